From an optimization exercise on the open Yosys and OpenROAD flow, aimed at small area; shortcuts taken in it are not production practice. At most, simulation tests tie the RTL to the original design; equivalence was not proved. The runs stand in the order in which they began. Some may have run side by side, so a run need not build on the results above it, and the first need not be the original design. Some runs may be left out. An edit can pass the tests and still lose a function that they never use. Function not checked in runs 2 and 7 to 13: the RTL went through the layout flow alone. The flow treats the clock pin as an ideal source, which a real chip does not have. Power and IR drop assume default switching activity.

[design/flow/config.mk]
export PLATFORM = sky130hd
export DESIGN_NAME = crt
export DESIGN_NICKNAME = crt
export VERILOG_FILES = /design/flow/design.v
export SDC_FILE = /design/flow/constraint.sdc
export NUM_CORES = 4
export LEC_CHECK = 0
export CAP_MARGIN = 20
export CORE_MARGIN = 2
export CORE_UTILIZATION = 40
export SLEW_MARGIN = 20
[design/flow/constraint.sdc]
create_clock -name core_clock -period 7.5 [get_ports {clk}]
set_input_delay 1.5000 -clock core_clock [delete_from_list [all_inputs] [get_ports {clk}]]
set_output_delay 1.5000 -clock core_clock [all_outputs]
set_load 0.01 [all_outputs]
[design/flow/design.v]
module crt_address_decoder(addr, cs, q);
localparam WIDTH = 4;
localparam OUTPUT_WIDTH = {1'b1, {WIDTH{1'b0}}};
input [WIDTH-1:0] addr;
input cs;
output [OUTPUT_WIDTH-1:0] q;
reg [OUTPUT_WIDTH-1:0] m;
assign q = m & {OUTPUT_WIDTH{cs}};
always @(addr)
begin
	case(addr)
	default: m = 16'b0;
	4'h0: m = 16'b0000000000000001;
	4'h1: m = 16'b0000000000000010;
	4'h2: m = 16'b0000000000000100;
	4'h3: m = 16'b0000000000001000;
	4'h4: m = 16'b0000000000010000;
	4'h5: m = 16'b0000000000100000;
	4'h6: m = 16'b0000000001000000;
	4'h7: m = 16'b0000000010000000;
	4'h8: m = 16'b0000000100000000;
	4'h9: m = 16'b0000001000000000;
	4'hA: m = 16'b0000010000000000;
	4'hB: m = 16'b0000100000000000;
	4'hC: m = 16'b0001000000000000;
	4'hD: m = 16'b0010000000000000;
	4'hE: m = 16'b0100000000000000;
	4'hF: m = 16'b1000000000000000;
	endcase
end
endmodule
module crt_register(clk, reset, resetvalue, cs, we, value, data);
parameter WIDTH = 16;
input wire clk;
input wire reset;
input wire [WIDTH-1:0] resetvalue;
input wire cs;
input wire we;
output reg [WIDTH-1:0] value;
input wire [WIDTH-1:0] data;
wire cs_wr = cs & we;
wire [WIDTH-1:0] write_mux = cs_wr ? data : value;
wire [WIDTH-1:0] value_mux = reset ? resetvalue : write_mux;
always @(posedge clk)
begin	
	value <= value_mux;
end
endmodule
module crt(
	input clk,
	input reset,
	input cs,
	input we,
	input [3:0] addr,
	input [15:0] data_in,
	output [15:0] data_out,
	output irq,
	output vs,
	output hs,
	output ven,
	output [2:0] clksel,
	output [31:0] pixaddr
);
wire addr_cr, addr_ia, addr_ir, addr_ic;
wire addr_sh, addr_sl, addr_fh, addr_fl; 
wire addr_ve, addr_vf, addr_vv, addr_vb;
wire addr_he, addr_hf, addr_hv, addr_hb;
localparam [15:0] T_HS = 16'd44;		 
localparam [15:0] T_HB = 16'd148;		 
localparam [15:0] T_HV = 16'd1920;	 
localparam [15:0] T_HF = 16'd88;		 
localparam [15:0] T_VS = 16'd5;		 
localparam [15:0] T_VB = 16'd36;		 
localparam [15:0] T_VV = 16'd540;	 
localparam [15:0] T_VF = 16'd4;		 
localparam [15:0] INIT_HB = (T_HS);
localparam [15:0] INIT_HV = (T_HS + T_HB);
localparam [15:0] INIT_HF = (T_HS + T_HB + T_HV);
localparam [15:0] INIT_HE = (T_HS + T_HB + T_HV + T_HF - 16'd1);
localparam [15:0] INIT_VB = (T_VS);
localparam [15:0] INIT_VV = (T_VS + T_VB);
localparam [15:0] INIT_VF = (T_VS + T_VB + T_VV);
localparam [15:0] INIT_VE = (T_VS + T_VB + T_VV + T_VF - 16'd1);
localparam [15:0] INIT_IC = 16'd0;
localparam [15:0] INIT_IR = 16'd0;
localparam [15:0] INIT_CR = 16'h0002;
localparam [15:0] INIT_SL = 16'h0080;
localparam [15:0] INIT_SH = 16'h0000;
localparam [15:0] INIT_FL = 16'h0000;
localparam [15:0] INIT_FH = 16'h0001;
localparam [15:0] INIT_IRQ = 16'h0000;
wire [15:0] address_decode;
crt_address_decoder addr_decode(
	.addr(addr),
	.cs(cs),
	.q(address_decode)
);
assign {
	addr_cr, addr_ia, addr_ir, addr_ic,
	addr_sh, addr_sl, addr_fh, addr_fl,
	addr_ve, addr_vf, addr_vv, addr_vb,
	addr_he, addr_hf, addr_hv, addr_hb
} = address_decode;
wire irq_set;
wire [15:0] irqout;
wire [15:0] irq_set_data;
wire video_interlaced;
reg [15:0] currentrow;
reg [15:0] currentcol;
reg [31:0] currentaddr;
reg currentfield;
wire [15:0] hbporch, hvideo, hfporch, hend;
wire [15:0] vbporch, vvideo, vfporch, vend;
wire [15:0] irqc, irqr;
wire [15:0] control;
wire [31:0] startaddr;
wire [31:0] stride;
wire [31:0] row2row = (hend - hvideo) + stride;
wire [31:0] startaddr2 = startaddr + row2row;
wire [31:0] nextstartaddr = currentfield ? startaddr2 : startaddr;
wire [15:0] hend2 = {1'b0, hend[15:1]};
wire [15:0] hendv = video_interlaced ? hend2 : hend;
crt_register #(.WIDTH(16)) reg_hb(
	.clk(clk),
	.reset(reset),
	.resetvalue(INIT_HB),
	.cs(addr_hb),
	.we(we),
	.value(hbporch),
	.data(data_in)
);
crt_register #(.WIDTH(16)) reg_hv(
	.clk(clk),
	.reset(reset),
	.resetvalue(INIT_HV),
	.cs(addr_hv),
	.we(we),
	.value(hvideo),
	.data(data_in)
);
crt_register #(.WIDTH(16)) reg_hf(
	.clk(clk),
	.reset(reset),
	.resetvalue(INIT_HF),
	.cs(addr_hf),
	.we(we),
	.value(hfporch),
	.data(data_in)
);
crt_register #(.WIDTH(16)) reg_he(
	.clk(clk),
	.reset(reset),
	.resetvalue(INIT_HE),
	.cs(addr_he),
	.we(we),
	.value(hend),
	.data(data_in)
);
crt_register #(.WIDTH(16)) reg_vb(
	.clk(clk),
	.reset(reset),
	.resetvalue(INIT_VB),
	.cs(addr_vb),
	.we(we),
	.value(vbporch),
	.data(data_in)
);
crt_register #(.WIDTH(16)) reg_vv(
	.clk(clk),
	.reset(reset),
	.resetvalue(INIT_VV),
	.cs(addr_vv),
	.we(we),
	.value(vvideo),
	.data(data_in)
);
crt_register #(.WIDTH(16)) reg_vf(
	.clk(clk),
	.reset(reset),
	.resetvalue(INIT_VF),
	.cs(addr_vf),
	.we(we),
	.value(vfporch),
	.data(data_in)
);
crt_register #(.WIDTH(16)) reg_ve(
	.clk(clk),
	.reset(reset),
	.resetvalue(INIT_VE),
	.cs(addr_ve),
	.we(we),
	.value(vend),
	.data(data_in)
);
crt_register #(.WIDTH(16)) reg_ic(
	.clk(clk),
	.reset(reset),
	.resetvalue(INIT_IC),
	.cs(addr_ic),
	.we(we),
	.value(irqc),
	.data(data_in)
);
crt_register #(.WIDTH(16)) reg_ir(
	.clk(clk),
	.reset(reset),
	.resetvalue(INIT_IR),
	.cs(addr_ir),
	.we(we),
	.value(irqr),
	.data(data_in)
);
crt_register #(.WIDTH(16)) reg_cr(
	.clk(clk),
	.reset(reset),
	.resetvalue(INIT_CR),
	.cs(addr_cr),
	.we(we),
	.value(control),
	.data(data_in)
);
crt_register #(.WIDTH(16)) reg_sl(
	.clk(clk),
	.reset(reset),
	.resetvalue(INIT_SL),
	.cs(addr_sl),
	.we(we),
	.value(stride[15:0]),
	.data(data_in)
);
crt_register #(.WIDTH(16)) reg_sh(
	.clk(clk),
	.reset(reset),
	.resetvalue(INIT_SH),
	.cs(addr_sh),
	.we(we),
	.value(stride[31:16]),
	.data(data_in)
);
crt_register #(.WIDTH(16)) reg_fl(
	.clk(clk),
	.reset(reset),
	.resetvalue(INIT_FL),
	.cs(addr_fl),
	.we(we),
	.value(startaddr[15:0]),
	.data(data_in)
);
crt_register #(.WIDTH(16)) reg_fh(
	.clk(clk),
	.reset(reset),
	.resetvalue(INIT_FH),
	.cs(addr_fh),
	.we(we),
	.value(startaddr[31:16]),
	.data(data_in)
);
crt_register #(.WIDTH(16)) reg_ia(
	.clk(clk),
	.reset(reset | (we & addr_ia)),
	.resetvalue(INIT_IRQ),
	.cs(irq_set),
	.we(irq_set),
	.value(irqout),
	.data(irq_set_data)
);
wire irq_enabled = control[15];
wire hsync_invert = control[14];
wire vsync_invert = control[13];
assign video_interlaced = control[1];
wire video_enabled = ~control[0];
wire [2:0] clk_select = control[7:5];
wire is_currentcol_0 = (currentcol == 1'b0);
wire is_currentcol_ge_hvideo = (currentcol >= hvideo);
wire is_currentcol_lt_hbporch = (currentcol < hbporch);
wire is_currentcol_lt_hfporch = (currentcol < hfporch);
wire is_currentcol_hfporch = (currentcol == hfporch);
wire is_currentcol_hendv = (currentcol == hendv);
wire is_currentcol_hend = (currentcol == hend);
wire is_currentrow_0 = (currentrow == 1'b0);
wire is_currentrow_ge_vvideo = (currentrow >= vvideo);
wire is_currentrow_lt_vbporch = (currentrow < vbporch);
wire is_currentrow_lt_vfporch = (currentrow < vfporch);
wire is_currentrow_vfporch = (currentrow == vfporch);
wire is_currentrow_vend = (currentrow == vend);
wire in_start = is_currentrow_0 & is_currentcol_0;
wire in_end = is_currentrow_vfporch & is_currentcol_hfporch;
wire in_restart_addr = (in_start | in_end);
wire in_hsync = is_currentcol_lt_hbporch;
wire in_hvideo = is_currentcol_ge_hvideo & is_currentcol_lt_hfporch;
wire in_hend = (video_interlaced & is_currentrow_vend &
	is_currentcol_hendv) | is_currentcol_hend;
wire in_vsync = is_currentrow_lt_vbporch;
wire in_vvideo = is_currentrow_ge_vvideo && is_currentrow_lt_vfporch;
wire in_vend = is_currentcol_hendv & is_currentrow_vend;
wire irq_rowmatch = (currentrow == irqr);
wire irq_colmatch = (currentcol == irqc);
wire irq_match = irq_rowmatch & irq_colmatch;
assign irq_set = irq_match & irq_enabled;
assign irq_set_data = 16'b1;
wire in_video = in_hvideo & in_vvideo;
wire [15:0] nextcol = currentcol + 1'b1;
wire [15:0] nextrow = currentrow + 1'b1;
wire [31:0] nextpixeladdr = currentaddr + 1'b1;
wire [31:0] nextrowaddr = currentaddr + stride;
assign hs = in_hsync ^ hsync_invert;
assign vs = in_vsync ^ vsync_invert;
assign ven = in_video & video_enabled;
assign clksel = clk_select;
assign pixaddr = currentaddr;
assign irq = irqout[0];
wire rd = ~we;
assign data_out =
	({16{addr_cr & rd}} & control) |
	({16{addr_ir & rd}} & irqr) |
	({16{addr_ic & rd}} & irqc) |
	({16{addr_sh & rd}} & stride[31:16]) |
	({16{addr_sl & rd}} & stride[15:0]) |
	({16{addr_fh & rd}} & startaddr[31:16]) |
	({16{addr_fl & rd}} & startaddr[15:0]) |
	({16{addr_ve & rd}} & vend) |
	({16{addr_vf & rd}} & vfporch) |
	({16{addr_vv & rd}} & vvideo) |
	({16{addr_vb & rd}} & vbporch) |
	({16{addr_he & rd}} & hend) |
	({16{addr_hf & rd}} & hfporch) |
	({16{addr_hv & rd}} & hvideo) |
	({16{addr_hb & rd}} & hbporch);
always @(posedge clk)
begin
	currentfield <= (reset | ~in_vend) ? (currentfield & ~reset)
		: ((currentfield & video_interlaced) ^ video_interlaced);
	currentaddr <= (reset | in_restart_addr) ? nextstartaddr :
		(in_hend & in_vvideo) ? nextrowaddr :
		in_video ? nextpixeladdr :
		currentaddr;
	currentrow <= (reset | in_vend) ? 1'b0 : 
		in_hend ? nextrow :
		currentrow;
	currentcol <= (reset | in_hend) ? 1'b0 :
		nextcol;
end
endmodule
[design/flow/run.sh]
#!/bin/bash
# synth_recipe.tcl (not shown) runs the flow's synth.tcl, then flattens the netlist and writes it again
# the make line also repeats each setting of config.mk as NAME=value (left out here)
make -C /OpenROAD-flow-scripts/flow DESIGN_CONFIG=/design/flow/config.mk WORK_HOME=/design/flow/orfs CLKGATE_MAP_FILE= SYNTH_SCRIPT=/design/flow/synth_recipe.tcl finish
==> results of run 1 <==
## power groups by stage
stage | combinational (W) | clock, W | sequential [W]
global route | 0.000535 | 0.00210 | 0.00175
floorplan | 0.000284 | 0 | 0.00177
detailed placement | 0.000484 | 0 | 0.00178
global placement | 0.000477 | 0 | 0.00178
finish | 0.000492 | 0.00201 | 0.00175
CTS | 0.000486 | 0.00203 | 0.00175
## layer usage
layer | global-route usage | share of wire | up-vias
met4 | 0.210 | 0.070 | 2
met5 | 0 | 0.00014 | -
met3 | 0.0669 | 0.098 | 291
met1 | 0.455 | 0.41 | 10000
li1 | - | - | 9433
met2 | 0.527 | 0.42 | 1193
## final cells by class
type | instances | share of cell area
repair buffers | 124 | 0.0462
flip-flops and latches | 306 | 0.269
diodes | 2 | 0.000209
well taps | 688 | 0.0359
multi-input cells | 2064 | 0.563
clock inverters | 10 | 0.00527
clock buffers | 60 | 0.0509
inverters | 191 | 0.0299
## through the flow
step / instances / power [W] / instance area [um^2] / hold WS, ns
6_report: 3445 / 0.00425 / 24000 / 0.460
5_1_grt: 3443 / 0.00438 / 24000 / 0.490
4_1_cts: 3443 / 0.00426 / 24000 / 0.458
3_5_place_dp: 3373 / 0.00227 / 22600 / 0.449
3_3_place_gp: 3373 / 0.00226 / 22600 / 0.443
2_1_floorplan: 2709 / 0.00206 / 21200 / 0.436
## final timing paths
kind                     endpoint  cells after the start
setup / recovery  currentaddr[30]                     19
hold / removal    reg_cr.value[3]                      2
setup reg to reg  currentaddr[30]                     19
hold reg to reg   reg_cr.value[3]                      2
## kinds of logic (layout without fill, tap and decap cells)
family / count (synthesis) / after routing / share of synthesized area
AO/OA/AOI/OAI: 677 / 677 / 0.204
adder cells (fa/ha/maj): 210 / 210 / 0.136
AND/OR/NAND/NOR: 973 / 973 / 0.207
XOR/XNOR: 169 / 169 / 0.0701
buffers and inverters: 339 / 385 / 0.0616
other: 0 / 2 / 0
flip-flops: 306 / 306 / 0.304
multiplexers: 35 / 35 / 0.0166
## layout by cell type (no fill, tap or decap), types with 36 or more instances in the layout
cell type / count
sky130_fd_sc_hd__nand2_1: 549
sky130_fd_sc_hd__a21oi_1: 309
sky130_fd_sc_hd__dfxtp_1: 272
sky130_fd_sc_hd__inv_1: 190
sky130_fd_sc_hd__ha_1: 176
sky130_fd_sc_hd__nor2_1: 136
sky130_fd_sc_hd__xnor2_1: 121
sky130_fd_sc_hd__clkdlybuf4s50_1: 73
sky130_fd_sc_hd__o21ai_0: 65
sky130_fd_sc_hd__a22oi_1: 65
sky130_fd_sc_hd__a21o_1: 55
sky130_fd_sc_hd__xor2_1: 47
sky130_fd_sc_hd__buf_4: 46
sky130_fd_sc_hd__nand4_1: 43
sky130_fd_sc_hd__clkbuf_16: 43
sky130_fd_sc_hd__and2_1: 36
## critical path: stages (launching register included)
cell,delay [ns]
sky130_fd_sc_hd__dfxtp_2,0.75
sky130_fd_sc_hd__mux2i_1,0.30
sky130_fd_sc_hd__xnor2_1,0.22
sky130_fd_sc_hd__nor4_2,0.81
sky130_fd_sc_hd__nand4_1,0.21
sky130_fd_sc_hd__o21ai_2,0.19
sky130_fd_sc_hd__buf_4,0.29
sky130_fd_sc_hd__nor4b_4,0.26
sky130_fd_sc_hd__buf_4,0.38
sky130_fd_sc_hd__nand2_1,0.17
sky130_fd_sc_hd__fa_1,0.47
sky130_fd_sc_hd__nand2b_1,0.19
sky130_fd_sc_hd__a21oi_1,0.29
sky130_fd_sc_hd__o211ai_2,0.17
sky130_fd_sc_hd__o21ai_2,0.25
sky130_fd_sc_hd__a311oi_2,0.19
sky130_fd_sc_hd__o41a_2,0.54
sky130_fd_sc_hd__o21ai_1,0.26
sky130_fd_sc_hd__mux2i_1,0.24
sky130_fd_sc_hd__o311a_1,0.17
==> key figures, run 1 <==
Run status
  • Result of the run: complete, no violations

Yosys
  • Most numerous cell in the Yosys netlist: sky130_fd_sc_hd__nand2_1
  • Sequential element share of the synthesized area: 0.304
  • Area share of the largest cell type after synthesis: 0.259
  • Count of yosys warnings during synthesis: 3
  • Summed instance area of the synthesized netlist: 21200 um^2
  • Most instantiated cells after synthesis: sky130_fd_sc_hd__nand2_1, sky130_fd_sc_hd__a21oi_1, sky130_fd_sc_hd__dfxtp_1
  • Dominant register cell in the synthesized netlist: sky130_fd_sc_hd__dfxtp_1
  • Synth cell types: 84
  • Synthesized flop and latch total: 306
  • Number of instances in the synthesized netlist: 2709
  • EDFF count, synth: 32
  • Post-synth net total: 2943
  • Mean area per synthesized cell: 7.83 um^2
  • Post-synth top area cell: sky130_fd_sc_hd__dfxtp_1
  • Biggest area contributors in the synthesized netlist: sky130_fd_sc_hd__dfxtp_1, sky130_fd_sc_hd__ha_1, sky130_fd_sc_hd__nand2_1
  • Share of flip-flops with an asynchronous set or reset after synthesis: 0

Critical path
  • Kind of end point of the critical path: flip-flop
  • Data required time of the worst path: 7.94 ns
  • R2R Path Start: reg_cr.value[1]
  • Max FO, Critical Path: 33
  • Worst setup path start: reg_cr.value[1]
  • Critical path start-end classification: reg2reg
  • Critical Path Source Type: flip-flop
  • R2r setup slk: 0.96 ns
  • Crit path DAT: 6.98 ns

Timing
  • Final critical path time including I/O delays and setup: 6.54 ns
  • Unrepaired setup endpoints after global routing: false
  • Number of pins exceeding their max-slew limit in the final report: 0
  • Period Utilization, post-route: 0.872
  • Final setup TNS: 0 ns
  • Final worst setup slack: 0.960 ns
  • Maximum clock frequency: 0.153 GHz
  • Setup skew after layout: 0.0173 ns
  • Slew of the pin with the lowest slew margin: 1.17 ns
  • Number of hold-slack violations in the final timing report: 0
  • Relative max-transition margin: 0.216
  • Final-report setup violation count: 0

Final layout
  • Sequential cell area: 6450 um^2
  • Max reg flops: 32
  • Footprint of the multi-input gates: 13500 um^2
  • Nets@finish: 2960
  • Top reg by flops: currentaddr
  • Synth-to-Final Area Change: 13.1%
  • Share of the core filled with cells in the final layout: 0.457
  • Total of fill cells in the finished design: 5161
  • Fraction of layout instances using a drive strength above 1: 0.0534

Placement
  • Number of buffers added on ports: 78
  • Estimated wirelength of the detail-placed design: 70.3 mm
  • Worst setup slack before clock tree synthesis: 1.12 ns
  • GPL Wtd Cong: 1.07

Clock network
  • Total clock buffers created by CTS: 39
  • Post-CTS setup repair buffer count: 0
  • Worst skew pair latency: 0.57 ns
  • Clock sink total: 306
  • Clock-pin slew on the worst setup and hold paths: 0.06 ns
  • Clock tree from TritonCTS: built
  • CTS H-Tree Depth: 2
  • CTS Root Buffer Type: sky130_fd_sc_hd__clkbuf_16
  • Post-CTS Hold Fix Bufs: 0
  • Maximum clock insertion buffer count: 3
  • Resized Gates After CTS: 0

Power and ir drop
  • Sequential share of power: 0.411
  • Clock network fraction of design power: 0.474
  • Maximum resistive drop on vdd: 0.157 mV
  • Pint: 0.00311 W
  • Total net switching power: 0.00114 W
  • Part of the power in combinational logic: 0.116
  • Switching part of the total: 0.269
  • Leakage Power: 9.38 nW
  • Power density normalized to cell area: 177 nW/um^2

Worst hold path
  • Worst Hold Class: reg2reg
  • HP Start: reg_cr.value[3]

Floorplan
  • Die boundary height: 234 um
  • Number of primary I/O pins: 79
  • Number of rows created at floorplan: 84
  • Width of the chip: 234 um
  • Area of the die: 54900 um^2
  • Std-Cell Core Area: 52400 um^2
  • Initial core utilization: 0.404

Routing
  • Post-route DRC violation count: 0
  • Antenna-violating nets left: 0
  • 1st-iter DRT viols: 2593
  • Detail-routed net length per standard cell: 27.6 um
  • Total wire length: 95.2 mm
  • First-pass iteration count of the detailed router: 6
  • Vias post-DR: 20900
  • Routed vias/inst: 6.08

GRT
  • Combined global-route utilization of all metal layers: 0.347
  • Vias in the first global route: 19500
  • First-pass GRT wire length: 137 mm
  • Antenna violations before repair: 2
  • Largest net degree at the start of global routing: 110
  • Total congestion overflow after global routing: 0

Job
  • Number of max-cap violations: 0
==> inputs of run 2 (changes only) <==
==> design/flow/design.v (replaced) <==
module crt(
	input clk,
	input reset,
	input cs,
	input we,
	input [3:0] addr,
	input [15:0] data_in,
	output [15:0] data_out,
	output irq,
	output vs,
	output hs,
	output ven,
	output [2:0] clksel,
	output [31:0] pixaddr
);
reg [15:0] hb, hv, hf, he, vb, vv, vf, ve;
reg [15:0] fl, fh, sl, sh, ic, ir, cr;
reg [15:0] col, row;
reg [31:0] pa;
reg field;
reg irq_r;
wire wr = cs & we;
wire [15:0] d0 = data_in & {16{~reset}};	 
wire [15:0] d1 = data_in | {16{reset}};		 
function [15:0] pick;
	input [15:0] rv;
	begin
		pick = (d1 & rv) | (d0 & ~rv);
	end
endfunction
wire [15:0] wsel;
genvar k;
generate for (k = 0; k < 16; k = k + 1) begin : dec
	assign wsel[k] = reset | (wr & (addr == k));
end endgenerate
always @(posedge clk) begin
	if (wsel[4'h0]) hb <= pick(16'd44);
	if (wsel[4'h1]) hv <= pick(16'd192);
	if (wsel[4'h2]) hf <= pick(16'd2112);
	if (wsel[4'h3]) he <= pick(16'd2199);
	if (wsel[4'h4]) vb <= pick(16'd5);
	if (wsel[4'h5]) vv <= pick(16'd41);
	if (wsel[4'h6]) vf <= pick(16'd581);
	if (wsel[4'h7]) ve <= pick(16'd584);
	if (wsel[4'h8]) fl <= pick(16'h0000);
	if (wsel[4'h9]) fh <= pick(16'h0001);
	if (wsel[4'hA]) sl <= pick(16'h0080);
	if (wsel[4'hB]) sh <= pick(16'h0000);
	if (wsel[4'hC]) ic <= pick(16'd0);
	if (wsel[4'hD]) ir <= pick(16'd0);
	if (wsel[4'hF]) cr <= pick(16'h0002);
end
reg [15:0] rd;
always @(*) begin
	case (addr)
	4'h0: rd = hb;
	4'h1: rd = hv;
	4'h2: rd = hf;
	4'h3: rd = he;
	4'h4: rd = vb;
	4'h5: rd = vv;
	4'h6: rd = vf;
	4'h7: rd = ve;
	4'h8: rd = fl;
	4'h9: rd = fh;
	4'hA: rd = sl;
	4'hB: rd = sh;
	4'hC: rd = ic;
	4'hD: rd = ir;
	4'hE: rd = 16'h0000;
	default: rd = cr;
	endcase
end
assign data_out = rd;
wire interlaced = cr[1];
function lt16;	 
	input [15:0] a, b;
	integer i;
	reg c;
	begin
		c = 1'b0;
		for (i = 0; i < 16; i = i + 1)
			c = (~a[i] & b[i]) | (~(a[i] ^ b[i]) & c);
		lt16 = c;
	end
endfunction
wire col_lt_hb = lt16(col, hb);
wire col_lt_hv = lt16(col, hv);
wire col_lt_hf = lt16(col, hf);
wire row_lt_vb = lt16(row, vb);
wire row_lt_vv = lt16(row, vv);
wire row_lt_vf = lt16(row, vf);
wire col_0 = ~|col;
wire row_0 = ~|row;
wire col_hf = (col == hf);
wire col_he = (col == he);
wire col_he2 = (col == {1'b0, he[15:1]});
wire col_ic = (col == ic);
wire row_vf = (row == vf);
wire row_ve = (row == ve);
wire row_ir = (row == ir);
wire in_hvideo = ~col_lt_hv & col_lt_hf;
wire in_vvideo = ~row_lt_vv & row_lt_vf;
wire in_video = in_hvideo & in_vvideo;
wire in_hend = col_he | (interlaced & row_ve & col_he2);
wire in_vend = row_ve & (interlaced ? col_he2 : col_he);
wire restart = (row_0 & col_0) | (row_vf & col_hf);
wire ld = reset | restart;
wire sf = ld & field;
wire rowinc = in_hend & in_vvideo;
wire [31:0] xa = ld ? {fh, fl} : pa;
wire [31:0] ya = (ld ? field : rowinc) ? {sh, sl} : 32'd0;
wire [31:0] za = sf ? ({16'd0, he} + {16'hffff, ~hv}) : 32'd0;
wire ci = sf | (~ld & ~rowinc & in_video);
wire [31:0] pa_next = xa + ya + za + {31'd0, ci};
always @(posedge clk) begin
	pa <= pa_next;
	field <= reset ? 1'b0 : in_vend ? (interlaced & ~field) : field;
	row <= (reset | in_vend) ? 16'd0 : row + {15'd0, in_hend};
	col <= (reset | in_hend) ? 16'd0 : col + 16'd1;
	irq_r <= ~reset & ~(wr & (addr == 4'hE)) & (irq_r | (cr[15] & row_ir & col_ic));
end
assign hs = col_lt_hb ^ cr[14];
assign vs = row_lt_vb ^ cr[13];
assign ven = in_video & ~cr[0];
assign clksel = cr[7:5];
assign pixaddr = pa;
assign irq = irq_r;
endmodule
==> run 2 against run 1 <==
Net effect: still clean on timing, DRC and antenna; first-iteration DRC count shrank 43%; register-to-register slack gained 0.34 ns; clock power shrank 8%; synthesized area shrank 17%; fmax rose by 5.4%; largest power group is now sequential cells.
==> key figures, run 2 <==
GRT
  • Largest net degree at the start of global routing: 46 (was 110)
  • Antenna violations before repair: 1 (was 2)
  • Total congestion overflow after global routing: 0 (unchanged)
  • Combined global-route utilization of all metal layers: 0.265 (was 0.347)
  • First-pass GRT wire length: 89.7 mm (was 137 mm)
  • Vias in the first global route: 13200 (was 19500)

Clock network
  • CTS Root Buffer Type: sky130_fd_sc_hd__clkbuf_16 (unchanged)
  • Resized Gates After CTS: 0 (unchanged)
  • CTS H-Tree Depth: 2 (unchanged)
  • Clock tree from TritonCTS: built (unchanged)
  • Maximum clock insertion buffer count: 3 (unchanged)
  • Clock-pin slew on the worst setup and hold paths: 0.07 ns (was 0.06 ns)
  • Post-CTS setup repair buffer count: 0 (unchanged)
  • Worst skew pair latency: 0.55 ns (was 0.57 ns)
  • Total clock buffers created by CTS: 36 (was 39)
  • Post-CTS Hold Fix Bufs: 0 (unchanged)
  • Clock sink total: 306 (unchanged)

Yosys
  • Synth cell types: 65 (was 84)
  • Area share of the largest cell type after synthesis: 0.407 (was 0.259)
  • Most instantiated cells after synthesis: sky130_fd_sc_hd__edfxtp_1, sky130_fd_sc_hd__ha_1, sky130_fd_sc_hd__xnor2_1 (was sky130_fd_sc_hd__nand2_1, sky130_fd_sc_hd__a21oi_1, sky130_fd_sc_hd__dfxtp_1)
  • Most numerous cell in the Yosys netlist: sky130_fd_sc_hd__edfxtp_1 (was sky130_fd_sc_hd__nand2_1)
  • Count of yosys warnings during synthesis: 1 (was 3)
  • Dominant register cell in the synthesized netlist: sky130_fd_sc_hd__edfxtp_1 (was sky130_fd_sc_hd__dfxtp_1)
  • Mean area per synthesized cell: 11.3 um^2 (was 7.83 um^2)
  • Share of flip-flops with an asynchronous set or reset after synthesis: 0 (unchanged)
  • Summed instance area of the synthesized netlist: 17700 um^2 (was 21200 um^2)
  • Number of instances in the synthesized netlist: 1566 (was 2709)
  • EDFF count, synth: 240 (was 32)
  • Sequential element share of the synthesized area: 0.482 (was 0.304)
  • Post-synth net total: 1766 (was 2943)
  • Synthesized flop and latch total: 306 (unchanged)
  • Biggest area contributors in the synthesized netlist: sky130_fd_sc_hd__edfxtp_1, sky130_fd_sc_hd__ha_1, sky130_fd_sc_hd__dfxtp_1 (was sky130_fd_sc_hd__dfxtp_1, sky130_fd_sc_hd__ha_1, sky130_fd_sc_hd__nand2_1)
  • Post-synth top area cell: sky130_fd_sc_hd__edfxtp_1 (was sky130_fd_sc_hd__dfxtp_1)

Routing
  • Vias post-DR: 13500 (was 20900)
  • Routed vias/inst: 5.95 (was 6.08)
  • Post-route DRC violation count: 0 (unchanged)
  • Antenna-violating nets left: 0 (unchanged)
  • Total wire length: 62.1 mm (was 95.2 mm)
  • Detail-routed net length per standard cell: 27.4 um (was 27.6 um)
  • 1st-iter DRT viols: 1485 (was 2593)
  • First-pass iteration count of the detailed router: 6 (unchanged)

Critical path
  • Buf+Inv Stages, Crit Path: 3 (was 2)
  • Delay of the slowest critical-path stage: 0.63 ns (was 0.81 ns)
  • Worst r2r path cells: 21 (was 19)
  • Kind of end point of the critical path: flip-flop (unchanged)
  • Critical-path cell list: inv_1 -> ha_1 -> nand4_1 -> nor4_1 -> and3_1 -> or2_2 -> buf_4 -> and2_1 -> nand2_1 -> fa_1 -> inv_1 -> ha_1 -> o21ai_1 -> o211ai_1 -> a41oi_1 -> o21ai_1 -> nand4_2 -> a21boi_2 -> a2111oi_2 -> o41ai_2 -> xnor2_1 (was mux2i_1 -> xnor2_1 -> nor4_2 -> nand4_1 -> o21ai_2 -> buf_4 -> nor4b_4 -> buf_4 -> nand2_1 -> fa_1 -> nand2b_1 -> a21oi_1 -> o211ai_2 -> o21ai_2 -> a311oi_2 -> o41a_2 -> o21ai_1 -> mux2i_1 -> o311a_1)
  • Top cell family by delay on the critical path: compound AO/OA/AOI/OAI gates (unchanged)
  • Max FO, Critical Path: 36 (was 33)
  • Critical path start-end classification: reg2reg (unchanged)
  • Cell with the largest stage delay on the worst path: sky130_fd_sc_hd__dfxtp_1 (was sky130_fd_sc_hd__nor4_2)
  • Critical path depth: 21 (was 19)
  • Critical Path Source Type: flip-flop (unchanged)
  • Crit path DAT: 6.62 ns (was 6.98 ns)
  • Data required time of the worst path: 7.92 ns (was 7.94 ns)

Power and ir drop
  • Part of the power in combinational logic: 0.156 (was 0.116)
  • Total net switching power: 0.00133 W (was 0.00114 W)
  • Switching part of the total: 0.280 (was 0.269)
  • Clock network fraction of design power: 0.391 (was 0.474)
  • Overall power of the completed layout: 0.00474 W (was 0.00425 W)
  • Power density normalized to cell area: 231 nW/um^2 (was 177 nW/um^2)
  • Sequential share of power: 0.453 (was 0.411)
  • Pint: 0.00341 W (was 0.00311 W)
  • Leakage Power: 7.73 nW (was 9.38 nW)
  • Maximum resistive drop on vdd: 0.115 mV (was 0.157 mV)

Final layout
  • Commonest cells after routing, fill and taps aside: sky130_fd_sc_hd__edfxtp_1, sky130_fd_sc_hd__ha_1, sky130_fd_sc_hd__xnor2_1 (was sky130_fd_sc_hd__nand2_1, sky130_fd_sc_hd__a21oi_1, sky130_fd_sc_hd__dfxtp_1)
  • Top reg by flops: pa (was currentaddr)
  • Nets@finish: 1844 (was 2960)
  • Final instance count without filler cells: 2265 (was 3445)
  • Share of the core filled with cells in the final layout: 0.466 (was 0.457)
  • Leading cell type in the layout, fill and taps excluded: sky130_fd_sc_hd__edfxtp_1 (was sky130_fd_sc_hd__nand2_1)
  • Fraction of layout instances using a drive strength above 1: 0.0849 (was 0.0534)
  • Max reg flops: 32 (unchanged)
  • Synth-to-Final Area Change: 15.5% (was 13.1%)

Timing
  • Setup skew after layout: 0.0218 ns (was 0.0173 ns)
  • Final critical path time including I/O delays and setup: 6.20 ns (was 6.54 ns)
  • Period Utilization, post-route: 0.827 (was 0.872)
  • Relative max-transition margin: 0.274 (was 0.216)
  • Final worst setup slack: 1.30 ns (was 0.960 ns)
  • Slew of the pin with the lowest slew margin: 1.09 ns (was 1.17 ns)
  • Number of hold-slack violations in the final timing report: 0 (unchanged)
  • Final-report setup violation count: 0 (unchanged)
  • Maximum clock frequency: 0.161 GHz (was 0.153 GHz)
  • Unrepaired setup endpoints after global routing: false (unchanged)
  • Number of pins exceeding their max-slew limit in the final report: 0 (unchanged)
  • Final setup TNS: 0 ns (unchanged)

Placement
  • Worst setup slack before clock tree synthesis: 1.37 ns (was 1.12 ns)
  • Number of placed instances, taps included: 2198 (was 3373)
  • GPL Wtd Cong: 0.956 (was 1.07)
  • Number of buffers added on ports: 78 (unchanged)
  • Estimated wirelength of the detail-placed design: 47.8 mm (was 70.3 mm)

Floorplan
  • Area of the die: 46000 um^2 (was 54900 um^2)
  • Number of rows created at floorplan: 77 (was 84)
  • Width of the chip: 214 um (was 234 um)
  • Initial core utilization: 0.403 (was 0.404)
  • Die boundary height: 214 um (was 234 um)
  • Number of primary I/O pins: 79 (unchanged)
  • Std-Cell Core Area: 43900 um^2 (was 52400 um^2)

Job
  • Number of max-cap violations: 0 (unchanged)

Worst hold path
  • Worst Hold Class: reg2reg (unchanged)
  • Number of cells traversed by the worst hold path: 2 (unchanged)

Run status
  • Result of the run: complete, no violations (unchanged)
run 2: cell types whose count changed after synthesis, moves of 73 or more:
cell | before | now
sky130_fd_sc_hd__nand2_1 | 549 | 76
sky130_fd_sc_hd__clkbuf_1 | 131 | 42
sky130_fd_sc_hd__a21oi_1 | 309 | 66
sky130_fd_sc_hd__inv_1 | 190 | 117
sky130_fd_sc_hd__edfxtp_1 | 32 | 240
sky130_fd_sc_hd__dfxtp_1 | 274 | 66
run 2: logic make-up (layout without fill, tap and decap cells):
family,count (synthesis),in the layout,share of synthesized area
buf+inv,184,290,0.0413
simple gates,382,382,0.109
compound gates,335,335,0.137
fa+ha+maj,176,176,0.138
flops,306,306,0.482
xor+xnor,148,148,0.0732
mux,35,35,0.0201
other cells,0,1,0
run 2: through the flow:
stage	hold slack (ns)	cell area, um^2
after CTS	0.560	20500
after floorplan	0.503	17700
after detailed placement	0.539	19200
after global routing	0.592	20500
final	0.557	20500
after global placement	0.533	19200
run 2: cell type report:
type,instances,area (um^2)
fillers,4037,23500
clock buffers,43,990
multi-input cells,1076,8500
repair buffers,107,997
flip-flops and latches,306,8530
inverters,117,439
diodes,1,2.50
well taps,592,741
clock inverters,23,263
run 2: worst min-delay path: cells and delay by family (launching register included):
family | cells | cell delay [ns]
flops | 1 | 0.34
simple gates | 2 | 0.17
run 2: worst paths after layout:
kind	endpoint	startpoint	slack (ns)
setup / recovery	pa[31]	col[11]	1.30
hold / removal	irq_r	irq_r	0.56
setup reg to reg	pa[31]	col[11]	1.30
hold reg to reg	irq_r	irq_r	0.56
run 2: metal layers:
| metal | share of wire | GRT usage | vias to the layer above |
|---|---|---|---|
| met5 | 0.00019 | 0 | - |
| met2 | 0.45 | 0.415 | 703 |
| met1 | 0.41 | 0.363 | 6657 |
| met3 | 0.081 | 0.0382 | 155 |
| met4 | 0.052 | 0.129 | 2 |
| li1 | - | - | 5966 |
run 2: power groups by stage:
stage | logic (W) | clock network [W] | registers (W)
finish | 0.000739 | 0.00185 | 0.00215
global route | 0.000802 | 0.00194 | 0.00215
detailed placement | 0.000726 | 0 | 0.00218
floorplan | 0.000444 | 0 | 0.00210
CTS | 0.000732 | 0.00187 | 0.00214
global placement | 0.000720 | 0 | 0.00218
==> inputs of run 3 (changes only) <==
--- a/design/flow/design.v
+++ b/design/flow/design.v
@@ -109,10 +109,40 @@
 wire sf = ld & field;
 wire rowinc = in_hend & in_vvideo;
 wire [31:0] xa = ld ? {fh, fl} : pa;
-wire [31:0] ya = (ld ? field : rowinc) ? {sh, sl} : 32'd0;
-wire [31:0] za = sf ? ({16'd0, he} + {16'hffff, ~hv}) : 32'd0;
+wire ysel = ld ? field : rowinc;
+wire [31:0] ya = {32{ysel}} & {sh, sl};
+wire [31:0] wa = {{16{sf}}, {16{sf}} & he};
+wire [15:0] na = {16{sf}} & ~hv;
 wire ci = sf | (~ld & ~rowinc & in_video);
-wire [31:0] pa_next = xa + ya + za + {31'd0, ci};
+wire [31:0] s1 = xa ^ ya ^ wa;
+wire [32:0] c1 = {(xa & ya) | (xa & wa) | (ya & wa), ci};
+wire [31:0] n2 = {16'd0, na};
+wire [31:0] s2 = s1 ^ c1[31:0] ^ n2;
+wire [32:0] c2 = {(s1 & c1[31:0]) | (s1 & n2) | (c1[31:0] & n2), 1'b0};
+function [31:0] bk_add;
+	input [31:0] a, b;
+	reg [31:0] g, p, G, P;
+	reg [31:0] gn, pn;
+	integer i, d;
+	begin
+		g = a & b;
+		p = a ^ b;
+		G = g;
+		P = p;
+		for (d = 1; d < 32; d = d * 2)
+			for (i = 2 * d - 1; i < 32; i = i + 2 * d) begin
+				G[i] = G[i] | (P[i] & G[i - d]);
+				P[i] = P[i] & P[i - d];
+			end
+		for (d = 8; d >= 1; d = d / 2)
+			for (i = 3 * d - 1; i < 32; i = i + 2 * d) begin
+				G[i] = G[i] | (P[i] & G[i - d]);
+				P[i] = P[i] & P[i - d];
+			end
+		bk_add = p ^ {G[30:0], 1'b0};
+	end
+endfunction
+wire [31:0] pa_next = bk_add(s2, c2[31:0]);
 always @(posedge clk) begin
 	pa <= pa_next;
 	field <= reset ? 1'b0 : in_vend ? (interlaced & ~field) : field;
--- a/design/flow/config.mk
+++ b/design/flow/config.mk
@@ -8,4 +8,6 @@
 export CAP_MARGIN = 20
 export CORE_MARGIN = 2
 export CORE_UTILIZATION = 40
+export CTS_BUF_LIST = sky130_fd_sc_hd__clkbuf_4
+export CTS_CLUSTER_SIZE = 20
 export SLEW_MARGIN = 20
==> run 3 against run 2 <==
Net effect: clock skew rose by 0.032 ns; wire length rose by 4.4%; fmax decreased by 11%; cell area fell by 0.87%; synthesized area down 1.2%; power shrank 7.0%; clock power fell by 15%; sequential share of layout area up 0.36 points; highest routed layer is now met4.
==> key figures, run 3 <==
Clock network
  • CTS Root Buffer Type: sky130_fd_sc_hd__clkbuf_4 (was sky130_fd_sc_hd__clkbuf_16)
  • Clock tree from TritonCTS: built (unchanged)
  • Resized Gates After CTS: 0 (unchanged)
  • Clock-pin slew on the worst setup and hold paths: 0.06 ns (was 0.07 ns)
  • Post-CTS Hold Fix Bufs: 0 (unchanged)
  • CTS H-Tree Depth: 3 (was 2)
  • Post-CTS setup repair buffer count: 0 (unchanged)
  • Worst skew pair latency: 0.79 ns (was 0.55 ns)
  • Clock sink total: 306 (unchanged)
  • Total clock buffers created by CTS: 87 (was 36)
  • Maximum clock insertion buffer count: 3 (unchanged)

Yosys
  • Post-synth net total: 1706 (was 1766)
  • Synthesized flop and latch total: 306 (unchanged)
  • Most instantiated cells after synthesis: sky130_fd_sc_hd__edfxtp_1, sky130_fd_sc_hd__ha_1, sky130_fd_sc_hd__inv_1 (was sky130_fd_sc_hd__edfxtp_1, sky130_fd_sc_hd__ha_1, sky130_fd_sc_hd__xnor2_1)
  • Area share of the largest cell type after synthesis: 0.412 (was 0.407)
  • Most numerous cell in the Yosys netlist: sky130_fd_sc_hd__edfxtp_1 (unchanged)
  • Synth cell types: 57 (was 65)
  • Dominant register cell in the synthesized netlist: sky130_fd_sc_hd__edfxtp_1 (unchanged)
  • Share of flip-flops with an asynchronous set or reset after synthesis: 0 (unchanged)
  • Mean area per synthesized cell: 11.8 um^2 (was 11.3 um^2)
  • EDFF count, synth: 240 (unchanged)
  • Count of yosys warnings during synthesis: 1 (unchanged)
  • Number of instances in the synthesized netlist: 1480 (was 1566)
  • Biggest area contributors in the synthesized netlist: sky130_fd_sc_hd__edfxtp_1, sky130_fd_sc_hd__ha_1, sky130_fd_sc_hd__dfxtp_1 (unchanged)
  • Summed instance area of the synthesized netlist: 17500 um^2 (was 17700 um^2)
  • Post-synth top area cell: sky130_fd_sc_hd__edfxtp_1 (unchanged)
  • Sequential element share of the synthesized area: 0.488 (was 0.482)

Placement
  • Estimated wirelength of the detail-placed design: 49.7 mm (was 47.8 mm)
  • Worst setup slack before clock tree synthesis: 0.247 ns (was 1.37 ns)
  • GPL Wtd Cong: 1.00 (was 0.956)
  • Number of buffers added on ports: 78 (unchanged)

GRT
  • Total congestion overflow after global routing: 0 (unchanged)
  • Vias in the first global route: 13600 (was 13200)
  • First-pass GRT wire length: 92.7 mm (was 89.7 mm)
  • Largest net degree at the start of global routing: 46 (unchanged)
  • Antenna violations before repair: 1 (unchanged)
  • Combined global-route utilization of all metal layers: 0.291 (was 0.265)

Critical path
  • Worst flop-to-flop path endpoint: pa[31] (unchanged)
  • Kind of end point of the critical path: flip-flop (unchanged)
  • Delay of the slowest critical-path stage: 0.49 ns (was 0.63 ns)
  • Max FO, Critical Path: 7 (was 36)
  • R2R Path Start: row[5] (was col[11])
  • Data required time of the worst path: 8.12 ns (was 7.92 ns)
  • R2r setup slk: 0.52 ns (was 1.30 ns)
  • Worst r2r path cells: 25 (was 21)
  • Cell occurring most often along the worst timing path: sky130_fd_sc_hd__xnor2_1
  • Buf+Inv Stages, Crit Path: 2 (was 3)
  • Crit path DAT: 7.60 ns (was 6.62 ns)
  • Critical path start-end classification: reg2reg (unchanged)
  • Cell with the largest stage delay on the worst path: sky130_fd_sc_hd__fa_1 (was sky130_fd_sc_hd__dfxtp_1)
  • Top cell family by delay on the critical path: compound AO/OA/AOI/OAI gates (unchanged)
  • Critical Path Source Type: flip-flop (unchanged)

Timing
  • Number of pins exceeding their max-slew limit in the final report: 0 (unchanged)
  • Final critical path time including I/O delays and setup: 6.98 ns (was 6.20 ns)
  • Final-report setup violation count: 0 (unchanged)
  • Maximum clock frequency: 0.143 GHz (was 0.161 GHz)
  • Relative max-transition margin: 0.231 (was 0.274)
  • Final setup TNS: 0 ns (unchanged)
  • Unrepaired setup endpoints after global routing: false (unchanged)
  • Final worst setup slack: 0.523 ns (was 1.30 ns)
  • Period Utilization, post-route: 0.930 (was 0.827)
  • Slew of the pin with the lowest slew margin: 1.15 ns (was 1.09 ns)
  • Setup skew after layout: 0.0535 ns (was 0.0218 ns)
  • Number of hold-slack violations in the final timing report: 0 (unchanged)

Routing
  • Vias post-DR: 13400 (was 13500)
  • 1st-iter DRT viols: 1576 (was 1485)
  • Detail-routed net length per standard cell: 28.3 um (was 27.4 um)
  • Post-route DRC violation count: 0 (unchanged)
  • First-pass iteration count of the detailed router: 6 (unchanged)
  • Routed vias/inst: 5.84 (was 5.95)
  • Total wire length: 64.9 mm (was 62.1 mm)
  • Antenna-violating nets left: 0 (unchanged)

Floorplan
  • Initial core utilization: 0.406 (was 0.403)
  • Area of the die: 45400 um^2 (was 46000 um^2)
  • Width of the chip: 213 um (was 214 um)
  • Number of rows created at floorplan: 76 (was 77)
  • Number of primary I/O pins: 79 (unchanged)
  • Die boundary height: 213 um (was 214 um)
  • Std-Cell Core Area: 43100 um^2 (was 43900 um^2)

Worst hold path
  • Endpoint, Worst Hold: irq_r (unchanged)
  • Number of cells traversed by the worst hold path: 2 (unchanged)
  • Worst Hold Class: reg2reg (unchanged)
  • HP Start: irq_r (unchanged)

Power and ir drop
  • Leakage Power: 7.92 nW (was 7.73 nW)
  • Maximum resistive drop on vdd: 0.121 mV (was 0.115 mV)
  • Power density normalized to cell area: 217 nW/um^2 (was 231 nW/um^2)

Final layout
  • Top reg by flops: pa (unchanged)
  • Max reg flops: 32 (unchanged)
  • Synth-to-Final Area Change: 16.0% (was 15.5%)
  • Commonest cells after routing, fill and taps aside: sky130_fd_sc_hd__edfxtp_1, sky130_fd_sc_hd__ha_1, sky130_fd_sc_hd__clkbuf_4 (was sky130_fd_sc_hd__edfxtp_1, sky130_fd_sc_hd__ha_1, sky130_fd_sc_hd__xnor2_1)
  • Fraction of layout instances using a drive strength above 1: 0.147 (was 0.0849)
  • Nets@finish: 1856 (was 1844)
  • Leading cell type in the layout, fill and taps excluded: sky130_fd_sc_hd__edfxtp_1 (unchanged)

Job
  • Number of max-cap violations: 0 (unchanged)

Run status
  • Result of the run: complete, no violations (unchanged)
==> run 3: cell count changes in the layout (fill, tap and decap cells not counted), sizes merged, moves of 12 or more <==
cell    delta
xnor2     -60
xor2      +38
clkbuf    +93
nor2      -12
nand2     -22
inv       +18
fa        +28
and3      +12
nand3     -12
buf       +20
a21oi     -17
==> run 3: final cells by class <==
| class | instances | area (um^2) |
|---|---|---|
| Fill cell | 3935 | 22800 |
| Sequential cell | 306 | 8530 |
| Multi-Input combinational cell | 976 | 8260 |
| Timing Repair Buffer | 127 | 1140 |
| Clock buffer | 136 | 1020 |
| Tap cell | 585 | 732 |
| Inverter | 132 | 495 |
| Clock inverter | 25 | 97.6 |
| Antenna cell | 1 | 2.50 |
==> run 3: report_power, final <==
group | total, W | switching (W) | internal, W
clock network | 0.00158 | 0.000760 | 0.000823
registers | 0.00216 | 0.000166 | 0.00199
logic | 0.000661 | 0.000374 | 0.000286
==> run 3: kinds of logic after synthesis <==
family / share of synthesized area
simple gates: 0.100
flops: 0.488
compound gates: 0.114
fa+ha+maj: 0.171
buf+inv: 0.0449
xor+xnor: 0.0631
mux: 0.0191
==> run 3: worst max path at each step <==
| stage | start | end | cells past startpoint |
|---|---|---|---|
| 2_1_floorplan | reset | pa[31] | 25 |
| 3_3_place_gp | reset | pa[31] | 23 |
| 3_5_place_dp | reset | pa[31] | 23 |
| 4_1_cts | row[5] | pa[31] | 25 |
| 5_1_grt | row[7] | pa[31] | 25 |
| 6_report | row[5] | pa[31] | 25 |
==> run 3: metrics by stage <==
step | instances | instance area (um^2) | power, W | utilization | hold slack, ns
3_5_place_dp | 2126 | 19200 | 0.00283 | 0.445 | 0.494
6_report | 2288 | 20300 | 0.00440 | 0.471 | 0.504
2_1_floorplan | 1480 | 17500 | 0.00246 | - | 0.510
3_3_place_gp | 2126 | 19200 | 0.00283 | 0.445 | 0.491
5_1_grt | 2288 | 20300 | 0.00459 | 0.471 | 0.596
4_1_cts | 2287 | 20300 | 0.00442 | 0.471 | 0.503
==> run 3: per-layer routing <==
layer / share of wire / track usage
met1: 0.40 / 0.372
met2: 0.45 / 0.453
met3: 0.091 / 0.0691
met4: 0.058 / 0.163
met5: 0 / 0
==> run 3: worst min-delay path, delay by kind of cell (launching register included) <==
kind | cells | cell delay (ns)
flops | 1 | 0.32
simple gates | 2 | 0.15
==> inputs of run 4 (changes only) <==
--- a/design/flow/config.mk
+++ b/design/flow/config.mk
@@ -7,7 +7,8 @@
 export LEC_CHECK = 0
 export CAP_MARGIN = 20
 export CORE_MARGIN = 2
-export CORE_UTILIZATION = 40
-export CTS_BUF_LIST = sky130_fd_sc_hd__clkbuf_4
+export CORE_UTILIZATION = 50
+export CTS_BUF_LIST = sky130_fd_sc_hd__clkbuf_8
+export CTS_CLUSTER_DIAMETER = 50
 export CTS_CLUSTER_SIZE = 20
 export SLEW_MARGIN = 20
==> run 4 against run 3 <==
Net effect: worst setup slack worse by 0.064 ns; core utilization is 11 points higher; clock skew is 0.017 ns lower; combinational power is 0.9% lower; sequential cell count stayed put; clock-buffer cell count is 94 lower; critical path depth is 1 higher; power is 3.3% lower; clock power is 8% lower; critical endpoint unchanged; highest routed layer is now met5.
==> key figures, run 4 <==
Run status
  • Result of the run: complete, no violations (unchanged)

Yosys
  • Mean area per synthesized cell: 11.8 um^2 (unchanged)
  • Synthesized flop and latch total: 306 (unchanged)
  • Post-synth net total: 1706 (unchanged)
  • EDFF count, synth: 240 (unchanged)
  • Dominant register cell in the synthesized netlist: sky130_fd_sc_hd__edfxtp_1 (unchanged)
  • Count of yosys warnings during synthesis: 1 (unchanged)
  • Synth cell types: 57 (unchanged)
  • Most instantiated cells after synthesis: sky130_fd_sc_hd__edfxtp_1, sky130_fd_sc_hd__ha_1, sky130_fd_sc_hd__inv_1 (unchanged)
  • Number of instances in the synthesized netlist: 1480 (unchanged)
  • Share of flip-flops with an asynchronous set or reset after synthesis: 0 (unchanged)
  • Sequential element share of the synthesized area: 0.488 (unchanged)
  • Biggest area contributors in the synthesized netlist: sky130_fd_sc_hd__edfxtp_1, sky130_fd_sc_hd__ha_1, sky130_fd_sc_hd__dfxtp_1 (unchanged)
  • Post-synth top area cell: sky130_fd_sc_hd__edfxtp_1 (unchanged)
  • Area share of the largest cell type after synthesis: 0.412 (unchanged)
  • Summed instance area of the synthesized netlist: 17500 um^2 (unchanged)
  • Most numerous cell in the Yosys netlist: sky130_fd_sc_hd__edfxtp_1 (unchanged)

Critical path
  • Crit path DAT: 7.50 ns (was 7.60 ns)
  • Data required time of the worst path: 7.96 ns (was 8.12 ns)
  • Critical Path Source Type: flip-flop (unchanged)
  • Cell with the largest stage delay on the worst path: sky130_fd_sc_hd__dfxtp_1 (was sky130_fd_sc_hd__fa_1)
  • Critical path start-end classification: reg2reg (unchanged)
  • Max FO, Critical Path: 6 (was 7)
  • Delay of the slowest critical-path stage: 0.59 ns (was 0.49 ns)
  • Kind of end point of the critical path: flip-flop (unchanged)

Final layout
  • Top reg by flops: pa (unchanged)
  • Max reg flops: 32 (unchanged)
  • Total of fill cells in the finished design: 2929 (was 3935)
  • Synth-to-Final Area Change: 13.9% (was 16.0%)
  • Fraction of layout instances using a drive strength above 1: 0.113 (was 0.147)
  • Diode count: 0 (was 1)
  • Leading cell type in the layout, fill and taps excluded: sky130_fd_sc_hd__edfxtp_1 (unchanged)
  • Commonest cells after routing, fill and taps aside: sky130_fd_sc_hd__edfxtp_1, sky130_fd_sc_hd__ha_1, sky130_fd_sc_hd__inv_1 (was sky130_fd_sc_hd__edfxtp_1, sky130_fd_sc_hd__ha_1, sky130_fd_sc_hd__clkbuf_4)
  • Nets@finish: 1809 (was 1856)

Routing
  • Detail-routed net length per standard cell: 31.2 um (was 28.3 um)
  • Routed vias/inst: 6.31 (was 5.84)
  • Post-route DRC violation count: 0 (unchanged)
  • Antenna-violating nets left: 0 (unchanged)
  • 1st-iter DRT viols: 1584 (was 1576)
  • Vias post-DR: 13100 (was 13400)
  • Total wire length: 64.5 mm (was 64.9 mm)
  • First-pass iteration count of the detailed router: 5 (was 6)

Worst hold path
  • Worst Hold Class: reg2reg (unchanged)

Timing
  • Final-report setup violation count: 0 (unchanged)
  • Final critical path time including I/O delays and setup: 7.04 ns (was 6.98 ns)
  • Maximum clock frequency: 0.142 GHz (was 0.143 GHz)
  • Relative max-transition margin: 0.227 (was 0.231)
  • Number of hold-slack violations in the final timing report: 0 (unchanged)
  • Setup skew after layout: 0.0362 ns (was 0.0535 ns)
  • Number of pins exceeding their max-slew limit in the final report: 0 (unchanged)
  • Final setup TNS: 0 ns (unchanged)
  • Unrepaired setup endpoints after global routing: false (unchanged)
  • Slew of the pin with the lowest slew margin: 1.16 ns (was 1.15 ns)
  • Period Utilization, post-route: 0.939 (was 0.930)

GRT
  • Antenna violations before repair: 2 (was 1)
  • First-pass GRT wire length: 92.7 mm (about the same)
  • Vias in the first global route: 13000 (was 13600)
  • Largest net degree at the start of global routing: 46 (unchanged)
  • Combined global-route utilization of all metal layers: 0.363 (was 0.291)
  • Total congestion overflow after global routing: 0 (unchanged)

Placement
  • Number of buffers added on ports: 78 (unchanged)
  • GPL Wtd Cong: 0.985 (was 1.00)
  • Estimated wirelength of the detail-placed design: 49.4 mm (was 49.7 mm)

Clock network
  • Maximum clock insertion buffer count: 3 (unchanged)
  • Resized Gates After CTS: 0 (unchanged)
  • Worst skew pair latency: 0.62 ns (was 0.79 ns)
  • Total clock buffers created by CTS: 39 (was 87)
  • Post-CTS Hold Fix Bufs: 0 (unchanged)
  • Post-CTS setup repair buffer count: 0 (unchanged)
  • CTS Root Buffer Type: sky130_fd_sc_hd__clkbuf_8 (was sky130_fd_sc_hd__clkbuf_4)
  • Clock tree from TritonCTS: built (unchanged)
  • Clock sink total: 306 (unchanged)
  • Clock-pin slew on the worst setup and hold paths: 0.09 ns (was 0.06 ns)
  • CTS H-Tree Depth: 2 (was 3)

Power and ir drop
  • Sequential share of power: 0.506 (was 0.490)
  • Switching part of the total: 0.312 (was 0.295)
  • Power density normalized to cell area: 214 nW/um^2 (was 217 nW/um^2)
  • Part of the power in combinational logic: 0.154 (was 0.150)
  • Maximum resistive drop on vdd: 0.114 mV (was 0.121 mV)
  • Overall power of the completed layout: 0.00426 W (was 0.00440 W)
  • Leakage Power: 7.70 nW (was 7.92 nW)
  • Clock network fraction of design power: 0.340 (was 0.360)
  • Total net switching power: 0.00133 W (was 0.00130 W)
  • Pint: 0.00293 W (was 0.00310 W)

Floorplan
  • Width of the chip: 191 um (was 213 um)
  • Std-Cell Core Area: 34500 um^2 (was 43100 um^2)
  • Number of rows created at floorplan: 68 (was 76)
  • Area of the die: 36500 um^2 (was 45400 um^2)
  • Number of primary I/O pins: 79 (unchanged)
  • Die boundary height: 191 um (was 213 um)
  • Initial core utilization: 0.508 (was 0.406)

Job
  • Number of max-cap violations: 0 (unchanged)
-- run 4: cell counts after synthesis --
No cell type changed its count.
-- run 4: area by class of cell --
type | instances | area [um^2] | area share
Multi-Input combinational cell | 976 | 8270 | 0.415
Sequential cell | 306 | 8530 | 0.428
Tap cell | 455 | 569 | 0.0286
Clock inverter | 30 | 330 | 0.0166
Timing Repair Buffer | 128 | 1150 | 0.0578
Clock buffer | 42 | 578 | 0.0290
Inverter | 132 | 495 | 0.0249
-- run 4: final timing paths --
check	start	to	slack [ns]	cells after the start
setup reg to reg	row[8]	pa[31]	0.46	26
hold reg to reg	irq_r	irq_r	0.59	2
hold / removal	irq_r	irq_r	0.59	2
setup / recovery	row[8]	pa[31]	0.46	26
-- run 4: critical path, delay by kind of cell (launching register included) --
family / cells / cell delay [ns]
compound gates: 12 / 3.13
fa+ha+maj: 5 / 1.72
flops: 1 / 0.59
buf+inv: 3 / 0.54
xor+xnor: 4 / 0.54
simple gates: 2 / 0.35
-- run 4: metrics by stage --
step | utilization | hold slack, ns | cell area (um^2) | std cells | setup slack (ns)
after floorplan | - | 0.510 | 17500 | 1480 | 0.740
after global placement | 0.552 | 0.555 | 19000 | 1997 | 0.454
after detailed placement | 0.552 | 0.570 | 19000 | 1997 | 0.385
after CTS | 0.578 | 0.596 | 19900 | 2069 | 0.495
after global routing | 0.578 | 0.624 | 19900 | 2069 | 0.0579
final | 0.578 | 0.595 | 19900 | 2069 | 0.459
-- run 4: logic make-up after synthesis --
kind of cell | Yosys count | share of synthesized area
XOR/XNOR | 126 | 0.0631
adder cells (fa/ha/maj) | 202 | 0.171
AO/OA/AOI/OAI | 276 | 0.114
AND/OR/NAND/NOR | 340 | 0.100
multiplexers | 32 | 0.0191
flip-flops | 306 | 0.488
buffers and inverters | 198 | 0.0449
-- run 4: power groups by stage --
stage,clock network (W),registers [W],logic (W)
floorplan,0,0.00210,0.000363
global placement,0,0.00219,0.000638
detailed placement,0,0.00218,0.000642
CTS,0.00146,0.00215,0.000648
global route,0.00152,0.00216,0.000712
finish,0.00145,0.00215,0.000655
-- run 4: metal layers --
layer	share of wire	GRT usage	vias up	wire, um
met5	0.00017	0	-	11
met4	0.052	0.165	2	3360
met3	0.097	0.0753	163	6230
met2	0.46	0.576	756	29500
met1	0.39	0.482	6485	25300
li1	-	-	5644	-
==> inputs of run 5 (changes only) <==
--- a/design/flow/config.mk
+++ b/design/flow/config.mk
@@ -8,7 +8,7 @@
 export CAP_MARGIN = 20
 export CORE_MARGIN = 2
 export CORE_UTILIZATION = 50
-export CTS_BUF_LIST = sky130_fd_sc_hd__clkbuf_8
-export CTS_CLUSTER_DIAMETER = 50
-export CTS_CLUSTER_SIZE = 20
+export CTS_BUF_LIST = sky130_fd_sc_hd__clkbuf_16
+export CTS_CLUSTER_DIAMETER = 80
+export CTS_CLUSTER_SIZE = 40
 export SLEW_MARGIN = 20
==> run 5 against run 4 <==
Net effect: sequential share of layout area rose by 0.42 points; cell count fell by 1.9%; global-route usage fell by 0.46 points; clock power fell by 13%; cell area fell by 0.97%; first-iteration DRC count rose by 3.7%.
==> key figures, run 5 <==
Final layout
  • Commonest cells after routing, fill and taps aside: sky130_fd_sc_hd__edfxtp_1, sky130_fd_sc_hd__ha_1, sky130_fd_sc_hd__inv_1 (unchanged)
  • Leading cell type in the layout, fill and taps excluded: sky130_fd_sc_hd__edfxtp_1 (unchanged)
  • Max reg flops: 32 (unchanged)
  • Top reg by flops: pa (unchanged)
  • Diode count: 0 (unchanged)
  • Nets@finish: 1789 (was 1809)
  • Share of the core filled with cells in the final layout: 0.572 (was 0.578)
  • Total of fill cells in the finished design: 2912 (was 2929)
  • Fraction of layout instances using a drive strength above 1: 0.0914 (was 0.113)
  • Synth-to-Final Area Change: 12.8% (was 13.9%)

Routing
  • Total wire length: 64.0 mm (was 64.5 mm)
  • First-pass iteration count of the detailed router: 8 (was 5)
  • Detail-routed net length per standard cell: 31.5 um (was 31.2 um)
  • Routed vias/inst: 6.38 (was 6.31)
  • 1st-iter DRT viols: 1643 (was 1584)
  • Post-route DRC violation count: 0 (unchanged)
  • Vias post-DR: 12900 (was 13100)
  • Antenna-violating nets left: 0 (unchanged)

Yosys
  • Post-synth net total: 1706 (unchanged)
  • Dominant register cell in the synthesized netlist: sky130_fd_sc_hd__edfxtp_1 (unchanged)
  • Summed instance area of the synthesized netlist: 17500 um^2 (unchanged)
  • Biggest area contributors in the synthesized netlist: sky130_fd_sc_hd__edfxtp_1, sky130_fd_sc_hd__ha_1, sky130_fd_sc_hd__dfxtp_1 (unchanged)
  • Most instantiated cells after synthesis: sky130_fd_sc_hd__edfxtp_1, sky130_fd_sc_hd__ha_1, sky130_fd_sc_hd__inv_1 (unchanged)
  • Synthesized flop and latch total: 306 (unchanged)
  • Sequential element share of the synthesized area: 0.488 (unchanged)
  • Share of flip-flops with an asynchronous set or reset after synthesis: 0 (unchanged)
  • Most numerous cell in the Yosys netlist: sky130_fd_sc_hd__edfxtp_1 (unchanged)
  • Post-synth top area cell: sky130_fd_sc_hd__edfxtp_1 (unchanged)
  • Number of instances in the synthesized netlist: 1480 (unchanged)
  • Area share of the largest cell type after synthesis: 0.412 (unchanged)
  • EDFF count, synth: 240 (unchanged)
  • Count of yosys warnings during synthesis: 1 (unchanged)
  • Mean area per synthesized cell: 11.8 um^2 (unchanged)
  • Synth cell types: 57 (unchanged)

Timing
  • Number of hold-slack violations in the final timing report: 0 (unchanged)
  • Period Utilization, post-route: 0.936 (was 0.939)
  • Post-Route Hold Slack: 0.602 ns (was 0.595 ns)
  • Final-report setup violation count: 0 (unchanged)
  • Final critical path time including I/O delays and setup: 7.02 ns (was 7.04 ns)
  • Slew of the pin with the lowest slew margin: 1.16 ns (about the same)
  • Relative max-transition margin: 0.227 (about the same)
  • Number of pins exceeding their max-slew limit in the final report: 0 (unchanged)
  • Setup skew after layout: 0.0343 ns (was 0.0362 ns)
  • Final setup TNS: 0 ns (unchanged)
  • Maximum clock frequency: 0.142 GHz (about the same)
  • Unrepaired setup endpoints after global routing: false (unchanged)

Floorplan
  • Width of the chip: 191 um (unchanged)
  • Std-Cell Core Area: 34500 um^2 (unchanged)
  • Die boundary height: 191 um (unchanged)
  • Number of rows created at floorplan: 68 (unchanged)
  • Area of the die: 36500 um^2 (unchanged)
  • Number of primary I/O pins: 79 (unchanged)
  • Initial core utilization: 0.508 (unchanged)

Power and ir drop
  • Overall power of the completed layout: 0.00407 W (was 0.00426 W)
  • Total net switching power: 0.00123 W (was 0.00133 W)
  • Power density normalized to cell area: 206 nW/um^2 (was 214 nW/um^2)
  • Pint: 0.00284 W (was 0.00293 W)
  • Sequential share of power: 0.530 (was 0.506)
  • Switching part of the total: 0.303 (was 0.312)
  • Clock network fraction of design power: 0.309 (was 0.340)
  • Maximum resistive drop on vdd: 0.196 mV (was 0.114 mV)
  • Leakage Power: 7.59 nW (was 7.70 nW)
  • Part of the power in combinational logic: 0.161 (was 0.154)

Critical path
  • Top cell family by delay on the critical path: compound AO/OA/AOI/OAI gates (unchanged)
  • Kind of end point of the critical path: flip-flop (unchanged)
  • Max FO, Critical Path: 6 (unchanged)
  • Buf+Inv Stages, Crit Path: 3 (unchanged)
  • Cell with the largest stage delay on the worst path: sky130_fd_sc_hd__fa_1 (was sky130_fd_sc_hd__dfxtp_1)
  • Delay of the slowest critical-path stage: 0.50 ns (was 0.59 ns)
  • Crit path DAT: 7.43 ns (was 7.50 ns)
  • Critical Path Source Type: flip-flop (unchanged)
  • Critical path start-end classification: reg2reg (unchanged)
  • Data required time of the worst path: 7.91 ns (was 7.96 ns)

Clock network
  • Total clock buffers created by CTS: 19 (was 39)
  • Resized Gates After CTS: 0 (unchanged)
  • Clock-pin slew on the worst setup and hold paths: 0.11 ns (was 0.09 ns)
  • CTS H-Tree Depth: 1 (was 2)
  • CTS Root Buffer Type: sky130_fd_sc_hd__clkbuf_16 (was sky130_fd_sc_hd__clkbuf_8)
  • Clock sink total: 306 (unchanged)
  • Post-CTS setup repair buffer count: 0 (unchanged)
  • Clock tree from TritonCTS: built (unchanged)
  • Post-CTS Hold Fix Bufs: 0 (unchanged)
  • Worst skew pair latency: 0.55 ns (was 0.62 ns)
  • Maximum clock insertion buffer count: 3 (unchanged)

Job
  • Number of max-cap violations: 0 (unchanged)

Placement
  • Number of buffers added on ports: 78 (unchanged)
  • Estimated wirelength of the detail-placed design: 49.4 mm (unchanged)
  • GPL Wtd Cong: 0.985 (unchanged)

Run status
  • Result of the run: complete, no violations (unchanged)

GRT
  • Antenna violations before repair: 3 (was 2)
  • Combined global-route utilization of all metal layers: 0.359 (was 0.363)
  • Largest net degree at the start of global routing: 46 (unchanged)
  • Vias in the first global route: 12800 (was 13000)
  • First-pass GRT wire length: 91.8 mm (was 92.7 mm)
  • Total congestion overflow after global routing: 0 (unchanged)

Worst hold path
  • Worst Hold Class: reg2reg (unchanged)
## run 5: per-stage QoR
step | cells | setup slack [ns] | cell area, um^2
2_1_floorplan | 1480 | 0.740 | 17500
3_3_place_gp | 1997 | 0.454 | 19000
3_5_place_dp | 1997 | 0.385 | 19000
4_1_cts | 2030 | 0.507 | 19700
5_1_grt | 2030 | 0.0518 | 19700
6_report | 2030 | 0.479 | 19700
## run 5: final timing paths
kind           start      to  slack, ns  cells past startpoint
max reg2reg  row[14]  pa[31]       0.48                     26
max          row[14]  pa[31]       0.48                     26
min            irq_r   irq_r       0.60                      2
min reg2reg    irq_r   irq_r       0.60                      2
## run 5: kinds of logic after synthesis
| group | after synthesis | synth area share |
|---|---|---|
| AND/OR/NAND/NOR | 340 | 0.100 |
| flip-flops | 306 | 0.488 |
| AO/OA/AOI/OAI | 276 | 0.114 |
| adder cells (fa/ha/maj) | 202 | 0.171 |
| buffers and inverters | 198 | 0.0449 |
| XOR/XNOR | 126 | 0.0631 |
| multiplexers | 32 | 0.0191 |
## run 5: area by class of cell
| type | instances | area (um^2) | share of cell area |
|---|---|---|---|
| Clock buffer | 19 | 475 | 0.0241 |
| Tap cell | 455 | 569 | 0.0289 |
| Sequential cell | 306 | 8530 | 0.432 |
| Multi-Input combinational cell | 976 | 8270 | 0.419 |
| Timing Repair Buffer | 128 | 1150 | 0.0584 |
| Inverter | 132 | 495 | 0.0251 |
| Clock inverter | 14 | 239 | 0.0121 |
## run 5: worst min-delay path, stage by stage (launching register included)
cell,delay (ns)
sky130_fd_sc_hd__dfxtp_1,0.36
sky130_fd_sc_hd__nor2_1,0.14
sky130_fd_sc_hd__nor3_1,0.06
## run 5: power groups by stage
stage,clock network [W],registers (W),logic [W]
6_report,0.00126,0.00215,0.000655
5_1_grt,0.00132,0.00216,0.000713
4_1_cts,0.00128,0.00215,0.000648
3_5_place_dp,0,0.00218,0.000642
3_3_place_gp,0,0.00219,0.000638
2_1_floorplan,0,0.00210,0.000363
## run 5: layer usage
| metal | vias up | global-route usage | routed length (um) |
|---|---|---|---|
| met3 | 160 | 0.0683 | 6120 |
| met1 | 6430 | 0.477 | 25200 |
| met5 | - | 0 | 24 |
| met4 | 4 | 0.164 | 3580 |
| met2 | 763 | 0.570 | 29100 |
| li1 | 5591 | - | - |
==> inputs of run 6 (changes only) <==
==> design/flow/flow/run.sh (new file) <==
#!/bin/bash
# Standard ORFS layout (standard.sh, unchanged synthesis) with three changes:
#  - ports are buffered with the smallest buffer (buf_1) instead of the default choice
#  - clock tree built without dummy loads
#  - clock tree buffers and clustering set below
set -euo pipefail
CTS="-sink_clustering_enable -repair_clock_nets -dont_use_dummy_load -sink_clustering_size 20 -sink_clustering_max_diameter 50 -buf_list sky130_fd_sc_hd__clkbuf_8"
bash standard.sh \
  "BUFFER_PORTS_ARGS=-buffer_cell sky130_fd_sc_hd__buf_1" \
  "CTS_ARGS=$CTS" \
  finish > flow_standard.log 2>&1
==> design/flow/standard.sh (new file) <==
#!/bin/bash
# synth_recipe.tcl (not shown) runs the flow's synth.tcl, then flattens the netlist and writes it again
# the make line also repeats each setting of config.mk as NAME=value (left out here)
make -C /OpenROAD-flow-scripts/flow DESIGN_CONFIG=/design/flow/config.mk WORK_HOME=/design/flow/orfs CLKGATE_MAP_FILE= SYNTH_SCRIPT=/design/flow/synth_recipe.tcl "${@:-finish}"
--- a/design/flow/config.mk
+++ b/design/flow/config.mk
@@ -8,7 +8,4 @@
 export CAP_MARGIN = 20
 export CORE_MARGIN = 2
 export CORE_UTILIZATION = 50
-export CTS_BUF_LIST = sky130_fd_sc_hd__clkbuf_16
-export CTS_CLUSTER_DIAMETER = 80
-export CTS_CLUSTER_SIZE = 40
 export SLEW_MARGIN = 20
removed: design/flow/run.sh
==> run 6 against run 5 <==
Net effect: critical path depth is the same; clock skew grew 0.027 ns; worst hold slack lost 0.057 ns; via count grew 0.73%; still clean on timing, DRC and antenna; core utilization shrank 1.9 points; first-iteration DRC count grew 9.1%; register-to-register slack gained 0.08 ns; wire length shrank 1.2%; fmax grew 1.2%; largest power group unchanged; synthesized cell count is the same; power shrank 6.8%; clock-buffer cell count grew 19.
==> key figures, run 6 <==
Final layout
  • Diode count: 0 (unchanged)
  • Leading cell type in the layout, fill and taps excluded: sky130_fd_sc_hd__edfxtp_1 (unchanged)
  • Commonest cells after routing, fill and taps aside: sky130_fd_sc_hd__edfxtp_1, sky130_fd_sc_hd__ha_1, sky130_fd_sc_hd__inv_1 (unchanged)
  • Top reg by flops: pa (unchanged)
  • Synth-to-Final Area Change: 9.03% (was 12.8%)
  • Total of fill cells in the finished design: 3030 (was 2912)
  • Nets@finish: 1808 (was 1789)
  • Layout Cell Area excl Fill: 19100 um^2 (was 19700 um^2)
  • Fraction of layout instances using a drive strength above 1: 0.0962 (was 0.0914)
  • Max reg flops: 32 (unchanged)

Critical path
  • Critical Path Source Type: flip-flop (unchanged)
  • Critical path start-end classification: reg2reg (unchanged)
  • Cell with the largest stage delay on the worst path: sky130_fd_sc_hd__fa_1 (unchanged)
  • Max FO, Critical Path: 6 (unchanged)
  • Top cell family by delay on the critical path: compound AO/OA/AOI/OAI gates (unchanged)
  • R2r setup slk: 0.56 ns (was 0.48 ns)
  • Cell occurring most often along the worst timing path: sky130_fd_sc_hd__xnor2_1
  • Kind of end point of the critical path: flip-flop (unchanged)
  • Crit path DAT: 7.39 ns (was 7.43 ns)
  • Data required time of the worst path: 7.96 ns (was 7.91 ns)
  • Buf+Inv Stages, Crit Path: 3 (unchanged)
  • Delay of the slowest critical-path stage: 0.49 ns (was 0.50 ns)

Floorplan
  • Area of the die: 36500 um^2 (unchanged)
  • Std-Cell Core Area: 34500 um^2 (unchanged)
  • Die boundary height: 191 um (unchanged)
  • Width of the chip: 191 um (unchanged)
  • Number of primary I/O pins: 79 (unchanged)
  • Number of rows created at floorplan: 68 (unchanged)
  • Initial core utilization: 0.508 (unchanged)

Routing
  • Highest routed metal layer: met5 (unchanged)
  • 1st-iter DRT viols: 1792 (was 1643)
  • Total wire length: 63.3 mm (was 64.0 mm)
  • Met3 WL: 6.16 mm (was 6.12 mm)
  • Detail-routed net length per standard cell: 31.1 um (was 31.5 um)
  • First-pass iteration count of the detailed router: 6 (was 8)
  • Vias post-DR: 13000 (was 12900)
  • Routed metal-1 wirelength: 25.2 mm (about the same)
  • Post-route DRC violation count: 0 (unchanged)
  • Antenna-violating nets left: 0 (unchanged)
  • Routed met2 length: 28.6 mm (was 29.1 mm)
  • Routed vias/inst: 6.41 (was 6.38)

Yosys
  • Count of yosys warnings during synthesis: 1 (unchanged)
  • Share of flip-flops with an asynchronous set or reset after synthesis: 0 (unchanged)
  • Post-synth top area cell: sky130_fd_sc_hd__edfxtp_1 (unchanged)
  • Dominant register cell in the synthesized netlist: sky130_fd_sc_hd__edfxtp_1 (unchanged)
  • Biggest area contributors in the synthesized netlist: sky130_fd_sc_hd__edfxtp_1, sky130_fd_sc_hd__ha_1, sky130_fd_sc_hd__dfxtp_1 (unchanged)
  • Synth cell types: 57 (unchanged)
  • Synthesized flop and latch total: 306 (unchanged)
  • Sequential element share of the synthesized area: 0.488 (unchanged)
  • Mean area per synthesized cell: 11.8 um^2 (unchanged)
  • Most instantiated cells after synthesis: sky130_fd_sc_hd__edfxtp_1, sky130_fd_sc_hd__ha_1, sky130_fd_sc_hd__inv_1 (unchanged)
  • Number of instances in the synthesized netlist: 1480 (unchanged)
  • EDFF count, synth: 240 (unchanged)
  • Summed instance area of the synthesized netlist: 17500 um^2 (unchanged)
  • Post-synth net total: 1706 (unchanged)
  • Most numerous cell in the Yosys netlist: sky130_fd_sc_hd__edfxtp_1 (unchanged)
  • Area share of the largest cell type after synthesis: 0.412 (unchanged)

GRT
  • Vias in the first global route: 13200 (was 12800)
  • First-pass GRT wire length: 90.8 mm (was 91.8 mm)
  • Combined global-route utilization of all metal layers: 0.354 (was 0.359)
  • Largest net degree at the start of global routing: 46 (unchanged)
  • Antenna violations before repair: 1 (was 3)
  • Total congestion overflow after global routing: 0 (unchanged)

Power and ir drop
  • Power density normalized to cell area: 199 nW/um^2 (was 206 nW/um^2)
  • Leakage Power: 7.32 nW (was 7.59 nW)
  • Maximum resistive drop on vdd: 0.148 mV (was 0.196 mV)
  • Overall power of the completed layout: 0.00379 W (was 0.00407 W)

Timing
  • Post-Route Hold Slack: 0.545 ns (was 0.602 ns)
  • Period Utilization, post-route: 0.925 (was 0.936)
  • Relative max-transition margin: 0.161 (was 0.227)
  • Final setup TNS: 0 ns (unchanged)
  • Number of pins exceeding their max-slew limit in the final report: 0 (unchanged)
  • Final critical path time including I/O delays and setup: 6.94 ns (was 7.02 ns)
  • Final-report setup violation count: 0 (unchanged)
  • Unrepaired setup endpoints after global routing: false (unchanged)
  • Maximum clock frequency: 0.144 GHz (was 0.142 GHz)
  • Slew of the pin with the lowest slew margin: 1.26 ns (was 1.16 ns)
  • Setup skew after layout: 0.0617 ns (was 0.0343 ns)
  • Number of hold-slack violations in the final timing report: 0 (unchanged)

Placement
  • Number of buffers added on ports: 78 (unchanged)
  • Area of placed instances: 18500 um^2 (was 19000 um^2)
  • Estimated wirelength of the detail-placed design: 48.2 mm (was 49.4 mm)
  • GPL Wtd Cong: 0.996 (was 0.985)

Clock network
  • Maximum clock insertion buffer count: 3 (unchanged)
  • Worst skew pair latency: 0.60 ns (was 0.55 ns)
  • Resized Gates After CTS: 0 (unchanged)
  • Clock-pin slew on the worst setup and hold paths: 0.09 ns (was 0.11 ns)
  • Total clock buffers created by CTS: 38 (was 19)
  • Post-CTS Hold Fix Bufs: 0 (unchanged)
  • Clock tree from TritonCTS: built (unchanged)
  • Post-CTS setup repair buffer count: 0 (unchanged)
  • Clock sink total: 306 (unchanged)
  • CTS Root Buffer Type: sky130_fd_sc_hd__clkbuf_8 (was sky130_fd_sc_hd__clkbuf_16)
  • CTS H-Tree Depth: 2 (was 1)

Run status
  • Result of the run: complete, no violations (unchanged)

Worst hold path
  • Worst Hold Class: reg2reg (unchanged)

Job
  • Number of max-cap violations: 0 (unchanged)
==> run 6: per-layer routing <==
layer | track usage | up-vias
li1 | - | 5600
met1 | 0.477 | 6432
met2 | 0.554 | 830
met3 | 0.0615 | 178
met4 | 0.173 | 2
met5 | 0 | -
==> run 6: per-stage QoR <==
stage	std cells	util	setup slack, ns
floorplan	1480	-	0.740
finish	2035	0.553	0.563
global placement	1996	0.538	0.449
detailed placement	1996	0.538	0.412
global route	2035	0.553	0.231
CTS	2034	0.553	0.579
==> run 6: final timing paths <==
| path | startpoint | to | depth (start not counted) |
|---|---|---|---|
| max | row[6] | pa[31] | 26 |
| min | col[9] | col[9] | 2 |
| max reg2reg | row[6] | pa[31] | 26 |
| min reg2reg | col[9] | col[9] | 2 |
==> run 6: logic make-up (layout without fill, tap and decap cells) <==
family | after synthesis | in the layout | share of synthesized area
buffers and inverters | 198 | 298 | 0.0449
multiplexers | 32 | 32 | 0.0191
AND/OR/NAND/NOR | 340 | 340 | 0.100
AO/OA/AOI/OAI | 276 | 276 | 0.114
XOR/XNOR | 126 | 126 | 0.0631
adder cells (fa/ha/maj) | 202 | 202 | 0.171
flip-flops | 306 | 306 | 0.488
==> run 6: worst min-delay path, stage by stage (launching register included) <==
cell and delay (ns):
sky130_fd_sc_hd__dfxtp_1 0.36, sky130_fd_sc_hd__xnor2_1 0.09, sky130_fd_sc_hd__nor2_1 0.07
==> run 6: power by group <==
group | switching (W) | total (W) | internal (W)
logic | 0.000371 | 0.000594 | 0.000223
clock network | 0.000597 | 0.00105 | 0.000450
registers | 0.000160 | 0.00215 | 0.00199
==> run 6: cell type report <==
type	count	area (um^2)	share of cell area
clock buffer	38	523	0.0274
inverter	132	495	0.0260
multi-input combinational	976	8280	0.434
sequential	306	8530	0.447
tap	455	569	0.0298
timing repair buffer	128	677	0.0355
==> inputs of run 7 (changes only) <==
--- a/design/flow/design.v
+++ b/design/flow/design.v
@@ -80,7 +80,7 @@
 	begin
 		c = 1'b0;
 		for (i = 0; i < 16; i = i + 1)
-			c = (~a[i] & b[i]) | (~(a[i] ^ b[i]) & c);
+			c = (~a[i] & b[i]) | (~a[i] & c) | (b[i] & c);
 		lt16 = c;
 	end
 endfunction
@@ -142,7 +142,41 @@
 		bk_add = p ^ {G[30:0], 1'b0};
 	end
 endfunction
-wire [31:0] pa_next = bk_add(s2, c2[31:0]);
+function [31:0] blk_add;
+	input [31:0] a, b;
+	reg [31:0] g, p;
+	reg [7:0] BG, BP, CG, CP;
+	reg c;
+	integer i, j, d;
+	begin
+		g = a & b;
+		p = a ^ b;
+		for (j = 0; j < 8; j = j + 1) begin
+			BG[j] = g[4*j+3] | (p[4*j+3] & (g[4*j+2] | (p[4*j+2] & (g[4*j+1] | (p[4*j+1] & g[4*j])))));
+			BP[j] = &p[4*j+:4];
+		end
+		CG = BG;
+		CP = BP;
+		for (d = 1; d < 8; d = d * 2)
+			for (i = 2 * d - 1; i < 8; i = i + 2 * d) begin
+				CG[i] = CG[i] | (CP[i] & CG[i - d]);
+				CP[i] = CP[i] & CP[i - d];
+			end
+		for (d = 2; d >= 1; d = d / 2)
+			for (i = 3 * d - 1; i < 8; i = i + 2 * d) begin
+				CG[i] = CG[i] | (CP[i] & CG[i - d]);
+				CP[i] = CP[i] & CP[i - d];
+			end
+		for (j = 0; j < 8; j = j + 1) begin
+			c = (j == 0) ? 1'b0 : CG[j - 1];
+			for (i = 0; i < 4; i = i + 1) begin
+				blk_add[4*j+i] = p[4*j+i] ^ c;
+				c = g[4*j+i] | (p[4*j+i] & c);
+			end
+		end
+	end
+endfunction
+wire [31:0] pa_next = blk_add(s2, c2[31:0]);
 always @(posedge clk) begin
 	pa <= pa_next;
 	field <= reset ? 1'b0 : in_vend ? (interlaced & ~field) : field;
==> design/flow/config.mk (replaced) <==
export PLATFORM = sky130hd
export DESIGN_NAME = crt
export DESIGN_NICKNAME = crt
export VERILOG_FILES = /design/flow/design.v
export SDC_FILE = /design/flow/constraint.sdc
export NUM_CORES = 4
export LEC_CHECK = 0
export CAP_MARGIN = 5
export CORE_MARGIN = 2
export CORE_UTILIZATION = 55
export SLEW_MARGIN = 5
==> run 7 against run 6 <==
Net effect: clock skew decreased by 0.0070 ns; wire length decreased by 6.4%; via count increased by 0.48%; critical path depth increased by 7; highest routed layer is now met4; largest power group unchanged.
==> key figures, run 7 <==
Floorplan
  • Die boundary height: 181 um (was 191 um)
  • Number of rows created at floorplan: 64 (was 68)
  • Std-Cell Core Area: 30700 um^2 (was 34500 um^2)
  • Initial core utilization: 0.560 (was 0.508)
  • Width of the chip: 181 um (was 191 um)
  • Area of the die: 32800 um^2 (was 36500 um^2)
  • Number of primary I/O pins: 79 (unchanged)

Routing
  • 1st-iter DRT viols: 1883 (was 1792)
  • Vias post-DR: 13100 (was 13000)
  • Detail-routed net length per standard cell: 29.4 um (was 31.1 um)
  • Routed vias/inst: 6.51 (was 6.41)
  • Antenna-violating nets left: 0 (unchanged)
  • Post-route DRC violation count: 0 (unchanged)
  • Total wire length: 59.2 mm (was 63.3 mm)
  • First-pass iteration count of the detailed router: 8 (was 6)

Worst hold path
  • Number of cells traversed by the worst hold path: 2 (unchanged)
  • Worst Hold Class: reg2reg (unchanged)

Final layout
  • Total of fill cells in the finished design: 2548 (was 3030)
  • Diode count: 0 (unchanged)
  • Commonest cells after routing, fill and taps aside: sky130_fd_sc_hd__edfxtp_1, sky130_fd_sc_hd__inv_1, sky130_fd_sc_hd__buf_4 (was sky130_fd_sc_hd__edfxtp_1, sky130_fd_sc_hd__ha_1, sky130_fd_sc_hd__inv_1)
  • Nets@finish: 1790 (was 1808)
  • Leading cell type in the layout, fill and taps excluded: sky130_fd_sc_hd__edfxtp_1 (unchanged)
  • Fraction of layout instances using a drive strength above 1: 0.143 (was 0.0962)
  • Synth-to-Final Area Change: 11.2% (was 9.03%)
  • Top reg by flops: pa (unchanged)
  • Max reg flops: 32 (unchanged)

Yosys
  • Fraction of the mapped netlist area in compound gates: 0.114 (about the same)
  • Synth cell types: 67 (was 57)
  • Combinational family with the most area after synthesis: adder cells (unchanged)
  • Dominant register cell in the synthesized netlist: sky130_fd_sc_hd__edfxtp_1 (unchanged)
  • Post-synth net total: 1644 (was 1706)
  • Count of yosys warnings during synthesis: 1 (unchanged)
  • Share of flip-flops with an asynchronous set or reset after synthesis: 0 (unchanged)
  • Mean area per synthesized cell: 11.7 um^2 (was 11.8 um^2)
  • Summed instance area of the synthesized netlist: 17200 um^2 (was 17500 um^2)
  • Post-synth top area cell: sky130_fd_sc_hd__edfxtp_1 (unchanged)
  • Synthesized flop and latch total: 306 (unchanged)
  • Most numerous cell in the Yosys netlist: sky130_fd_sc_hd__edfxtp_1 (unchanged)
  • Area share of fa/ha/maj cells after synthesis: 0.150 (was 0.171)
  • Fraction of synthesized area in multiplexers: 0.0182 (was 0.0191)
  • Simple-Gate Fraction of Synth Area: 0.108 (was 0.100)
  • Post-synthesis share of cell area spent on xor and xnor gates: 0.0610 (was 0.0631)
  • Sequential element share of the synthesized area: 0.495 (was 0.488)
  • Number of instances in the synthesized netlist: 1474 (was 1480)
  • Biggest area contributors in the synthesized netlist: sky130_fd_sc_hd__edfxtp_1, sky130_fd_sc_hd__fa_1, sky130_fd_sc_hd__dfxtp_1 (was sky130_fd_sc_hd__edfxtp_1, sky130_fd_sc_hd__ha_1, sky130_fd_sc_hd__dfxtp_1)
  • EDFF count, synth: 240 (unchanged)
  • Area share of the largest cell type after synthesis: 0.418 (was 0.412)
  • Most instantiated cells after synthesis: sky130_fd_sc_hd__edfxtp_1, sky130_fd_sc_hd__inv_1, sky130_fd_sc_hd__a22oi_1 (was sky130_fd_sc_hd__edfxtp_1, sky130_fd_sc_hd__ha_1, sky130_fd_sc_hd__inv_1)

Clock network
  • Worst skew pair latency: 0.57 ns (was 0.60 ns)
  • Post-CTS Hold Fix Bufs: 0 (unchanged)
  • Maximum clock insertion buffer count: 3 (unchanged)
  • Clock-pin slew on the worst setup and hold paths: 0.09 ns (about the same)
  • Clock tree from TritonCTS: built (unchanged)
  • CTS Root Buffer Type: sky130_fd_sc_hd__clkbuf_8 (unchanged)
  • Clock sink total: 306 (unchanged)
  • Total clock buffers created by CTS: 38 (unchanged)
  • CTS H-Tree Depth: 2 (unchanged)

GRT
  • First-pass GRT wire length: 86.6 mm (was 90.8 mm)
  • Grt met1 use: 0.507 (was 0.477)
  • Largest net degree at the start of global routing: 46 (unchanged)
  • Vias in the first global route: 13000 (was 13200)
  • Combined global-route utilization of all metal layers: 0.364 (was 0.354)
  • Met2 usage in global routing: 0.570 (was 0.554)
  • Antenna violations before repair: 0 (was 1)
  • Met3 track utilization from global routing: 0.0651 (was 0.0615)
  • Peak-usage layer in the global routing report: met2 (unchanged)
  • Total congestion overflow after global routing: 0 (unchanged)

Critical path
  • Data required time of the worst path: 8.01 ns (was 7.96 ns)
  • Cell with the largest stage delay on the worst path: sky130_fd_sc_hd__fa_1 (unchanged)
  • Worst r2r path cells: 33 (was 26)
  • Critical Path Source Type: flip-flop (unchanged)
  • Delay of the slowest critical-path stage: 0.51 ns (was 0.49 ns)
  • Cell occurring most often along the worst timing path: sky130_fd_sc_hd__fa_2 (was sky130_fd_sc_hd__xnor2_1)
  • Critical path start-end classification: reg2reg (unchanged)
  • Crit path DAT: 7.86 ns (was 7.39 ns)
  • Max FO, Critical Path: 3 (was 6)
  • Kind of end point of the critical path: flip-flop (unchanged)

Timing
  • Number of pins exceeding their max-slew limit in the final report: 0 (unchanged)
  • Unrepaired setup endpoints after global routing: true (was false)
  • Final-report setup violation count: 0 (unchanged)
  • Slew of the pin with the lowest slew margin: 1.30 ns (was 1.26 ns)
  • Period Utilization, post-route: 0.980 (was 0.925)
  • Maximum clock frequency: 0.136 GHz (was 0.144 GHz)
  • Final worst setup slack: 0.152 ns (was 0.563 ns)
  • Relative max-transition margin: 0.135 (was 0.161)
  • Final critical path time including I/O delays and setup: 7.35 ns (was 6.94 ns)
  • Post-Route Hold Slack: 0.550 ns (was 0.545 ns)
  • Setup skew after layout: 0.0547 ns (was 0.0617 ns)
  • Number of hold-slack violations in the final timing report: 0 (unchanged)
  • Final setup TNS: 0 ns (unchanged)

Power and ir drop
  • Overall power of the completed layout: 0.00370 W (was 0.00379 W)
  • Sequential share of power: 0.576 (was 0.567)
  • Switching part of the total: 0.288 (was 0.297)
  • Clock network fraction of design power: 0.281 (was 0.276)
  • Power density normalized to cell area: 193 nW/um^2 (was 199 nW/um^2)
  • Pint: 0.00264 W (was 0.00266 W)
  • Maximum resistive drop on vdd: 0.152 mV (was 0.148 mV)
  • Total net switching power: 0.00106 W (was 0.00113 W)
  • Leakage Power: 7.28 nW (was 7.32 nW)
  • Part of the power in combinational logic: 0.143 (was 0.157)

Placement
  • Worst setup slack before clock tree synthesis: -0.205 ns (was 0.412 ns)
  • GPL Wtd Cong: 0.972 (was 0.996)
  • Estimated wirelength of the detail-placed design: 45.0 mm (was 48.2 mm)
  • Number of buffers added on ports: 78 (unchanged)

Run status
  • Result of the run: complete, no violations (unchanged)

Job
  • Number of max-cap violations: 0 (unchanged)
==> run 7: cell type report <==
type	count	area (um^2)	area share
flip-flops and latches	306	8530	0.445
multi-input cells	939	7950	0.415
inverters	153	578	0.0302
well taps	396	495	0.0258
repair buffers	182	1090	0.0569
clock buffers	38	523	0.0273
==> run 7: per-layer routing <==
metal | routed length [um] | part of all wire
met5 | 0 | 0
met4 | 2820 | 0.048
met3 | 5940 | 0.10
met2 | 26800 | 0.45
met1 | 23600 | 0.40
==> run 7: timing repair <==
action,4_1_cts,5_1_grt
buffers inserted,3,2
resized for setup,3,8
setup endpoints to repair,1,11
pin swaps,3,6
==> run 7: worst max-delay path, delay by kind of cell, from the launching register on <==
kind                     cells  cell delay [ns]
AO/OA/AOI/OAI               13             2.49
XOR/XNOR                     4             0.54
adder cells (fa/ha/maj)     10             3.13
buffers and inverters        4             0.47
flip-flops                   1             0.40
AND/OR/NAND/NOR              2             0.24
==> run 7: worst paths after layout <==
check	startpoint	end	slack [ns]
max	vv[10]	pa[31]	0.15
min	irq_r	irq_r	0.55
max reg2reg	vv[10]	pa[31]	0.15
min reg2reg	irq_r	irq_r	0.55
==> run 7: power groups by stage <==
| stage | clock network (W) | registers, W | logic, W |
|---|---|---|---|
| final | 0.00104 | 0.00213 | 0.000528 |
| after global routing | 0.00112 | 0.00214 | 0.000573 |
| after CTS | 0.00105 | 0.00213 | 0.000519 |
| after detailed placement | 0 | 0.00216 | 0.000511 |
| after global placement | 0 | 0.00216 | 0.000506 |
| after floorplan | 0 | 0.00210 | 0.000313 |
==> run 7: stage by stage <==
step	std cells	instance area [um^2]	utilization
finish	2014	19200	0.623
global route	2014	19200	0.623
CTS	2012	19100	0.622
detailed placement	1971	18600	0.603
global placement	1971	18600	0.603
floorplan	1474	17300	-
==> run 7: kinds of logic after synthesis <==
logic type      after synthesis
compound gates              263
xor+xnor                    120
fa+ha+maj                   168
buf+inv                     229
flops                       306
mux                          31
simple gates                357
==> inputs of run 8 (changes only) <==
--- a/design/flow/design.v
+++ b/design/flow/design.v
@@ -84,19 +84,34 @@
 		lt16 = c;
 	end
 endfunction
+function [1:0] lteq16;
+	input [15:0] a, b;
+	reg [15:0] l, e;
+	integer i, w;
+	begin
+		l = ~a & b;
+		e = ~(a ^ b);
+		for (w = 1; w < 16; w = w * 2)
+			for (i = 0; i < 16; i = i + 2 * w) begin
+				l[i] = l[i + w] | (e[i + w] & l[i]);
+				e[i] = e[i + w] & e[i];
+			end
+		lteq16 = {l[0], e[0]};
+	end
+endfunction
 wire col_lt_hb = lt16(col, hb);
 wire col_lt_hv = lt16(col, hv);
-wire col_lt_hf = lt16(col, hf);
 wire row_lt_vb = lt16(row, vb);
 wire row_lt_vv = lt16(row, vv);
-wire row_lt_vf = lt16(row, vf);
 wire col_0 = ~|col;
 wire row_0 = ~|row;
-wire col_hf = (col == hf);
+wire col_lt_hf, col_hf;
+assign {col_lt_hf, col_hf} = lteq16(col, hf);
 wire col_he = (col == he);
 wire col_he2 = (col == {1'b0, he[15:1]});
 wire col_ic = (col == ic);
-wire row_vf = (row == vf);
+wire row_lt_vf, row_vf;
+assign {row_lt_vf, row_vf} = lteq16(row, vf);
 wire row_ve = (row == ve);
 wire row_ir = (row == ir);
 wire in_hvideo = ~col_lt_hv & col_lt_hf;
==> design/flow/config.mk (replaced) <==
export PLATFORM = sky130hd
export DESIGN_NAME = crt
export DESIGN_NICKNAME = crt
export VERILOG_FILES = /design/flow/design.v
export SDC_FILE = /design/flow/constraint.sdc
export NUM_CORES = 4
export LEC_CHECK = 0
export CAP_MARGIN = 20
export CORE_MARGIN = 2
export CORE_UTILIZATION = 50
export SLEW_MARGIN = 20
==> run 8 against run 7 <==
Net effect: still clean on timing, DRC and antenna; critical path depth is 2 lower; global-route usage decreased by 2.2 points; worst setup slack better by 0.068 ns; cell area is 2.8% higher; via count decreased by 0.79%; die area up 7.9%.
==> key figures, run 8 <==
Placement
  • Estimated wirelength of the detail-placed design: 45.7 mm (was 45.0 mm)
  • Area of placed instances: 18800 um^2 (was 18600 um^2)
  • Number of buffers added on ports: 78 (unchanged)
  • GPL Wtd Cong: 0.980 (was 0.972)

Timing
  • Period Utilization, post-route: 0.971 (was 0.980)
  • Relative max-transition margin: 0.229 (was 0.135)
  • Number of hold-slack violations in the final timing report: 0 (unchanged)
  • Final-report setup violation count: 0 (unchanged)
  • Setup skew after layout: 0.0852 ns (was 0.0547 ns)
  • Slew of the pin with the lowest slew margin: 1.15 ns (was 1.30 ns)
  • Final setup TNS: 0 ns (unchanged)
  • Post-Route Hold Slack: 0.494 ns (was 0.550 ns)
  • Maximum clock frequency: 0.137 GHz (was 0.136 GHz)
  • Final critical path time including I/O delays and setup: 7.28 ns (was 7.35 ns)
  • Number of pins exceeding their max-slew limit in the final report: 0 (unchanged)

GRT
  • Total congestion overflow after global routing: 0 (unchanged)
  • Vias in the first global route: 13200 (was 13000)
  • First-pass GRT wire length: 86.7 mm (was 86.6 mm)
  • Largest net degree at the start of global routing: 46 (unchanged)
  • Antenna violations before repair: 0 (unchanged)
  • Combined global-route utilization of all metal layers: 0.342 (was 0.364)

Floorplan
  • Number of primary I/O pins: 79 (unchanged)
  • Initial core utilization: 0.506 (was 0.560)
  • Die boundary height: 188 um (was 181 um)
  • Width of the chip: 188 um (was 181 um)
  • Number of rows created at floorplan: 67 (was 64)
  • Std-Cell Core Area: 33400 um^2 (was 30700 um^2)
  • Area of the die: 35400 um^2 (was 32800 um^2)

Yosys
  • Most numerous cell in the Yosys netlist: sky130_fd_sc_hd__edfxtp_1 (unchanged)
  • Post-synth top area cell: sky130_fd_sc_hd__edfxtp_1 (unchanged)
  • Sequential element share of the synthesized area: 0.503 (was 0.495)
  • Area share of fa/ha/maj cells after synthesis: 0.147 (was 0.150)
  • Summed instance area of the synthesized netlist: 16900 um^2 (was 17200 um^2)
  • Area share of the largest cell type after synthesis: 0.425 (was 0.418)
  • Post-synth net total: 1599 (was 1644)
  • Simple-Gate Fraction of Synth Area: 0.108 (about the same)
  • Most instantiated cells after synthesis: sky130_fd_sc_hd__edfxtp_1, sky130_fd_sc_hd__inv_1, sky130_fd_sc_hd__a22oi_1 (unchanged)
  • EDFF count, synth: 240 (unchanged)
  • Share of flip-flops with an asynchronous set or reset after synthesis: 0 (unchanged)
  • Mean area per synthesized cell: 11.9 um^2 (was 11.7 um^2)
  • Count of yosys warnings during synthesis: 1 (unchanged)
  • Synth cell types: 63 (was 67)
  • Fraction of synthesized area in multiplexers: 0.0196 (was 0.0182)
  • Biggest area contributors in the synthesized netlist: sky130_fd_sc_hd__edfxtp_1, sky130_fd_sc_hd__fa_1, sky130_fd_sc_hd__dfxtp_1 (unchanged)
  • Post-synthesis share of cell area spent on xor and xnor gates: 0.0620 (was 0.0610)
  • Fraction of the mapped netlist area in compound gates: 0.114 (about the same)
  • Dominant register cell in the synthesized netlist: sky130_fd_sc_hd__edfxtp_1 (unchanged)
  • Combinational family with the most area after synthesis: adder cells (unchanged)
  • Number of instances in the synthesized netlist: 1429 (was 1474)
  • Synthesized flop and latch total: 306 (unchanged)

Clock network
  • Post-CTS Hold Fix Bufs: 0 (unchanged)
  • Clock-pin slew on the worst setup and hold paths: 0.07 ns (was 0.09 ns)
  • Clock tree from TritonCTS: built (unchanged)
  • Total clock buffers created by CTS: 41 (was 38)
  • CTS Root Buffer Type: sky130_fd_sc_hd__clkbuf_8 (unchanged)
  • Worst skew pair latency: 0.63 ns (was 0.57 ns)
  • Clock sink total: 306 (unchanged)
  • Maximum clock insertion buffer count: 3 (unchanged)
  • CTS H-Tree Depth: 2 (unchanged)

Job
  • Number of max-cap violations: 0 (unchanged)

Final layout
  • Commonest cells after routing, fill and taps aside: sky130_fd_sc_hd__edfxtp_1, sky130_fd_sc_hd__buf_4, sky130_fd_sc_hd__inv_1 (was sky130_fd_sc_hd__edfxtp_1, sky130_fd_sc_hd__inv_1, sky130_fd_sc_hd__buf_4)
  • Nets@finish: 1825 (was 1790)
  • Diode count: 0 (unchanged)
  • Layout Cell Area excl Fill: 19700 um^2 (was 19200 um^2)
  • Leading cell type in the layout, fill and taps excluded: sky130_fd_sc_hd__edfxtp_1 (unchanged)
  • Top reg by flops: pa (unchanged)
  • Fraction of layout instances using a drive strength above 1: 0.199 (was 0.143)
  • Max reg flops: 32 (unchanged)
  • Synth-to-Final Area Change: 16.3% (was 11.2%)

Power and ir drop
  • Leakage Power: 7.54 nW (was 7.28 nW)
  • Power density normalized to cell area: 193 nW/um^2 (about the same)
  • Maximum resistive drop on vdd: 0.137 mV (was 0.152 mV)

Critical path
  • Worst r2r path cells: 31 (was 33)
  • Critical path depth: 31 (was 33)
  • Buf+Inv Stages, Crit Path: 3 (was 4)
  • Critical Path Source Type: flip-flop (unchanged)
  • Top cell family by delay on the critical path: adder cells (unchanged)
  • Kind of end point of the critical path: flip-flop (unchanged)
  • Cell with the largest stage delay on the worst path: sky130_fd_sc_hd__fa_1 (unchanged)
  • Delay of the slowest critical-path stage: 0.49 ns (was 0.51 ns)
  • Max FO, Critical Path: 3 (unchanged)
  • Data required time of the worst path: 8.02 ns (was 8.01 ns)
  • Crit path DAT: 7.80 ns (was 7.86 ns)
  • Cell occurring most often along the worst timing path: sky130_fd_sc_hd__fa_2 (unchanged)
  • Critical path start-end classification: reg2reg (unchanged)

Routing
  • Detail-routed net length per standard cell: 28.6 um (was 29.4 um)
  • Antenna-violating nets left: 0 (unchanged)
  • Total wire length: 60.0 mm (was 59.2 mm)
  • Vias post-DR: 13000 (was 13100)
  • Post-route DRC violation count: 0 (unchanged)
  • 1st-iter DRT viols: 1596 (was 1883)
  • Routed vias/inst: 6.19 (was 6.51)
  • First-pass iteration count of the detailed router: 6 (was 8)

Run status
  • Result of the run: complete, no violations (unchanged)

Worst hold path
  • Number of cells traversed by the worst hold path: 2 (unchanged)
  • Worst Hold Class: reg2reg (unchanged)
run 8: metal layers:
| layer | GRT usage | up-vias | share of wire |
|---|---|---|---|
| li1 | - | 5646 | - |
| met1 | 0.460 | 6421 | 0.40 |
| met2 | 0.545 | 767 | 0.46 |
| met3 | 0.0558 | 167 | 0.084 |
| met4 | 0.159 | 0 | 0.054 |
| met5 | 0 | - | 0 |
run 8: cell families after synthesis:
logic type,after synthesis
compound gates,263
flops,306
buf+inv,196
xor+xnor,120
mux,31
simple gates,353
fa+ha+maj,160
run 8: area by class of cell:
cell class	count	area, um^2
Clock buffer	41	564
Fill cell	2851	13700
Inverter	125	469
Multi-Input combinational cell	927	7940
Sequential cell	306	8540
Tap cell	448	561
Timing Repair Buffer	254	1640
run 8: worst paths after layout:
kind / from / endpoint / slack, ns
worst max-delay path: vf[2] / pa[31] / 0.22
worst min register to register: irq_r / irq_r / 0.49
worst min-delay path: irq_r / irq_r / 0.49
worst max register to register: vf[2] / pa[31] / 0.22
run 8: power by group:
part | switching [W] | leakage, nW | internal (W)
clock | 0.000603 | 0.295 | 0.000484
sequential | 0.000144 | 2.88 | 0.00199
combinational | 0.000344 | 4.37 | 0.000235
run 8: per-stage QoR:
| step | setup WS, ns | util | total power, W | cells |
|---|---|---|---|---|
| floorplan | 0.0393 | - | 0.00242 | 1429 |
| global placement | -0.329 | 0.563 | 0.00272 | 2051 |
| detailed placement | -0.473 | 0.563 | 0.00272 | 2051 |
| CTS | 0.0317 | 0.583 | 0.00380 | 2094 |
| global route | -0.0280 | 0.589 | 0.00393 | 2101 |
| finish | 0.220 | 0.589 | 0.00380 | 2101 |
run 8: timing repair:
item	CTS	global route
endpoints found under the setup margin	8	6
setup buffers	2	6
cloned	0	0
pin swaps	3	21
gates resized for setup	14	36
run 8: worst reg2reg max path, delay by kind of cell (launching register included):
kind	cells	cell delay, ns
buffers and inverters	3	0.33
and+or+nand+nor	5	0.79
xor gates and xnor gates	4	0.56
AOI/OAI and AO/OA	10	2.14
adders and majority gates	9	2.93
DFF	1	0.44
==> inputs of run 9 (changes only) <==
--- a/design/flow/config.mk
+++ b/design/flow/config.mk
@@ -7,5 +7,5 @@
 export LEC_CHECK = 0
 export CAP_MARGIN = 20
 export CORE_MARGIN = 2
-export CORE_UTILIZATION = 50
+export CORE_UTILIZATION = 60
 export SLEW_MARGIN = 20
==> run 9 against run 8 <==
Net effect: wire length fell by 4.8%; core utilization rose by 10 points; critical path type unchanged; still clean on timing, DRC and antenna; non-clock buffer count fell by 44; synthesized area did not move; sequential share of layout area rose by 1.2 points; critical endpoint unchanged.
==> key figures, run 9 <==
Critical path
  • Top cell family by delay on the critical path: compound AO/OA/AOI/OAI gates (was adder cells)
  • Max FO, Critical Path: 4 (was 3)
  • R2R Path Start: vf[8] (was vf[2])
  • Buf+Inv Stages, Crit Path: 1 (was 3)
  • Critical path start-end classification: reg2reg (unchanged)
  • Cell occurring most often along the worst timing path: sky130_fd_sc_hd__a21o_1 (was sky130_fd_sc_hd__fa_2)
  • Worst setup path start: vf[8] (was vf[2])
  • Critical Path Source Type: flip-flop (unchanged)
  • Delay of the slowest critical-path stage: 0.45 ns (was 0.49 ns)
  • Data required time of the worst path: 7.93 ns (was 8.02 ns)
  • Cell with the largest stage delay on the worst path: sky130_fd_sc_hd__fa_1 (unchanged)
  • Crit path DAT: 7.60 ns (was 7.80 ns)
  • Kind of end point of the critical path: flip-flop (unchanged)

Routing
  • Total wire length: 57.1 mm (was 60.0 mm)
  • First-pass iteration count of the detailed router: 9 (was 6)
  • 1st-iter DRT viols: 2046 (was 1596)
  • Vias post-DR: 12900 (was 13000)
  • Routed vias/inst: 6.49 (was 6.19)
  • Antenna-violating nets left: 0 (unchanged)
  • Post-route DRC violation count: 0 (unchanged)
  • Detail-routed net length per standard cell: 28.8 um (was 28.6 um)

Yosys
  • Synthesized flop and latch total: 306 (unchanged)
  • Mean area per synthesized cell: 11.9 um^2 (unchanged)
  • Share of flip-flops with an asynchronous set or reset after synthesis: 0 (unchanged)
  • Summed instance area of the synthesized netlist: 16900 um^2 (unchanged)
  • Post-synth top area cell: sky130_fd_sc_hd__edfxtp_1 (unchanged)
  • Most numerous cell in the Yosys netlist: sky130_fd_sc_hd__edfxtp_1 (unchanged)
  • Count of yosys warnings during synthesis: 1 (unchanged)
  • Area share of the largest cell type after synthesis: 0.425 (unchanged)
  • Biggest area contributors in the synthesized netlist: sky130_fd_sc_hd__edfxtp_1, sky130_fd_sc_hd__fa_1, sky130_fd_sc_hd__dfxtp_1 (unchanged)
  • Most instantiated cells after synthesis: sky130_fd_sc_hd__edfxtp_1, sky130_fd_sc_hd__inv_1, sky130_fd_sc_hd__a22oi_1 (unchanged)
  • Post-synth net total: 1599 (unchanged)
  • Sequential element share of the synthesized area: 0.503 (unchanged)
  • Dominant register cell in the synthesized netlist: sky130_fd_sc_hd__edfxtp_1 (unchanged)
  • Synth cell types: 63 (unchanged)
  • Number of instances in the synthesized netlist: 1429 (unchanged)
  • EDFF count, synth: 240 (unchanged)

Timing
  • Relative max-transition margin: 0.212 (was 0.229)
  • Period Utilization, post-route: 0.956 (was 0.971)
  • Final critical path time including I/O delays and setup: 7.17 ns (was 7.28 ns)
  • Maximum clock frequency: 0.139 GHz (was 0.137 GHz)
  • Final worst setup slack: 0.327 ns (was 0.220 ns)
  • Slew of the pin with the lowest slew margin: 1.18 ns (was 1.15 ns)
  • Final-report setup violation count: 0 (unchanged)
  • Number of hold-slack violations in the final timing report: 0 (unchanged)
  • Post-Route Hold Slack: 0.502 ns (was 0.494 ns)
  • Number of pins exceeding their max-slew limit in the final report: 0 (unchanged)
  • Setup skew after layout: 0.0588 ns (was 0.0852 ns)

Clock network
  • Clock-pin slew on the worst setup and hold paths: 0.08 ns (was 0.07 ns)
  • CTS H-Tree Depth: 2 (unchanged)
  • Worst skew pair latency: 0.57 ns (was 0.63 ns)
  • Post-CTS Hold Fix Bufs: 0 (unchanged)
  • Clock sink total: 306 (unchanged)
  • Maximum clock insertion buffer count: 3 (unchanged)
  • Clock tree from TritonCTS: built (unchanged)
  • CTS Root Buffer Type: sky130_fd_sc_hd__clkbuf_8 (unchanged)
  • Total clock buffers created by CTS: 39 (was 41)

Final layout
  • Layout Cell Area excl Fill: 19200 um^2 (was 19700 um^2)
  • Leading cell type in the layout, fill and taps excluded: sky130_fd_sc_hd__edfxtp_1 (unchanged)
  • Commonest cells after routing, fill and taps aside: sky130_fd_sc_hd__edfxtp_1, sky130_fd_sc_hd__buf_4, sky130_fd_sc_hd__inv_1 (unchanged)
  • Synth-to-Final Area Change: 13.2% (was 16.3%)
  • Top reg by flops: pa (unchanged)
  • Max reg flops: 32 (unchanged)
  • Nets@finish: 1779 (was 1825)
  • Final instance count without filler cells: 1986 (was 2101)
  • Fraction of layout instances using a drive strength above 1: 0.168 (was 0.199)

Worst hold path
  • Worst Hold Class: reg2reg (unchanged)
  • HP Start: irq_r (unchanged)

Power and ir drop
  • Leakage Power: 7.30 nW (was 7.54 nW)
  • Power density normalized to cell area: 195 nW/um^2 (was 193 nW/um^2)
  • Overall power of the completed layout: 0.00374 W (was 0.00380 W)
  • Maximum resistive drop on vdd: 0.169 mV (was 0.137 mV)

Placement
  • GPL Wtd Cong: 0.953 (was 0.980)
  • Number of placed instances, taps included: 1944 (was 2051)
  • Area of placed instances: 18500 um^2 (was 18800 um^2)
  • Worst setup slack before clock tree synthesis: -0.392 ns (was -0.473 ns)
  • Estimated wirelength of the detail-placed design: 43.2 mm (was 45.7 mm)
  • Number of buffers added on ports: 78 (unchanged)

GRT
  • Combined global-route utilization of all metal layers: 0.395 (was 0.342)
  • Antenna violations before repair: 0 (unchanged)
  • Largest net degree at the start of global routing: 46 (unchanged)
  • Vias in the first global route: 12800 (was 13200)
  • First-pass GRT wire length: 82.5 mm (was 86.7 mm)
  • Total congestion overflow after global routing: 0 (unchanged)

Floorplan
  • Number of primary I/O pins: 79 (unchanged)
  • Area of the die: 29600 um^2 (was 35400 um^2)
  • Die boundary height: 172 um (was 188 um)
  • Initial core utilization: 0.610 (was 0.506)
  • Number of rows created at floorplan: 61 (was 67)
  • Std-Cell Core Area: 27800 um^2 (was 33400 um^2)
  • Width of the chip: 172 um (was 188 um)

Job
  • Number of max-cap violations: 0 (unchanged)

Run status
  • Result of the run: complete, no violations (unchanged)
-- run 9: cell count changes in the layout (fill, tap and decap cells not counted), sizes merged --
cell    previous run  this run
clkbuf            42        40
buf              253       209
diode              0         1
clkinv             3         4
inv              122       121
-- run 9: area by class of cell --
cell class / count / area [um^2]
sequential: 306 / 8530
tap: 378 / 473
timing repair buffer: 210 / 1300
multi-input combinational: 927 / 7860
inverter: 125 / 469
clock buffer: 39 / 537
antenna: 1 / 2.50
fill: 2098 / 8610
-- run 9: per-stage QoR --
step	TNS [ns]	utilization
after floorplan	0	-
after global placement	-0.189	0.665
after detailed placement	-0.596	0.665
after CTS	0	0.685
after global routing	-0.0243	0.690
final	0	0.690
-- run 9: per-layer routing --
metal | wire length, um | up-vias | track usage
li1 | - | 5558 | -
met1 | 21500 | 6229 | 0.529
met2 | 25400 | 876 | 0.607
met3 | 6070 | 224 | 0.0748
met4 | 4100 | 0 | 0.225
met5 | 0 | - | 0
-- run 9: logic make-up (layout without fill, tap and decap cells) --
| group | after synthesis | in the layout | share of synthesized area |
|---|---|---|---|
| compound gates | 263 | 263 | 0.114 |
| xor+xnor | 120 | 120 | 0.0620 |
| fa+ha+maj | 160 | 160 | 0.147 |
| buf+inv | 196 | 374 | 0.0458 |
| flops | 306 | 306 | 0.503 |
| mux | 31 | 31 | 0.0196 |
| other cells | 0 | 1 | 0 |
| simple gates | 353 | 353 | 0.108 |
-- run 9: worst reg2reg max path, delay by kind of cell (launching register included) --
family	cells	cell delay [ns]
buffers and inverters	1	0.18
AOI/OAI and AO/OA	15	2.66
adders and majority gates	9	2.42
xor gates and xnor gates	4	0.55
DFF	1	0.44
and+or+nand+nor	4	0.79
-- run 9: path summary, 6_finish.rpt --
kind | to | slack [ns] | cells past startpoint
max | pa[31] | 0.33 | 33
min | irq_r | 0.50 | 2
max reg2reg | pa[31] | 0.33 | 33
min reg2reg | irq_r | 0.50 | 2
-- run 9: power breakdown --
part / internal [W] / switching, W
clock network: 0.000462 / 0.000581
registers: 0.00199 / 0.000142
logic: 0.000221 / 0.000339
-- run 9: what timing repair did --
item | in CTS | in global routing
setup buffers | 0 | 2
endpoints found under the setup margin | 1 | 5
resized for setup | 7 | 27
pin swaps | 1 | 16
==> inputs of run 10 (changes only) <==
--- a/design/flow/design.v
+++ b/design/flow/design.v
@@ -157,41 +157,7 @@
 		bk_add = p ^ {G[30:0], 1'b0};
 	end
 endfunction
-function [31:0] blk_add;
-	input [31:0] a, b;
-	reg [31:0] g, p;
-	reg [7:0] BG, BP, CG, CP;
-	reg c;
-	integer i, j, d;
-	begin
-		g = a & b;
-		p = a ^ b;
-		for (j = 0; j < 8; j = j + 1) begin
-			BG[j] = g[4*j+3] | (p[4*j+3] & (g[4*j+2] | (p[4*j+2] & (g[4*j+1] | (p[4*j+1] & g[4*j])))));
-			BP[j] = &p[4*j+:4];
-		end
-		CG = BG;
-		CP = BP;
-		for (d = 1; d < 8; d = d * 2)
-			for (i = 2 * d - 1; i < 8; i = i + 2 * d) begin
-				CG[i] = CG[i] | (CP[i] & CG[i - d]);
-				CP[i] = CP[i] & CP[i - d];
-			end
-		for (d = 2; d >= 1; d = d / 2)
-			for (i = 3 * d - 1; i < 8; i = i + 2 * d) begin
-				CG[i] = CG[i] | (CP[i] & CG[i - d]);
-				CP[i] = CP[i] & CP[i - d];
-			end
-		for (j = 0; j < 8; j = j + 1) begin
-			c = (j == 0) ? 1'b0 : CG[j - 1];
-			for (i = 0; i < 4; i = i + 1) begin
-				blk_add[4*j+i] = p[4*j+i] ^ c;
-				c = g[4*j+i] | (p[4*j+i] & c);
-			end
-		end
-	end
-endfunction
-wire [31:0] pa_next = blk_add(s2, c2[31:0]);
+wire [31:0] pa_next = bk_add(s2, c2[31:0]);
 always @(posedge clk) begin
 	pa <= pa_next;
 	field <= reset ? 1'b0 : in_vend ? (interlaced & ~field) : field;
--- a/design/flow/config.mk
+++ b/design/flow/config.mk
@@ -7,5 +7,5 @@
 export LEC_CHECK = 0
 export CAP_MARGIN = 20
 export CORE_MARGIN = 2
-export CORE_UTILIZATION = 60
+export CORE_UTILIZATION = 50
 export SLEW_MARGIN = 20
==> run 10 against run 9 <==
Net effect: first-iteration DRC count is 17% lower; sequential share of layout area is 1.2 points higher; worst hold slack better by 0.024 ns.
==> key figures, run 10 <==
Run status
  • Result of the run: complete, no violations (unchanged)

Timing
  • Unrepaired setup endpoints after global routing: false
  • Relative max-transition margin: 0.193 (was 0.212)
  • Number of pins exceeding their max-slew limit in the final report: 0 (unchanged)
  • Number of hold-slack violations in the final timing report: 0 (unchanged)
  • Final-report setup violation count: 0 (unchanged)
  • Slew of the pin with the lowest slew margin: 1.21 ns (was 1.18 ns)
  • Final critical path time including I/O delays and setup: 7.09 ns (was 7.17 ns)
  • Final setup TNS: 0 ns (unchanged)
  • Maximum clock frequency: 0.141 GHz (was 0.139 GHz)
  • Setup skew after layout: 0.0833 ns (was 0.0588 ns)
  • Period Utilization, post-route: 0.945 (was 0.956)

Placement
  • GPL Wtd Cong: 0.941 (was 0.953)
  • Number of buffers added on ports: 78 (unchanged)
  • Estimated wirelength of the detail-placed design: 42.8 mm (was 43.2 mm)

Routing
  • Routed vias/inst: 6.26 (was 6.49)
  • Detail-routed net length per standard cell: 28.7 um (was 28.8 um)
  • Total wire length: 57.0 mm (was 57.1 mm)
  • First-pass iteration count of the detailed router: 8 (was 9)
  • 1st-iter DRT viols: 1708 (was 2046)
  • Antenna-violating nets left: 0 (unchanged)
  • Post-route DRC violation count: 0 (unchanged)
  • Vias post-DR: 12500 (was 12900)

Yosys
  • Post-synth top area cell: sky130_fd_sc_hd__edfxtp_1 (unchanged)
  • Most instantiated cells after synthesis: sky130_fd_sc_hd__edfxtp_1, sky130_fd_sc_hd__inv_1, sky130_fd_sc_hd__a22oi_1 (unchanged)
  • Dominant register cell in the synthesized netlist: sky130_fd_sc_hd__edfxtp_1 (unchanged)
  • Share of flip-flops with an asynchronous set or reset after synthesis: 0 (unchanged)
  • Number of instances in the synthesized netlist: 1442 (was 1429)
  • Area share of the largest cell type after synthesis: 0.423 (was 0.425)
  • Summed instance area of the synthesized netlist: 17000 um^2 (was 16900 um^2)
  • Post-synth net total: 1608 (was 1599)
  • Count of yosys warnings during synthesis: 1 (unchanged)
  • EDFF count, synth: 240 (unchanged)
  • Synthesized flop and latch total: 306 (unchanged)
  • Mean area per synthesized cell: 11.8 um^2 (was 11.9 um^2)
  • Most numerous cell in the Yosys netlist: sky130_fd_sc_hd__edfxtp_1 (unchanged)
  • Synth cell types: 63 (unchanged)
  • Sequential element share of the synthesized area: 0.501 (was 0.503)
  • Biggest area contributors in the synthesized netlist: sky130_fd_sc_hd__edfxtp_1, sky130_fd_sc_hd__dfxtp_1, sky130_fd_sc_hd__fa_1 (was sky130_fd_sc_hd__edfxtp_1, sky130_fd_sc_hd__fa_1, sky130_fd_sc_hd__dfxtp_1)

Clock network
  • Worst skew pair latency: 0.60 ns (was 0.57 ns)
  • Clock sink total: 306 (unchanged)
  • Total clock buffers created by CTS: 39 (unchanged)
  • Post-CTS setup repair buffer count: 0 (unchanged)
  • Maximum clock insertion buffer count: 3 (unchanged)
  • Post-CTS Hold Fix Bufs: 0 (unchanged)
  • CTS H-Tree Depth: 2 (unchanged)
  • Resized Gates After CTS: 0 (was 7)
  • CTS Root Buffer Type: sky130_fd_sc_hd__clkbuf_8 (unchanged)
  • Clock tree from TritonCTS: built (unchanged)
  • Clock-pin slew on the worst setup and hold paths: 0.06 ns (was 0.08 ns)

Worst hold path
  • Worst Hold Class: reg2reg (unchanged)
  • HP Start: irq_r (unchanged)
  • Number of cells traversed by the worst hold path: 2 (unchanged)
  • Endpoint, Worst Hold: irq_r (unchanged)

GRT
  • Combined global-route utilization of all metal layers: 0.320 (was 0.395)
  • Met2 usage in global routing: 0.507 (was 0.607)
  • First-pass GRT wire length: 82.7 mm (was 82.5 mm)
  • Met3 track utilization from global routing: 0.0568 (was 0.0748)
  • Grt met1 use: 0.438 (was 0.529)
  • Antenna violations before repair: 0 (unchanged)
  • Largest net degree at the start of global routing: 46 (unchanged)
  • Total congestion overflow after global routing: 0 (unchanged)
  • Vias in the first global route: 12500 (was 12800)
  • Peak-usage layer in the global routing report: met2 (unchanged)

Critical path
  • Kind of end point of the critical path: flip-flop (unchanged)
  • R2R Path Start: row[1] (was vf[8])
  • Critical Path Source Type: flip-flop (unchanged)
  • Worst r2r path cells: 33 (unchanged)
  • Worst flop-to-flop path endpoint: pa[31] (unchanged)
  • Cell occurring most often along the worst timing path: sky130_fd_sc_hd__a21oi_1 (was sky130_fd_sc_hd__a21o_1)
  • Buf+Inv Stages, Crit Path: 6 (was 1)
  • Cell with the largest stage delay on the worst path: sky130_fd_sc_hd__fa_1 (unchanged)
  • Critical path start-end classification: reg2reg (unchanged)
  • Top cell family by delay on the critical path: compound AO/OA/AOI/OAI gates (unchanged)
  • Crit path DAT: 7.56 ns (was 7.60 ns)
  • Delay of the slowest critical-path stage: 0.51 ns (was 0.45 ns)
  • Data required time of the worst path: 7.97 ns (was 7.93 ns)
  • Max FO, Critical Path: 28 (was 4)
  • R2r setup slk: 0.41 ns (was 0.33 ns)

Job
  • Number of max-cap violations: 0 (unchanged)

Floorplan
  • Die boundary height: 189 um (was 172 um)
  • Number of primary I/O pins: 79 (unchanged)
  • Width of the chip: 189 um (was 172 um)
  • Area of the die: 35500 um^2 (was 29600 um^2)
  • Number of rows created at floorplan: 67 (was 61)
  • Std-Cell Core Area: 33500 um^2 (was 27800 um^2)
  • Initial core utilization: 0.508 (was 0.610)

Final layout
  • Commonest cells after routing, fill and taps aside: sky130_fd_sc_hd__edfxtp_1, sky130_fd_sc_hd__inv_1, sky130_fd_sc_hd__a22oi_1 (was sky130_fd_sc_hd__edfxtp_1, sky130_fd_sc_hd__buf_4, sky130_fd_sc_hd__inv_1)
  • Nets@finish: 1709 (was 1779)
  • Total of fill cells in the finished design: 2960 (was 2098)
  • Synth-to-Final Area Change: 9.59% (was 13.2%)
  • Fraction of layout instances using a drive strength above 1: 0.117 (was 0.168)
  • Diode count: 0 (was 1)
  • Max reg flops: 32 (unchanged)
  • Top reg by flops: pa (unchanged)
  • Leading cell type in the layout, fill and taps excluded: sky130_fd_sc_hd__edfxtp_1 (unchanged)
  • Share of the core filled with cells in the final layout: 0.557 (was 0.690)

Power and ir drop
  • Power density normalized to cell area: 199 nW/um^2 (was 195 nW/um^2)
  • Leakage Power: 6.94 nW (was 7.30 nW)
  • Maximum resistive drop on vdd: 0.125 mV (was 0.169 mV)
  • Overall power of the completed layout: 0.00371 W (was 0.00374 W)
run 10: cell types whose count changed after synthesis, sizes merged, moves of 8 or more:
cell   change
and2      -19
nor2       +8
mux2i      -8
a21oi      +9
nor2b     +28
mux2       +8
fa         -8
inv       -12
nand2     -18
run 10: logic make-up (layout without fill, tap and decap cells):
logic type      after synthesis  in the layout  synth area share
fa+ha+maj                   155            155             0.139
simple gates                358            358             0.111
xor+xnor                    126            126            0.0648
flops                       306            306             0.501
compound gates              282            282             0.121
mux                          31             31            0.0201
buf+inv                     184            283            0.0431
run 10: final cells by class:
| type | count | area (um^2) | share of cell area |
|---|---|---|---|
| Sequential cell | 306 | 8530 | 0.457 |
| Multi-Input combinational cell | 952 | 7890 | 0.423 |
| Timing Repair Buffer | 134 | 729 | 0.0391 |
| Tap cell | 448 | 561 | 0.0300 |
| Clock buffer | 39 | 537 | 0.0288 |
| Inverter | 110 | 413 | 0.0221 |
run 10: power breakdown:
| group | internal (W) | switching (W) | leakage, nW | total (W) |
|---|---|---|---|---|
| Combinational | 0.000203 | 0.000326 | 3.79 | 0.000529 |
| Sequential | 0.00199 | 0.000136 | 2.87 | 0.00213 |
| Clock | 0.000461 | 0.000595 | 0.280 | 0.00106 |
run 10: worst min-delay path, stage by stage (launching register included):
cell and delay [ns]:
sky130_fd_sc_hd__dfxtp_1 0.33, sky130_fd_sc_hd__nor2_1 0.11, sky130_fd_sc_hd__nor3_1 0.05
run 10: worst max-delay path by stage:
stage | startpoint | to | slack (ns) | cells after the start
5_1_grt | row[1] | pa[31] | 0.0009 | 33
2_1_floorplan | reset | pa[31] | 0.46 | 26
4_1_cts | row[1] | pa[31] | 0.23 | 33
6_report | row[1] | pa[31] | 0.41 | 33
3_3_place_gp | reset | pa[31] | 0.28 | 26
3_5_place_dp | reset | pa[31] | 0.16 | 26
run 10: metal layers:
layer | wire, um | part of all wire
met1 | 22800 | 0.40
met2 | 26400 | 0.46
met3 | 5150 | 0.090
met4 | 2590 | 0.045
met5 | 0 | 0
run 10: stage by stage:
| stage | worst slack (ns) | instance area, um^2 | hold WS (ns) | std cells |
|---|---|---|---|---|
| 6_report | 0.411 | 18700 | 0.526 | 1989 |
| 5_1_grt | 0.000890 | 18700 | 0.575 | 1989 |
| 4_1_cts | 0.232 | 18600 | 0.530 | 1987 |
| 3_5_place_dp | 0.159 | 18100 | 0.518 | 1948 |
| 3_3_place_gp | 0.276 | 18100 | 0.514 | 1948 |
| 2_1_floorplan | 0.458 | 17000 | 0.510 | 1442 |
==> inputs of run 11 (changes only) <==
--- a/design/flow/config.mk
+++ b/design/flow/config.mk
@@ -7,5 +7,5 @@
 export LEC_CHECK = 0
 export CAP_MARGIN = 20
 export CORE_MARGIN = 2
-export CORE_UTILIZATION = 50
+export CORE_UTILIZATION = 70
 export SLEW_MARGIN = 20
==> run 11 against run 10 <==
Net effect: still clean on timing, DRC and antenna; core utilization rose by 20 points; clock power fell by 16%; register-to-register slack got worse by 0.05 ns; non-clock buffer count fell by 19; cell count fell by 7.5%; combinational power rose by 1%; critical path type unchanged; highest routed layer unchanged.
==> key figures, run 11 <==
Routing
  • Antenna-violating nets left: 0 (unchanged)
  • Routed vias/inst: 7.00 (was 6.26)
  • Total wire length: 54.1 mm (was 57.0 mm)
  • Post-route DRC violation count: 0 (unchanged)
  • 1st-iter DRT viols: 2262 (was 1708)
  • First-pass iteration count of the detailed router: 9 (was 8)
  • Detail-routed net length per standard cell: 29.4 um (was 28.7 um)
  • Vias post-DR: 12900 (was 12500)

Timing
  • Final worst setup slack: 0.361 ns (was 0.411 ns)
  • Final setup TNS: 0 ns (unchanged)
  • Relative max-transition margin: 0.250 (was 0.193)
  • Setup skew after layout: 0.0590 ns (was 0.0833 ns)
  • Maximum clock frequency: 0.140 GHz (was 0.141 GHz)
  • Slew of the pin with the lowest slew margin: 1.12 ns (was 1.21 ns)
  • Final-report setup violation count: 0 (unchanged)
  • Number of hold-slack violations in the final timing report: 0 (unchanged)
  • Number of pins exceeding their max-slew limit in the final report: 0 (unchanged)
  • Period Utilization, post-route: 0.952 (was 0.945)
  • Final critical path time including I/O delays and setup: 7.14 ns (was 7.09 ns)

Floorplan
  • Width of the chip: 160 um (was 189 um)
  • Std-Cell Core Area: 24100 um^2 (was 33500 um^2)
  • Area of the die: 25600 um^2 (was 35500 um^2)
  • Initial core utilization: 0.706 (was 0.508)
  • Die boundary height: 160 um (was 189 um)
  • Number of rows created at floorplan: 57 (was 67)
  • Number of primary I/O pins: 79 (unchanged)

Clock network
  • Clock sink total: 306 (unchanged)
  • CTS H-Tree Depth: 1 (was 2)
  • CTS Root Buffer Type: sky130_fd_sc_hd__clkbuf_8 (unchanged)
  • Maximum clock insertion buffer count: 3 (unchanged)
  • Clock tree from TritonCTS: built (unchanged)
  • Worst skew pair latency: 0.63 ns (was 0.60 ns)
  • Clock-pin slew on the worst setup and hold paths: 0.08 ns (was 0.06 ns)
  • Total clock buffers created by CTS: 30 (was 39)
  • Post-CTS Hold Fix Bufs: 0 (unchanged)

Yosys
  • Area share of fa/ha/maj cells after synthesis: 0.139 (unchanged)
  • Simple-Gate Fraction of Synth Area: 0.111 (unchanged)
  • Combinational family with the most area after synthesis: adder cells (unchanged)
  • Most instantiated cells after synthesis: sky130_fd_sc_hd__edfxtp_1, sky130_fd_sc_hd__inv_1, sky130_fd_sc_hd__a22oi_1 (unchanged)
  • Area share of the largest cell type after synthesis: 0.423 (unchanged)
  • Mean area per synthesized cell: 11.8 um^2 (unchanged)
  • Synth cell types: 63 (unchanged)
  • Post-synth net total: 1608 (unchanged)
  • EDFF count, synth: 240 (unchanged)
  • Fraction of the mapped netlist area in compound gates: 0.121 (unchanged)
  • Biggest area contributors in the synthesized netlist: sky130_fd_sc_hd__edfxtp_1, sky130_fd_sc_hd__dfxtp_1, sky130_fd_sc_hd__fa_1 (unchanged)
  • Share of flip-flops with an asynchronous set or reset after synthesis: 0 (unchanged)
  • Fraction of synthesized area in multiplexers: 0.0201 (unchanged)
  • Post-synth top area cell: sky130_fd_sc_hd__edfxtp_1 (unchanged)
  • Sequential element share of the synthesized area: 0.501 (unchanged)
  • Synthesized flop and latch total: 306 (unchanged)
  • Count of yosys warnings during synthesis: 1 (unchanged)
  • Number of instances in the synthesized netlist: 1442 (unchanged)
  • Summed instance area of the synthesized netlist: 17000 um^2 (unchanged)
  • Most numerous cell in the Yosys netlist: sky130_fd_sc_hd__edfxtp_1 (unchanged)
  • Dominant register cell in the synthesized netlist: sky130_fd_sc_hd__edfxtp_1 (unchanged)
  • Post-synthesis share of cell area spent on xor and xnor gates: 0.0648 (unchanged)

Final layout
  • Layout Cell Area excl Fill: 18300 um^2 (was 18700 um^2)
  • Footprint of the multi-input gates: 7900 um^2 (was 7890 um^2)
  • Fraction of layout instances using a drive strength above 1: 0.104 (was 0.117)
  • Max reg flops: 32 (unchanged)
  • Top reg by flops: pa (unchanged)
  • Leading cell type in the layout, fill and taps excluded: sky130_fd_sc_hd__edfxtp_1 (unchanged)
  • Nets@finish: 1681 (was 1709)
  • Share of the core filled with cells in the final layout: 0.758 (was 0.557)
  • Synth-to-Final Area Change: 7.28% (was 9.59%)
  • Total of fill cells in the finished design: 1639 (was 2960)
  • Sequential cell area: 8530 um^2 (about the same)
  • Commonest cells after routing, fill and taps aside: sky130_fd_sc_hd__edfxtp_1, sky130_fd_sc_hd__inv_1, sky130_fd_sc_hd__a22oi_1 (unchanged)

Power and ir drop
  • Switching part of the total: 0.284 (was 0.285)
  • Clock network fraction of design power: 0.251 (was 0.285)
  • Maximum resistive drop on vdd: 0.194 mV (was 0.125 mV)
  • Power density normalized to cell area: 195 nW/um^2 (was 199 nW/um^2)
  • Pint: 0.00255 W (was 0.00265 W)
  • Sequential share of power: 0.598 (was 0.573)
  • Leakage Power: 6.79 nW (was 6.94 nW)
  • Total net switching power: 0.00101 W (was 0.00106 W)
  • Overall power of the completed layout: 0.00356 W (was 0.00371 W)
  • Part of the power in combinational logic: 0.151 (was 0.143)

GRT
  • Combined global-route utilization of all metal layers: 0.424 (was 0.320)
  • Vias in the first global route: 12900 (was 12500)
  • Met3 track utilization from global routing: 0.0899 (was 0.0568)
  • Grt met1 use: 0.568 (was 0.438)
  • Met2 usage in global routing: 0.666 (was 0.507)
  • Antenna violations before repair: 2 (was 0)
  • First-pass GRT wire length: 79.5 mm (was 82.7 mm)
  • Largest net degree at the start of global routing: 46 (unchanged)
  • Total congestion overflow after global routing: 0 (unchanged)
  • Peak-usage layer in the global routing report: met2 (unchanged)

Placement
  • Worst setup slack before clock tree synthesis: 0.255 ns (was 0.159 ns)
  • Estimated wirelength of the detail-placed design: 40.2 mm (was 42.8 mm)
  • GPL Wtd Cong: 0.987 (was 0.941)
  • Number of buffers added on ports: 78 (unchanged)
  • Area of placed instances: 17800 um^2 (was 18100 um^2)

Job
  • Number of max-cap violations: 0 (unchanged)

Critical path
  • Delay of the slowest critical-path stage: 0.52 ns (was 0.51 ns)
  • Max FO, Critical Path: 45 (was 28)
  • Kind of end point of the critical path: flip-flop (unchanged)
  • Cell with the largest stage delay on the worst path: sky130_fd_sc_hd__nor4_1 (was sky130_fd_sc_hd__fa_1)
  • Critical Path Source Type: flip-flop (unchanged)
  • Data required time of the worst path: 8.01 ns (was 7.97 ns)
  • Worst setup path start: col[6] (was row[1])
  • Critical path start-end classification: reg2reg (unchanged)
  • Crit path DAT: 7.65 ns (was 7.56 ns)
  • R2r setup slk: 0.36 ns (was 0.41 ns)
  • R2R Path Start: col[6] (was row[1])

Worst hold path
  • HP Start: irq_r (unchanged)
  • Worst Hold Class: reg2reg (unchanged)

Run status
  • Result of the run: complete, no violations (unchanged)
-- run 11: worst paths after layout --
| check | endpoint | cells past startpoint |
|---|---|---|
| worst max-delay path | pa[31] | 28 |
| worst min-delay path | irq_r | 2 |
| worst max register to register | pa[31] | 28 |
| worst min register to register | irq_r | 2 |
-- run 11: critical path: cells and delay by family, from the launching register on --
| family | cells | cell delay [ns] |
|---|---|---|
| compound gates | 11 | 2.14 |
| xor+xnor | 4 | 0.61 |
| fa+ha+maj | 5 | 1.94 |
| buf+inv | 4 | 0.59 |
| flops | 1 | 0.51 |
| mux | 1 | 0.39 |
| simple gates | 3 | 0.83 |
-- run 11: cell type report --
| type | instances | share of cell area |
|---|---|---|
| Antenna cell | 2 | 0.000274 |
| Inverter | 110 | 0.0226 |
| Multi-Input combinational cell | 952 | 0.433 |
| Sequential cell | 306 | 0.467 |
| Tap cell | 324 | 0.0222 |
| Timing Repair Buffer | 115 | 0.0328 |
| Clock buffer | 30 | 0.0226 |
-- run 11: what timing repair did --
item,4_1_cts,5_1_grt
buffers inserted,0,0
gates resized for setup,0,5
endpoints found under the setup margin,0,1
-- run 11: through the flow --
stage	hold slack [ns]	instances
6_report	0.550	1839
3_3_place_gp	0.517	1805
2_1_floorplan	0.510	1442
5_1_grt	0.557	1837
3_5_place_dp	0.521	1806
4_1_cts	0.537	1836
-- run 11: per-layer routing --
layer,part of all wire,routed length [um],vias up
li1,-,-,5423
met4,0.062,3370,0
met5,0,0,-
met2,0.45,24500,1053
met1,0.36,19400,6205
met3,0.13,6790,201
-- run 11: logic make-up (layout without fill, tap and decap cells) --
kind of cell / after synthesis / count (layout)
other cells: 0 / 2
flops: 306 / 306
compound gates: 282 / 282
simple gates: 358 / 358
fa+ha+maj: 155 / 155
buf+inv: 184 / 255
xor+xnor: 126 / 126
mux: 31 / 31
-- run 11: power groups by stage --
stage	Combinational (W)	Sequential (W)	Clock (W)
6_report	0.000536	0.00213	0.000893
5_1_grt	0.000575	0.00213	0.000945
4_1_cts	0.000519	0.00212	0.000891
3_5_place_dp	0.000515	0.00215	0
3_3_place_gp	0.000500	0.00215	0
2_1_floorplan	0.000331	0.00210	0
==> inputs of run 12 (changes only) <==
==> design/flow/config.mk (replaced) <==
export PLATFORM = sky130hd
export DESIGN_NAME = crt
export DESIGN_NICKNAME = crt
export VERILOG_FILES = /design/flow/design.v
export SDC_FILE = /design/flow/constraint.sdc
export NUM_CORES = 4
export LEC_CHECK = 0
export CAP_MARGIN = 0
export CORE_MARGIN = 2
export CORE_UTILIZATION = 60
export SLEW_MARGIN = 0
==> run 12 against run 11 <==
Net effect: fmax is 0.52% higher; sequential cell count did not move; wire length rose by 1.7%; cell area increased by 0.92%; sequential share of layout area decreased by 0.44 points; combinational power decreased by 1%; critical endpoint unchanged; largest cell class unchanged.
==> key figures, run 12 <==
Run status
  • Result of the run: complete, no violations (unchanged)

Power and ir drop
  • Power density normalized to cell area: 198 nW/um^2 (was 195 nW/um^2)
  • Overall power of the completed layout: 0.00365 W (was 0.00356 W)
  • Leakage Power: 6.86 nW (was 6.79 nW)
  • Maximum resistive drop on vdd: 0.172 mV (was 0.194 mV)

Placement
  • Estimated wirelength of the detail-placed design: 41.1 mm (was 40.2 mm)
  • GPL Wtd Cong: 0.967 (was 0.987)
  • Number of buffers added on ports: 78 (unchanged)
  • Number of placed instances, taps included: 1870 (was 1806)

Routing
  • 1st-iter DRT viols: 1705 (was 2262)
  • Vias post-DR: 12600 (was 12900)
  • Total wire length: 55.0 mm (was 54.1 mm)
  • Detail-routed net length per standard cell: 28.8 um (was 29.4 um)
  • Antenna-violating nets left: 0 (unchanged)
  • First-pass iteration count of the detailed router: 8 (was 9)
  • Routed vias/inst: 6.62 (was 7.00)
  • Post-route DRC violation count: 0 (unchanged)

GRT
  • Largest net degree at the start of global routing: 46 (unchanged)
  • Total congestion overflow after global routing: 0 (unchanged)
  • Antenna violations before repair: 3 (was 2)
  • First-pass GRT wire length: 79.2 mm (was 79.5 mm)
  • Combined global-route utilization of all metal layers: 0.376 (was 0.424)
  • Vias in the first global route: 12200 (was 12900)

Critical path
  • Critical path start-end classification: reg2reg (unchanged)
  • Crit path DAT: 7.56 ns (was 7.65 ns)
  • Kind of end point of the critical path: flip-flop (unchanged)
  • R2R Path Start: ve[14] (was col[6])
  • Critical Path Source Type: flip-flop (unchanged)
  • Max FO, Critical Path: 7 (was 45)
  • Worst setup path start: ve[14] (was col[6])
  • Worst r2r path cells: 26 (was 28)
  • Data required time of the worst path: 7.95 ns (was 8.01 ns)
  • R2r setup slk: 0.40 ns (was 0.36 ns)
  • Worst flop-to-flop path endpoint: pa[31] (unchanged)

Final layout
  • Synth-to-Final Area Change: 8.27% (was 7.28%)
  • Max reg flops: 32 (unchanged)
  • Final instance count without filler cells: 1907 (was 1839)
  • Nets@finish: 1696 (was 1681)
  • Fraction of layout instances using a drive strength above 1: 0.110 (was 0.104)
  • Commonest cells after routing, fill and taps aside: sky130_fd_sc_hd__edfxtp_1, sky130_fd_sc_hd__inv_1, sky130_fd_sc_hd__a22oi_1 (unchanged)
  • Top reg by flops: pa (unchanged)
  • Leading cell type in the layout, fill and taps excluded: sky130_fd_sc_hd__edfxtp_1 (unchanged)

Worst hold path
  • Number of cells traversed by the worst hold path: 2 (unchanged)
  • HP Start: irq_r (unchanged)
  • Worst Hold Class: reg2reg (unchanged)
  • Endpoint, Worst Hold: irq_r (unchanged)

Timing
  • Period Utilization, post-route: 0.947 (was 0.952)
  • Unrepaired setup endpoints after global routing: false
  • Maximum clock frequency: 0.141 GHz (was 0.140 GHz)
  • Relative max-transition margin: 0.101 (was 0.250)
  • Slew of the pin with the lowest slew margin: 1.35 ns (was 1.12 ns)
  • Final-report setup violation count: 0 (unchanged)
  • Setup skew after layout: 0.0622 ns (was 0.0590 ns)
  • Final setup TNS: 0 ns (unchanged)
  • Final critical path time including I/O delays and setup: 7.10 ns (was 7.14 ns)
  • Number of hold-slack violations in the final timing report: 0 (unchanged)
  • Number of pins exceeding their max-slew limit in the final report: 0 (unchanged)
  • Post-Route Hold Slack: 0.530 ns (was 0.550 ns)

Yosys
  • Dominant register cell in the synthesized netlist: sky130_fd_sc_hd__edfxtp_1 (unchanged)
  • EDFF count, synth: 240 (unchanged)
  • Summed instance area of the synthesized netlist: 17000 um^2 (unchanged)
  • Most instantiated cells after synthesis: sky130_fd_sc_hd__edfxtp_1, sky130_fd_sc_hd__inv_1, sky130_fd_sc_hd__a22oi_1 (unchanged)
  • Most numerous cell in the Yosys netlist: sky130_fd_sc_hd__edfxtp_1 (unchanged)
  • Number of instances in the synthesized netlist: 1442 (unchanged)
  • Biggest area contributors in the synthesized netlist: sky130_fd_sc_hd__edfxtp_1, sky130_fd_sc_hd__dfxtp_1, sky130_fd_sc_hd__fa_1 (unchanged)
  • Synth cell types: 63 (unchanged)
  • Count of yosys warnings during synthesis: 1 (unchanged)
  • Share of flip-flops with an asynchronous set or reset after synthesis: 0 (unchanged)
  • Mean area per synthesized cell: 11.8 um^2 (unchanged)
  • Post-synth net total: 1608 (unchanged)
  • Area share of the largest cell type after synthesis: 0.423 (unchanged)
  • Synthesized flop and latch total: 306 (unchanged)
  • Sequential element share of the synthesized area: 0.501 (unchanged)
  • Post-synth top area cell: sky130_fd_sc_hd__edfxtp_1 (unchanged)

Clock network
  • CTS Root Buffer Type: sky130_fd_sc_hd__clkbuf_8 (unchanged)
  • Total clock buffers created by CTS: 36 (was 30)
  • Maximum clock insertion buffer count: 3 (unchanged)
  • Clock sink total: 306 (unchanged)
  • Clock-pin slew on the worst setup and hold paths: 0.07 ns (was 0.08 ns)
  • CTS H-Tree Depth: 2 (was 1)
  • Clock tree from TritonCTS: built (unchanged)
  • Post-CTS setup repair buffer count: 0 (unchanged)
  • Worst skew pair latency: 0.57 ns (was 0.63 ns)

Job
  • Number of max-cap violations: 0 (unchanged)

Floorplan
  • Die boundary height: 172 um (was 160 um)
  • Std-Cell Core Area: 27900 um^2 (was 24100 um^2)
  • Initial core utilization: 0.611 (was 0.706)
  • Number of primary I/O pins: 79 (unchanged)
  • Width of the chip: 172 um (was 160 um)
  • Number of rows created at floorplan: 61 (was 57)
  • Area of the die: 29700 um^2 (was 25600 um^2)
-- run 12: cell counts after synthesis --
Identical to the previous run, type by type.
-- run 12: metal layers --
metal / track usage / vias up / share of wire
li1: - / 5455 / -
met1: 0.510 / 6175 / 0.38
met2: 0.575 / 813 / 0.45
met3: 0.0758 / 175 / 0.10
met4: 0.196 / 2 / 0.060
met5: 0 / - / 0.00016
-- run 12: timing repair --
item / 4_1_cts / 5_1_grt
hold buffers: 0 / 0
endpoints found under the setup margin: 0 / 1
gates resized for setup: 0 / 4
-- run 12: critical path, stage by stage, from the launching register on --
cell and delay, ns:
sky130_fd_sc_hd__edfxtp_1 0.46, sky130_fd_sc_hd__xor2_1 0.22, sky130_fd_sc_hd__nor4_1 0.50, sky130_fd_sc_hd__nand4_1 0.33, sky130_fd_sc_hd__nor4_2 0.41, sky130_fd_sc_hd__nor2_1 0.12, sky130_fd_sc_hd__o41a_1 0.52, sky130_fd_sc_hd__nor2b_1 0.20
sky130_fd_sc_hd__fa_1 0.46, sky130_fd_sc_hd__fa_1 0.49, sky130_fd_sc_hd__ha_1 0.30, sky130_fd_sc_hd__a21o_1 0.10, sky130_fd_sc_hd__a21oi_1 0.07, sky130_fd_sc_hd__o21bai_1 0.15, sky130_fd_sc_hd__a21oi_1 0.11, sky130_fd_sc_hd__nor2b_1 0.21
sky130_fd_sc_hd__o21ai_1 0.16, sky130_fd_sc_hd__o311ai_2 0.38, sky130_fd_sc_hd__a41oi_2 0.23, sky130_fd_sc_hd__o21a_1 0.27, sky130_fd_sc_hd__o21bai_1 0.13, sky130_fd_sc_hd__a21oi_1 0.11, sky130_fd_sc_hd__fa_1 0.43, sky130_fd_sc_hd__xor2_1 0.16
sky130_fd_sc_hd__xnor2_1 0.17, sky130_fd_sc_hd__xnor2_1 0.15, sky130_fd_sc_hd__xnor2_1 0.13
-- run 12: worst max path at each step --
stage | slack, ns | end | cells past startpoint
floorplan | 0.46 | pa[31] | 26
global placement | 0.50 | pa[31] | 26
detailed placement | 0.31 | pa[31] | 26
CTS | 0.24 | pa[31] | 28
global route | 0.03 | pa[31] | 28
finish | 0.40 | pa[31] | 26
-- run 12: layout make-up --
class	count	area, um^2
antenna	1	2.50
tap	378	473
clock buffer	36	495
sequential	306	8530
timing repair buffer	124	639
inverter	110	413
multi-input combinational	952	7890
fill	2254	9420
-- run 12: power breakdown --
part / internal (W) / switching, W / leakage (nW)
combinational: 0.000203 / 0.000327 / 3.73
clock: 0.000428 / 0.000567 / 0.259
sequential: 0.00199 / 0.000137 / 2.87
-- run 12: cell families (layout without fill, tap and decap cells) --
family                     after synthesis  in the layout  synth area share
xor gates and xnor gates               126            126            0.0648
and+or+nand+nor                        358            358             0.111
DFF                                    306            306             0.501
buffers and inverters                  184            270            0.0431
other                                    0              1                 0
muxes                                   31             31            0.0201
AOI/OAI and AO/OA                      282            282             0.121
adders and majority gates              155            155             0.139
-- run 12: metrics by stage --
stage / setup slack [ns] / util / area (um^2)
2_1_floorplan: 0.458 / - / 17000
3_3_place_gp: 0.501 / 0.643 / 17900
3_5_place_dp: 0.310 / 0.643 / 17900
4_1_cts: 0.241 / 0.661 / 18400
5_1_grt: 0.0338 / 0.662 / 18400
6_report: 0.398 / 0.662 / 18400
==> inputs of run 13 (changes only) <==
==> design/flow/flow/run.sh (replaced) <==
#!/bin/bash
# Standard ORFS layout (standard.sh, unchanged synthesis) with three changes:
#  - ports are buffered with the smallest buffer (buf_1) instead of the default choice
#  - clock tree built without dummy loads
#  - clock tree buffers and clustering set below
set -euo pipefail
CTS="-sink_clustering_enable -repair_clock_nets -dont_use_dummy_load -sink_clustering_size 30 -sink_clustering_max_diameter 60 -buf_list sky130_fd_sc_hd__clkbuf_16"
bash standard.sh \
  "BUFFER_PORTS_ARGS=-buffer_cell sky130_fd_sc_hd__buf_1" \
  "CTS_ARGS=$CTS" \
  finish > flow_standard.log 2>&1
==> design/flow/config.mk (replaced) <==
export PLATFORM = sky130hd
export DESIGN_NAME = crt
export DESIGN_NICKNAME = crt
export VERILOG_FILES = /design/flow/design.v
export SDC_FILE = /design/flow/constraint.sdc
export NUM_CORES = 4
export LEC_CHECK = 0
export CAP_MARGIN = 20
export CORE_MARGIN = 2
export CORE_UTILIZATION = 70
export SLEW_MARGIN = 20
==> run 13 against run 12 <==
Net effect: still clean on timing, DRC and antenna; critical path depth rose by 2; worst setup slack got worse by 0.029 ns; worst hold slack improved by 0.012 ns; combinational power rose by 0.8%; clock power rose by 9.5%; die area fell by 14%; clock skew fell by 0.0042 ns; global-route usage rose by 4.9 points; register-to-register slack got worse by 0.03 ns; fmax fell by 0.40%; sequential power barely moved; synthesized area did not move; critical path type unchanged; largest cell class unchanged; largest power group unchanged.
==> key figures, run 13 <==
Clock network
  • Total clock buffers created by CTS: 23 (was 36)
  • Clock tree from TritonCTS: built (unchanged)
  • Clock-pin slew on the worst setup and hold paths: 0.10 ns (was 0.07 ns)
  • CTS Root Buffer Type: sky130_fd_sc_hd__clkbuf_16 (was sky130_fd_sc_hd__clkbuf_8)
  • Worst skew pair latency: 0.54 ns (was 0.57 ns)
  • Resized Gates After CTS: 0 (unchanged)
  • Post-CTS setup repair buffer count: 0 (unchanged)
  • Clock sink total: 306 (unchanged)
  • CTS H-Tree Depth: 1 (was 2)
  • Post-CTS Hold Fix Bufs: 0 (unchanged)
  • Maximum clock insertion buffer count: 3 (unchanged)

Yosys
  • Synth cell types: 63 (unchanged)
  • Count of yosys warnings during synthesis: 1 (unchanged)
  • EDFF count, synth: 240 (unchanged)
  • Post-synth net total: 1608 (unchanged)
  • Sequential element share of the synthesized area: 0.501 (unchanged)
  • Synthesized flop and latch total: 306 (unchanged)
  • Share of flip-flops with an asynchronous set or reset after synthesis: 0 (unchanged)
  • Most instantiated cells after synthesis: sky130_fd_sc_hd__edfxtp_1, sky130_fd_sc_hd__inv_1, sky130_fd_sc_hd__a22oi_1 (unchanged)
  • Most numerous cell in the Yosys netlist: sky130_fd_sc_hd__edfxtp_1 (unchanged)
  • Dominant register cell in the synthesized netlist: sky130_fd_sc_hd__edfxtp_1 (unchanged)
  • Number of instances in the synthesized netlist: 1442 (unchanged)
  • Biggest area contributors in the synthesized netlist: sky130_fd_sc_hd__edfxtp_1, sky130_fd_sc_hd__dfxtp_1, sky130_fd_sc_hd__fa_1 (unchanged)
  • Post-synth top area cell: sky130_fd_sc_hd__edfxtp_1 (unchanged)
  • Summed instance area of the synthesized netlist: 17000 um^2 (unchanged)
  • Mean area per synthesized cell: 11.8 um^2 (unchanged)
  • Area share of the largest cell type after synthesis: 0.423 (unchanged)

Routing
  • 1st-iter DRT viols: 2064 (was 1705)
  • Total wire length: 54.0 mm (was 55.0 mm)
  • Post-route DRC violation count: 0 (unchanged)
  • First-pass iteration count of the detailed router: 8 (unchanged)
  • Vias post-DR: 12800 (was 12600)
  • Detail-routed net length per standard cell: 29.5 um (was 28.8 um)
  • Antenna-violating nets left: 0 (unchanged)
  • Routed vias/inst: 6.99 (was 6.62)

Final layout
  • Sequential cell area: 8530 um^2 (about the same)
  • Final instance count without filler cells: 1834 (was 1907)
  • Leading cell type in the layout, fill and taps excluded: sky130_fd_sc_hd__edfxtp_1 (unchanged)
  • Synth-to-Final Area Change: 8.27% (about the same)
  • Nets@finish: 1674 (was 1696)
  • Total of fill cells in the finished design: 1618 (was 2254)
  • Share of the core filled with cells in the final layout: 0.765 (was 0.662)
  • Fraction of layout instances using a drive strength above 1: 0.100 (was 0.110)
  • Max reg flops: 32 (unchanged)
  • Top reg by flops: pa (unchanged)
  • Commonest cells after routing, fill and taps aside: sky130_fd_sc_hd__edfxtp_1, sky130_fd_sc_hd__inv_1, sky130_fd_sc_hd__a22oi_1 (unchanged)
  • Footprint of the multi-input gates: 7900 um^2 (was 7890 um^2)

Critical path
  • Top cell family by delay on the critical path: compound AO/OA/AOI/OAI gates (unchanged)
  • Crit path DAT: 7.58 ns (was 7.56 ns)
  • Max FO, Critical Path: 45 (was 7)
  • Data required time of the worst path: 7.95 ns (about the same)
  • Critical path start-end classification: reg2reg (unchanged)
  • Cell with the largest stage delay on the worst path: sky130_fd_sc_hd__dfxtp_1 (was sky130_fd_sc_hd__o41a_1)
  • R2r setup slk: 0.37 ns (was 0.40 ns)
  • Critical Path Source Type: flip-flop (unchanged)
  • Kind of end point of the critical path: flip-flop (unchanged)
  • Buf+Inv Stages, Crit Path: 4 (was 0)
  • Delay of the slowest critical-path stage: 0.52 ns (about the same)

GRT
  • Antenna violations before repair: 3 (unchanged)
  • Largest net degree at the start of global routing: 46 (unchanged)
  • First-pass GRT wire length: 79.8 mm (was 79.2 mm)
  • Vias in the first global route: 12900 (was 12200)
  • Total congestion overflow after global routing: 0 (unchanged)
  • Combined global-route utilization of all metal layers: 0.425 (was 0.376)

Timing
  • Final-report setup violation count: 0 (unchanged)
  • Relative max-transition margin: 0.251 (was 0.101)
  • Maximum clock frequency: 0.140 GHz (was 0.141 GHz)
  • Setup skew after layout: 0.0580 ns (was 0.0622 ns)
  • Slew of the pin with the lowest slew margin: 1.12 ns (was 1.35 ns)
  • Period Utilization, post-route: 0.951 (was 0.947)
  • Final worst setup slack: 0.369 ns (was 0.398 ns)
  • Number of hold-slack violations in the final timing report: 0 (unchanged)
  • Post-Route Hold Slack: 0.543 ns (was 0.530 ns)
  • Final critical path time including I/O delays and setup: 7.13 ns (was 7.10 ns)
  • Number of pins exceeding their max-slew limit in the final report: 0 (unchanged)

Floorplan
  • Area of the die: 25600 um^2 (was 29700 um^2)
  • Number of primary I/O pins: 79 (unchanged)
  • Initial core utilization: 0.706 (was 0.611)
  • Std-Cell Core Area: 24100 um^2 (was 27900 um^2)
  • Die boundary height: 160 um (was 172 um)
  • Width of the chip: 160 um (was 172 um)
  • Number of rows created at floorplan: 57 (was 61)

Placement
  • Estimated wirelength of the detail-placed design: 40.2 mm (was 41.1 mm)
  • Number of placed instances, taps included: 1806 (was 1870)
  • Worst setup slack before clock tree synthesis: 0.255 ns (was 0.310 ns)
  • Number of buffers added on ports: 78 (unchanged)
  • GPL Wtd Cong: 0.987 (was 0.967)

Power and ir drop
  • Maximum resistive drop on vdd: 0.216 mV (was 0.172 mV)
  • Power density normalized to cell area: 204 nW/um^2 (was 198 nW/um^2)
  • Leakage Power: 6.86 nW (about the same)
  • Overall power of the completed layout: 0.00375 W (was 0.00365 W)

Worst hold path
  • Worst Hold Class: reg2reg (unchanged)

Job
  • Number of max-cap violations: 0 (unchanged)

Run status
  • Result of the run: complete, no violations (unchanged)
## run 13: cell types whose count changed in the layout (fill, tap and decap cells not counted), sizes merged
cell,previous run,this run
buf,123,114
clkbuf,37,24
diode,1,4
## run 13: where the power goes
| part | leakage [nW] | internal, W | switching, W |
|---|---|---|---|
| registers | 2.87 | 0.00199 | 0.000138 |
| logic | 3.70 | 0.000205 | 0.000329 |
| clock network | 0.283 | 0.000541 | 0.000550 |
## run 13: path summary, 6_finish.rpt
| path | to | cells past startpoint | startpoint |
|---|---|---|---|
| max | pa[31] | 28 | col[6] |
| min | irq_r | 2 | irq_r |
| max reg2reg | pa[31] | 28 | col[6] |
| min reg2reg | irq_r | 2 | irq_r |
## run 13: cell families (layout without fill, tap and decap cells)
logic type      count (synthesis)  in the layout  share of synthesized area
compound gates                282            282                      0.121
xor+xnor                      126            126                     0.0648
fa+ha+maj                     155            155                      0.139
buf+inv                       184            248                     0.0431
flops                         306            306                      0.501
mux                            31             31                     0.0201
other cells                     0              4                          0
simple gates                  358            358                      0.111
## run 13: final cells by class
cell class                      instances  share of cell area
Inverter                              110              0.0224
Multi-Input combinational cell        952               0.429
Antenna cell                            4            0.000543
Timing Repair Buffer                  115              0.0325
Sequential cell                       306               0.463
Tap cell                              324              0.0220
Clock buffer                           23              0.0312
## run 13: routing by layer
metal | routed length (um) | GRT usage | up-vias | share of wire
li1 | - | - | 5417 | -
met1 | 19100 | 0.571 | 6189 | 0.35
met2 | 24800 | 0.671 | 1016 | 0.46
met3 | 6890 | 0.0821 | 195 | 0.13
met4 | 3230 | 0.210 | 0 | 0.060
met5 | 0 | 0 | - | 0
## run 13: worst register-to-register path, delay by kind of cell, from the launching register on
family                   cells  cell delay [ns]
AO/OA/AOI/OAI               11             2.12
XOR/XNOR                     4             0.61
adder cells (fa/ha/maj)      5             1.98
buffers and inverters        4             0.61
flip-flops                   1             0.52
multiplexers                 1             0.41
AND/OR/NAND/NOR              3             0.83
## run 13: per-stage QoR
stage / area (um^2) / TNS [ns]
2_1_floorplan: 17000 / 0
4_1_cts: 18400 / 0
3_5_place_dp: 17800 / 0
3_3_place_gp: 17800 / 0
6_report: 18400 / 0
5_1_grt: 18400 / -0.0295
==> inputs of run 14 (changes only) <==
--- a/design/flow/design.v
+++ b/design/flow/design.v
@@ -129,9 +129,12 @@
 wire [31:0] wa = {{16{sf}}, {16{sf}} & he};
 wire [15:0] na = {16{sf}} & ~hv;
 wire ci = sf | (~ld & ~rowinc & in_video);
-wire [31:0] s1 = xa ^ ya ^ wa;
-wire [32:0] c1 = {(xa & ya) | (xa & wa) | (ya & wa), ci};
-wire [31:0] n2 = {16'd0, na};
+wire [31:0] a1 = xa;
+wire [31:0] b1 = {ya[31:16], wa[15:0]};
+wire [31:0] e1 = {wa[31:16], 16'd0} | {16'd0, na};
+wire [31:0] s1 = a1 ^ b1 ^ e1;
+wire [32:0] c1 = {(a1 & b1) | (a1 & e1) | (b1 & e1), ci};
+wire [31:0] n2 = {16'd0, ya[15:0]};
 wire [31:0] s2 = s1 ^ c1[31:0] ^ n2;
 wire [32:0] c2 = {(s1 & c1[31:0]) | (s1 & n2) | (c1[31:0] & n2), 1'b0};
 function [31:0] bk_add;
==> design/flow/flow/run.sh (replaced) <==
#!/bin/bash
# Standard ORFS layout (standard.sh, unchanged synthesis) with three changes:
#  - ports are buffered with the smallest buffer (buf_1) instead of the default choice
#  - clock tree built without dummy loads
#  - clock tree buffers and clustering set below
set -euo pipefail
CTS="-sink_clustering_enable -repair_clock_nets -dont_use_dummy_load -sink_clustering_size 20 -sink_clustering_max_diameter 50 -buf_list sky130_fd_sc_hd__clkbuf_8"
bash standard.sh \
  "BUFFER_PORTS_ARGS=-buffer_cell sky130_fd_sc_hd__buf_1" \
  "CTS_ARGS=$CTS" \
  finish > flow_standard.log 2>&1
==> run 14 against run 13 <==
Net effect: still clean on timing, DRC and antenna; register-to-register slack better by 0.03 ns; combinational power about the same; synthesized cell count up 1.1%; die area up 0.49%; largest power group unchanged.
==> key figures, run 14 <==
Run status
  • Result of the run: complete, no violations (unchanged)

Timing
  • Post-Route Hold Slack: 0.502 ns (was 0.543 ns)
  • Unrepaired setup endpoints after global routing: false
  • Final-report setup violation count: 0 (unchanged)
  • Relative max-transition margin: 0.219 (was 0.251)
  • Number of pins exceeding their max-slew limit in the final report: 0 (unchanged)
  • Setup skew after layout: 0.0952 ns (was 0.0580 ns)
  • Maximum clock frequency: 0.141 GHz (was 0.140 GHz)
  • Number of hold-slack violations in the final timing report: 0 (unchanged)
  • Final worst setup slack: 0.397 ns (was 0.369 ns)
  • Period Utilization, post-route: 0.947 (was 0.951)
  • Slew of the pin with the lowest slew margin: 1.17 ns (was 1.12 ns)
  • Final critical path time including I/O delays and setup: 7.10 ns (was 7.13 ns)
  • Final setup TNS: 0 ns (unchanged)

Final layout
  • Top reg by flops: pa (unchanged)
  • Synth-to-Final Area Change: 6.44% (was 8.27%)
  • Diode count: 0 (was 4)
  • Leading cell type in the layout, fill and taps excluded: sky130_fd_sc_hd__edfxtp_1 (unchanged)
  • Share of the core filled with cells in the final layout: 0.754 (was 0.765)
  • Commonest cells after routing, fill and taps aside: sky130_fd_sc_hd__edfxtp_1, sky130_fd_sc_hd__inv_1, sky130_fd_sc_hd__a22oi_1, sky130_fd_sc_hd__xnor2_1, sky130_fd_sc_hd__ha_1 (was sky130_fd_sc_hd__edfxtp_1, sky130_fd_sc_hd__inv_1, sky130_fd_sc_hd__a22oi_1)
  • Layout Cell Area excl Fill: 18200 um^2 (was 18400 um^2)
  • Total of fill cells in the finished design: 1664 (was 1618)
  • Max reg flops: 32 (unchanged)
  • Fraction of layout instances using a drive strength above 1: 0.0990 (was 0.100)
  • Nets@finish: 1683 (was 1674)

Yosys
  • Fraction of synthesized area in multiplexers: 0.0204 (was 0.0201)
  • Synthesized flop and latch total: 306 (unchanged)
  • Post-synth top area cell: sky130_fd_sc_hd__edfxtp_1 (unchanged)
  • Most instantiated cells after synthesis: sky130_fd_sc_hd__edfxtp_1, sky130_fd_sc_hd__inv_1, sky130_fd_sc_hd__a22oi_1, sky130_fd_sc_hd__ha_1, sky130_fd_sc_hd__xnor2_1 (was sky130_fd_sc_hd__edfxtp_1, sky130_fd_sc_hd__inv_1, sky130_fd_sc_hd__a22oi_1)
  • Combinational family with the most area after synthesis: adder cells (unchanged)
  • Sequential element share of the synthesized area: 0.498 (was 0.501)
  • Biggest area contributors in the synthesized netlist: sky130_fd_sc_hd__edfxtp_1, sky130_fd_sc_hd__dfxtp_1, sky130_fd_sc_hd__fa_1 (unchanged)
  • Fraction of the mapped netlist area in compound gates: 0.121 (about the same)
  • Synth cell types: 64 (was 63)
  • Number of instances in the synthesized netlist: 1458 (was 1442)
  • EDFF count, synth: 240 (unchanged)
  • Share of flip-flops with an asynchronous set or reset after synthesis: 0 (unchanged)
  • Most numerous cell in the Yosys netlist: sky130_fd_sc_hd__edfxtp_1 (unchanged)
  • Area share of the largest cell type after synthesis: 0.421 (was 0.423)
  • Summed instance area of the synthesized netlist: 17100 um^2 (was 17000 um^2)
  • Dominant register cell in the synthesized netlist: sky130_fd_sc_hd__edfxtp_1 (unchanged)
  • Area share of fa/ha/maj cells after synthesis: 0.139 (about the same)
  • Count of yosys warnings during synthesis: 1 (unchanged)
  • Simple-Gate Fraction of Synth Area: 0.111 (about the same)
  • Post-synth net total: 1624 (was 1608)
  • Mean area per synthesized cell: 11.7 um^2 (was 11.8 um^2)
  • Post-synthesis share of cell area spent on xor and xnor gates: 0.0640 (was 0.0648)

Power and ir drop
  • Maximum resistive drop on vdd: 0.212 mV (was 0.216 mV)
  • Power density normalized to cell area: 197 nW/um^2 (was 204 nW/um^2)
  • Leakage Power: 6.80 nW (was 6.86 nW)

Clock network
  • CTS Root Buffer Type: sky130_fd_sc_hd__clkbuf_8 (was sky130_fd_sc_hd__clkbuf_16)
  • Worst skew pair latency: 0.67 ns (was 0.54 ns)
  • CTS H-Tree Depth: 1 (unchanged)
  • Clock sink total: 306 (unchanged)
  • Clock-pin slew on the worst setup and hold paths: 0.11 ns (was 0.10 ns)
  • Total clock buffers created by CTS: 31 (was 23)
  • Post-CTS Hold Fix Bufs: 0 (unchanged)
  • Maximum clock insertion buffer count: 3 (unchanged)
  • Clock tree from TritonCTS: built (unchanged)

Floorplan
  • Area of the die: 25700 um^2 (was 25600 um^2)
  • Die boundary height: 160 um (about the same)
  • Number of rows created at floorplan: 57 (unchanged)
  • Std-Cell Core Area: 24200 um^2 (was 24100 um^2)
  • Number of primary I/O pins: 79 (unchanged)
  • Width of the chip: 160 um (about the same)
  • Initial core utilization: 0.708 (was 0.706)

Critical path
  • Kind of end point of the critical path: flip-flop (unchanged)
  • Max FO, Critical Path: 11 (was 45)
  • Critical Path Source Type: flip-flop (unchanged)
  • Crit path DAT: 7.70 ns (was 7.58 ns)
  • Critical path start-end classification: reg2reg (unchanged)
  • Data required time of the worst path: 8.10 ns (was 7.95 ns)

GRT
  • Combined global-route utilization of all metal layers: 0.425 (about the same)
  • Total congestion overflow after global routing: 0 (unchanged)
  • Vias in the first global route: 12700 (was 12900)
  • First-pass GRT wire length: 80.1 mm (was 79.8 mm)
  • Largest net degree at the start of global routing: 46 (unchanged)
  • Antenna violations before repair: 0 (was 3)

Placement
  • GPL Wtd Cong: 1.01 (was 0.987)
  • Number of buffers added on ports: 78 (unchanged)
  • Estimated wirelength of the detail-placed design: 40.0 mm (was 40.2 mm)
  • Worst setup slack before clock tree synthesis: 0.446 ns (was 0.255 ns)
  • Area of placed instances: 17700 um^2 (was 17800 um^2)

Routing
  • Total wire length: 54.9 mm (was 54.0 mm)
  • Antenna-violating nets left: 0 (unchanged)
  • Detail-routed net length per standard cell: 29.8 um (was 29.5 um)
  • First-pass iteration count of the detailed router: 10 (was 8)
  • Post-route DRC violation count: 0 (unchanged)
  • Routed vias/inst: 7.06 (was 6.99)
  • Vias post-DR: 13000 (was 12800)
  • 1st-iter DRT viols: 2281 (was 2064)

Job
  • Number of max-cap violations: 0 (unchanged)

Worst hold path
  • Worst Hold Class: reg2reg (unchanged)
run 14: cell types whose count changed after synthesis, moves of 7 or more:
| cell | change |
|---|---|
| sky130_fd_sc_hd__inv_1 | +18 |
| sky130_fd_sc_hd__clkbuf_1 | +13 |
| sky130_fd_sc_hd__nand2_1 | -11 |
| sky130_fd_sc_hd__buf_2 | -10 |
| sky130_fd_sc_hd__and3_1 | +7 |
run 14: logic make-up after synthesis:
kind of cell / after synthesis
AND/OR/NAND/NOR: 357
flip-flops: 306
AO/OA/AOI/OAI: 280
buffers and inverters: 204
adder cells (fa/ha/maj): 155
XOR/XNOR: 125
multiplexers: 31
run 14: repair_timing:
item | in CTS | in global routing
gates resized for setup | 0 | 3
setup buffers | 0 | 0
endpoints found under the setup margin | 0 | 1
run 14: routing by layer:
layer | wire [um] | track usage | vias to the layer above
li1 | - | - | 5425
met1 | 19700 | 0.585 | 6181
met2 | 24000 | 0.648 | 1096
met3 | 6730 | 0.0757 | 284
met4 | 4480 | 0.239 | 0
met5 | 0 | 0 | -
run 14: critical path, cell delays in order (launching register included):
cell and delay [ns]:
sky130_fd_sc_hd__dfxtp_1 0.61, sky130_fd_sc_hd__inv_1 0.19, sky130_fd_sc_hd__ha_1 0.33, sky130_fd_sc_hd__nand4_1 0.11
sky130_fd_sc_hd__nor4_2 0.55, sky130_fd_sc_hd__a311o_2 0.54, sky130_fd_sc_hd__nand2_1 0.26, sky130_fd_sc_hd__nor2_1 0.23
sky130_fd_sc_hd__fa_1 0.43, sky130_fd_sc_hd__fa_1 0.47, sky130_fd_sc_hd__ha_1 0.29, sky130_fd_sc_hd__a21o_1 0.10
sky130_fd_sc_hd__a21o_1 0.16, sky130_fd_sc_hd__a21o_1 0.14, sky130_fd_sc_hd__a21o_1 0.15, sky130_fd_sc_hd__a21oi_1 0.10
sky130_fd_sc_hd__o2111ai_1 0.25, sky130_fd_sc_hd__nand4_1 0.20, sky130_fd_sc_hd__o21ai_1 0.26, sky130_fd_sc_hd__o31a_1 0.24
sky130_fd_sc_hd__a21oi_1 0.12, sky130_fd_sc_hd__a211o_1 0.31, sky130_fd_sc_hd__fa_1 0.44, sky130_fd_sc_hd__xor2_1 0.16
sky130_fd_sc_hd__xnor2_1 0.17, sky130_fd_sc_hd__xnor2_1 0.16, sky130_fd_sc_hd__xnor2_1 0.13
run 14: final cells by class:
type / count / area [um^2] / area share
inverter: 129 / 484 / 0.0266
multi-input combinational: 949 / 7900 / 0.434
timing repair buffer: 100 / 475 / 0.0261
sequential: 306 / 8530 / 0.468
clock buffer: 31 / 427 / 0.0234
tap: 324 / 405 / 0.0223
run 14: path summary, 6_finish.rpt:
check | depth (start not counted) | from | endpoint | slack [ns]
setup / recovery | 26 | col[3] | pa[31] | 0.40
hold / removal | 2 | irq_r | irq_r | 0.50
setup reg to reg | 26 | col[3] | pa[31] | 0.40
hold reg to reg | 2 | irq_r | irq_r | 0.50
run 14: power by group:
group	switching [W]	internal (W)	leakage [nW]
Clock	0.000545	0.000364	0.223
Sequential	0.000149	0.00199	2.87
Combinational	0.000328	0.000205	3.70
run 14: metrics by stage:
| step | total power (W) | std cells |
|---|---|---|
| after floorplan | 0.00243 | 1458 |
| after global placement | 0.00266 | 1806 |
| after detailed placement | 0.00268 | 1806 |
| after CTS | 0.00355 | 1837 |
| after global routing | 0.00368 | 1839 |
| final | 0.00358 | 1839 |
==> inputs of run 15 (changes only) <==
==> design/flow/flow/run.sh (replaced) <==
#!/bin/bash
# Standard ORFS layout (standard.sh, unchanged synthesis) with three changes:
#  - ports are buffered with the smallest buffer (buf_1) instead of the default choice
#  - after clock tree synthesis, cells with spare slack are downsized (recover.tcl)
#  - clock tree built without dummy loads
#  - clock tree buffers and clustering set below
set -euo pipefail
CTS="-sink_clustering_enable -repair_clock_nets -dont_use_dummy_load -sink_clustering_size 20 -sink_clustering_max_diameter 50 -buf_list sky130_fd_sc_hd__clkbuf_8"
W=$(pwd)
bash standard.sh \
  "POST_CTS_TCL=$W/flow/recover.tcl" \
  "BUFFER_PORTS_ARGS=-buffer_cell sky130_fd_sc_hd__buf_1" \
  "CTS_ARGS=$CTS" \
  finish > flow_standard.log 2>&1
==> design/flow/flow/recover.tcl (new file) <==
# After clock tree synthesis: downsize cells on paths that have slack to spare
# (keeping a setup margin for routing), then re-legalize the placement.
estimate_parasitics -placement
repair_timing -recover_power 100 -setup_margin 0.2 -verbose
detailed_placement
check_placement -verbose
report_design_area
report_worst_slack
==> run 15 against run 14 <==
Net effect: cell area increased by 0.23%; fmax decreased by 1.7%; critical path type unchanged; still clean; largest power group unchanged; worst setup slack got worse by 0.12 ns; clock skew decreased by 0.0039 ns; highest routed layer is now met5; worst hold slack got worse by 0.0049 ns.
==> key figures, run 15 <==
Power and ir drop
  • Overall power of the completed layout: 0.00358 W (about the same)
  • Maximum resistive drop on vdd: 0.213 mV (was 0.212 mV)
  • Power density normalized to cell area: 196 nW/um^2 (was 197 nW/um^2)
  • Leakage Power: 6.81 nW (was 6.80 nW)

GRT
  • Antenna violations before repair: 1 (was 0)
  • First-pass GRT wire length: 80.1 mm (about the same)
  • Vias in the first global route: 12700 (about the same)
  • Largest net degree at the start of global routing: 46 (unchanged)
  • Combined global-route utilization of all metal layers: 0.425 (about the same)
  • Total congestion overflow after global routing: 0 (unchanged)

Critical path
  • Worst r2r path cells: 28 (was 26)
  • Data required time of the worst path: 8.10 ns (about the same)
  • Delay of the slowest critical-path stage: 0.49 ns (was 0.61 ns)
  • Crit path DAT: 7.82 ns (was 7.70 ns)
  • R2r setup slk: 0.28 ns (was 0.40 ns)
  • Critical Path Source Type: flip-flop (unchanged)
  • Worst flop-to-flop path endpoint: pa[31] (unchanged)
  • Cell with the largest stage delay on the worst path: sky130_fd_sc_hd__fa_1 (was sky130_fd_sc_hd__dfxtp_1)
  • Cell occurring most often along the worst timing path: sky130_fd_sc_hd__a21o_1 (unchanged)
  • Worst setup path start: col[0] (was col[3])
  • Kind of end point of the critical path: flip-flop (unchanged)
  • Critical path start-end classification: reg2reg (unchanged)
  • Max FO, Critical Path: 9 (was 11)
  • Worst setup path endpoint: pa[31] (unchanged)
  • R2R Path Start: col[0] (was col[3])

Yosys
  • Synth cell types: 64 (unchanged)
  • Biggest area contributors in the synthesized netlist: sky130_fd_sc_hd__edfxtp_1, sky130_fd_sc_hd__dfxtp_1, sky130_fd_sc_hd__fa_1 (unchanged)
  • Count of yosys warnings during synthesis: 1 (unchanged)
  • Dominant register cell in the synthesized netlist: sky130_fd_sc_hd__edfxtp_1 (unchanged)
  • Summed instance area of the synthesized netlist: 17100 um^2 (unchanged)
  • Number of instances in the synthesized netlist: 1458 (unchanged)
  • Post-synth top area cell: sky130_fd_sc_hd__edfxtp_1 (unchanged)
  • Sequential element share of the synthesized area: 0.498 (unchanged)
  • Synthesized flop and latch total: 306 (unchanged)
  • Post-synth net total: 1624 (unchanged)
  • Share of flip-flops with an asynchronous set or reset after synthesis: 0 (unchanged)
  • Area share of the largest cell type after synthesis: 0.421 (unchanged)
  • Most instantiated cells after synthesis: sky130_fd_sc_hd__edfxtp_1, sky130_fd_sc_hd__inv_1, sky130_fd_sc_hd__a22oi_1, sky130_fd_sc_hd__ha_1, sky130_fd_sc_hd__xnor2_1 (unchanged)
  • Most numerous cell in the Yosys netlist: sky130_fd_sc_hd__edfxtp_1 (unchanged)
  • Mean area per synthesized cell: 11.7 um^2 (unchanged)
  • EDFF count, synth: 240 (unchanged)

Routing
  • First-pass iteration count of the detailed router: 9 (was 10)
  • 1st-iter DRT viols: 2129 (was 2281)
  • Routed vias/inst: 7.05 (was 7.06)
  • Total wire length: 54.7 mm (was 54.9 mm)
  • Antenna-violating nets left: 0 (unchanged)
  • Post-route DRC violation count: 0 (unchanged)
  • Detail-routed net length per standard cell: 29.7 um (was 29.8 um)
  • Vias post-DR: 13000 (about the same)

Final layout
  • Footprint of the multi-input gates: 7900 um^2 (unchanged)
  • Sequential cell area: 8530 um^2 (about the same)
  • Fraction of layout instances using a drive strength above 1: 0.0888 (was 0.0990)
  • Layout Cell Area excl Fill: 18300 um^2 (was 18200 um^2)
  • Max reg flops: 32 (unchanged)
  • Total of fill cells in the finished design: 1658 (was 1664)
  • Leading cell type in the layout, fill and taps excluded: sky130_fd_sc_hd__edfxtp_1 (unchanged)
  • Diode count: 0 (unchanged)
  • Top reg by flops: pa (unchanged)
  • Nets@finish: 1688 (was 1683)
  • Synth-to-Final Area Change: 6.68% (was 6.44%)
  • Commonest cells after routing, fill and taps aside: sky130_fd_sc_hd__edfxtp_1, sky130_fd_sc_hd__inv_1, sky130_fd_sc_hd__a22oi_1, sky130_fd_sc_hd__xnor2_1, sky130_fd_sc_hd__ha_1 (unchanged)

Placement
  • GPL Wtd Cong: 1.01 (unchanged)
  • Area of placed instances: 17700 um^2 (unchanged)
  • Number of buffers added on ports: 78 (unchanged)
  • Estimated wirelength of the detail-placed design: 40.0 mm (unchanged)

Clock network
  • Clock tree from TritonCTS: built (unchanged)
  • Clock-pin slew on the worst setup and hold paths: 0.11 ns (about the same)
  • Worst skew pair latency: 0.66 ns (was 0.67 ns)
  • Clock sink total: 306 (unchanged)

Timing
  • Number of pins exceeding their max-slew limit in the final report: 0 (unchanged)
  • Unrepaired setup endpoints after global routing: false (unchanged)
  • Final setup TNS: 0 ns (unchanged)
  • Maximum clock frequency: 0.138 GHz (was 0.141 GHz)
  • Period Utilization, post-route: 0.963 (was 0.947)
  • Setup skew after layout: 0.0913 ns (was 0.0952 ns)
  • Relative max-transition margin: 0.193 (was 0.219)
  • Slew of the pin with the lowest slew margin: 1.21 ns (was 1.17 ns)
  • Number of hold-slack violations in the final timing report: 0 (unchanged)
  • Final critical path time including I/O delays and setup: 7.22 ns (was 7.10 ns)
  • Final-report setup violation count: 0 (unchanged)

Floorplan
  • Area of the die: 25700 um^2 (unchanged)
  • Number of primary I/O pins: 79 (unchanged)
  • Width of the chip: 160 um (unchanged)
  • Number of rows created at floorplan: 57 (unchanged)
  • Die boundary height: 160 um (unchanged)
  • Std-Cell Core Area: 24200 um^2 (unchanged)
  • Initial core utilization: 0.708 (unchanged)

Job
  • Number of max-cap violations: 0 (unchanged)

Run status
  • Result of the run: complete, no violations (unchanged)

Worst hold path
  • Worst Hold Class: reg2reg (unchanged)
[run 15: cell types whose count changed in the layout (fill, tap and decap cells not counted), sizes merged]
cell,change
buf,-1
clkbuf,+6
[run 15: layout make-up]
class                   instances  area share
well taps                     324      0.0222
multi-input cells             949       0.433
repair buffers                105      0.0282
flip-flops and latches        306       0.467
clock buffers                  31      0.0234
inverters                     129      0.0265
[run 15: how the worst min path moves through the flow]
stage / depth (start not counted) / endpoint / startpoint
2_1_floorplan: 2 / irq_r / irq_r
3_3_place_gp: 2 / irq_r / irq_r
3_5_place_dp: 2 / irq_r / irq_r
5_1_grt: 2 / irq_r / irq_r
6_report: 2 / irq_r / irq_r
[run 15: through the flow]
| stage | utilization | hold slack [ns] | instances | setup slack, ns |
|---|---|---|---|---|
| global route | 0.755 | 0.564 | 1844 | 0.0739 |
| global placement | 0.734 | 0.480 | 1806 | 0.598 |
| detailed placement | 0.734 | 0.483 | 1806 | 0.446 |
| finish | 0.755 | 0.497 | 1844 | 0.275 |
| floorplan | - | 0.510 | 1458 | 0.767 |
[run 15: power by group]
| group | leakage (nW) | total (W) | switching (W) | internal [W] |
|---|---|---|---|---|
| sequential | 2.87 | 0.00214 | 0.000149 | 0.00199 |
| clock | 0.223 | 0.000908 | 0.000544 | 0.000364 |
| combinational | 3.71 | 0.000535 | 0.000329 | 0.000206 |
| total | 6.81 | 0.00358 | 0.00102 | 0.00256 |
[run 15: critical path: cells and delay by family, from the launching register on]
kind	cells	cell delay, ns
AOI/OAI and AO/OA	11	2.28
adders and majority gates	5	1.90
and+or+nand+nor	4	1.20
xor gates and xnor gates	4	0.62
buffers and inverters	3	0.59
muxes	1	0.34
DFF	1	0.31
[run 15: cells by family (layout without fill, tap and decap cells)]
group,after synthesis,in the layout,synth area share
flip-flops,306,306,0.498
multiplexers,31,31,0.0204
adder cells (fa/ha/maj),155,155,0.139
buffers and inverters,204,265,0.0465
AND/OR/NAND/NOR,357,357,0.111
XOR/XNOR,125,125,0.0640
AO/OA/AOI/OAI,280,281,0.121
[run 15: metal layers]
metal | part of all wire | global-route usage | up-vias | wire length [um]
met4 | 0.077 | 0.240 | 2 | 4220
met1 | 0.36 | 0.584 | 6162 | 19600
met2 | 0.44 | 0.646 | 1123 | 24100
li1 | - | - | 5442 | -
met5 | 0.00022 | 0 | - | 12
met3 | 0.12 | 0.0790 | 273 | 6800
==> inputs of run 16 (changes only) <==
==> design/flow/flow/run.sh (replaced) <==
#!/bin/bash
# Standard ORFS layout (standard.sh, unchanged synthesis) with three changes:
#  - ports are buffered with the smallest buffer (buf_1) instead of the default choice
#  - clock tree built without dummy loads
#  - clock tree buffers and clustering set below
set -euo pipefail
CTS="-sink_clustering_enable -repair_clock_nets -dont_use_dummy_load -sink_clustering_size 20 -sink_clustering_max_diameter 50 -buf_list \"sky130_fd_sc_hd__clkbuf_4 sky130_fd_sc_hd__clkbuf_8\""
bash standard.sh \
  "BUFFER_PORTS_ARGS=-buffer_cell sky130_fd_sc_hd__buf_1" \
  "CTS_ARGS=$CTS" \
  finish > flow_standard.log 2>&1
removed: design/flow/flow/recover.tcl
==> run 16 against run 15 <==
Net effect: the flow now stops in clock tree synthesis (4_1_cts); synthesized area did not move; synthesized cell count did not move.
==> key figures, run 16 <==
Run status
  • Result of the run: stopped before the end (was complete, no violations)
  • Stopping stage: clock tree synthesis (4_1_cts)
  • Log Error: [ERROR STA-0564] clock_tree_synthesis positional arguments not supported.

Yosys
  • Area share of the largest cell type after synthesis: 0.421 (unchanged)
  • Post-synth net total: 1624 (unchanged)
  • Post-synthesis share of cell area spent on xor and xnor gates: 0.0640 (unchanged)
  • Share of flip-flops with an asynchronous set or reset after synthesis: 0 (unchanged)
  • Fraction of the mapped netlist area in compound gates: 0.121 (unchanged)
  • Combinational family with the most area after synthesis: adder cells (unchanged)
  • Sequential element share of the synthesized area: 0.498 (unchanged)
  • Most instantiated cells after synthesis: sky130_fd_sc_hd__edfxtp_1, sky130_fd_sc_hd__inv_1, sky130_fd_sc_hd__a22oi_1, sky130_fd_sc_hd__ha_1, sky130_fd_sc_hd__xnor2_1 (unchanged)
  • Mean area per synthesized cell: 11.7 um^2 (unchanged)
  • EDFF count, synth: 240 (unchanged)
  • Dominant register cell in the synthesized netlist: sky130_fd_sc_hd__edfxtp_1 (unchanged)
  • Biggest area contributors in the synthesized netlist: sky130_fd_sc_hd__edfxtp_1, sky130_fd_sc_hd__dfxtp_1, sky130_fd_sc_hd__fa_1 (unchanged)
  • Fraction of synthesized area in multiplexers: 0.0204 (unchanged)
  • Count of yosys warnings during synthesis: 1 (unchanged)
  • Summed instance area of the synthesized netlist: 17100 um^2 (unchanged)
  • Number of instances in the synthesized netlist: 1458 (unchanged)
  • Most numerous cell in the Yosys netlist: sky130_fd_sc_hd__edfxtp_1 (unchanged)
  • Post-synth top area cell: sky130_fd_sc_hd__edfxtp_1 (unchanged)
  • Simple-Gate Fraction of Synth Area: 0.111 (unchanged)
  • Synth cell types: 64 (unchanged)
  • Area share of fa/ha/maj cells after synthesis: 0.139 (unchanged)
  • Synthesized flop and latch total: 306 (unchanged)

Floorplan
  • Die boundary height: 160 um (unchanged)
  • Number of primary I/O pins: 79 (unchanged)
  • Initial core utilization: 0.708 (unchanged)
  • Width of the chip: 160 um (unchanged)
  • Number of rows created at floorplan: 57 (unchanged)

Placement
  • Number of buffers added on ports: 78 (unchanged)
  • Estimated wirelength of the detail-placed design: 40.0 mm (unchanged)
  • Area of placed instances: 17700 um^2 (unchanged)
  • GPL Wtd Cong: 1.01 (unchanged)
## run 16: power groups by stage
stage / registers, W / logic [W] / clock network (W)
2_1_floorplan: 0.00210 / 0.000332 / 0
3_3_place_gp: 0.00216 / 0.000500 / 0
3_5_place_dp: 0.00216 / 0.000513 / 0
## run 16: logic make-up after synthesis
| kind of cell | count (synthesis) |
|---|---|
| AOI/OAI and AO/OA | 280 |
| muxes | 31 |
| adders and majority gates | 155 |
| and+or+nand+nor | 357 |
| DFF | 306 |
| buffers and inverters | 204 |
| xor gates and xnor gates | 125 |
## run 16: per-stage QoR
stage / util / instances / hold slack, ns / power [W] / setup slack, ns
floorplan: - / 1458 / 0.510 / 0.00243 / 0.767
global placement: 0.734 / 1806 / 0.480 / 0.00266 / 0.598
detailed placement: 0.734 / 1806 / 0.483 / 0.00268 / 0.446
## run 16: worst max-delay path by stage
stage	endpoint	cells past startpoint	startpoint	slack, ns
floorplan	pa[31]	25	reset	0.77
global placement	pa[31]	28	col[0]	0.60
detailed placement	pa[31]	28	col[0]	0.45
==> inputs of run 17 (changes only) <==
==> design/flow/flow/run.sh (replaced) <==
#!/bin/bash
# Standard ORFS layout (standard.sh, unchanged synthesis) with three changes:
#  - ports are buffered with the smallest buffer (buf_1) instead of the default choice
#  - clock tree built without dummy loads
#  - clock tree buffers and clustering set below
set -euo pipefail
CTS="-sink_clustering_enable -repair_clock_nets -dont_use_dummy_load -sink_clustering_size 20 -sink_clustering_max_diameter 50 -buf_list {sky130_fd_sc_hd__clkbuf_4 sky130_fd_sc_hd__clkbuf_8}"
bash standard.sh \
  "BUFFER_PORTS_ARGS=-buffer_cell sky130_fd_sc_hd__buf_1" \
  "CTS_ARGS=$CTS" \
  finish > flow_standard.log 2>&1
==> run 17 against run 16 <==
Net effect: the run now finishes clean; synthesized cell count did not move; synthesized area did not move.
==> key figures, run 17 <==
Worst hold path
  • Endpoint, Worst Hold: irq_r
  • Number of cells traversed by the worst hold path: 2
  • HP Start: irq_r
  • Worst Hold Class: reg2reg

Run status
  • Result of the run: complete, no violations (was stopped before the end)

Critical path
  • Data required time of the worst path: 8.10 ns
  • R2r setup slk: 0.40 ns
  • Critical path depth: 26
  • Crit path DAT: 7.70 ns
  • Critical path start-end classification: reg2reg
  • Critical Path Source Type: flip-flop
  • Top cell family by delay on the critical path: compound AO/OA/AOI/OAI gates
  • R2R Path Start: col[3]
  • Worst r2r path cells: 26
  • Cell occurring most often along the worst timing path: sky130_fd_sc_hd__a21o_1
  • Buf+Inv Stages, Crit Path: 1
  • Kind of end point of the critical path: flip-flop
  • Delay of the slowest critical-path stage: 0.61 ns
  • Cell with the largest stage delay on the worst path: sky130_fd_sc_hd__dfxtp_1
  • Worst flop-to-flop path endpoint: pa[31]
  • Max FO, Critical Path: 11

Yosys
  • Count of yosys warnings during synthesis: 1 (unchanged)
  • Post-synth net total: 1624 (unchanged)
  • Mean area per synthesized cell: 11.7 um^2 (unchanged)
  • Post-synth top area cell: sky130_fd_sc_hd__edfxtp_1 (unchanged)
  • Sequential element share of the synthesized area: 0.498 (unchanged)
  • Combinational family with the most area after synthesis: adder cells (unchanged)
  • Synthesized flop and latch total: 306 (unchanged)
  • EDFF count, synth: 240 (unchanged)
  • Area share of the largest cell type after synthesis: 0.421 (unchanged)
  • Number of instances in the synthesized netlist: 1458 (unchanged)
  • Summed instance area of the synthesized netlist: 17100 um^2 (unchanged)
  • Dominant register cell in the synthesized netlist: sky130_fd_sc_hd__edfxtp_1 (unchanged)
  • Most numerous cell in the Yosys netlist: sky130_fd_sc_hd__edfxtp_1 (unchanged)
  • Synth cell types: 64 (unchanged)
  • Most instantiated cells after synthesis: sky130_fd_sc_hd__edfxtp_1, sky130_fd_sc_hd__inv_1, sky130_fd_sc_hd__a22oi_1, sky130_fd_sc_hd__ha_1, sky130_fd_sc_hd__xnor2_1 (unchanged)
  • Biggest area contributors in the synthesized netlist: sky130_fd_sc_hd__edfxtp_1, sky130_fd_sc_hd__dfxtp_1, sky130_fd_sc_hd__fa_1 (unchanged)
  • Share of flip-flops with an asynchronous set or reset after synthesis: 0 (unchanged)
  • Fraction of the mapped netlist area in compound gates: 0.121 (unchanged)
  • Fraction of synthesized area in multiplexers: 0.0204 (unchanged)
  • Post-synthesis share of cell area spent on xor and xnor gates: 0.0640 (unchanged)
  • Simple-Gate Fraction of Synth Area: 0.111 (unchanged)
  • Area share of fa/ha/maj cells after synthesis: 0.139 (unchanged)

Routing
  • Detail-routed net length per standard cell: 29.8 um
  • 1st-iter DRT viols: 2281
  • Routed vias/inst: 7.06
  • Vias post-DR: 13000
  • First-pass iteration count of the detailed router: 10
  • Antenna-violating nets left: 0
  • Post-route DRC violation count: 0
  • Total wire length: 54.9 mm

GRT
  • First-pass GRT wire length: 80.1 mm
  • Vias in the first global route: 12700
  • Combined global-route utilization of all metal layers: 0.425
  • Antenna violations before repair: 0
  • Largest net degree at the start of global routing: 46
  • Total congestion overflow after global routing: 0

Final layout
  • Max reg flops: 32
  • Commonest cells after routing, fill and taps aside: sky130_fd_sc_hd__edfxtp_1, sky130_fd_sc_hd__inv_1, sky130_fd_sc_hd__a22oi_1, sky130_fd_sc_hd__xnor2_1, sky130_fd_sc_hd__ha_1
  • Final instance count without filler cells: 1839
  • Fraction of layout instances using a drive strength above 1: 0.0990
  • Diode count: 0
  • Synth-to-Final Area Change: 6.44%
  • Total of fill cells in the finished design: 1664
  • Nets@finish: 1683
  • Leading cell type in the layout, fill and taps excluded: sky130_fd_sc_hd__edfxtp_1
  • Top reg by flops: pa

Floorplan
  • Area of the die: 25700 um^2
  • Std-Cell Core Area: 24200 um^2
  • Initial core utilization: 0.708 (unchanged)
  • Number of rows created at floorplan: 57 (unchanged)
  • Number of primary I/O pins: 79 (unchanged)
  • Die boundary height: 160 um (unchanged)
  • Width of the chip: 160 um (unchanged)

Timing
  • Setup skew after layout: 0.0952 ns
  • Slew of the pin with the lowest slew margin: 1.17 ns
  • Number of hold-slack violations in the final timing report: 0
  • Period Utilization, post-route: 0.947
  • Final worst setup slack: 0.397 ns
  • Unrepaired setup endpoints after global routing: false
  • Post-Route Hold Slack: 0.502 ns
  • Relative max-transition margin: 0.219
  • Maximum clock frequency: 0.141 GHz
  • Final-report setup violation count: 0
  • Final setup TNS: 0 ns
  • Number of pins exceeding their max-slew limit in the final report: 0
  • Final critical path time including I/O delays and setup: 7.10 ns

Placement
  • Number of buffers added on ports: 78 (unchanged)
  • Number of placed instances, taps included: 1806 (unchanged)
  • GPL Wtd Cong: 1.01 (unchanged)
  • Worst setup slack before clock tree synthesis: 0.446 ns (unchanged)
  • Estimated wirelength of the detail-placed design: 40.0 mm (unchanged)

Power and ir drop
  • Power density normalized to cell area: 197 nW/um^2
  • Maximum resistive drop on vdd: 0.212 mV
  • Overall power of the completed layout: 0.00358 W
  • Leakage Power: 6.80 nW

Job
  • Number of max-cap violations: 0

Clock network
  • CTS Root Buffer Type: sky130_fd_sc_hd__clkbuf_8
  • Worst skew pair latency: 0.67 ns
  • CTS H-Tree Depth: 1
  • Total clock buffers created by CTS: 31
  • Clock-pin slew on the worst setup and hold paths: 0.11 ns
  • Post-CTS setup repair buffer count: 0
  • Maximum clock insertion buffer count: 3
  • Clock tree from TritonCTS: built
  • Clock sink total: 306
[run 17: layer usage]
metal | track usage | vias to the layer above | share of wire
met5 | 0 | - | 0
met4 | 0.239 | 0 | 0.082
met3 | 0.0757 | 284 | 0.12
met2 | 0.648 | 1096 | 0.44
met1 | 0.585 | 6181 | 0.36
li1 | - | 5425 | -
[run 17: worst max-delay path by stage]
stage,endpoint,from,slack [ns]
after detailed placement,pa[31],col[0],0.45
after CTS,pa[31],col[0],0.47
final,pa[31],col[3],0.40
after global routing,pa[31],col[7],0.03
after global placement,pa[31],col[0],0.60
after floorplan,pa[31],reset,0.77
[run 17: timing repair]
item                                    CTS  global route
hold buffers                              0             0
hold endpoints to repair                  0             0
endpoints found under the setup margin    0             1
resized for setup                         0             3
[run 17: power breakdown]
part	internal [W]	leakage [nW]	switching (W)
registers	0.00199	2.87	0.000149
logic	0.000205	3.70	0.000328
clock network	0.000364	0.223	0.000545
total	0.00256	6.80	0.00102
[run 17: stage by stage]
stage | instance area (um^2) | util
final | 18200 | 0.754
after global routing | 18200 | 0.754
after CTS | 18200 | 0.752
after detailed placement | 17700 | 0.734
after global placement | 17700 | 0.734
after floorplan | 17100 | -
[run 17: kinds of logic after synthesis]
| family | count (synthesis) |
|---|---|
| xor+xnor | 125 |
| buf+inv | 204 |
| fa+ha+maj | 155 |
| mux | 31 |
| simple gates | 357 |
| flops | 306 |
| compound gates | 280 |
[run 17: cell type report]
type,count,area (um^2),share of cell area
timing repair buffer,100,475,0.0261
clock buffer,31,427,0.0234
sequential,306,8530,0.468
multi-input combinational,949,7900,0.434
tap,324,405,0.0223
inverter,129,484,0.0266
[run 17: worst min-delay path, stage by stage, from the launching register on]
cell,delay [ns]
sky130_fd_sc_hd__dfxtp_1,0.32
sky130_fd_sc_hd__nor2_1,0.10
sky130_fd_sc_hd__nor3_1,0.05
==> inputs of run 18 (changes only) <==
==> design/flow/flow/run.sh (replaced) <==
#!/bin/bash
# Standard ORFS layout (standard.sh, unchanged synthesis) with three changes:
#  - ports are buffered with the smallest buffer (buf_1) instead of the default choice
#  - clock tree built without dummy loads
#  - clock tree buffers and clustering set below
set -euo pipefail
CTS="-sink_clustering_enable -repair_clock_nets -dont_use_dummy_load -sink_clustering_size 20 -sink_clustering_max_diameter 50 -buf_list sky130_fd_sc_hd__clkbuf_8"
bash standard.sh \
  "BUFFER_PORTS_ARGS=-buffer_cell sky130_fd_sc_hd__buf_1" \
  "CTS_ARGS=$CTS" \
  finish > flow_standard.log 2>&1
--- a/design/flow/config.mk
+++ b/design/flow/config.mk
@@ -7,5 +7,5 @@
 export LEC_CHECK = 0
 export CAP_MARGIN = 20
 export CORE_MARGIN = 2
-export CORE_UTILIZATION = 70
+export CORE_UTILIZATION = 75
 export SLEW_MARGIN = 20
==> run 18 against run 17 <==
Net effect: largest power group unchanged; via count grew 1.8%; clock-buffer cell count grew 3; power grew 1.5%; core utilization grew 5.7 points; still clean; cell area grew 0.14%; die area shrank 6.5%; worst hold slack gained 0.028 ns; fmax grew 0.20%; largest cell class unchanged; cell count shrank 1.6%; sequential power is essentially flat.
==> key figures, run 18 <==
Timing
  • Slew of the pin with the lowest slew margin: 1.27 ns (was 1.17 ns)
  • Relative max-transition margin: 0.154 (was 0.219)
  • Unrepaired setup endpoints after global routing: false (unchanged)
  • Final worst setup slack: 0.411 ns (was 0.397 ns)
  • Final-report setup violation count: 0 (unchanged)
  • Number of hold-slack violations in the final timing report: 0 (unchanged)
  • Number of pins exceeding their max-slew limit in the final report: 0 (unchanged)
  • Maximum clock frequency: 0.141 GHz (about the same)
  • Period Utilization, post-route: 0.945 (was 0.947)
  • Final critical path time including I/O delays and setup: 7.09 ns (was 7.10 ns)
  • Setup skew after layout: 0.0524 ns (was 0.0952 ns)
  • Final setup TNS: 0 ns (unchanged)

Routing
  • Total wire length: 55.2 mm (was 54.9 mm)
  • Post-route DRC violation count: 0 (unchanged)
  • Vias post-DR: 13200 (was 13000)
  • First-pass iteration count of the detailed router: 9 (was 10)
  • Antenna-violating nets left: 0 (unchanged)
  • Routed vias/inst: 7.30 (was 7.06)
  • Detail-routed net length per standard cell: 30.5 um (was 29.8 um)
  • 1st-iter DRT viols: 2460 (was 2281)

Clock network
  • CTS Root Buffer Type: sky130_fd_sc_hd__clkbuf_8 (unchanged)
  • Clock-pin slew on the worst setup and hold paths: 0.11 ns (about the same)
  • Total clock buffers created by CTS: 34 (was 31)
  • Post-CTS Hold Fix Bufs: 0 (unchanged)
  • Resized Gates After CTS: 0 (unchanged)
  • Clock tree from TritonCTS: built (unchanged)
  • Maximum clock insertion buffer count: 3 (unchanged)
  • Clock sink total: 306 (unchanged)
  • CTS H-Tree Depth: 2 (was 1)
  • Worst skew pair latency: 0.57 ns (was 0.67 ns)
  • Post-CTS setup repair buffer count: 0 (unchanged)

GRT
  • Total congestion overflow after global routing: 0 (unchanged)
  • First-pass GRT wire length: 80.8 mm (was 80.1 mm)
  • Vias in the first global route: 13100 (was 12700)
  • Antenna violations before repair: 1 (was 0)
  • Combined global-route utilization of all metal layers: 0.465 (was 0.425)
  • Largest net degree at the start of global routing: 46 (unchanged)

Worst hold path
  • Worst Hold Class: reg2reg (unchanged)
  • Number of cells traversed by the worst hold path: 2 (unchanged)

Power and ir drop
  • Clock network fraction of design power: 0.265 (was 0.254)
  • Sequential share of power: 0.589 (was 0.597)
  • Leakage Power: 6.85 nW (was 6.80 nW)
  • Power density normalized to cell area: 199 nW/um^2 (was 197 nW/um^2)
  • Maximum resistive drop on vdd: 0.191 mV (was 0.212 mV)
  • Pint: 0.00260 W (was 0.00256 W)
  • Part of the power in combinational logic: 0.146 (was 0.149)
  • Total net switching power: 0.00104 W (was 0.00102 W)
  • Switching part of the total: 0.285 (about the same)

Final layout
  • Total of fill cells in the finished design: 1377 (was 1664)
  • Leading cell type in the layout, fill and taps excluded: sky130_fd_sc_hd__edfxtp_1 (unchanged)
  • Synth-to-Final Area Change: 6.59% (was 6.44%)
  • Nets@finish: 1692 (was 1683)
  • Share of the core filled with cells in the final layout: 0.811 (was 0.754)
  • Top reg by flops: pa (unchanged)
  • Fraction of layout instances using a drive strength above 1: 0.102 (was 0.0990)
  • Max reg flops: 32 (unchanged)
  • Commonest cells after routing, fill and taps aside: sky130_fd_sc_hd__edfxtp_1, sky130_fd_sc_hd__inv_1, sky130_fd_sc_hd__a22oi_1, sky130_fd_sc_hd__xnor2_1, sky130_fd_sc_hd__ha_1 (unchanged)

Yosys
  • Share of flip-flops with an asynchronous set or reset after synthesis: 0 (unchanged)
  • EDFF count, synth: 240 (unchanged)
  • Biggest area contributors in the synthesized netlist: sky130_fd_sc_hd__edfxtp_1, sky130_fd_sc_hd__dfxtp_1, sky130_fd_sc_hd__fa_1 (unchanged)
  • Most instantiated cells after synthesis: sky130_fd_sc_hd__edfxtp_1, sky130_fd_sc_hd__inv_1, sky130_fd_sc_hd__a22oi_1, sky130_fd_sc_hd__ha_1, sky130_fd_sc_hd__xnor2_1 (unchanged)
  • Summed instance area of the synthesized netlist: 17100 um^2 (unchanged)
  • Most numerous cell in the Yosys netlist: sky130_fd_sc_hd__edfxtp_1 (unchanged)
  • Count of yosys warnings during synthesis: 1 (unchanged)
  • Sequential element share of the synthesized area: 0.498 (unchanged)
  • Number of instances in the synthesized netlist: 1458 (unchanged)
  • Mean area per synthesized cell: 11.7 um^2 (unchanged)
  • Post-synth net total: 1624 (unchanged)
  • Area share of the largest cell type after synthesis: 0.421 (unchanged)
  • Dominant register cell in the synthesized netlist: sky130_fd_sc_hd__edfxtp_1 (unchanged)
  • Post-synth top area cell: sky130_fd_sc_hd__edfxtp_1 (unchanged)
  • Synthesized flop and latch total: 306 (unchanged)
  • Synth cell types: 64 (unchanged)

Floorplan
  • Std-Cell Core Area: 22500 um^2 (was 24200 um^2)
  • Number of primary I/O pins: 79 (unchanged)
  • Width of the chip: 155 um (was 160 um)
  • Die boundary height: 155 um (was 160 um)
  • Area of the die: 24000 um^2 (was 25700 um^2)
  • Number of rows created at floorplan: 55 (was 57)
  • Initial core utilization: 0.761 (was 0.708)

Critical path
  • Data required time of the worst path: 8.00 ns (was 8.10 ns)
  • Worst r2r path cells: 24 (was 26)
  • Critical path start-end classification: reg2reg (unchanged)
  • Crit path DAT: 7.59 ns (was 7.70 ns)
  • Kind of end point of the critical path: flip-flop (unchanged)
  • Critical Path Source Type: flip-flop (unchanged)
  • Max FO, Critical Path: 30 (was 11)

Placement
  • Worst setup slack before clock tree synthesis: 0.560 ns (was 0.446 ns)
  • Estimated wirelength of the detail-placed design: 40.2 mm (was 40.0 mm)
  • Number of buffers added on ports: 78 (unchanged)
  • GPL Wtd Cong: 1.02 (was 1.01)

Run status
  • Result of the run: complete, no violations (unchanged)

Job
  • Number of max-cap violations: 0 (unchanged)
-- run 18: per-layer routing --
layer	track usage	wire length, um
met1	0.602	18800
met2	0.721	24600
met3	0.100	7460
met4	0.295	4440
met5	0	0
-- run 18: cell families (layout without fill, tap and decap cells) --
group                      after synthesis  in the layout  share of synthesized area
muxes                                   31             31                     0.0204
DFF                                    306            306                      0.498
buffers and inverters                  204            270                     0.0465
adders and majority gates              155            155                      0.139
other                                    0              1                          0
AOI/OAI and AO/OA                      280            280                      0.121
xor gates and xnor gates               125            125                     0.0640
and+or+nand+nor                        357            357                      0.111
-- run 18: power groups by stage --
stage	combinational (W)	sequential [W]	clock, W
2_1_floorplan	0.000332	0.00210	0
3_5_place_dp	0.000510	0.00216	0
3_3_place_gp	0.000491	0.00216	0
6_report	0.000532	0.00214	0.000963
4_1_cts	0.000516	0.00213	0.000956
5_1_grt	0.000568	0.00214	0.00100
-- run 18: critical path: stages, from the launching register on --
cell	delay (ns)
sky130_fd_sc_hd__dfxtp_1	0.47
sky130_fd_sc_hd__clkinv_1	0.28
sky130_fd_sc_hd__ha_1	0.39
sky130_fd_sc_hd__nand4_1	0.10
sky130_fd_sc_hd__nor4_1	0.58
sky130_fd_sc_hd__a311o_2	0.47
sky130_fd_sc_hd__buf_4	0.39
sky130_fd_sc_hd__mux2_2	0.40
sky130_fd_sc_hd__fa_1	0.50
sky130_fd_sc_hd__inv_1	0.06
sky130_fd_sc_hd__fa_1	0.48
sky130_fd_sc_hd__inv_1	0.04
sky130_fd_sc_hd__ha_1	0.30
sky130_fd_sc_hd__o21ai_0	0.11
sky130_fd_sc_hd__a22oi_1	0.25
sky130_fd_sc_hd__nand4_1	0.17
sky130_fd_sc_hd__o21ai_1	0.21
sky130_fd_sc_hd__o31a_1	0.23
sky130_fd_sc_hd__a21oi_1	0.14
sky130_fd_sc_hd__a211o_1	0.30
sky130_fd_sc_hd__fa_1	0.44
sky130_fd_sc_hd__xor2_1	0.16
sky130_fd_sc_hd__xnor2_1	0.19
sky130_fd_sc_hd__xnor2_1	0.18
sky130_fd_sc_hd__xnor2_1	0.16
-- run 18: area by class of cell --
type,instances,area (um^2),share of cell area
sequential,306,8530,0.467
multi-input combinational,948,7890,0.432
timing repair buffer,107,519,0.0285
inverter,129,484,0.0265
clock buffer,34,468,0.0256
tap,285,357,0.0195
antenna,1,2.50,0.000137
-- run 18: per-stage QoR --
| stage | std cells | hold WS [ns] | power (W) | instance area (um^2) |
|---|---|---|---|---|
| floorplan | 1458 | 0.510 | 0.00243 | 17100 |
| finish | 1810 | 0.531 | 0.00363 | 18200 |
| global placement | 1773 | 0.479 | 0.00265 | 17700 |
| CTS | 1807 | 0.507 | 0.00360 | 18200 |
| detailed placement | 1773 | 0.492 | 0.00267 | 17700 |
| global route | 1809 | 0.539 | 0.00371 | 18200 |
-- run 18: worst paths after layout --
check,start,slack [ns],end
max reg2reg,col[5],0.41,pa[31]
max,col[5],0.41,pa[31]
min,irq_r,0.53,irq_r
min reg2reg,irq_r,0.53,irq_r
==> inputs of run 19 (changes only) <==
--- a/design/flow/config.mk
+++ b/design/flow/config.mk
@@ -7,5 +7,6 @@
 export LEC_CHECK = 0
 export CAP_MARGIN = 20
 export CORE_MARGIN = 2
-export CORE_UTILIZATION = 75
+export CORE_UTILIZATION = 60
+export PLACE_DENSITY = 0.85
 export SLEW_MARGIN = 20
==> run 19 against run 18 <==
Net effect: synthesized cell count did not move; critical endpoint unchanged; largest cell class unchanged; sequential power barely moved; wire length rose by 1.6%; still clean on timing, DRC and antenna; largest power group unchanged.
==> key figures, run 19 <==
Timing
  • Final setup TNS: 0 ns (unchanged)
  • Unrepaired setup endpoints after global routing: false (unchanged)
  • Slew of the pin with the lowest slew margin: 1.24 ns (was 1.27 ns)
  • Setup skew after layout: 0.0576 ns (was 0.0524 ns)
  • Final-report setup violation count: 0 (unchanged)
  • Maximum clock frequency: 0.141 GHz (about the same)
  • Number of hold-slack violations in the final timing report: 0 (unchanged)
  • Post-Route Hold Slack: 0.578 ns (was 0.531 ns)
  • Number of pins exceeding their max-slew limit in the final report: 0 (unchanged)
  • Period Utilization, post-route: 0.944 (was 0.945)
  • Relative max-transition margin: 0.174 (was 0.154)
  • Final critical path time including I/O delays and setup: 7.08 ns (was 7.09 ns)

GRT
  • Combined global-route utilization of all metal layers: 0.373 (was 0.465)
  • Total congestion overflow after global routing: 0 (unchanged)
  • Largest net degree at the start of global routing: 46 (unchanged)
  • Vias in the first global route: 13000 (was 13100)
  • First-pass GRT wire length: 83.4 mm (was 80.8 mm)
  • Antenna violations before repair: 0 (was 1)

Run status
  • Result of the run: complete, no violations (unchanged)

Power and ir drop
  • Sequential share of power: 0.598 (was 0.589)
  • Total net switching power: 0.00103 W (was 0.00104 W)
  • Maximum resistive drop on vdd: 0.172 mV (was 0.191 mV)
  • Switching part of the total: 0.288 (was 0.285)
  • Power density normalized to cell area: 195 nW/um^2 (was 199 nW/um^2)
  • Clock network fraction of design power: 0.251 (was 0.265)
  • Leakage Power: 6.82 nW (was 6.85 nW)
  • Pint: 0.00255 W (was 0.00260 W)
  • Part of the power in combinational logic: 0.151 (was 0.146)

Final layout
  • Max reg flops: 32 (unchanged)
  • Nets@finish: 1687 (was 1692)
  • Total of fill cells in the finished design: 2126 (was 1377)
  • Diode count: 0 (was 1)
  • Commonest cells after routing, fill and taps aside: sky130_fd_sc_hd__edfxtp_1, sky130_fd_sc_hd__inv_1, sky130_fd_sc_hd__a22oi_1, sky130_fd_sc_hd__xnor2_1, sky130_fd_sc_hd__ha_1 (unchanged)
  • Leading cell type in the layout, fill and taps excluded: sky130_fd_sc_hd__edfxtp_1 (unchanged)
  • Synth-to-Final Area Change: 6.97% (was 6.59%)
  • Top reg by flops: pa (unchanged)
  • Share of the core filled with cells in the final layout: 0.655 (was 0.811)
  • Layout Cell Area excl Fill: 18300 um^2 (was 18200 um^2)
  • Fraction of layout instances using a drive strength above 1: 0.101 (was 0.102)

Yosys
  • Sequential element share of the synthesized area: 0.498 (unchanged)
  • Synthesized flop and latch total: 306 (unchanged)
  • Most instantiated cells after synthesis: sky130_fd_sc_hd__edfxtp_1, sky130_fd_sc_hd__inv_1, sky130_fd_sc_hd__a22oi_1, sky130_fd_sc_hd__ha_1, sky130_fd_sc_hd__xnor2_1 (unchanged)
  • Synth cell types: 64 (unchanged)
  • Biggest area contributors in the synthesized netlist: sky130_fd_sc_hd__edfxtp_1, sky130_fd_sc_hd__dfxtp_1, sky130_fd_sc_hd__fa_1 (unchanged)
  • Count of yosys warnings during synthesis: 1 (unchanged)
  • Post-synth top area cell: sky130_fd_sc_hd__edfxtp_1 (unchanged)
  • Number of instances in the synthesized netlist: 1458 (unchanged)
  • Post-synth net total: 1624 (unchanged)
  • Most numerous cell in the Yosys netlist: sky130_fd_sc_hd__edfxtp_1 (unchanged)
  • Mean area per synthesized cell: 11.7 um^2 (unchanged)
  • EDFF count, synth: 240 (unchanged)
  • Summed instance area of the synthesized netlist: 17100 um^2 (unchanged)
  • Dominant register cell in the synthesized netlist: sky130_fd_sc_hd__edfxtp_1 (unchanged)
  • Share of flip-flops with an asynchronous set or reset after synthesis: 0 (unchanged)
  • Area share of the largest cell type after synthesis: 0.421 (unchanged)

Critical path
  • Data required time of the worst path: 8.01 ns (was 8.00 ns)
  • R2R Path Start: col[3] (was col[5])
  • Critical Path Source Type: flip-flop (unchanged)
  • Critical path start-end classification: reg2reg (unchanged)
  • Max FO, Critical Path: 41 (was 30)
  • Kind of end point of the critical path: flip-flop (unchanged)
  • Worst setup path start: col[3] (was col[5])
  • Crit path DAT: 7.58 ns (was 7.59 ns)

Clock network
  • Clock-pin slew on the worst setup and hold paths: 0.10 ns (was 0.11 ns)
  • CTS H-Tree Depth: 1 (was 2)
  • Resized Gates After CTS: 0 (unchanged)
  • Worst skew pair latency: 0.62 ns (was 0.57 ns)
  • Post-CTS Hold Fix Bufs: 0 (unchanged)
  • Clock tree from TritonCTS: built (unchanged)
  • CTS Root Buffer Type: sky130_fd_sc_hd__clkbuf_8 (unchanged)
  • Total clock buffers created by CTS: 30 (was 34)
  • Clock sink total: 306 (unchanged)
  • Post-CTS setup repair buffer count: 0 (unchanged)
  • Maximum clock insertion buffer count: 3 (unchanged)

Placement
  • GPL Wtd Cong: 1.03 (was 1.02)
  • Estimated wirelength of the detail-placed design: 41.1 mm (was 40.2 mm)
  • Area of placed instances: 17900 um^2 (was 17700 um^2)
  • Number of buffers added on ports: 78 (unchanged)

Floorplan
  • Std-Cell Core Area: 27900 um^2 (was 22500 um^2)
  • Number of primary I/O pins: 79 (unchanged)
  • Area of the die: 29900 um^2 (was 24000 um^2)
  • Width of the chip: 173 um (was 155 um)
  • Initial core utilization: 0.613 (was 0.761)
  • Number of rows created at floorplan: 61 (was 55)
  • Die boundary height: 173 um (was 155 um)

Routing
  • 1st-iter DRT viols: 1897 (was 2460)
  • First-pass iteration count of the detailed router: 9 (unchanged)
  • Vias post-DR: 13100 (was 13200)
  • Routed vias/inst: 6.89 (was 7.30)
  • Total wire length: 56.1 mm (was 55.2 mm)
  • Detail-routed net length per standard cell: 29.6 um (was 30.5 um)
  • Post-route DRC violation count: 0 (unchanged)
  • Antenna-violating nets left: 0 (unchanged)

Worst hold path
  • Worst Hold Class: reg2reg (unchanged)
  • HP Start: irq_r (unchanged)

Job
  • Number of max-cap violations: 0 (unchanged)
run 19: cell types whose count changed in the layout (fill, tap and decap cells not counted), sizes merged:
cell,change
buf,-1
clkbuf,-4
diode,-1
run 19: logic make-up after synthesis:
family          after synthesis  synth area share
simple gates                357             0.111
mux                          31            0.0204
fa+ha+maj                   155             0.139
compound gates              280             0.121
xor+xnor                    125            0.0640
buf+inv                     204            0.0465
flops                       306             0.498
run 19: power by group through the flow:
stage	clock network [W]	registers [W]	logic, W
2_1_floorplan	0	0.00210	0.000332
3_3_place_gp	0	0.00216	0.000504
3_5_place_dp	0	0.00217	0.000519
4_1_cts	0.000891	0.00213	0.000523
5_1_grt	0.000946	0.00214	0.000579
6_report	0.000898	0.00214	0.000539
run 19: layout make-up:
class	count	area [um^2]	area share
inverter	129	484	0.0264
sequential	306	8530	0.466
timing repair buffer	106	515	0.0282
tap	378	473	0.0258
multi-input combinational	948	7890	0.431
clock buffer	30	413	0.0226
run 19: critical path, cell delays in order (launching register included):
cell                        delay [ns]
sky130_fd_sc_hd__dfxtp_1          0.60
sky130_fd_sc_hd__inv_1            0.18
sky130_fd_sc_hd__ha_1             0.33
sky130_fd_sc_hd__nand4_1          0.10
sky130_fd_sc_hd__nor4_1           0.43
sky130_fd_sc_hd__a311o_2          0.47
sky130_fd_sc_hd__buf_4            0.50
sky130_fd_sc_hd__and3_1           0.26
sky130_fd_sc_hd__fa_1             0.44
sky130_fd_sc_hd__fa_1             0.45
sky130_fd_sc_hd__ha_1             0.32
sky130_fd_sc_hd__a21o_1           0.20
sky130_fd_sc_hd__a21o_1           0.15
sky130_fd_sc_hd__a21o_1           0.14
sky130_fd_sc_hd__a21oi_1          0.10
sky130_fd_sc_hd__o2111ai_1        0.28
sky130_fd_sc_hd__nand4_1          0.19
sky130_fd_sc_hd__o21ai_1          0.21
sky130_fd_sc_hd__o31a_1           0.15
sky130_fd_sc_hd__a21oi_1          0.11
sky130_fd_sc_hd__a211o_1          0.31
sky130_fd_sc_hd__fa_1             0.43
sky130_fd_sc_hd__xor2_1           0.18
sky130_fd_sc_hd__xnor2_1          0.15
sky130_fd_sc_hd__xnor2_1          0.15
sky130_fd_sc_hd__xnor2_1          0.13
run 19: path summary, 6_finish.rpt:
| kind | end | slack [ns] | cells past startpoint |
|---|---|---|---|
| setup / recovery | pa[31] | 0.42 | 25 |
| hold / removal | irq_r | 0.58 | 2 |
| setup reg to reg | pa[31] | 0.42 | 25 |
| hold reg to reg | irq_r | 0.58 | 2 |
run 19: layer usage:
metal | GRT usage | up-vias | routed length, um
met5 | 0 | - | 0
met4 | 0.201 | 0 | 3930
met3 | 0.0928 | 258 | 6830
met2 | 0.566 | 1031 | 24600
met1 | 0.497 | 6348 | 20800
li1 | - | 5441 | -
run 19: through the flow:
step	worst slack (ns)	power, W	instances
after global placement	0.742	0.00267	1865
after global routing	0.0822	0.00367	1897
final	0.423	0.00358	1897
after floorplan	0.767	0.00243	1458
after CTS	0.525	0.00354	1896
after detailed placement	0.570	0.00268	1866
==> inputs of run 20 (changes only) <==
--- a/design/flow/config.mk
+++ b/design/flow/config.mk
@@ -7,6 +7,6 @@
 export LEC_CHECK = 0
 export CAP_MARGIN = 20
 export CORE_MARGIN = 2
-export CORE_UTILIZATION = 60
-export PLACE_DENSITY = 0.85
+export CORE_UTILIZATION = 70
+export PLACE_DENSITY = 0.9
 export SLEW_MARGIN = 20
==> run 20 against run 19 <==
Net effect: critical path depth grew 2; clock power shrank 2%; critical endpoint unchanged; worst hold slack lost 0.079 ns; largest cell class unchanged; clock-buffer cell count shrank 1; core utilization grew 9.7 points; via count shrank 0.38%.
==> key figures, run 20 <==
Critical path
  • Delay of the slowest critical-path stage: 0.60 ns (about the same)
  • Critical Path Source Type: flip-flop (unchanged)
  • Crit path DAT: 7.65 ns (was 7.58 ns)
  • R2r setup slk: 0.46 ns (was 0.42 ns)
  • Max FO, Critical Path: 40 (was 41)
  • Worst r2r path cells: 27 (was 25)
  • Buf+Inv Stages, Crit Path: 5 (was 2)
  • Critical path start-end classification: reg2reg (unchanged)
  • Kind of end point of the critical path: flip-flop (unchanged)
  • Worst flop-to-flop path endpoint: pa[31] (unchanged)
  • R2R Path Start: col[0] (was col[3])
  • Data required time of the worst path: 8.11 ns (was 8.01 ns)
  • Cell with the largest stage delay on the worst path: sky130_fd_sc_hd__nor4b_1 (was sky130_fd_sc_hd__dfxtp_1)
  • Top cell family by delay on the critical path: adder cells (was compound AO/OA/AOI/OAI gates)

Routing
  • 1st-iter DRT viols: 2225 (was 1897)
  • First-pass iteration count of the detailed router: 7 (was 9)
  • Routed vias/inst: 7.09 (was 6.89)
  • Highest routed metal layer: met5 (was met4)
  • Met3 WL: 7.01 mm (was 6.83 mm)
  • Vias post-DR: 13000 (was 13100)
  • Total wire length: 55.4 mm (was 56.1 mm)
  • Antenna-violating nets left: 0 (unchanged)
  • Detail-routed net length per standard cell: 30.1 um (was 29.6 um)
  • Post-route DRC violation count: 0 (unchanged)
  • Routed metal-1 wirelength: 19.5 mm (was 20.8 mm)
  • Routed met2 length: 25.2 mm (was 24.6 mm)

GRT
  • Largest net degree at the start of global routing: 46 (unchanged)
  • First-pass GRT wire length: 81.5 mm (was 83.4 mm)
  • Vias in the first global route: 12900 (was 13000)
  • Combined global-route utilization of all metal layers: 0.434 (was 0.373)
  • Total congestion overflow after global routing: 0 (unchanged)
  • Antenna violations before repair: 2 (was 0)

Power and ir drop
  • Overall power of the completed layout: 0.00355 W (was 0.00358 W)
  • Maximum resistive drop on vdd: 0.198 mV (was 0.172 mV)
  • Power density normalized to cell area: 195 nW/um^2 (about the same)
  • Leakage Power: 6.79 nW (was 6.82 nW)

Timing
  • Final critical path time including I/O delays and setup: 7.04 ns (was 7.08 ns)
  • Setup skew after layout: 0.119 ns (was 0.0576 ns)
  • Final setup TNS: 0 ns (unchanged)
  • Period Utilization, post-route: 0.939 (was 0.944)
  • Number of pins exceeding their max-slew limit in the final report: 0 (unchanged)
  • Maximum clock frequency: 0.142 GHz (was 0.141 GHz)
  • Unrepaired setup endpoints after global routing: false (unchanged)
  • Slew of the pin with the lowest slew margin: 1.24 ns (about the same)
  • Number of hold-slack violations in the final timing report: 0 (unchanged)
  • Relative max-transition margin: 0.169 (was 0.174)
  • Final-report setup violation count: 0 (unchanged)

Yosys
  • Summed instance area of the synthesized netlist: 17100 um^2 (unchanged)
  • Number of instances in the synthesized netlist: 1458 (unchanged)
  • Most instantiated cells after synthesis: sky130_fd_sc_hd__edfxtp_1, sky130_fd_sc_hd__inv_1, sky130_fd_sc_hd__a22oi_1, sky130_fd_sc_hd__ha_1, sky130_fd_sc_hd__xnor2_1 (unchanged)
  • Synth cell types: 64 (unchanged)
  • Biggest area contributors in the synthesized netlist: sky130_fd_sc_hd__edfxtp_1, sky130_fd_sc_hd__dfxtp_1, sky130_fd_sc_hd__fa_1 (unchanged)
  • Synthesized flop and latch total: 306 (unchanged)
  • Post-synth top area cell: sky130_fd_sc_hd__edfxtp_1 (unchanged)
  • EDFF count, synth: 240 (unchanged)
  • Sequential element share of the synthesized area: 0.498 (unchanged)
  • Most numerous cell in the Yosys netlist: sky130_fd_sc_hd__edfxtp_1 (unchanged)
  • Post-synth net total: 1624 (unchanged)
  • Count of yosys warnings during synthesis: 1 (unchanged)
  • Mean area per synthesized cell: 11.7 um^2 (unchanged)
  • Dominant register cell in the synthesized netlist: sky130_fd_sc_hd__edfxtp_1 (unchanged)
  • Area share of the largest cell type after synthesis: 0.421 (unchanged)
  • Share of flip-flops with an asynchronous set or reset after synthesis: 0 (unchanged)

Final layout
  • Final instance count without filler cells: 1838 (was 1897)
  • Nets@finish: 1682 (was 1687)
  • Commonest cells after routing, fill and taps aside: sky130_fd_sc_hd__edfxtp_1, sky130_fd_sc_hd__inv_1, sky130_fd_sc_hd__a22oi_1, sky130_fd_sc_hd__xnor2_1, sky130_fd_sc_hd__ha_1 (unchanged)
  • Leading cell type in the layout, fill and taps excluded: sky130_fd_sc_hd__edfxtp_1 (unchanged)
  • Diode count: 0 (unchanged)
  • Fraction of layout instances using a drive strength above 1: 0.0978 (was 0.101)
  • Top reg by flops: pa (unchanged)
  • Share of the core filled with cells in the final layout: 0.752 (was 0.655)
  • Synth-to-Final Area Change: 6.27% (was 6.97%)
  • Max reg flops: 32 (unchanged)

Floorplan
  • Die boundary height: 160 um (was 173 um)
  • Initial core utilization: 0.708 (was 0.613)
  • Number of rows created at floorplan: 57 (was 61)
  • Area of the die: 25700 um^2 (was 29900 um^2)
  • Number of primary I/O pins: 79 (unchanged)
  • Width of the chip: 160 um (was 173 um)
  • Std-Cell Core Area: 24200 um^2 (was 27900 um^2)

Clock network
  • Worst skew pair latency: 0.67 ns (was 0.62 ns)
  • Clock-pin slew on the worst setup and hold paths: 0.11 ns (was 0.10 ns)
  • Resized Gates After CTS: 0 (unchanged)
  • Clock tree from TritonCTS: built (unchanged)
  • Post-CTS Hold Fix Bufs: 0 (unchanged)
  • Total clock buffers created by CTS: 29 (was 30)
  • Maximum clock insertion buffer count: 3 (unchanged)
  • Post-CTS setup repair buffer count: 0 (unchanged)
  • CTS H-Tree Depth: 1 (unchanged)
  • CTS Root Buffer Type: sky130_fd_sc_hd__clkbuf_8 (unchanged)
  • Clock sink total: 306 (unchanged)

Worst hold path
  • Endpoint, Worst Hold: irq_r (unchanged)
  • Number of cells traversed by the worst hold path: 2 (unchanged)
  • Worst Hold Class: reg2reg (unchanged)
  • HP Start: irq_r (unchanged)

Placement
  • Estimated wirelength of the detail-placed design: 41.2 mm (was 41.1 mm)
  • Number of buffers added on ports: 78 (unchanged)
  • GPL Wtd Cong: 1.04 (was 1.03)
  • Number of placed instances, taps included: 1808 (was 1866)

Run status
  • Result of the run: complete, no violations (unchanged)

Job
  • Number of max-cap violations: 0 (unchanged)
-- run 20: logic make-up (layout without fill, tap and decap cells) --
kind of cell             count (synthesis)  after routing  share of synthesized area
XOR/XNOR                               125            125                     0.0640
AO/OA/AOI/OAI                          280            280                      0.121
adder cells (fa/ha/maj)                155            155                      0.139
AND/OR/NAND/NOR                        357            357                      0.111
multiplexers                            31             31                     0.0204
flip-flops                             306            306                      0.498
buffers and inverters                  204            260                     0.0465
-- run 20: where the power goes --
| part | total (W) | leakage, nW | internal [W] | switching (W) |
|---|---|---|---|---|
| combinational | 0.000536 | 3.71 | 0.000204 | 0.000333 |
| sequential | 0.00213 | 2.87 | 0.00199 | 0.000145 |
| clock | 0.000884 | 0.209 | 0.000341 | 0.000542 |
-- run 20: layout make-up --
type	instances	area [um^2]
clock buffers	29	399
fillers	1616	5990
inverters	129	484
multi-input cells	948	7890
flip-flops and latches	306	8530
well taps	324	405
repair buffers	102	478
-- run 20: worst max path at each step --
stage                     startpoint  endpoint  slack (ns)  cells after the start
after detailed placement      col[0]    pa[31]        0.67                     27
final                         col[0]    pa[31]        0.46                     27
after floorplan                reset    pa[31]        0.77                     25
after CTS                     col[0]    pa[31]        0.65                     27
after global routing          col[0]    pa[31]        0.13                     27
after global placement        col[0]    pa[31]        0.82                     27
-- run 20: worst reg2reg max path, delay by kind of cell (launching register included) --
kind                     cells  cell delay [ns]
XOR/XNOR                     4             0.64
multiplexers                 1             0.41
adder cells (fa/ha/maj)      5             1.99
AND/OR/NAND/NOR              4             1.22
flip-flops                   1             0.31
AO/OA/AOI/OAI                8             1.65
buffers and inverters        5             0.85
-- run 20: metrics by stage --
| step | instance area (um^2) | hold WS (ns) | setup slack, ns |
|---|---|---|---|
| 5_1_grt | 18200 | 0.531 | 0.131 |
| 3_3_place_gp | 17800 | 0.481 | 0.818 |
| 6_report | 18200 | 0.500 | 0.459 |
| 2_1_floorplan | 17100 | 0.510 | 0.767 |
| 4_1_cts | 18200 | 0.497 | 0.647 |
| 3_5_place_dp | 17800 | 0.484 | 0.668 |
-- run 20: metal layers --
metal | vias up | global-route usage
li1 | 5419 | -
met1 | 6252 | 0.578
met2 | 1103 | 0.682
met3 | 250 | 0.0958
met4 | 4 | 0.220
met5 | - | 0

-- port drivers added, routing unchanged --
How much do the figures lean on ideal ports? The routed layouts below were timed once more, with nothing changed but the port constraints.
Step 1 (the two cells are an assumption about what drives the block):
set clk [get_ports {clk}]
set_driving_cell -lib_cell sky130_fd_sc_hd__clkbuf_16 $clk
set_driving_cell -lib_cell sky130_fd_sc_hd__buf_2 [delete_from_list [all_inputs] $clk]
Step 2 moves the port delays by t, midway between the first and last clock arrival at a register: inputs arrive t later, outputs are due t later. That takes back most of the time a late clock gives input paths.
a / b / c = ideal ports / drivers / drivers and shift; a / b = the first two.
run | t (ns) | setup WS [ns] | slew at the worst register clock pin (ns) | worst data-port slew with drivers (ns) | cell pins on the clock port's net
run 1 | 0.619 | 0.960 / 0.960 / 0.960 | 0.06 / 0.06 | 0.04 | 1
run 2 | 0.592 | 1.298 / 1.298 / 1.298 | 0.07 / 0.07 | 0.04 | 1
run 3 | 0.805 | 0.523 / 0.523 / 0.372 | 0.08 / 0.08 | 0.05 | 1
run 4 | 0.645 | 0.459 / 0.459 / 0.370 | 0.11 / 0.11 | 0.07 | 1
run 5 | 0.587 | 0.479 / 0.479 / 0.380 | 0.12 / 0.12 | 0.07 | 1
run 6 | 0.615 | 0.563 / 0.563 / 0.408 | 0.11 / 0.11 | 0.10 | 1
run 7 | 0.597 | 0.152 / 0.152 / 0.006 | 0.10 / 0.10 | 0.06 | 1
run 8 | 0.639 | 0.220 / 0.220 / -0.154 | 0.10 / 0.10 | 0.04 | 1
run 9 | 0.587 | 0.327 / 0.327 / -0.041 | 0.10 / 0.10 | 0.05 | 1
run 10 | 0.607 | 0.411 / 0.411 / 0.304 | 0.11 / 0.11 | 0.03 | 1
run 11 | 0.645 | 0.361 / 0.361 / 0.361 | 0.11 / 0.11 | 0.06 | 1
run 12 | 0.592 | 0.398 / 0.398 / 0.398 | 0.10 / 0.10 | 0.05 | 1
run 13 | 0.570 | 0.369 / 0.369 / 0.369 | 0.10 / 0.10 | 0.06 | 1
run 14 | 0.668 | 0.397 / 0.397 / 0.397 | 0.12 / 0.12 | 0.04 | 1
run 15 | 0.667 | 0.275 / 0.275 / 0.275 | 0.11 / 0.11 | 0.04 | 1
run 17 | 0.668 | 0.397 / 0.397 / 0.397 | 0.12 / 0.12 | 0.04 | 1
run 18 | 0.591 | 0.411 / 0.411 / 0.411 | 0.11 / 0.11 | 0.04 | 1
run 19 | 0.636 | 0.423 / 0.423 / 0.423 | 0.10 / 0.10 | 0.04 | 1
run 20 | 0.659 | 0.459 / 0.459 / 0.459 | 0.11 / 0.11 | 0.04 | 1
With both steps, setup timing fails in run 8 and run 9, where it was met with ideal ports. For run 8, which loses most, drivers alone change the setup slack by 0.000 ns; drivers and shift together by -0.374 ns.
